What follows belongs to an exercise in optimizing a design on an open flow for small area, a short achievable clock period and few clock cycles; a production flow would make more cautious choices. In this exercise RTL edits were held to simulation tests only and were not proved equivalent to the original. Order is by start time. A run may have started before the one above it ended, and the first run may already hold edits. Some runs may be left out. An edit can pass the tests and still lose a function that they never use. No activity file was given, so power comes from the tool's default toggle rates.

**config.mk**
```make
export PLATFORM = sky130hd
export DESIGN_NAME = cpu
export DESIGN_NICKNAME = cpu
export VERILOG_FILES = /design/flow/design.v
export SDC_FILE = /design/flow/constraint.sdc
export NUM_CORES = 4
export LEC_CHECK = 0
export CAP_MARGIN = 20
export CORE_MARGIN = 2
export CORE_UTILIZATION = 40
export SLEW_MARGIN = 20
```
**constraint.sdc**
```tcl
create_clock -name core_clock -period 22.0 [get_ports {clk}]
set_input_delay 4.4000 -clock core_clock [delete_from_list [all_inputs] [get_ports {clk}]]
set_output_delay 4.4000 -clock core_clock [all_outputs]
set_load 0.01 [all_outputs]
```
**design.v**
```verilog
module Registrador (
    input  wire        Clk,
    input  wire        Reset,
    input  wire        Load,
    input  wire [31:0] Entrada,
    output reg  [31:0] Saida
);
    always @(posedge Clk or posedge Reset) begin
        if (Reset)
            Saida <= 32'd0;
        else if (Load)
            Saida <= Entrada;
    end
endmodule
module Instr_Reg (
    input  wire        Clk,
    input  wire        Reset,
    input  wire        Load_ir,
    input  wire [31:0] Entrada,
    output reg  [5:0]  Instr31_26,
    output reg  [4:0]  Instr25_21,
    output reg  [4:0]  Instr20_16,
    output reg  [15:0] Instr15_0
);
    always @(posedge Clk or posedge Reset) begin
        if (Reset) begin
            Instr31_26 <= 6'd0;
            Instr25_21 <= 5'd0;
            Instr20_16 <= 5'd0;
            Instr15_0  <= 16'd0;
        end else if (Load_ir) begin
            Instr31_26 <= Entrada[31:26];
            Instr25_21 <= Entrada[25:21];
            Instr20_16 <= Entrada[20:16];
            Instr15_0  <= Entrada[15:0];
        end
    end
endmodule
module Banco_reg (
    input  wire        Clk,
    input  wire        Reset,
    input  wire        RegWrite,
    input  wire [4:0]  ReadReg1,
    input  wire [4:0]  ReadReg2,
    input  wire [4:0]  WriteReg,
    input  wire [31:0] WriteData,
    output wire [31:0] ReadData1,
    output wire [31:0] ReadData2
);
    reg [31:0] Cluster [0:31];
    integer i;
    assign ReadData1 = Cluster[ReadReg1];
    assign ReadData2 = Cluster[ReadReg2];
    always @(posedge Clk or posedge Reset) begin
        if (Reset) begin
            for (i = 0; i < 32; i = i + 1)
                Cluster[i] <= 32'd0;
        end else if (RegWrite) begin
            Cluster[WriteReg] <= WriteData;
        end
    end
endmodule
module RegDesloc (
    input  wire        Clk,
    input  wire        Reset,
    input  wire [2:0]  Shift,
    input  wire [4:0]  N,
    input  wire [31:0] Entrada,
    output wire [31:0] Saida
);
    reg [31:0] temp;
    reg [4:0]  n_shift;
    assign Saida = temp;
    always @(posedge Clk or posedge Reset) begin
        if (Reset) begin
            temp <= 32'd0;
        end else begin
            case (Shift)
                3'b001: temp <= Entrada;
                3'b010: temp <= temp << n_shift;
                3'b011: temp <= temp >> n_shift;
                3'b100: temp <= $signed(temp) >>> n_shift;
                3'b101: temp <= (temp >> n_shift) | (temp << (6'd32 - {1'b0, n_shift}));
                3'b110: temp <= (temp << n_shift) | (temp >> (6'd32 - {1'b0, n_shift}));
                default: temp <= temp;
            endcase
        end
    end
    always @(posedge Clk) begin
        if (Shift == 3'b001)
            n_shift <= N;
    end
endmodule
module ula32 (
    input  wire [31:0] A,
    input  wire [31:0] B,
    input  wire [2:0]  Seletor,
    output reg  [31:0] S,
    output wire        Overflow,
    output wire        Negativo,
    output wire        z,
    output wire        Igual,
    output wire        Maior,
    output wire        Menor
);
    reg  [31:0] novo_B;
    reg  [31:0] soma_temp;
    reg  [31:0] carry_temp;
    reg         c;
    integer     k;
    always @(*) begin
        case (Seletor)
            3'b001:  novo_B = B;
            3'b100:  novo_B = 32'd1;
            default: novo_B = ~B;
        endcase
        c = Seletor[1];
        for (k = 0; k < 32; k = k + 1) begin
            soma_temp[k]  = A[k] ^ novo_B[k] ^ c;
            carry_temp[k] = (c & (A[k] | novo_B[k])) | (A[k] & novo_B[k]);
            c = carry_temp[k];
        end
    end
    always @(*) begin
        case (Seletor)
            3'b000:  S = A;
            3'b001:  S = soma_temp;
            3'b010:  S = soma_temp;
            3'b011:  S = A & B;
            3'b110:  S = A ^ B;
            3'b101:  S = ~A;
            3'b100:  S = soma_temp;
            default: S = 32'd0;
        endcase
    end
    assign Negativo = S[31];
    assign z        = (S == 32'd0);
    assign Overflow = carry_temp[31] ^ carry_temp[30];
    assign Igual    = (soma_temp == 32'd0) ? ~Overflow : 1'b0;
    assign Maior    = ((~soma_temp[31] & ~Overflow) | (Overflow & ~A[31])) & ~Igual;
    assign Menor    = (soma_temp[31] & ~Overflow) | (Overflow & A[31]);
endmodule
module concat_IPC(
    input   wire    [27:0]   Data_Instr,  
    input   wire    [31:0]   Data_PC,  
    output  wire    [31:0]   Data_out
);
    assign Data_out = {Data_PC[31:28], Data_Instr};
endmodule
module concat_inst(
    input   wire    [4:0]   Instr_25_21,  
    input   wire    [4:0]   Instr_20_16,  
    input   wire    [15:0]  Instr_15_0,  
    output  wire    [25:0]  Data_out
);
    assign Data_out = {Instr_25_21, Instr_20_16, Instr_15_0};
endmodule
module shift_left16(
    input   wire    [15:0]  Data_in,  
    output  wire    [31:0]  Data_out
);
    assign Data_out     =   Data_in << 16;
endmodule
module shift_left2(
    input   wire    [31:0]  Data_in,  
    output  wire    [31:0]  Data_out
);
    assign Data_out     =   Data_in << 2;
endmodule
module shift_left26(
    input   wire    [25:0]  Data_in,  
    output  wire    [27:0]  Data_out
);
    assign Data_out     =   {Data_in, 2'b0};
endmodule
module sign_extend16_32(
    input wire  [15:0] Data_in,      
    output wire [31:0] Data_out
);
    assign Data_out = (Data_in[15]) ? {{16{1'b1}}, Data_in} : {{16{1'b0}}, Data_in};
endmodule
module sign_extend1_32(
    input wire         Data_in,      
    output wire [31:0] Data_out
);
    assign Data_out = {31'b0, Data_in};
endmodule
module load_size (
    input   wire       [1:0]  LSCtrl,
    input   wire       [31:0] Data_MDR, 
    output  reg       [31:0] Data_out
);
    always @ (*) begin
        case(LSCtrl)
            2'b01: Data_out     =   Data_MDR;                     
            2'b10: Data_out     =   {16'b0, Data_MDR[15:0]};     
            2'b11: Data_out     =   {24'b0, Data_MDR[7:0]};      
            default: Data_out   =   Data_MDR;
        endcase
    end
endmodule
module store_size(
    input   wire       [1:0]  SSCtrl,
    input   wire       [31:0] Data_MDR,
    input   wire       [31:0] Data_B,
    output  reg       [31:0] Data_out
);
    always @ (*) begin
        case(SSCtrl)
            2'b01:  Data_out    =   Data_B;                              
            2'b10:  Data_out    =   {Data_MDR[31:16], Data_B[15:0]};      
            2'b11:  Data_out    =   {Data_MDR[31:8], Data_B[7:0]};        
            default: Data_out   =   Data_B;
        endcase
    end
endmodule
module mux_Except(
    input   wire    [1:0]       ExcptCtrl,
    output  wire    [31:0]      Data_out    
);
    parameter OPCODE    = 32'd253;
    parameter Overflow  = 32'd254;
    parameter Div0      = 32'd255;
    wire [31:0] out1;
    assign out1     =   (ExcptCtrl[0]) ? Overflow : OPCODE;      
    assign Data_out =   (ExcptCtrl[1]) ? Div0 : out1;          
endmodule
module mux_HI (
    input   wire    HISrc,
    input   wire    [31:0]  Data_0,      
    input   wire    [31:0]  Data_1,      
    output  wire    [31:0]  Data_out
);
    assign  Data_out    =   (HISrc) ? Data_1  :   Data_0;
endmodule
module mux_IorD (
    input wire  [2:0] selector,          
    input wire  [31:0] Data_0,       
    input wire  [31:0] Data_1,       
    input wire  [31:0] Data_2,       
    input wire  [31:0] Data_3,       
    input wire  [31:0] Data_4,       
    input wire  [31:0] Data_5,       
    output wire [31:0] Data_out      
);
    wire [31:0] out1, out2, out3, out4;
    assign out1 = (selector[0]) ? Data_1 : Data_0;
    assign out2 = (selector[0]) ? Data_3 : Data_2;
    assign out3 = (selector[1]) ? out2 : out1;
    assign out4 = (selector[1]) ? Data_5 : Data_4;
    assign Data_out = (selector[2]) ? out4 : out3;
endmodule
module mux_LO (
    input   wire    LOSrc,
    input   wire    [31:0]  Data_0,      
    input   wire    [31:0]  Data_1,      
    output  wire    [31:0]  Data_out
);
assign  Data_out    =   (LOSrc) ? Data_1  :   Data_0;
endmodule
module mux_LdA (
    input   wire    LoadAMem,
    input   wire    [31:0]  Data_0,      
    input   wire    [31:0]  Data_1,      
    output  wire    [31:0]  Data_out
);
assign  Data_out    =   (LoadAMem) ? Data_1  :   Data_0;
endmodule
module mux_LdB (
    input   wire    LoadBMem,
    input   wire    [31:0]  Data_0,      
    input   wire    [31:0]  Data_1,      
    output  wire    [31:0]  Data_out
);
assign  Data_out    =   (LoadBMem) ? Data_1  :   Data_0;
endmodule
module mux_Sa (
    input wire  [1:0] selector,     
    input wire  [31:0] Data_0,       
    input wire  [15:0] Data_1,       
    input wire  [31:0] Data_2,        
    output wire [4:0] Data_out      
);
    wire [4:0] out;
    assign out = (selector[0]) ? Data_1[10:6] : Data_0[4:0];
    assign Data_out = (selector[1]) ? Data_2[4:0] : out;
endmodule
module mux_Src(
    input   wire    SHIFTSrc,
    input   wire    [31:0]  Data_0,      
    input   wire    [31:0]  Data_1,      
    output   wire    [31:0]  Data_out
);
    assign  Data_out    =   (SHIFTSrc) ? Data_1  :   Data_0;
endmodule
module mux_aluA(
    input wire [1:0] ALUSrcA,
    input wire [31:0] Data_0,  
    input wire [31:0] Data_1,  
    input wire [31:0] Data_2,  
    output wire [31:0] Data_out
);
    wire [31:0] out1;
    assign out1 = (ALUSrcA[0]) ? Data_1 : Data_0;
    assign Data_out = (ALUSrcA[1]) ? Data_2 : out1;
endmodule
module mux_aluB(
    input wire [1:0] ALUSrcB,
    input wire [31:0] Data_0,  
    input wire [31:0] Data_2,  
    input wire [31:0] Data_3,  
    output wire [31:0] Data_out
);
    parameter four = 32'd4;
    wire [31:0] out1;
    wire [31:0] out2;
    assign out1 = (ALUSrcB[0]) ? four : Data_0;
    assign out2 = (ALUSrcB[0]) ? Data_3 : Data_2;
    assign Data_out = (ALUSrcB[1]) ? out2 : out1;
endmodule
module mux_pc(
    input wire [1:0] PCSrc, 
    input wire [31:0] Data_0,  
    input wire [31:0] Data_1,  
    input wire [31:0] Data_2,  
    input wire [31:0] Data_3,  
    output wire [31:0] Data_out      
);
    wire [31:0] out1, out2;
    assign out1 = (PCSrc[0]) ? Data_1 : Data_0;
    assign out2 = (PCSrc[0]) ? Data_3 : Data_2;
    assign Data_out = (PCSrc[1]) ? out2 : out1;
endmodule
module mux_wd(
    input wire [3:0] DataSrc, 
    input wire [31:0] Data_0,  
    input wire [31:0] Data_1,  
    input wire [31:0] Data_2,  
    input wire [31:0] Data_3,  
    input wire [31:0] Data_5,  
    input wire [31:0] Data_6,  
    input wire [31:0] Data_7,  
    input wire [31:0] Data_8,  
    output wire [31:0] Data_out
);
    wire [31:0] out1, out2, out3, out4, out5, out6, out7;
    parameter spAddr = 32'd227;
    assign out1 = (DataSrc[0]) ? Data_1 : Data_0;
    assign out2 = (DataSrc[0]) ? Data_3 : Data_2;
    assign out3 = (DataSrc[0]) ? Data_5 : spAddr;
    assign out4 = (DataSrc[0]) ? Data_7 : Data_6;
    assign out5 = (DataSrc[1]) ? out2 : out1;
    assign out6 = (DataSrc[1]) ? out4 : out3;
    assign out7 = (DataSrc[2]) ? out6 : out5;
    assign Data_out = (DataSrc[3]) ? Data_8 : out7;
endmodule
module mux_wr(
    input wire [1:0] Selector,
    input wire [4:0] Data_0,  
    input wire [15:0] Data_3,  
    output wire [4:0] Data_out
);
    wire [31:0] out1, out2;
    parameter sp = 5'd29;
    parameter ra = 5'd31;
    assign out1 = (Selector[0]) ? sp : Data_0;
    assign out2 = (Selector[0]) ? Data_3[15:11] : ra;
    assign Data_out = (Selector[1]) ? out2 : out1;
endmodule
module control_unit(
    input wire clk,
    input wire reset,
    input wire overflow,
    input wire EQ,
    input wire GT,
    input wire zero,
    input wire NG,
    input wire DivZero,
    input wire [5:0] OPCODE,
    input wire [5:0] funct,
    output reg [2:0] ALUOp,
    output reg [2:0] SHIFTOp,
    output reg [1:0] SSCtrl,
    output reg [1:0] LSCtrl,
    output reg       MultCtrl,
    output reg       DivCtrl,
    output reg [2:0] IorD, 
    output reg [1:0] EXCPCtrl,
    output reg [1:0] RegDst,
    output reg [3:0] DataSrc,
    output reg       LoadAMem,
    output reg       LoadBMem,
    output reg [1:0] SHIFTAmt,
    output reg       SHIFTSrc,
    output reg [1:0] ALUSrcA,
    output reg [1:0] ALUSrcB, 
    output reg       LOSrc,
    output reg       HISrc,
    output reg [1:0] PCSrc,
    output reg PCWrite,
    output reg MemWrite,
    output reg IRWrite,
    output reg RegWrite,
    output reg ALUOutWrite,
    output reg EPCWrite,
    output reg HILOWrite,
    output reg RegAWrite,
    output reg RegBWrite,
    output reg MDRWrite
);
parameter FETCH1            = 7'd0;
parameter FETCH2            = 7'd1;
parameter FETCH3            = 7'd2;
parameter DECODE1           = 7'd3;
parameter DECODE2           = 7'd4;
parameter EXECUTE           = 7'd5;
parameter ALUOUTRT          = 7'd9;
parameter ALUOUTRD          = 7'd10;
parameter SHIFTENDRD        = 7'd11;
parameter SHIFTENDRT        = 7'd12;
parameter EXCEPTOPCODE1     = 7'd20;
parameter EXCEPTOVERFLOW1   = 7'd21;
parameter EXCEPTOVERFLOW2   = 7'd22;
parameter EXCEPTOPCODE2     = 7'd23;
parameter ENDEXCEPT1        = 7'd24;
parameter ENDEXCEPT2        = 7'd25;
parameter ENDEXCEPT3        = 7'd26;
parameter SLLM2     = 7'd30;
parameter SLLM3     = 7'd31;
parameter SLLM4     = 7'd32;
parameter SLLM5     = 7'd33;
parameter SLLM6     = 7'd34;
parameter ADDM2     = 7'd35;
parameter ADDM3     = 7'd36;
parameter ADDM4     = 7'd37;
parameter ADDM5     = 7'd38;
parameter JAL2      = 7'd39;
parameter JAL3      = 7'd40;
parameter SB2       = 7'd41;
parameter LW2       = 7'd42;
parameter LW3       = 7'd43;
parameter LW4       = 7'd44;
parameter LH2       = 7'd45;
parameter LH3       = 7'd46;
parameter LH4       = 7'd47;
parameter LB2       = 7'd48; 
parameter LB3       = 7'd49; 
parameter LB4       = 7'd50;  
parameter SLLV2     = 7'd51; 
parameter SRAV2     = 7'd52; 
parameter SLL2      = 7'd53;  
parameter SRL2      = 7'd54;
parameter SRA2      = 7'd55;
parameter BEQ2      = 7'd56;
parameter BNE2      = 7'd57;
parameter BLE2      = 7'd58;
parameter BGT2      = 7'd59;
parameter SB3       = 7'd60;
parameter SB4       = 7'd61;
parameter SB5       = 7'd62;
parameter SW2       = 7'd63;
parameter SW3       = 7'd64;
parameter SW4       = 7'd65;
parameter SW5       = 7'd66;
parameter SH2       = 7'd67;
parameter SH3       = 7'd68;
parameter SH4       = 7'd69;
parameter SH5       = 7'd70;
parameter LB5       = 7'd71;
parameter LB6       = 7'd72;
parameter END       = 7'd100;  
parameter OPCODEZero = 6'd0;
parameter ADD         = 6'h20;
parameter AND         = 6'h24;
parameter DIV         = 6'h1a;
parameter MULT        = 6'h18;
parameter JR          = 6'h8;
parameter MFHI        = 6'h10;
parameter MFLO        = 6'h12;
parameter SLL         = 6'h0;
parameter SLLV        = 6'h4;
parameter SLT         = 6'h2a;
parameter SRA         = 6'h3;
parameter SRAV        = 6'h7;
parameter SRL         = 6'h2;
parameter SUB         = 6'h22;
parameter BREAK       = 6'hD;
parameter RTE         = 6'h13;
parameter ADDM        = 6'h5;
parameter ADDI      = 6'h8;
parameter ADDIU     = 6'h9;
parameter BEQ       = 6'h4;
parameter BNE       = 6'h5;
parameter BLE       = 6'h6;
parameter BGT       = 6'h7;
parameter SLLM      = 6'h1;
parameter LB        = 6'h20;
parameter LH        = 6'h21;
parameter LUI       = 6'hF;
parameter LW        = 6'h23;
parameter SB        = 6'h28;
parameter SH        = 6'h29;
parameter SLTI      = 6'hA;
parameter SW        = 6'h2a;
parameter J     = 6'h2;
parameter JAL   = 6'h3;
reg[6:0] CURRSTATE;
always @(posedge clk) begin
    if(reset == 1'b1) begin
      PCWrite      <= 0;
      MemWrite     <= 0;
      IRWrite      <= 0;
      RegWrite     <= 1;   
      ALUOutWrite  <= 0;
      EPCWrite     <= 0;
      HILOWrite    <= 0;
      RegAWrite    <= 0; 
      RegBWrite    <= 0; 
      MDRWrite     <= 0;
      ALUOp        <= 3'b000;
      SHIFTOp      <= 3'b000;
      SSCtrl       <= 2'b00;
      LSCtrl       <= 2'b00;
      MultCtrl     <= 0;
      DivCtrl      <= 0;
      IorD         <= 3'd0;
      EXCPCtrl     <= 2'd0;
      RegDst       <= 2'd1;    
      DataSrc      <= 4'd4;  
      LoadAMem     <= 0;
      LoadBMem     <= 0;
      SHIFTAmt     <= 2'd0;
      SHIFTSrc     <= 0;
      ALUSrcA      <= 2'd0;
      ALUSrcB      <= 2'd0;
      LOSrc        <= 0;
      HISrc        <= 0;
      PCSrc        <= 2'd0;
      CURRSTATE <= FETCH1;        
    end
    else begin
        case(CURRSTATE)
            FETCH1: begin
                RegWrite    <= 0;
                RegDst      <= 2'd0;  
                DataSrc     <= 4'd0;  
                IorD        <= 3'd0;  
                MemWrite    <= 0;  
                ALUSrcA     <= 2'd0;  
                ALUOp       <= 3'b001;  
                ALUSrcB     <= 2'd1;  
                CURRSTATE <= FETCH2;             
            end
            FETCH2: begin
                PCSrc       <= 2'd0;  
                PCWrite     <= 1;
                CURRSTATE <= FETCH3;  
            end
            FETCH3: begin
                PCWrite     <= 0;
                LSCtrl      <= 0;
                SSCtrl      <= 0;
                IRWrite     <= 1;
                CURRSTATE <= DECODE1;
            end
            DECODE1: begin  
                IRWrite     <= 0;
                ALUSrcA     <= 2'd0;  
                ALUSrcB     <= 2'd3;  
                ALUOp       <= 3'b001;  
                ALUOutWrite <= 1;
                CURRSTATE <= DECODE2; 
            end
            DECODE2: begin  
                LoadAMem    <= 0;
                LoadBMem    <= 0;
                RegAWrite   <= 1;  
                RegBWrite   <= 1;  
                ALUOutWrite <= 0;
                CURRSTATE <= EXECUTE;
            end
            EXECUTE: begin
                RegAWrite <= 0;
                RegBWrite <= 0; 
                case(OPCODE)
                    OPCODEZero: begin 
                        case(funct)
                                ADD: begin  
                                    ALUSrcA <= 2'd2;  
                                    ALUSrcB <= 2'd0;  
                                    ALUOp <= 3'b001;  
                                    ALUOutWrite <= 1;
                                    CURRSTATE <= ALUOUTRD;
                                end
                                AND: begin  
                                    ALUSrcA <= 2'd2;  
                                    ALUSrcB <= 2'd0;  
                                    ALUOp <= 3'b011;  
                                    ALUOutWrite <= 1;
                                    CURRSTATE <= ALUOUTRD;
                                end
                                DIV: begin
                                end
                                MULT: begin
                                end
                                JR: begin   
                                    ALUSrcA <= 2'd2;  
                                    ALUOp <= 3'b000;  
                                    PCSrc <= 2'd0;
                                    PCWrite <= 1;
                                    CURRSTATE <= END;
                                end
                                MFHI: begin  
                                    DataSrc <= 4'd2;  
                                    RegDst <=  2'd3;  
                                    RegWrite <= 1;
                                    CURRSTATE <= END;
                                end 
                                MFLO: begin  
                                    DataSrc <= 4'd3;  
                                    RegDst <=  2'd3;  
                                    RegWrite <= 1;
                                    CURRSTATE <= END; 
                                end
                                SLL: begin  
                                    SHIFTSrc <= 0;  
                                    SHIFTAmt <= 2'd1;  
                                    SHIFTOp <= 3'b001;  
                                    CURRSTATE <= SLL2;
                                end
                                SLLV: begin  
                                    SHIFTSrc <= 1;  
                                    SHIFTAmt <= 2'd0;  
                                    SHIFTOp <= 3'b001;  
                                    CURRSTATE <= SLLV2;
                                end  
                                SLT: begin  
                                    ALUSrcA <= 2'd2;  
                                    ALUSrcB <= 2'd0;  
                                    ALUOp <= 3'b111;  
                                    DataSrc <= 4'd6;  
                                    RegDst <= 2'd3;  
                                    RegWrite <= 1;
                                    CURRSTATE <= END;
                                end                                                                                                      
                                SRA: begin  
                                    SHIFTSrc <= 0 ;  
                                    SHIFTAmt <= 2'd1;  
                                    SHIFTOp <= 3'b001;  
                                    CURRSTATE <= SRA2;
                                end  
                                SRAV: begin    
                                    SHIFTSrc <= 1;  
                                    SHIFTAmt <= 2'd0;  
                                    SHIFTOp <= 3'b001;  
                                    CURRSTATE <= SRAV2;
                                end  
                                SRL: begin  
                                    SHIFTSrc <= 0;  
                                    SHIFTAmt <= 2'd1;  
                                    SHIFTOp <= 3'b001;  
                                    CURRSTATE <= SRL2;
                                end
                                SUB: begin
                                    ALUSrcA <= 2'd2;  
                                    ALUSrcB <= 2'd0;  
                                    ALUOp <= 3'b010;  
                                    ALUOutWrite <= 1;
                                    CURRSTATE <= ALUOUTRD;
                                end
                                BREAK: begin  
                                    ALUSrcA <= 2'd1;  
                                    ALUSrcB <= 2'd1;  
                                    ALUOp <= 3'b010;  
                                    PCSrc <= 2'd0;
                                    PCWrite <= 1;
                                    CURRSTATE <= END;
                                end
                                RTE: begin  
                                    PCSrc <= 2'd3;  
                                    PCWrite <= 1;
                                    CURRSTATE <= END;
                                end
                                ADDM: begin  
                                    IorD <= 3'd5;  
                                    MDRWrite <= 1;
                                    CURRSTATE <= ADDM2;     
                                end 
                        endcase
                    end
                    J: begin 
                        PCSrc <= 2'd2;  
                        PCWrite <= 1;
                        CURRSTATE <= END;
                    end 
                    JAL: begin
                        ALUSrcA <= 2'd0;  
                        ALUOp <= 3'b000;  
                        ALUOutWrite <= 1; 
                        CURRSTATE <= JAL2;                        
                    end                   
                    ADDI: begin  
                        ALUSrcA <= 2'd2;  
                        ALUSrcB <= 2'd2;  
                        ALUOp <= 3'b001;  
                        ALUOutWrite <= 1;
                        CURRSTATE <= ALUOUTRT;
                    end
                    ADDIU: begin  
                        ALUSrcA <= 2'd2;  
                        ALUSrcB <= 2'd2;  
                        ALUOp <= 3'b001;  
                        ALUOutWrite <= 1;
                        CURRSTATE <= ALUOUTRT;
                    end
                    BEQ: begin
                        ALUSrcA <= 2'd2;  
                        ALUSrcB <= 2'd0;  
                        ALUOp <= 3'b111;  
                        CURRSTATE <= BEQ2;
                    end
                    BNE: begin
                        ALUSrcA <= 2'd2;  
                        ALUSrcB <= 2'd0;  
                        ALUOp <= 3'b111;  
                        CURRSTATE <= BNE2;
                    end
                    BLE: begin
                        ALUSrcA <= 2'd2;  
                        ALUSrcB <= 2'd0;  
                        ALUOp <= 3'b111;  
                        CURRSTATE <= BLE2;
                    end
                    BGT: begin
                        ALUSrcA <= 2'd2;  
                        ALUSrcB <= 2'd0;  
                        ALUOp <= 3'b111;  
                        CURRSTATE <= BGT2;
                    end
                    SLLM: begin   
                        ALUSrcA <= 2'd2;  
                        ALUSrcB <= 2'd2;  
                        ALUOp <= 3'b001;  
                        ALUOutWrite <= 1;
                        IorD <= 3'd3;
                        CURRSTATE <= SLLM2; 
                    end
                    LB: begin
                        ALUSrcA    <= 2'd2;   
                        ALUSrcB    <= 2'd2;   
                        ALUOp      <= 3'b001;    
                        IorD       <=  3'd2;   
                        MemWrite   <= 0;
                        CURRSTATE  <= LB2;
                    end
                    LH: begin
                        LoadAMem   <= 0;      
                        ALUSrcA    <= 2'd2;   
                        ALUSrcB    <= 2'd2;   
                        ALUOp      <= 3'b001;    
                        IorD       <= 3'd2;   
                        MemWrite   <= 0;
                        CURRSTATE  <= LH2;
                    end
                    LUI: begin
                        DataSrc <= 4'd5;    
                        RegDst <= 2'd0;      
                        RegWrite <= 1;
                        CURRSTATE <= END;
                    end
                    LW: begin
                        LoadAMem   <= 0;      
                        ALUSrcA    <= 2'd2;   
                        ALUSrcB    <= 2'd2;   
                        ALUOp      <= 3'b001;    
                        IorD       <= 3'd2;   
                        MemWrite   <= 0;
                        CURRSTATE  <= LW2;
                    end
                    SB: begin
                        LoadAMem    <= 0;
                        ALUSrcA     <= 2'd2;  
                        ALUSrcB     <= 2'd2;  
                        ALUOp       <= 3'b001;  
                        ALUOutWrite <= 1;
                        CURRSTATE   <= SB2;
                    end
                    SH: begin
                        LoadAMem    <= 0;
                        ALUSrcA     <= 2'd2;  
                        ALUSrcB     <= 2'd2;  
                        ALUOp       <= 3'b001;  
                        ALUOutWrite <= 1;
                        CURRSTATE   <= SH2;
                    end
                    SLTI: begin  
                        ALUSrcA  <= 2'd2;    
                        ALUSrcB  <= 2'd2;    
                        ALUOp    <= 3'b111;   
                        DataSrc  <= 4'd6;  
                        RegDst   <= 2'd0;    
                        RegWrite <= 1;  
                        CURRSTATE <= END;
                    end
                    SW: begin  
                        ALUSrcA     <= 2'd2;  
                        ALUSrcB     <= 2'd2;  
                        ALUOp       <= 3'b001;  
                        ALUOutWrite <= 1;
                        CURRSTATE   <= SW2;
                    end
                    default: begin  
                        CURRSTATE <= EXCEPTOPCODE1;
                    end
                endcase
            end
            ALUOUTRD: begin
                RegWrite <= 1;
                ALUOutWrite <= 0;
                RegDst <= 2'd3;  
                DataSrc <= 4'd0;  
                CURRSTATE <= END; 
            end
            ALUOUTRT: begin
                RegWrite <= 1;
                ALUOutWrite <= 0;
                RegDst <= 2'd0;  
                DataSrc <= 4'd0;  
                CURRSTATE <= END; 
            end
            ADDM2: begin  
                MDRWrite <= 0;
                LoadBMem <= 1;
                RegBWrite <= 1;
                CURRSTATE <= ADDM3;
            end
            ADDM3: begin  
                LoadBMem <= 0;
                RegBWrite <= 0;
                IorD <= 3'd5;  
                MDRWrite <= 1;
                CURRSTATE <= ADDM4;
            end
            ADDM4: begin  
                MDRWrite <= 0;
                LoadAMem <= 1;
                RegAWrite <= 1;
                CURRSTATE <= ADDM5;
            end
            ADDM5: begin  
                LoadAMem <= 0;
                ALUSrcA <= 2'd2;  
                ALUSrcB <= 2'd0;  
                ALUOp <= 3'b001;  
                ALUOutWrite <= 1;
                CURRSTATE <= ALUOUTRD;
            end
            JAL2: begin
                ALUOutWrite <= 0;
                DataSrc <= 4'd0;  
                RegDst <= 2'd2;  
                RegWrite <= 1;
                CURRSTATE <= JAL3;
            end
            JAL3: begin
                RegWrite <= 0;
                PCSrc <= 2'd2; 
                PCWrite <= 1;
                CURRSTATE <= END;
            end
            BEQ2: begin
                if (EQ == 1) begin
                    PCSrc <= 2'd1;
                    PCWrite <= 1;                
                end    
                CURRSTATE <= END;
            end
            BNE2: begin
                if (EQ == 0) begin
                    PCSrc <= 2'd1;
                    PCWrite <= 1;                                    
                end
                CURRSTATE <= END;
            end
            BLE2: begin
                if(GT == 0) begin
                    PCSrc <= 2'd1;
                    PCWrite <= 1;                    
                end
                CURRSTATE <= END;
            end
            BGT2: begin
                if(GT == 1) begin
                    PCSrc <= 2'd1;
                    PCWrite <= 1;
                end
                CURRSTATE <= END;
            end
            SLLM2: begin  
                MDRWrite <= 1;
                CURRSTATE <= SLLM3;
            end
            SLLM3: begin
                MDRWrite <= 0;
                CURRSTATE <= SLLM4;           
            end
            SLLM4: begin  
                SHIFTAmt <= 2'd2;  
                SHIFTSrc <= 0;  
                SHIFTOp <= 3'b001;  
                CURRSTATE <= SLLM5;
            end
            SLLM5: begin  
                SHIFTOp <= 3'b010; 
                CURRSTATE <= SHIFTENDRT;
            end
            LB2: begin
                MemWrite <= 0;     
                CURRSTATE <= LB3;  
            end
            LB3: begin
                MemWrite <= 0;
                CURRSTATE <= LB4;
            end
            LB4: begin
                MemWrite <= 0;
                CURRSTATE <= LB5;
            end
            LB5: begin
                MDRWrite <= 1;
                CURRSTATE <= LB6;
            end
            LB6: begin
                LSCtrl       <= 2'b11;     
                DataSrc      <= 4'd1;   
                RegDst       <= 2'd0;     
                RegWrite     <= 1;
                CURRSTATE <= END;
            end
            LH2: begin
                MDRWrite <= 1;
                CURRSTATE  <= LH3;
            end
            LH3: begin
                CURRSTATE  <= LH4;
            end
            LH4: begin
                LSCtrl <= 2'd2;  
                RegWrite <= 1;
                RegDst  <= 2'd0;
                DataSrc <= 4'd1;
                CURRSTATE  <= END;
            end
            LW2: begin
                MDRWrite <= 1;   
                CURRSTATE <= LW3;  
            end
            LW3: begin
                CURRSTATE <= LW4;
            end
            LW4: begin
                MDRWrite <= 0;    
                MDRWrite <= 0;
                LSCtrl <= 2'd1;  
                RegWrite <= 1;
                DataSrc <= 4'd1;
                RegDst <= 2'd0;
                CURRSTATE <= END;
            end
            SLLV2: begin
                SHIFTOp <= 3'b010;
                CURRSTATE <= SHIFTENDRD;
            end
            SRAV2: begin
                SHIFTOp <= 3'b100;
                CURRSTATE <= SHIFTENDRD;
            end 
            SLL2: begin
                SHIFTOp <= 3'b010;
                CURRSTATE <= SHIFTENDRD;
            end
            SRL2: begin
                SHIFTOp <= 3'b011;
                CURRSTATE <= SHIFTENDRD;                
            end
            SRA2: begin
                SHIFTOp <= 3'b100;
                CURRSTATE <= SHIFTENDRD;
            end
            SB2: begin
                MemWrite <= 0;
                IorD <= 2'd2;     
                MDRWrite <= 1;
                CURRSTATE <= SB3;
            end
            SB3: begin
                CURRSTATE <= SB4;
            end
            SB4: begin
                CURRSTATE <= SB5;
            end
            SB5: begin
                MemWrite <= 1;
                SSCtrl <= 2'b11;  
                CURRSTATE <= END;
            end
            SW2: begin  
                MemWrite <= 1;
                IorD <= 2'd3;     
                MDRWrite <= 1;
                CURRSTATE <= SW3;
            end
            SW3: begin 
                MemWrite <= 1;
                SSCtrl <= 2'b01;  
                CURRSTATE <= END;
            end
            SH2: begin
                MemWrite <= 0;
                IorD <= 2'd2;     
                MDRWrite <= 1;
                CURRSTATE <= SH3;
            end
            SH3: begin
                CURRSTATE <= SH4;
            end
            SH4: begin
                CURRSTATE <= SH5;
            end
            SH5: begin
                MemWrite <= 1;
                SSCtrl <= 2'b10;  
                CURRSTATE <= END;
            end
            SHIFTENDRT: begin
                DataSrc <= 4'd7;
                RegDst <= 2'd0;  
                RegWrite <= 1;
                CURRSTATE <= END;
            end
            SHIFTENDRD: begin
                DataSrc <= 4'd7;
                RegDst <= 2'd3;  
                RegWrite <= 1;
                CURRSTATE <= END;
            end
            EXCEPTOPCODE1 : begin  
                ALUSrcA     <= 2'd0;  
                ALUSrcB     <= 2'd1;  
                ALUOp       <= 3'b10;  
                EPCWrite    <= 1;
                CURRSTATE <= EXCEPTOPCODE2;
            end
            EXCEPTOPCODE2 : begin
                IorD      <= 3'd1;
                MemWrite  <= 0;
                CURRSTATE <= ENDEXCEPT1;
            end
            EXCEPTOVERFLOW1 : begin
                ALUSrcA   <= 2'd0;
                ALUSrcB   <= 2'd1;
                ALUOp     <= 3'b10;   
                EPCWrite  <= 1;
                CURRSTATE <= EXCEPTOVERFLOW2;
            end
            EXCEPTOVERFLOW2 : begin
                IorD      <= 3'd1;
                MemWrite  <= 0;
                CURRSTATE <= ENDEXCEPT1;
            end
            ENDEXCEPT1 : begin
                CURRSTATE <= ENDEXCEPT2;
            end
            ENDEXCEPT2 : begin
                CURRSTATE <= ENDEXCEPT3;
            end
            ENDEXCEPT3 : begin
                PCWrite     <= 1;
                MDRWrite    <= 1;
                EXCPCtrl    <= 0;
                LSCtrl      <= 2'b11;
                PCSrc       <= 2'd1;
                CURRSTATE <= END;
            end
            END: begin  
                PCWrite      <= 0;
                MemWrite     <= 0;
                IRWrite      <= 0;
                RegWrite     <= 0;   
                ALUOutWrite  <= 0;
                EPCWrite     <= 0;
                HILOWrite    <= 0;
                RegAWrite    <= 0; 
                RegBWrite    <= 0; 
                MDRWrite     <= 0;
                ALUOp        <= 3'b000;
                SHIFTOp      <= 3'b000;
                SSCtrl       <= 2'b00;
                LSCtrl       <= 2'b00;
                MultCtrl     <= 0;
                DivCtrl      <= 0;
                IorD         <= 3'b000;
                EXCPCtrl     <= 2'b00;
                RegDst       <= 2'b00;    
                DataSrc      <= 4'b0000;  
                LoadAMem     <= 0;
                LoadBMem     <= 0;
                SHIFTAmt     <= 2'b00;
                SHIFTSrc     <= 0;
                ALUSrcA      <= 2'b00;
                ALUSrcB      <= 2'b00;
                LOSrc        <= 0;
                HISrc        <= 0;
                PCSrc        <= 2'b00;
                CURRSTATE <= FETCH1;        
            end
        endcase
    end
end
endmodule
module cpu (
    input wire clk,
    input wire reset,
    output wire [31:0] mem_addr,
    output wire [31:0] mem_wdata,
    output wire        mem_we,
    input  wire [31:0] mem_rdata
);
    wire overflow;
    wire EQ;
    wire GT;
    wire zero;
    wire NG; 
    wire LT;  
    wire [2:0] IorD; 
    wire [1:0] EXCPCtrl;
    wire [1:0] RegDst;
    wire [3:0] DataSrc;
    wire LoadAMem;
    wire LoadBMem;
    wire [1:0] SHIFTAmt;
    wire SHIFTSrc;
    wire [1:0] ALUSrcA;
    wire [1:0] ALUSrcB; 
    wire LOSrc;
    wire HISrc;
    wire [1:0] PCSrc;
    wire [2:0] SHIFTOp;
    wire [2:0] ALUOp;
    wire [1:0]  LSCtrl;
    wire [1:0]  SSCtrl; 
    wire PCWrite;
    wire MemWrite;
    wire IRWrite;
    wire RegWrite;
    wire ALUOutWrite;
    wire EPCWrite;
    wire HILOWrite;
    wire RegAWrite;
    wire RegBWrite;
    wire MDRWrite;
    wire  MultCtrl;
    wire  DivCtrl;
    wire  DivZero;
    wire [31:0] MUXIorDOut;
    wire [4:0] MUXRegDstOut;
    wire [31:0] MUXDataSrcOut;
    wire [31:0] MUXEXCPOut;
    wire [31:0] MUXLoadAOut;
    wire [31:0] MUXLoadBOut;
    wire [31:0] MUXALUSrcAOut;
    wire [31:0] MUXALUSrcBOut;
    wire [31:0] MUXLOOut;
    wire [31:0] MUXHIOut;
    wire [4:0] MUXSHIFTAmtOut;
    wire [31:0] MUXSHIFTSrcOut;
    wire [31:0] MUXPCSrcOut;
    wire [31:0] PCOut;
    wire [31:0] HIOut;
    wire [31:0] LOOut;
    wire [31:0] AOut;
    wire [31:0] BOut;
    wire [31:0] ALUOutOut;
    wire [31:0] MDROut;
    wire [31:0] EPCOut;
    wire [5:0] OPCODE;
    wire [4:0] RS;
    wire [4:0] RT;
    wire [15:0] IMMEDIATE;
    wire [31:0] ReadData1Out;  
    wire [31:0] ReadData2Out;  
    wire [31:0] MEMOut;
    wire [31:0] SSOut;  
    wire [31:0] LSOut;  
    wire [31:0] SL16Out;  
    wire [27:0] SL26_28Out;  
    wire [31:0] SL2Out;  
    wire [31:0] SE1_32Out;  
    wire [31:0] SE16_32Out;  
    wire [31:0] SHIFTRegOut;
    wire [31:0] ALUResult;
    wire [31:0]  MultHOut;
    wire [31:0]  MultLOut;
    wire [31:0]  DivHOut;
    wire [31:0]  DivLOut;
    wire [25:0] ConcatINSTOut;
    wire [31:0] ConcatIPCOut;
    Registrador PC_ (
        clk,
        reset,
        PCWrite,
        MUXPCSrcOut,
        PCOut
    );
    Registrador MDR_(
        clk,
        reset,
        MDRWrite,
        MEMOut,
        MDROut
    );
    Registrador HI_(
        clk,
        reset,
        HILOWrite,
        MUXHIOut,
        HIOut        
    );
    Registrador LO_(
        clk,
        reset,
        HILOWrite,
        MUXLOOut,
        LOOut        
    );
    Registrador A_(
        clk,
        reset,
        RegAWrite,   
        MUXLoadAOut,
        AOut
    );
    Registrador B_(
        clk,
        reset,
        RegBWrite,   
        MUXLoadBOut,
        BOut
    );
    Registrador ALUOut_(
        clk,
        reset,
        ALUOutWrite,
        ALUResult,
        ALUOutOut
    );
    Registrador EPC_(
        clk,
        reset,
        EPCWrite,
        ALUResult,
        EPCOut
    );
    RegDesloc SHIFTReg_(
        clk,
        reset,
        SHIFTOp,
        MUXSHIFTAmtOut,
        MUXSHIFTSrcOut,
        SHIFTRegOut
    );
    ula32 ALU_(
        MUXALUSrcAOut,
        MUXALUSrcBOut,
        ALUOp,
        ALUResult,
        overflow,
        NG,
        zero,
        EQ,
        GT,
        LT
    );
    assign mem_addr  = MUXIorDOut;
    assign mem_wdata = SSOut;
    assign mem_we    = MemWrite;
    assign MEMOut    = mem_rdata;
    Instr_Reg IR_(
        clk,
        reset,
        IRWrite,
        MEMOut,
        OPCODE,
        RS,
        RT,
        IMMEDIATE
    );
    Banco_reg REGS_(
        clk,
        reset,
        RegWrite,
        RS,
        RT,
        MUXRegDstOut,
        MUXDataSrcOut,
        ReadData1Out,
        ReadData2Out
    );
    load_size LSize_(
        LSCtrl,
        MDROut,
        LSOut
    );
    store_size SSize_(
        SSCtrl,
        MDROut,
        BOut,
        SSOut
    );
    assign MultHOut = 32'd0;
    assign MultLOut = 32'd0;
    assign DivHOut  = 32'd0;
    assign DivLOut  = 32'd0;
    assign DivZero  = 1'b0;
    concat_inst concat_inst_(
         RS,
         RT,
         IMMEDIATE,
         ConcatINSTOut
    );
    concat_IPC concat_IPC_(
        SL26_28Out,
        PCOut,
        ConcatIPCOut
    );
    shift_left26 shift_left26_(
        ConcatINSTOut,
        SL26_28Out
    );
    shift_left16 shift_left16_(
        IMMEDIATE,
        SL16Out
    );
    shift_left2 shift_left2_(
        SE16_32Out,
        SL2Out   
    );
     sign_extend1_32 sign_extend1_32_(
         LT,
         SE1_32Out
     );
     sign_extend16_32 sign_extend16_32_(
         IMMEDIATE,
         SE16_32Out
     );
    mux_IorD mux_IorD_( 
        IorD, 
        PCOut,
        MUXEXCPOut,
        ALUResult,
        ALUOutOut,
        AOut,
        BOut,
        MUXIorDOut
    );
    mux_Except mux_Except_(
        EXCPCtrl,
        MUXEXCPOut
    );
    mux_LO mux_LO_(
        LOSrc,
        MultLOut,
        DivLOut,
        MUXLOOut
    );
    mux_HI mux_HI_( 
        HISrc,
        MultHOut,
        DivHOut,
        MUXHIOut
    );
    mux_wr mux_WR_(
        RegDst,
        RT,
        IMMEDIATE,
        MUXRegDstOut 
    );
    mux_wd mux_WD_(
        DataSrc,
        ALUOutOut,
        LSOut,
        HIOut,
        LOOut,
        SL16Out,
        SE1_32Out,  
        SHIFTRegOut,
        PCOut,
        MUXDataSrcOut 
    );
    mux_LdA mux_LdA_( 
        LoadAMem,
        ReadData1Out,
        MDROut,
        MUXLoadAOut
    );
    mux_LdB mux_LdB_( 
        LoadBMem,
        ReadData2Out,
        MDROut,
        MUXLoadBOut
    );
    mux_Sa mux_Sa_(
        SHIFTAmt,
        BOut,
        IMMEDIATE,
        MDROut,
        MUXSHIFTAmtOut
    );
    mux_Src mux_Src_( 
        SHIFTSrc,
        BOut,
        AOut,
        MUXSHIFTSrcOut
    );
    mux_aluA mux_aluA_(
        ALUSrcA,
        PCOut,
        PCOut,
        AOut,
        MUXALUSrcAOut
    );
    mux_aluB mux_aluB_(
        ALUSrcB,
        BOut,
        SE16_32Out,
        SL2Out,
        MUXALUSrcBOut      
    );
    mux_pc mux_pc_( 
        PCSrc,
        ALUResult,
        ALUOutOut,
        ConcatIPCOut,
        EPCOut,
        MUXPCSrcOut
    );
    control_unit control_unit_(
        clk,
        reset,
        overflow,
        EQ,
        GT,
        zero,
        NG,
        DivZero,
        OPCODE,
        IMMEDIATE[5:0],  
        ALUOp,
        SHIFTOp,
        SSCtrl,
        LSCtrl,
        MultCtrl,
        DivCtrl,
        IorD,
        EXCPCtrl,
        RegDst,
        DataSrc,
        LoadAMem,
        LoadBMem,
        SHIFTAmt,
        SHIFTSrc,
        ALUSrcA,
        ALUSrcB,
        LOSrc,
        HISrc,
        PCSrc,
        PCWrite,
        MemWrite,
        IRWrite,
        RegWrite,
        ALUOutWrite,
        EPCWrite,
        HILOWrite,
        RegAWrite,   
        RegBWrite,   
        MDRWrite
    );
endmodule          
```
**run.sh**
```bash
#!/bin/bash
# synth_recipe.tcl (not shown) runs the flow's synth.tcl, then flattens the netlist and writes it again
# the make line also repeats each setting of config.mk as NAME=value (left out here)
make -C /OpenROAD-flow-scripts/flow DESIGN_CONFIG=/design/flow/config.mk WORK_HOME=/design/flow/orfs CLKGATE_MAP_FILE= SYNTH_SCRIPT=/design/flow/synth_recipe.tcl finish
```
==> impl_metrics.yaml, run 1 <==
placement:
  hpwl_um: 255000
  post-place-ws_ns: 3.24
  gp_congestion: 1.04
  numPortBuffers: 98
  place_area_um2: 81600
drt:
  first_iter_violations: 14857
  drc_errors: 0
  post_drt_wl_per_cell_um: 37.7
  viasPerCell: 7.10
  drtAntennaViolNets: 0
  first_pass_iters: 11
  vias: 80534
  routed_wl_um: 428000
synthesis:
  synthTopCellsByArea: "dfrtp_1 (41%), a22oi_1 (9.2%), a21oi_1 (6.8%)"
  synthFlopType: "dfrtp_1"
  syn_inst: 9007
  yosys.area.top_type: "dfrtp_1"
  yosysMostFrequentCell: "dfrtp_1"
  synth_common_cells: "dfrtp_1 (1280), nand2_1 (1096), a21oi_1 (1062), nor2_1 (1051), a22oi_1 (962)"
  ys_seq_area_frac: 0.423
  synth_async_sr_flop_share: 0.963
  synth_top_area_frac: 0.410
  yosys_warnings: 9
  synth_area_um2: 78100
  yosysUniqueCellTypes: 105
  synth_nets: 9107
  synth_edf_count: 5
  synth-seq-cells: 1329
  synth_area_per_cell_um2: 8.67
cts:
  cts_tree: "built"
  clock_latency_ns: 0.85
  cts_resized: 0
  clkSinkCount: 1329
  cts_made_buffers: 154
  post_cts_buffers: 0
  clockBufferDepth: 3
  cts_hold_buf: 0
  root_buffer: "clkbuf_16"
  cts.clk_slew.worst_paths_ns: 0.06
  htree_levels: 4
cells_and_area:
  drive_gt1_frac: 0.129
  fin_nets: 8751
  area_delta_synth_final_pct: 11.6
  stdcell_area_um2: 87200
timing:
  worst_slew_pin_slew_ns: 1.39
  hold_viol_final: 0
  fin_crit_sh: 0.900
  fin_ws_ns: 2.19
  fin_worst_skew_ns: 0.0676
  slew_headroom: 0.0756
  period_minus_slack_ns: 19.81
  slew_viol_final: 0
  grt_setup_unrepaired: "false"
  fin_tns_setup_ns: 0
  fmax_ghz: 0.0505
  setup_viol: 0
grt:
  grt_max_degree: 160
  grt_pass1_vias: 74677
  gr-usage-all-layers: 0.419
  antenna_found_initial: 32
  grt_overflow: 0
  grt_pass1_wl_um: 592000
floorplan:
  boundaryPins: 99
  dieWidth_um: 446
  die_h_um: 446
  row_count: 162
  dieArea_um2: 199000
  start_util: 0.402
  core_um2: 195000
worst_setup_path:
  worstSetupPathType: "flip-flop to output port"
  worstPathArrival_ns: 15.41
  endpoint_kind: "output port"
  cpMaxStageDelayCell: "dfxtp_4"
  cpPeakStageDelay_ns: 0.64
  startpoint_type: "flip-flop"
  cp_max_fo: 37
  critPathMostFrequentCell: "fa_1"
  regToRegSetupSlack_ns: 7.01
  crit_required_ns: 17.60
pwr:
  clkPwrFrac: 0.200
  seq_power_share: 0.313
  pwr-share-comb: 0.486
  p_leak_uw: 0.0367
  power.density_nw_per_um2: 159
  switching_share: 0.479
  ir_drop_mv: 0.0972
  power_switching_uw: 6630
  internal_power_uw: 7220
run:
  drv_cap: 0
min_path:
  hold_path.class: "flip-flop to flip-flop"
outcome:
  status: "no timing/DRC/antenna violations"
==> cell type report <==
| cell class | count | area (µm²) |
|---|---|---|
| fill | 18914 | 107000 |
| multi-input combinational | 6708 | 41900 |
| sequential | 1329 | 33100 |
| clock buffer | 221 | 4500 |
| timing repair buffer | 390 | 3300 |
| tap | 2542 | 3180 |
| clock inverter | 62 | 911 |
| inverter | 68 | 262 |
| antenna | 26 | 65.1 |
==> cells by family (layout without fill, tap and decap cells) <==
| logic type | Yosys count | count (layout) | synth area share |
|---|---|---|---|
| buf+inv | 970 | 741 | 0.0508 |
| mux | 596 | 596 | 0.0933 |
| simple gates | 2832 | 2832 | 0.158 |
| xor+xnor | 16 | 16 | 0.00189 |
| other cells | 0 | 26 | 0 |
| fa+ha+maj | 66 | 66 | 0.0137 |
| flops | 1329 | 1329 | 0.423 |
| compound gates | 3198 | 3198 | 0.259 |
==> layout by cell type, fill, tap and decap left out, drive strengths merged, types with 79 or more instances in the layout <==
cell           instances
dfrtp               1280
nand2               1096
a21oi               1062
nor2                1053
a22oi                962
o21ai                592
mux2                 294
buf                  292
mux2i                226
clkbuf               221
nor3                 112
clkdlybuf4s50         98
a211oi                86
nand4                 81
nor4                  80
nand3                 79
==> sequential cells by signal (all words and copies together), names as in the netlist, 3 cells and up <==
| signal | count |
|---|---|
| REGS_.Cluster | 1024 |
| ALUOut_.Saida | 32 |
| A_.Saida | 32 |
| B_.Saida | 32 |
| EPC_.Saida | 32 |
| MDR_.Saida | 32 |
| PC_.Saida | 32 |
| SHIFTReg_.temp | 32 |
| IR_.Instr15_0 | 16 |
| control_unit_.CURRSTATE | 7 |
| IR_.Instr31_26 | 6 |
| IR_.Instr20_16 | 5 |
| IR_.Instr25_21 | 5 |
| SHIFTReg_.n_shift | 5 |
| control_unit_.ALUOp | 3 |
| control_unit_.DataSrc | 3 |
| control_unit_.IorD | 3 |
| control_unit_.SHIFTOp | 3 |
==> routing by layer <==
layer,global-route usage,part of all wire,vias to the layer above
met2,0.565,0.39,7110
met1,0.529,0.36,39064
met5,0,0.0014,-
met4,0.291,0.089,42
met3,0.190,0.16,2123
li1,-,-,32195
==> path summary, 6_finish.rpt <==
check                                        from                endpoint  cells after the start
min in group asynchronous                   reset    REGS_.Cluster[0][27]                      3
max reg2reg                control_unit_.ALUOp[2]  control_unit_.PCSrc[0]                     48
min                        control_unit_.MemWrite  control_unit_.MemWrite                      2
max in group asynchronous                   reset    REGS_.Cluster[12][6]                      8
max                        control_unit_.ALUOp[2]            mem_addr[31]                     49
min reg2reg                control_unit_.MemWrite  control_unit_.MemWrite                      2
==> per-stage QoR <==
stage	total power (µW)	utilization	hold WS (ns)	cells
floorplan	7970	-	0.435	9007
global route	14300	0.448	0.517	11324
global placement	10600	0.419	0.469	11031
detailed placement	10700	0.419	0.475	11033
CTS	13500	0.447	0.489	11316
finish	13900	0.448	0.499	11346
==> power by group through the flow <==
| stage | registers [µW] | logic [µW] | clock network (µW) |
|---|---|---|---|
| floorplan | 3870 | 4100 | 0 |
| global placement | 4290 | 6290 | 0 |
| detailed placement | 4320 | 6370 | 0 |
| CTS | 4290 | 6400 | 2770 |
| global route | 4420 | 7040 | 2870 |
| finish | 4340 | 6740 | 2770 |
==> worst max-delay path: cells and delay by family, from the launching register on <==
family / cells / cell delay, ns
simple gates: 3 / 0.50
mux: 1 / 0.17
flops: 1 / 0.64
buf+inv: 7 / 0.98
fa+ha+maj: 32 / 10.93
compound gates: 6 / 1.39
Testbench counts, summed over its fixed seeds: cycles 147,840.
==> run 2, diff against run 1 <==
==> design.v (replaced) <==
module cpu (
    input  wire        clk,
    input  wire        reset,
    output wire [31:0] mem_addr,
    output wire [31:0] mem_wdata,
    output wire        mem_we,
    input  wire [31:0] mem_rdata
);
    reg  [31:0] ma;                  
    reg  [31:0] wd;                  
    reg         we;                  
    reg         isf0, isf1, isf2;    
    reg  [31:0] fpc;                 
    reg  [31:0] npc;                 
    reg  [31:0] ir;
    reg         irv;
    reg         l1v, l2v, l3v;
    reg  [4:0]  l1r, l2r, l3r;
    reg  [1:0]  l1t, l2t, l3t;       
    reg  [1:0]  rmw;                 
    reg  [31:0] rf [0:31];           
    reg  [31:0] rv;                  
    assign mem_addr  = ma;
    assign mem_wdata = wd;
    assign mem_we    = we;
    wire [5:0]  op  = ir[31:26];
    wire [4:0]  rs  = ir[25:21];
    wire [4:0]  rt  = ir[20:16];
    wire [4:0]  rd  = ir[15:11];
    wire [4:0]  sh  = ir[10:6];
    wire [5:0]  fn  = ir[5:0];
    wire [15:0] imm = ir[15:0];
    wire [31:0] sext = {{16{imm[15]}}, imm};
    wire rtype  = (op == 6'h00);
    wire r_add  = rtype & (fn == 6'h20);
    wire r_sub  = rtype & (fn == 6'h22);
    wire r_and  = rtype & (fn == 6'h24);
    wire r_slt  = rtype & (fn == 6'h2A);
    wire r_sll  = rtype & (fn == 6'h00);
    wire r_srl  = rtype & (fn == 6'h02);
    wire r_sra  = rtype & (fn == 6'h03);
    wire r_sllv = rtype & (fn == 6'h04);
    wire r_srav = rtype & (fn == 6'h07);
    wire r_jr   = rtype & (fn == 6'h08);
    wire r_brk  = rtype & (fn == 6'h0D);
    wire i_addi = (op == 6'h08) | (op == 6'h09);
    wire i_slti = (op == 6'h0A);
    wire i_lui  = (op == 6'h0F);
    wire i_ld   = (op == 6'h23) | (op == 6'h21) | (op == 6'h20);
    wire i_sw   = (op == 6'h2A);
    wire i_sp   = (op == 6'h29) | (op == 6'h28);     
    wire i_br   = (op[5:2] == 4'b0001);              
    wire i_j    = (op == 6'h02);
    wire i_jal  = (op == 6'h03);
    wire r_shift = r_sll | r_srl | r_sra | r_sllv | r_srav;
    wire w_rd    = r_add | r_sub | r_and | r_slt | r_shift;
    wire w_rt    = i_addi | i_slti | i_lui;
    wire writes  = w_rd | w_rt | i_jal;
    wire [4:0] dest = w_rd ? rd : (w_rt ? rt : 5'd31);
    wire uses_rs = ~(i_j | i_jal);
    wire uses_rt = rtype | i_br | i_sw | i_sp;
    wire d_wr    = writes | i_ld;
    wire [4:0] d_dest = i_ld ? rt : dest;
    wire [31:0] ra = rv[rs] ? rf[rs] : ((rs == 5'd29) ? 32'd227 : 32'd0);
    wire [31:0] rb = rv[rt] ? rf[rt] : ((rt == 5'd29) ? 32'd227 : 32'd0);
    wire hz1 = l1v & ((uses_rs & (rs == l1r)) | (uses_rt & (rt == l1r)) | (d_wr & (d_dest == l1r)));
    wire hz2 = l2v & ((uses_rs & (rs == l2r)) | (uses_rt & (rt == l2r)) | (d_wr & (d_dest == l2r)));
    wire hz3 = l3v & (writes | (uses_rs & (rs == l3r)) | (uses_rt & (rt == l3r)));
    wire e_ok = irv & ~hz1 & ~hz2 & ~hz3 & ~r_brk & (rmw == 2'd0);
    wire rmw_end = (rmw == 2'd3);
    wire use_imm = i_addi | i_slti | i_ld | i_sw | i_sp;
    wire do_sub  = r_sub | r_slt | i_slti | i_br;
    wire [31:0] bop = use_imm ? sext : rb;
    wire [31:0] sum = ra + (do_sub ? ~bop : bop) + {31'd0, do_sub};
    wire lt = (ra[31] ^ bop[31]) ? ra[31] : sum[31];
    wire eq = (ra == rb);
    wire [31:0] shv = (r_sllv | r_srav) ? ra : rb;
    wire [4:0]  sha = (r_sllv | r_srav) ? rb[4:0] : sh;
    wire        sh_left  = r_sll | r_sllv;
    wire        sh_arith = r_sra | r_srav;
    wire [31:0] shl = shv << sha;
    wire signed [31:0] sra = $signed(shv) >>> sha;
    wire [31:0] shr = sh_arith ? sra : (shv >> sha);
    wire [31:0] shres = sh_left ? shl : shr;
    reg [31:0] res;
    always @(*) begin
        if (r_and)               res = ra & rb;
        else if (r_slt | i_slti) res = {31'd0, lt};
        else if (i_lui)          res = {imm, 16'd0};
        else if (r_shift)        res = shres;
        else if (i_jal)          res = npc;
        else                     res = sum;
    end
    reg taken;
    always @(*) begin
        case (op[1:0])
            2'b00: taken = eq;           
            2'b01: taken = ~eq;          
            2'b10: taken = lt | eq;      
            default: taken = ~(lt | eq);  
        endcase
    end
    wire [31:0] btgt = npc + {sext[29:0], 2'b00};
    wire [31:0] jtgt = {npc[31:28], ir[25:0], 2'b00};
    wire [31:0] tgt  = r_jr ? ra : ((i_j | i_jal) ? jtgt : btgt);
    wire redirect = e_ok & ((i_br & taken) | i_j | i_jal | r_jr);
    wire consume  = (e_ok & ~i_sp) | rmw_end;
    wire memop    = (e_ok & (i_ld | i_sw | i_sp)) | rmw_end;
    wire ir_free  = ~irv | consume;
    wire drop     = isf2 & ~redirect & ~ir_free;
    wire kill     = redirect | drop;
    wire [31:0] fa  = redirect ? tgt : (drop ? npc : fpc);
    wire [31:0] fa4 = fa + 32'd4;
    reg [31:0] ldata;
    always @(*) begin
        case (l3t)
            2'd2:    ldata = mem_rdata;
            2'd1:    ldata = {16'd0, mem_rdata[15:0]};
            default: ldata = {24'd0, mem_rdata[7:0]};
        endcase
    end
    wire        wen   = l3v | (e_ok & writes);
    wire [4:0]  waddr = l3v ? l3r : dest;
    wire [31:0] wdat  = l3v ? ldata : res;
    always @(posedge clk) begin
        if (wen) rf[waddr] <= wdat;
    end
    always @(posedge clk or posedge reset) begin
        if (reset) rv <= 32'd0;
        else if (wen) rv[waddr] <= 1'b1;
    end
    always @(posedge clk or posedge reset) begin
        if (reset) begin
            ma   <= 32'd0;
            we   <= 1'b0;
            isf0 <= 1'b1;
            isf1 <= 1'b0;
            isf2 <= 1'b0;
            fpc  <= 32'd4;
            npc  <= 32'd4;
            irv  <= 1'b0;
            l1v  <= 1'b0;
            l2v  <= 1'b0;
            l3v  <= 1'b0;
            rmw  <= 2'd0;
        end else begin
            ma   <= memop ? sum : fa;
            we   <= (e_ok & i_sw) | rmw_end;
            fpc  <= memop ? fa : fa4;
            npc  <= redirect ? fa4 : (consume ? npc + 32'd4 : npc);
            isf0 <= ~memop;
            isf1 <= isf0 & ~kill;
            isf2 <= isf1 & ~kill;
            if (isf2 & ~redirect & ir_free) irv <= 1'b1;
            else if (consume)               irv <= 1'b0;
            l1v  <= e_ok & i_ld;
            l2v  <= l1v;
            l3v  <= l2v;
            if (e_ok & i_sp)  rmw <= 2'd1;
            else if (rmw != 2'd0) rmw <= rmw + 2'd1;
        end
    end
    always @(posedge clk) begin
        if (isf2 & ~redirect & ir_free) ir <= mem_rdata;
        l1r <= rt;
        l1t <= op[1] ? 2'd2 : (op[0] ? 2'd1 : 2'd0);
        l2r <= l1r;  l2t <= l1t;
        l3r <= l2r;  l3t <= l2t;
        if (e_ok & (i_sw | i_sp))  wd <= rb;
        else if (rmw_end)          wd <= op[0] ? {mem_rdata[31:16], wd[15:0]}    
                                               : {mem_rdata[31:8],  wd[7:0]};    
    end
endmodule
==> run 2 against run 1 <==
Non-clock buffer count decreased by 94. First-iteration DRC count decreased by 52%. Synthesized cell count shrank 47%. Clock skew is 0.012 ns lower. Register-to-register slack improved by 4.9 ns. Worst hold slack lost 0.17 ns. Critical path depth is 19 lower. Global-route usage decreased by 14 points.
==> impl_metrics.yaml, run 2 <==
timing:
  fin_crit_sh: 0.457
  slew_viol_final: 0
  slew_headroom: 0.229
  fmax_ghz: 0.0995
  hold_viol_final: 0
  worst_slew_pin_slew_ns: 1.16
  fin_tns_setup_ns: 0
  grt_setup_unrepaired: "false"
  fin_worst_skew_ns: 0.0561
  period_minus_slack_ns: 10.05
  setup_viol: 0
floorplan:
  boundaryPins: 99
  core_um2: 174000
  die_h_um: 422
  row_count: 153
  start_util: 0.402
  dieWidth_um: 422
  dieArea_um2: 178000
cts:
  cts_hold_buf: 0
  cts_made_buffers: 137
  htree_levels: 4
  post_cts_buffers: 0
  root_buffer: "clkbuf_16"
  cts_tree: "built"
  clkSinkCount: 1257
  cts.clk_slew.worst_paths_ns: 0.06
  clock_latency_ns: 0.81
  cts_resized: 0
  clockBufferDepth: 3
grt:
  grt_pass1_vias: 46144
  gr-usage-all-layers: 0.275
  antenna_found_initial: 6
  grt_pass1_wl_um: 350000
  grt_overflow: 0
  grt_max_degree: 101
placement:
  numPortBuffers: 98
  gp_congestion: 1.02
  dp_cells: 7060
  hpwl_um: 155000
  place_area_um2: 74200
cells_and_area:
  regMostFlops: "rf"
  fin_nets: 5013
  fillers: 15251
  layout_common_cells: "edfxtp_1 (1088), mux4_2 (644), nand2_1 (355), mux2i_1 (257), nor2_1 (245)"
  stdcell_area_um2: 78800
  drive_gt1_frac: 0.256
  layout_commonest_cell: "edfxtp_1"
  largest_reg_flops: 1024
  area_delta_synth_final_pct: 12.9
  finalCoreUtilization: 0.454
  final_cells: 7306
worst_setup_path:
  cpPeakStageDelay_ns: 0.90
  r2r_cells: 30
  worstPathArrival_ns: 10.75
  regToRegSetupSlack_ns: 11.95
  cpMaxStageDelayCell: "dfxtp_4"
  endpoint_kind: "flip-flop"
  startpoint_type: "flip-flop"
  worstSetupPathType: "flip-flop to flip-flop"
  cp_max_fo: 100
  r2r_end: "npc[16]"
  critPathMostFrequentCell: "mux2i_1"
  crit_required_ns: 22.70
drt:
  viasPerCell: 6.50
  post_drt_wl_per_cell_um: 33.9
  vias: 47515
  routed_wl_um: 248000
  drc_errors: 0
  first_pass_iters: 8
  first_iter_violations: 7124
  drtAntennaViolNets: 0
synthesis:
  synthFlopType: "edfxtp_1"
  yosysUniqueCellTypes: 101
  synth_top_area_frac: 0.468
  synth_edf_count: 1088
  yosysMostFrequentCell: "edfxtp_1"
  synthTopCellsByArea: "edfxtp_1 (47%), mux4_2 (21%), dfrtp_1 (4.8%)"
  synth-seq-cells: 1257
  synth_area_per_cell_um2: 14.6
  synth_nets: 4925
  synth_common_cells: "edfxtp_1 (1088), mux4_2 (644), nand2_1 (358), nor2_1 (279), mux2i_1 (260)"
  ys_seq_area_frac: 0.527
  syn_inst: 4788
  synth_area_um2: 69800
  yosys.area.top_type: "edfxtp_1"
  synth_async_sr_flop_share: 0.110
  yosys_warnings: 1
min_path:
  hold_path.class: "flip-flop to flip-flop"
  hold_depth: 0
  hp-start: "l1t[0]"
  hold_end: "l2t[0]"
run:
  drv_cap: 0
outcome:
  status: "no timing/DRC/antenna violations"
[run 2: cell count changes after synthesis, sizes merged, moves of 65 or more]
cell / previous run / this run
xor2: 7 / 72
edfxtp: 5 / 1088
nor2: 1053 / 279
nand2: 1096 / 358
mux2: 294 / 96
o21ai: 592 / 206
a21oi: 1062 / 246
xnor2: 9 / 114
mux4: 76 / 644
a22oi: 962 / 17
dfrtp: 1280 / 135
clkbuf: 714 / 163
ha: 33 / 101
a221o: 67 / 2
[run 2: cell families after synthesis]
logic type,synth area share
AO/OA/AOI/OAI,0.0783
XOR/XNOR,0.0233
adder cells (fa/ha/maj),0.0187
buffers and inverters,0.0263
flip-flops,0.527
multiplexers,0.261
AND/OR/NAND/NOR,0.0661
[run 2: routing by layer]
metal,track usage,share of wire,vias up
met3,0.0526,0.094,503
li1,-,-,19461
met1,0.377,0.39,24835
met2,0.426,0.46,2716
met4,0.121,0.049,0
met5,0,0,-
[run 2: layout make-up]
type	instances	area (µm²)	area share
Antenna cell	2	5.00	0.0000635
Multi-Input combinational cell	3143	31900	0.404
Tap cell	2325	2910	0.0369
Inverter	41	161	0.00205
Timing Repair Buffer	296	2510	0.0319
Sequential cell	1257	36800	0.467
Clock buffer	166	3620	0.0460
Clock inverter	76	935	0.0119
[run 2: worst max-delay path by stage]
| stage | from | end | slack [ns] | depth (start not counted) |
|---|---|---|---|---|
| 4_1_cts | flip-flop | npc[16] | 11.98 | 30 |
| 3_3_place_gp | flip-flop | npc[16] | 12.03 | 30 |
| 5_1_grt | flip-flop | npc[24] | 11.04 | 30 |
| 3_5_place_dp | flip-flop | npc[26] | 12.03 | 30 |
| 2_1_floorplan | reset | fpc[0] | 13.91 | 1 |
| 6_report | flip-flop | npc[16] | 11.95 | 30 |
[run 2: per-stage QoR]
step / setup WS (ns) / hold WS (ns)
after CTS: 11.98 / 0.331
after detailed placement: 12.03 / 0.312
after floorplan: 13.91 / 0.310
final: 11.95 / 0.327
after global routing: 11.04 / 0.332
after global placement: 12.03 / 0.313
[run 2: critical path: cells and delay by family (launching register included)]
family,cells,cell delay (ns)
AOI/OAI and AO/OA,8,2.15
xor gates and xnor gates,1,0.09
adders and majority gates,2,0.67
buffers and inverters,5,1.76
DFF,1,0.90
muxes,6,2.35
and+or+nand+nor,8,1.85
Testbench counts for the RTL of run 2, summed over its fixed seeds: cycles 31,730.
Power of run 2 is not shown: the default activity estimate is doubtful for this run.
==> run 3, diff against run 2 <==
--- a/design.v
+++ b/design.v
@@ -10,14 +10,17 @@
     reg  [31:0] wd;                  
     reg         we;                  
     reg         isf0, isf1, isf2;    
-    reg  [31:0] fpc;                 
-    reg  [31:0] npc;                 
+    reg  [31:0] fsave;               
+    reg  [31:0] pc;                  
     reg  [31:0] ir;
     reg         irv;
+    reg         boot;                
     reg         l1v, l2v, l3v;
     reg  [4:0]  l1r, l2r, l3r;
     reg  [1:0]  l1t, l2t, l3t;       
     reg  [1:0]  rmw;                 
+    reg         rmwh;                
+    reg  [31:0] da;                  
     reg  [31:0] rf [0:31];           
     reg  [31:0] rv;                  
     assign mem_addr  = ma;
@@ -66,8 +69,11 @@
     wire hz1 = l1v & ((uses_rs & (rs == l1r)) | (uses_rt & (rt == l1r)) | (d_wr & (d_dest == l1r)));
     wire hz2 = l2v & ((uses_rs & (rs == l2r)) | (uses_rt & (rt == l2r)) | (d_wr & (d_dest == l2r)));
     wire hz3 = l3v & (writes | (uses_rs & (rs == l3r)) | (uses_rt & (rt == l3r)));
-    wire e_ok = irv & ~hz1 & ~hz2 & ~hz3 & ~r_brk & (rmw == 2'd0);
     wire rmw_end = (rmw == 2'd3);
+    wire e_mem   = i_ld | i_sw | i_sp;
+    wire e_ctl   = i_br | i_j | i_jal | r_jr;
+    wire hzm     = ((rmw != 2'd0) & e_mem) | (rmw_end & e_ctl);
+    wire e_ok = irv & ~hz1 & ~hz2 & ~hz3 & ~hzm & ~r_brk;
     wire use_imm = i_addi | i_slti | i_ld | i_sw | i_sp;
     wire do_sub  = r_sub | r_slt | i_slti | i_br;
     wire [31:0] bop = use_imm ? sext : rb;
@@ -82,13 +88,16 @@
     wire signed [31:0] sra = $signed(shv) >>> sha;
     wire [31:0] shr = sh_arith ? sra : (shv >> sha);
     wire [31:0] shres = sh_left ? shl : shr;
+    wire [31:0] pc4 = pc + 32'd4;
+    wire [31:0] pc8 = pc + 32'd8;
+    wire [3:0]  pc8h = pc8[31:28];
     reg [31:0] res;
     always @(*) begin
         if (r_and)               res = ra & rb;
         else if (r_slt | i_slti) res = {31'd0, lt};
         else if (i_lui)          res = {imm, 16'd0};
         else if (r_shift)        res = shres;
-        else if (i_jal)          res = npc;
+        else if (i_jal)          res = pc4;
         else                     res = sum;
     end
     reg taken;
@@ -100,17 +109,21 @@
             default: taken = ~(lt | eq);  
         endcase
     end
-    wire [31:0] btgt = npc + {sext[29:0], 2'b00};
-    wire [31:0] jtgt = {npc[31:28], ir[25:0], 2'b00};
-    wire [31:0] tgt  = r_jr ? ra : ((i_j | i_jal) ? jtgt : btgt);
-    wire redirect = e_ok & ((i_br & taken) | i_j | i_jal | r_jr);
-    wire consume  = (e_ok & ~i_sp) | rmw_end;
-    wire memop    = (e_ok & (i_ld | i_sw | i_sp)) | rmw_end;
+    wire [31:0] btgt = pc4 + {sext[29:0], 2'b00};
+    wire [31:0] jtgt = {pc4[31:28], ir[25:0], 2'b00};
+    wire [31:0] tgt  = r_jr ? ra : btgt;
+    wire redirect = e_ok & ((i_br & taken) | r_jr);
+    wire consume  = e_ok;
+    wire memop    = e_ok & e_mem;
     wire ir_free  = ~irv | consume;
+    wire ir_load  = isf2 & ~redirect & ir_free;
     wire drop     = isf2 & ~redirect & ~ir_free;
-    wire kill     = redirect | drop;
-    wire [31:0] fa  = redirect ? tgt : (drop ? npc : fpc);
-    wire [31:0] fa4 = fa + 32'd4;
+    wire pj       = ir_load & (mem_rdata[31:27] == 5'b00001);
+    wire [3:0]  pjh = irv ? pc8h : pc4[31:28];           
+    wire [31:0] pjt = {pjh, mem_rdata[25:0], 2'b00};
+    wire kill     = redirect | drop | pj;
+    wire [31:0] fpc = isf0 ? ma + 32'd4 : fsave;
+    wire [31:0] fa  = redirect ? tgt : (pj ? pjt : (drop ? pc4 : fpc));
     reg [31:0] ldata;
     always @(*) begin
         case (l3t)
@@ -125,8 +138,8 @@
     always @(posedge clk) begin
         if (wen) rf[waddr] <= wdat;
     end
-    always @(posedge clk or posedge reset) begin
-        if (reset) rv <= 32'd0;
+    always @(posedge clk) begin
+        if (boot)     rv <= 32'd0;
         else if (wen) rv[waddr] <= 1'b1;
     end
     always @(posedge clk or posedge reset) begin
@@ -136,23 +149,21 @@
             isf0 <= 1'b1;
             isf1 <= 1'b0;
             isf2 <= 1'b0;
-            fpc  <= 32'd4;
-            npc  <= 32'd4;
             irv  <= 1'b0;
+            boot <= 1'b1;
             l1v  <= 1'b0;
             l2v  <= 1'b0;
             l3v  <= 1'b0;
             rmw  <= 2'd0;
         end else begin
-            ma   <= memop ? sum : fa;
+            ma   <= rmw_end ? da : (memop ? sum : fa);
             we   <= (e_ok & i_sw) | rmw_end;
-            fpc  <= memop ? fa : fa4;
-            npc  <= redirect ? fa4 : (consume ? npc + 32'd4 : npc);
-            isf0 <= ~memop;
+            isf0 <= ~(memop | rmw_end);
             isf1 <= isf0 & ~kill;
             isf2 <= isf1 & ~kill;
-            if (isf2 & ~redirect & ir_free) irv <= 1'b1;
-            else if (consume)               irv <= 1'b0;
+            if (ir_load)      irv <= 1'b1;
+            else if (consume) irv <= 1'b0;
+            boot <= 1'b0;
             l1v  <= e_ok & i_ld;
             l2v  <= l1v;
             l3v  <= l2v;
@@ -161,13 +172,23 @@
         end
     end
     always @(posedge clk) begin
-        if (isf2 & ~redirect & ir_free) ir <= mem_rdata;
+        fsave <= fa;
+        if (boot)          pc <= 32'd0;
+        else if (redirect) pc <= tgt;
+        else if (consume)  pc <= (i_j | i_jal) ? jtgt : pc4;
+        if (ir_load) begin
+            ir  <= mem_rdata;
+        end
         l1r <= rt;
         l1t <= op[1] ? 2'd2 : (op[0] ? 2'd1 : 2'd0);
         l2r <= l1r;  l2t <= l1t;
         l3r <= l2r;  l3t <= l2t;
+        if (e_ok & i_sp) begin
+            da   <= sum;
+            rmwh <= op[0];
+        end
         if (e_ok & (i_sw | i_sp))  wd <= rb;
-        else if (rmw_end)          wd <= op[0] ? {mem_rdata[31:16], wd[15:0]}    
-                                               : {mem_rdata[31:8],  wd[7:0]};    
+        else if (rmw_end)          wd <= rmwh ? {mem_rdata[31:16], wd[15:0]}    
+                                              : {mem_rdata[31:8],  wd[7:0]};    
     end
 endmodule
==> flow/run.sh (new file) <==
#!/bin/bash
# Own layout flow: the standard synthesis unchanged, then the standard
# layout with a larger setup-slack margin for ORFS's repair_timing, so that the
# layout is optimised for a clock well below the 22 ns it is signed off at.
# Each step's full output goes to a log file in the work folder.
set -euo pipefail
bash standard.sh synth > synth.log 2>&1
bash standard.sh SETUP_SLACK_MARGIN=16 finish > layout.log 2>&1
==> standard.sh (new file) <==
#!/bin/bash
# synth_recipe.tcl (not shown) runs the flow's synth.tcl, then flattens the netlist and writes it again
# the make line also repeats each setting of config.mk as NAME=value (left out here)
make -C /OpenROAD-flow-scripts/flow DESIGN_CONFIG=/design/flow/config.mk WORK_HOME=/design/flow/orfs CLKGATE_MAP_FILE= SYNTH_SCRIPT=/design/flow/synth_recipe.tcl "${@:-finish}"
removed: run.sh
==> run 3 against run 2 <==
Synthesized cell count increased by 20%. Design area increased by 12%. Utilization increased by 3.4 points. Critical endpoint is now rf[23][30]. Highest routed layer is now met5.
==> impl_metrics.yaml, run 3 <==
outcome:
  status: "no timing/DRC/antenna violations"
synthesis:
  synth_area_um2: 72500
  yosys_warnings: 1
  synth_top_area_frac: 0.465
  synth_edf_count: 1121
  yosysUniqueCellTypes: 98
  synthTopCellsByArea: "edfxtp_1 (46%), mux4_2 (12%), mux2i_1 (6.2%)"
  synth_async_sr_flop_share: 0.0333
  yosys.area.top_type: "edfxtp_1"
  syn_inst: 5764
  synthFlopType: "edfxtp_1"
  synth_nets: 5901
  yosysMostFrequentCell: "edfxtp_1"
  ys_seq_area_frac: 0.515
  synth_common_cells: "edfxtp_1 (1121), mux2i_1 (446), nand2_1 (426), mux4_2 (396), nor2_1 (384)"
  synth_area_per_cell_um2: 12.6
  synth-seq-cells: 1291
worst_setup_path:
  regToRegSetupSlack_ns: 15.66
  startpoint_type: "flip-flop"
  worstPathArrival_ns: 6.93
  cp_max_fo: 24
  endpoint_kind: "flip-flop"
  worstSetupPathType: "flip-flop to flip-flop"
  crit_required_ns: 22.59
  cpMaxStageDelayCell: "or4_4"
  cpPeakStageDelay_ns: 0.54
  critPathMostFrequentCell: "a21o_1"
floorplan:
  die_h_um: 430
  start_util: 0.402
  dieWidth_um: 430
  boundaryPins: 99
  dieArea_um2: 185000
  core_um2: 180000
  row_count: 156
cells_and_area:
  largest_reg_flops: 1024
  area_delta_synth_final_pct: 21.3
  layout_commonest_cell: "edfxtp_1"
  regMostFlops: "rf"
  drive_gt1_frac: 0.262
  fin_nets: 6285
  layout_common_cells: "edfxtp_1 (1121), mux2i_1 (435), nand2_1 (408), mux4_2 (396), buf_4 (367)"
drt:
  vias: 60213
  first_iter_violations: 9706
  post_drt_wl_per_cell_um: 39.1
  viasPerCell: 6.97
  routed_wl_um: 338000
  drtAntennaViolNets: 0
  drc_errors: 0
  first_pass_iters: 9
grt:
  grt_pass1_vias: 56040
  grt_max_degree: 66
  grt_pass1_wl_um: 450000
  grt_overflow: 0
  gr-usage-all-layers: 0.348
  antenna_found_initial: 16
timing:
  worst_slew_pin_slew_ns: 1.33
  fin_tns_setup_ns: 0
  slew_viol_final: 0
  hold_viol_final: 0
  setup_viol: 0
  period_minus_slack_ns: 6.34
  fin_crit_sh: 0.288
  fin_worst_skew_ns: 0.0541
  slew_headroom: 0.112
  grt_setup_unrepaired: "true"
  fmax_ghz: 0.158
placement:
  numPortBuffers: 98
  hpwl_um: 200000
  gp_congestion: 1.07
cts:
  cts_tree: "built"
  htree_levels: 4
  cts_made_buffers: 143
  root_buffer: "clkbuf_16"
  clock_latency_ns: 0.84
  clockBufferDepth: 3
  clkSinkCount: 1291
  cts.clk_slew.worst_paths_ns: 0.06
min_path:
  hold_path.class: "flip-flop to flip-flop"
run:
  drv_cap: 0
run 3: cell count changes after synthesis, sizes merged, moves of 37 or more:
| cell | before | now |
|---|---|---|
| clkbuf | 163 | 238 |
| nand4 | 31 | 68 |
| nand2 | 358 | 427 |
| dfxtp | 31 | 127 |
| nor2 | 279 | 384 |
| a22oi | 17 | 221 |
| mux4 | 644 | 396 |
| dfrtp | 135 | 41 |
| mux2i | 260 | 461 |
| nand3 | 70 | 144 |
| inv | 41 | 112 |
| o22ai | 20 | 61 |
run 3: worst paths after layout:
path | startpoint | to | cells after the start
min reg2reg | l2t[0] | l3t[0] | 0
max reg2reg | flip-flop | rf[23][30] | 26
max | flip-flop | rf[23][30] | 26
min in group asynchronous | reset | ma[8] | 3
min | l2t[0] | l3t[0] | 0
max in group asynchronous | reset | ma[22] | 3
run 3: layout make-up:
type / count / area [µm²]
sequential: 1291 / 37300
tap: 2370 / 2970
timing repair buffer: 642 / 7330
clock buffer: 177 / 3740
fill: 15731 / 92500
inverter: 114 / 465
multi-input combinational: 3956 / 35100
clock inverter: 85 / 920
antenna: 5 / 12.5
run 3: routing by layer:
layer  wire length, µm  track usage  share of wire  up-vias
met5               380            0         0.0011        -
li1                  -            -              -    23673
met4             26000        0.209          0.077       20
met1            118000        0.437           0.35    30285
met2            147000        0.529           0.43     5010
met3             46200        0.106           0.14     1225
run 3: cells by family (layout without fill, tap and decap cells):
kind of cell	Yosys count	count (layout)	share of synthesized area
AND/OR/NAND/NOR	1410	1418	0.0921
AO/OA/AOI/OAI	1330	1340	0.125
flip-flops	1291	1291	0.515
multiplexers	917	917	0.197
buffers and inverters	535	1018	0.0316
XOR/XNOR	176	176	0.0213
adder cells (fa/ha/maj)	104	104	0.0181
other	1	6	0.0000518
run 3: through the flow:
| stage | cells | cell area, µm² | utilization | worst slack [ns] | hold WS [ns] |
|---|---|---|---|---|---|
| 2_1_floorplan | 5764 | 72600 | - | 16.00 | 0.310 |
| 3_3_place_gp | 8021 | 76800 | 0.426 | 12.44 | 0.312 |
| 3_5_place_dp | 8022 | 76800 | 0.426 | 12.48 | 0.317 |
| 4_1_cts | 8521 | 85700 | 0.475 | 15.79 | 0.326 |
| 5_1_grt | 8635 | 87900 | 0.487 | 15.64 | 0.338 |
| 6_report | 8640 | 87900 | 0.487 | 15.66 | 0.327 |
run 3: timing repair:
action,CTS,global route
gates resized for setup,440,219
gates cloned,47,27
hold buffers,0,0
setup buffers,190,85
endpoints found under the hold margin,0,0
setup endpoints to repair,1391,1253
pin swaps,58,67
run 3: worst max-delay path, delay by kind of cell (launching register included):
kind	cells	cell delay [ns]
mux	2	0.28
flops	1	0.36
buf+inv	7	1.51
simple gates	5	1.31
fa+ha+maj	1	0.34
compound gates	10	2.08
xor+xnor	1	0.15
Testbench counts for the RTL of run 3, summed over its fixed seeds: cycles 29,288.
Power of run 3 is not shown: the default activity estimate is doubtful for this run.
==> run 4, diff against run 3 <==
--- a/design.v
+++ b/design.v
@@ -18,6 +18,7 @@
     reg         l1v, l2v, l3v;
     reg  [4:0]  l1r, l2r, l3r;
     reg  [1:0]  l1t, l2t, l3t;       
+    reg  [1:0]  sk;                  
     reg  [1:0]  rmw;                 
     reg         rmwh;                
     reg  [31:0] da;                  
@@ -84,10 +85,16 @@
     wire [4:0]  sha = (r_sllv | r_srav) ? rb[4:0] : sh;
     wire        sh_left  = r_sll | r_sllv;
     wire        sh_arith = r_sra | r_srav;
-    wire [31:0] shl = shv << sha;
-    wire signed [31:0] sra = $signed(shv) >>> sha;
-    wire [31:0] shr = sh_arith ? sra : (shv >> sha);
-    wire [31:0] shres = sh_left ? shl : shr;
+    function [31:0] rev(input [31:0] x);
+        integer k;
+        begin
+            for (k = 0; k < 32; k = k + 1) rev[k] = x[31-k];
+        end
+    endfunction
+    wire [31:0] shx  = sh_left ? rev(shv) : shv;
+    wire        shf  = sh_arith & shv[31];
+    wire [63:0] shy  = {{32{shf}}, shx} >> sha;
+    wire [31:0] shres = sh_left ? rev(shy[31:0]) : shy[31:0];
     wire [31:0] pc4 = pc + 32'd4;
     wire [31:0] pc8 = pc + 32'd8;
     wire [3:0]  pc8h = pc8[31:28];
@@ -112,12 +119,17 @@
     wire [31:0] btgt = pc4 + {sext[29:0], 2'b00};
     wire [31:0] jtgt = {pc4[31:28], ir[25:0], 2'b00};
     wire [31:0] tgt  = r_jr ? ra : btgt;
-    wire redirect = e_ok & ((i_br & taken) | r_jr);
+    wire [1:0] nfl  = {1'b0, isf2} + {1'b0, isf1} + {1'b0, isf0};    
+    wire short_br   = (imm[15:2] == 14'd0) & (imm[1:0] != 2'd0) & (imm[1:0] < nfl);
+    wire btaken     = e_ok & i_br & taken;
+    wire skip       = btaken & short_br;
+    wire redirect   = (btaken & ~short_br) | (e_ok & r_jr);
+    wire skipping   = skip | (sk != 2'd0);           
     wire consume  = e_ok;
     wire memop    = e_ok & e_mem;
     wire ir_free  = ~irv | consume;
-    wire ir_load  = isf2 & ~redirect & ir_free;
-    wire drop     = isf2 & ~redirect & ~ir_free;
+    wire ir_load  = isf2 & ~redirect & ~skipping & ir_free;
+    wire drop     = isf2 & ~redirect & ~skipping & ~ir_free;
     wire pj       = ir_load & (mem_rdata[31:27] == 5'b00001);
     wire [3:0]  pjh = irv ? pc8h : pc4[31:28];           
     wire [31:0] pjt = {pjh, mem_rdata[25:0], 2'b00};
@@ -155,7 +167,10 @@
             l2v  <= 1'b0;
             l3v  <= 1'b0;
             rmw  <= 2'd0;
+            sk   <= 2'd0;
         end else begin
+            if (skip)            sk <= imm[1:0] - {1'b0, isf2};
+            else if (isf2 & (sk != 2'd0)) sk <= sk - 2'd1;
             ma   <= rmw_end ? da : (memop ? sum : fa);
             we   <= (e_ok & i_sw) | rmw_end;
             isf0 <= ~(memop | rmw_end);
@@ -174,7 +189,7 @@
     always @(posedge clk) begin
         fsave <= fa;
         if (boot)          pc <= 32'd0;
-        else if (redirect) pc <= tgt;
+        else if (redirect | skip) pc <= tgt;
         else if (consume)  pc <= (i_j | i_jal) ? jtgt : pc4;
         if (ir_load) begin
             ir  <= mem_rdata;
==> run 4 against run 3 <==
Now fails the layout checks on max-capacitance violations, max-slew violations. Worst hold slack improved by 0.0016 ns. Global-route usage fell by 1.0 points. Maximum frequency fell by 3.8%. Critical path depth fell by 9. Non-clock buffer count rose by 33. Via count fell by 8.9%. Clock skew rose by 0.034 ns. Critical path type unchanged. Critical endpoint is now ma[22]. Largest cell class unchanged.
==> impl_metrics.yaml, run 4 <==
outcome:
  status: "finished with violations"
  failed_checks: "max-capacitance violations, max-slew violations"
cells_and_area:
  area_delta_synth_final_pct: 25.5
  layout_common_cells: "edfxtp_1 (1121), mux4_2 (583), nand2_1 (370), buf_4 (333), nor2_1 (290)"
  finalCoreUtilization: 0.504
  drive_gt1_frac: 0.348
  largest_reg_flops: 1024
  stdcell_area_um2: 88600
  fin_nets: 5674
  seq_area_um2: 37400
  layout_commonest_cell: "edfxtp_1"
  fillers: 14725
  multiInputGateArea_um2: 34900
  regMostFlops: "rf"
worst_setup_path:
  startpoint_type: "flip-flop"
  worstPathCellList: "nand3_1 -> xor2_1 -> inv_1 -> ha_1 -> inv_1 -> o21bai_1 -> a21oi_1 -> o21ai_0 -> a211o_1 -> a31o_2 -> a21oi_1 -> o21ai_0 -> a21oi_1 -> xnor2_1 -> o21ai_0 -> nor2_1 -> o31a_1"
  r2r_start: "pc[2]"
  worstPathArrival_ns: 7.31
  cpPeakStageDelay_ns: 1.55
  crit_required_ns: 22.71
  cpMaxStageDelayCell: "o21ai_0"
  worstSetupPathType: "flip-flop to flip-flop"
  cp_max_fo: 11
  crit_start: "pc[2]"
  endpoint_kind: "flip-flop"
drt:
  post_drt_wl_per_cell_um: 38.9
  routed_wl_um: 311000
  first_iter_violations: 9225
  drtAntennaViolNets: 0
  first_pass_iters: 6
  viasPerCell: 6.86
  drc_errors: 0
  vias: 54862
placement:
  place_area_um2: 75200
  numPortBuffers: 98
  hpwl_um: 183000
  gp_congestion: 1.05
run:
  drv_cap: 1
synthesis:
  yosys_warnings: 1
  synth_mux_area_frac: 0.238
  synth_nets: 5201
  synth_top_area_frac: 0.476
  yosysUniqueCellTypes: 108
  synth_area_per_cell_um2: 14.0
  synth_compound_area_frac: 0.0860
  synth_area_um2: 70700
  yosysMostFrequentCell: "edfxtp_1"
  yosys.area.top_type: "edfxtp_1"
  synth-seq-cells: 1293
  synth_top_family_by_area: "multiplexers"
  synthAdderAreaFrac: 0.0194
  ys_seq_area_frac: 0.528
  synthTopCellsByArea: "edfxtp_1 (48%), mux4_2 (19%), dfxtp_1 (3.6%)"
  synthFlopType: "edfxtp_1"
  synth_common_cells: "edfxtp_1 (1121), mux4_2 (583), nand2_1 (392), nor2_1 (349), a21oi_1 (243)"
  synth_edf_count: 1121
  synth_async_sr_flop_share: 0.0348
  syn_inst: 5060
  synthSimpleGateAreaFrac: 0.0744
  synthXorXnorAreaFrac: 0.0237
min_path:
  hold_path.class: "flip-flop to flip-flop"
  hp-start: "l2t[0]"
cts:
  cts_tree: "built"
  clockBufferDepth: 3
  htree_levels: 4
  clkSinkCount: 1293
  root_buffer: "clkbuf_16"
  cts.clk_slew.worst_paths_ns: 0.06
  clock_latency_ns: 0.86
  cts_hold_buf: 0
  cts_made_buffers: 142
grt:
  antenna_found_initial: 19
  gr-usage-all-layers: 0.338
  grt_max_degree: 65
  grt_pass1_wl_um: 423000
  grt_overflow: 0
  grt_pass1_vias: 52166
timing:
  period_minus_slack_ns: 6.60
  grt_setup_unrepaired: "true"
  slew_viol_final: 3
  worst_slew_pin_slew_ns: 2.04
  fin_crit_sh: 0.300
  slew_headroom: -0.375
  setup_viol: 0
  fin_tns_setup_ns: 0
  hold_viol_final: 0
  fmax_ghz: 0.152
  fin_worst_skew_ns: 0.0882
floorplan:
  boundaryPins: 99
  dieWidth_um: 424
  start_util: 0.402
  dieArea_um2: 180000
  row_count: 154
  core_um2: 176000
  die_h_um: 424
pwr:
  power.density_nw_per_um2: 178
  p_leak_uw: 0.0312
  ir_drop_mv: 0.130
-- run 4: cell types whose count changed in the layout (fill, tap and decap cells not counted), moves of 39 or more --
cell	delta
mux2i_1	-221
a22oi_1	-195
mux4_2	+187
o21ai_0	-86
nand3_1	-69
a21oi_1	-50
o21ai_1	+47
nand4_1	-46
nor2_1	-40
a21o_1	-39
-- run 4: timing repair --
item,in CTS,in global routing
hold endpoints to repair,0,0
resized for setup,741,203
setup endpoints to repair,1520,1593
setup buffers,203,67
pin swaps,185,127
gates cloned,95,14
-- run 4: worst max-delay path, delay by kind of cell, from the launching register on --
family	cells	cell delay (ns)
AO/OA/AOI/OAI	10	3.81
XOR/XNOR	2	0.77
adder cells (fa/ha/maj)	1	0.34
buffers and inverters	2	0.39
flip-flops	1	0.68
AND/OR/NAND/NOR	2	0.50
-- run 4: final cells by class --
class | instances | area share
flip-flops and latches | 1293 | 0.422
multi-input cells | 3322 | 0.393
repair buffers | 675 | 0.0943
clock buffers | 169 | 0.0418
well taps | 2340 | 0.0330
clock inverters | 85 | 0.0109
inverters | 99 | 0.00440
diodes | 10 | 0.000282
-- run 4: kinds of logic (layout without fill, tap and decap cells) --
group / after synthesis / count (layout)
AOI/OAI and AO/OA: 936 / 955
xor gates and xnor gates: 191 / 191
adders and majority gates: 108 / 108
buffers and inverters: 473 / 1028
DFF: 1293 / 1293
muxes: 903 / 903
other: 1 / 11
and+or+nand+nor: 1155 / 1164
-- run 4: report_power, final --
group / switching, µW / internal, µW
Sequential: 215 / 3830
Combinational: 5280 / 4010
Clock: 1080 / 1350
-- run 4: final timing paths --
check	end	slack (ns)	depth (start not counted)
min in group asynchronous	l3v	4.14	3
min	l3t[0]	0.33	0
max in group asynchronous	ma[18]	17.21	3
max reg2reg	ma[22]	15.40	17
max	ma[22]	15.40	17
min reg2reg	l3t[0]	0.33	0
-- run 4: routing by layer --
layer / track usage / share of wire / vias up
li1: - / - / 21328
met1: 0.443 / 0.36 / 28241
met2: 0.492 / 0.43 / 4348
met3: 0.102 / 0.13 / 933
met4: 0.205 / 0.074 / 12
met5: 0 / 0.00031 / -
-- run 4: metrics by stage --
step	setup WS, ns	hold WS (ns)	std cells	power, µW
finish	15.40	0.329	7993	15800
global route	15.41	0.334	7984	16100
CTS	15.58	0.328	7898	15000
detailed placement	12.22	0.314	7346	10500
global placement	12.03	0.311	7340	10500
floorplan	15.67	0.310	5060	8120
Testbench counts for the RTL of run 4, summed over its fixed seeds: cycles 28,911.
==> run 5, diff against run 4 <==
--- a/design.v
+++ b/design.v
@@ -74,7 +74,7 @@
     wire e_mem   = i_ld | i_sw | i_sp;
     wire e_ctl   = i_br | i_j | i_jal | r_jr;
     wire hzm     = ((rmw != 2'd0) & e_mem) | (rmw_end & e_ctl);
-    wire e_ok = irv & ~hz1 & ~hz2 & ~hz3 & ~hzm & ~r_brk;
+    wire e_ok = irv & ~hz1 & ~hz2 & ~hz3 & ~hzm;
     wire use_imm = i_addi | i_slti | i_ld | i_sw | i_sp;
     wire do_sub  = r_sub | r_slt | i_slti | i_br;
     wire [31:0] bop = use_imm ? sext : rb;
@@ -118,12 +118,12 @@
     end
     wire [31:0] btgt = pc4 + {sext[29:0], 2'b00};
     wire [31:0] jtgt = {pc4[31:28], ir[25:0], 2'b00};
-    wire [31:0] tgt  = r_jr ? ra : btgt;
+    wire [31:0] tgt  = r_jr ? ra : (r_brk ? pc : btgt);    
     wire [1:0] nfl  = {1'b0, isf2} + {1'b0, isf1} + {1'b0, isf0};    
     wire short_br   = (imm[15:2] == 14'd0) & (imm[1:0] != 2'd0) & (imm[1:0] < nfl);
     wire btaken     = e_ok & i_br & taken;
     wire skip       = btaken & short_br;
-    wire redirect   = (btaken & ~short_br) | (e_ok & r_jr);
+    wire redirect   = (btaken & ~short_br) | (e_ok & (r_jr | r_brk));
     wire skipping   = skip | (sk != 2'd0);           
     wire consume  = e_ok;
     wire memop    = e_ok & e_mem;
--- a/config.mk
+++ b/config.mk
@@ -5,7 +5,7 @@
 export SDC_FILE = /design/flow/constraint.sdc
 export NUM_CORES = 4
 export LEC_CHECK = 0
-export CAP_MARGIN = 20
+export CAP_MARGIN = 30
 export CORE_MARGIN = 2
 export CORE_UTILIZATION = 40
-export SLEW_MARGIN = 20
+export SLEW_MARGIN = 30
==> run 5 against run 4 <==
Now clean on timing, DRC and antenna. Worst setup slack better by 0.22 ns. Synthesized cell count up 6.5%. Combinational power down 9.6%. First-iteration DRC count down 3.3%. Sequential power down 4%. Critical path depth up 5. Die area about the same. Via count up 3.4%. Sequential cell count unchanged. Maximum frequency up 3.4%. Worst hold slack worse by 0.0067 ns. Critical path type unchanged. Critical endpoint is now ma[15]. Largest power group unchanged.
==> impl_metrics.yaml, run 5 <==
outcome:
  status: "no timing/DRC/antenna violations"
worst_setup_path:
  critPathMostFrequentCell: "buf_4"
  cpPeakStageDelay_ns: 0.57
  path_buf_inv: 6
  critPathTopFamily: "simple AND/OR/NAND/NOR gates"
  crit_required_ns: 22.72
  endpoint_kind: "flip-flop"
  worstPathCellList: "buf_16 -> buf_4 -> and3b_4 -> buf_4 -> a22oi_1 -> o211ai_1 -> nor2_1 -> buf_4 -> buf_4 -> nor2_1 -> ha_1 -> nor4_1 -> nand4_1 -> o31ai_1 -> nand2_1 -> a21boi_1 -> nor2_1 -> nand4_1 -> buf_12 -> mux2_4 -> mux2_4 -> a221o_1"
  startpoint_type: "flip-flop"
  cpMaxStageDelayCell: "nor2_1"
  cp_max_fo: 13
  worstSetupPathType: "flip-flop to flip-flop"
  worstPathArrival_ns: 7.09
cells_and_area:
  layout_commonest_cell: "edfxtp_1"
  regMostFlops: "rf"
  layout_common_cells: "edfxtp_1 (1121), mux4_2 (445), buf_4 (393), nand2_1 (383), nor2_1 (335)"
  fin_nets: 5993
  drive_gt1_frac: 0.297
  diodes: 0
  largest_reg_flops: 1024
  finalCoreUtilization: 0.498
  fillers: 15018
  area_delta_synth_final_pct: 24.1
floorplan:
  row_count: 154
  dieArea_um2: 180000
  die_h_um: 424
  start_util: 0.402
  boundaryPins: 99
  dieWidth_um: 424
  core_um2: 176000
pwr:
  power_switching_uw: 6370
  pwr-share-comb: 0.570
  totalPowerFinal_uw: 14700
  p_leak_uw: 0.0314
  seq_power_share: 0.264
  ir_drop_mv: 0.0901
  power.density_nw_per_um2: 168
  clkPwrFrac: 0.166
  internal_power_uw: 8370
  switching_share: 0.432
timing:
  hold_ws_ns: 0.322
  slew_viol_final: 0
  hold_viol_final: 0
  slew_headroom: 0.175
  fin_worst_skew_ns: 0.0696
  fmax_ghz: 0.157
  grt_setup_unrepaired: "true"
  fin_crit_sh: 0.290
  setup_viol: 0
  period_minus_slack_ns: 6.38
  worst_slew_pin_slew_ns: 1.23
  fin_tns_setup_ns: 0
synthesis:
  synth_top_area_frac: 0.476
  synth_edf_count: 1121
  synth_area_per_cell_um2: 13.1
  yosys_warnings: 1
  synth_common_cells: "edfxtp_1 (1121), mux4_2 (445), nor2_1 (414), nand2_1 (394), mux2i_1 (351)"
  yosysUniqueCellTypes: 90
  synth_area_um2: 70700
  synthFlopType: "edfxtp_1"
  yosysMostFrequentCell: "edfxtp_1"
  ys_seq_area_frac: 0.528
  syn_inst: 5390
  synth_async_sr_flop_share: 0.0348
  synthTopCellsByArea: "edfxtp_1 (48%), mux4_2 (14%), mux2i_1 (5.0%)"
  yosys.area.top_type: "edfxtp_1"
  synth-seq-cells: 1293
  synth_nets: 5531
cts:
  cts_made_buffers: 145
  root_buffer: "clkbuf_16"
  cts_hold_buf: 0
  clkSinkCount: 1293
  htree_levels: 4
  cts.clk_slew.worst_paths_ns: 0.06
  clockBufferDepth: 3
  cts_tree: "built"
  clock_latency_ns: 0.85
drt:
  drtAntennaViolNets: 0
  viasPerCell: 6.82
  vias: 56712
  drc_errors: 0
  post_drt_wl_per_cell_um: 38.9
  first_pass_iters: 6
  routed_wl_um: 323000
  first_iter_violations: 8919
run:
  drv_cap: 0
grt:
  grt_pass1_vias: 53668
  grt_max_degree: 63
  antenna_found_initial: 17
  grt_overflow: 0
  gr-usage-all-layers: 0.347
  grt_pass1_wl_um: 434000
placement:
  numPortBuffers: 98
  hpwl_um: 193000
  gp_congestion: 1.03
min_path:
  hold_path.class: "flip-flop to flip-flop"
  hp-start: "l1t[0]"
==> run 5: stage by stage <==
stage,cells,cell area (µm²),setup slack (ns)
2_1_floorplan,5390,70900,15.72
3_3_place_gp,7651,75100,12.08
3_5_place_dp,7655,75300,12.10
4_1_cts,8181,85400,15.76
5_1_grt,8312,87700,15.67
6_report,8312,87700,15.62
==> run 5: what timing repair did <==
action / in CTS / in global routing
cloned: 53 / 17
buffers inserted: 206 / 114
pin swaps: 118 / 134
gates resized for setup: 603 / 206
setup endpoints to repair: 1447 / 1336
==> run 5: path summary, 6_finish.rpt <==
| kind | end | slack, ns | cells past startpoint |
|---|---|---|---|
| worst min register to register | l2t[0] | 0.32 | 0 |
| worst max register to register | ma[15] | 15.62 | 22 |
| max in group asynchronous | ma[22] | 17.35 | 3 |
| worst max-delay path | ma[15] | 15.62 | 22 |
| min in group asynchronous | ma[0] | 4.07 | 3 |
| worst min-delay path | l2t[0] | 0.32 | 0 |
==> run 5: power by group through the flow <==
stage / clock, µW / sequential [µW] / combinational (µW)
final: 2450 / 3900 / 8400
after global placement: 0 / 4020 / 6120
after detailed placement: 0 / 4020 / 6200
after floorplan: 0 / 3880 / 3850
after CTS: 2460 / 3890 / 7700
after global routing: 2560 / 3910 / 8630
==> run 5: worst reg2reg max path, stage by stage (launching register included) <==
cell      delay (ns)
dfxtp_4         0.40
buf_16          0.23
buf_4           0.18
and3b_4         0.29
buf_4           0.39
a22oi_1         0.16
o211ai_1        0.26
nor2_1          0.10
buf_4           0.19
buf_4           0.18
nor2_1          0.57
ha_1            0.36
nor4_1          0.43
nand4_1         0.39
o31ai_1         0.35
nand2_1         0.15
a21boi_1        0.35
nor2_1          0.08
nand4_1         0.22
buf_12          0.16
mux2_4          0.29
mux2_4          0.26
a221o_1         0.29
==> run 5: metal layers <==
layer / track usage / part of all wire
met5: 0 / 0.00043
met4: 0.217 / 0.080
met3: 0.0874 / 0.12
met2: 0.528 / 0.44
met1: 0.444 / 0.36
==> run 5: layout make-up <==
class,count,area (µm²),area share
flip-flops and latches,1293,37400,0.426
multi-input cells,3627,34000,0.388
repair buffers,700,8260,0.0943
clock buffers,182,3850,0.0440
well taps,2340,2930,0.0334
clock inverters,85,897,0.0102
inverters,85,319,0.00364
==> run 5: logic make-up after synthesis <==
group                    after synthesis  synth area share
AO/OA/AOI/OAI                       1158             0.113
XOR/XNOR                             186            0.0231
adder cells (fa/ha/maj)              107            0.0193
buffers and inverters                481            0.0294
flip-flops                          1293             0.528
multiplexers                         854             0.201
other                                  1         0.0000531
AND/OR/NAND/NOR                     1310            0.0859
Testbench counts for the RTL of run 5, summed over its fixed seeds: cycles 28,911.
==> run 6, diff against run 5 <==
--- a/design.v
+++ b/design.v
@@ -65,8 +65,11 @@
     wire uses_rt = rtype | i_br | i_sw | i_sp;
     wire d_wr    = writes | i_ld;
     wire [4:0] d_dest = i_ld ? rt : dest;
-    wire [31:0] ra = rv[rs] ? rf[rs] : ((rs == 5'd29) ? 32'd227 : 32'd0);
-    wire [31:0] rb = rv[rt] ? rf[rt] : ((rt == 5'd29) ? 32'd227 : 32'd0);
+    wire [4:0]  ars = mem_rdata[25:21];
+    wire [4:0]  art = mem_rdata[20:16];
+    wire [31:0] pra = rv[ars] ? rf[ars] : ((ars == 5'd29) ? 32'd227 : 32'd0);
+    wire [31:0] prb = rv[art] ? rf[art] : ((art == 5'd29) ? 32'd227 : 32'd0);
+    reg  [31:0] ra, rb;
     wire hz1 = l1v & ((uses_rs & (rs == l1r)) | (uses_rt & (rt == l1r)) | (d_wr & (d_dest == l1r)));
     wire hz2 = l2v & ((uses_rs & (rs == l2r)) | (uses_rt & (rt == l2r)) | (d_wr & (d_dest == l2r)));
     wire hz3 = l3v & (writes | (uses_rs & (rs == l3r)) | (uses_rt & (rt == l3r)));
@@ -193,6 +196,11 @@
         else if (consume)  pc <= (i_j | i_jal) ? jtgt : pc4;
         if (ir_load) begin
             ir  <= mem_rdata;
+            ra  <= (wen & (waddr == ars)) ? wdat : pra;
+            rb  <= (wen & (waddr == art)) ? wdat : prb;
+        end else begin
+            if (wen & (waddr == rs)) ra <= wdat;
+            if (wen & (waddr == rt)) rb <= wdat;
         end
         l1r <= rt;
         l1t <= op[1] ? 2'd2 : (op[0] ? 2'd1 : 2'd0);
==> run 6 against run 5 <==
Still clean on timing, DRC and antenna. Via count is 2.0% lower. Wire length fell by 3.7%. Synthesized cell count decreased by 2.5%. Clock skew is 0.031 ns lower. Design area increased by 1.6%. Global-route usage is 2.9 points lower. Critical path type is now input pin to flip-flop. Highest routed layer unchanged.
==> impl_metrics.yaml, run 6 <==
timing:
  fin_crit_sh: 0.281
  slew_headroom: 0.195
  worst_slew_pin_slew_ns: 1.21
  fin_ws_ns: 15.82
  fin_tns_setup_ns: 0
  fmax_ghz: 0.162
  grt_setup_unrepaired: "true"
  slew_viol_final: 0
  hold_viol_final: 0
  period_minus_slack_ns: 6.18
  fin_worst_skew_ns: 0.0391
  setup_viol: 0
cts:
  clockBufferDepth: 3
  clkSinkCount: 1347
  root_buffer: "clkbuf_16"
  htree_levels: 4
  cts.clk_slew.worst_paths_ns: 0.06
  clock_latency_ns: 0.83
  cts_hold_buf: 0
  cts_made_buffers: 146
  cts_tree: "built"
placement:
  numPortBuffers: 98
  gp_congestion: 1.01
  post-place-ws_ns: 12.72
  place_area_um2: 79700
  hpwl_um: 176000
  dp_cells: 7621
synthesis:
  yosys_warnings: 1
  yosysMostFrequentCell: "edfxtp_1"
  ys_seq_area_frac: 0.519
  syn_inst: 5256
  synthFlopType: "edfxtp_1"
  synth_edf_count: 1185
  yosys.area.top_type: "edfxtp_1"
  synth_nets: 5398
  yosysUniqueCellTypes: 108
  synth_top_area_frac: 0.473
  synth_area_um2: 75200
  synth_common_cells: "edfxtp_1 (1185), mux4_2 (664), nor2_1 (331), mux2i_1 (310), clkbuf_1 (268)"
  synthTopCellsByArea: "edfxtp_1 (47%), mux4_2 (20%), mux2i_1 (4.1%)"
  synth_area_per_cell_um2: 14.3
  synth-seq-cells: 1347
  synth_async_sr_flop_share: 0.0334
drt:
  first_iter_violations: 8563
  first_pass_iters: 10
  viasPerCell: 6.89
  drc_errors: 0
  drtAntennaViolNets: 0
  post_drt_wl_per_cell_um: 38.6
  routed_wl_um: 311000
  vias: 55563
floorplan:
  boundaryPins: 99
  dieArea_um2: 191000
  dieWidth_um: 438
  row_count: 159
  start_util: 0.402
  core_um2: 187000
  die_h_um: 438
grt:
  grt_overflow: 0
  use_met3: 0.0819
  grt.busiest_layer: "met2"
  grt_pass1_vias: 53147
  grt_pass1_wl_um: 425000
  use_met1: 0.409
  gr-usage-all-layers: 0.317
  grt_max_degree: 69
  met2_usage: 0.477
  antenna_found_initial: 18
cells_and_area:
  layout_common_cells: "edfxtp_1 (1185), mux4_2 (664), mux2i_1 (279), nor2_1 (261), nand2_1 (233)"
  regMostFlops: "rf"
  drive_gt1_frac: 0.296
  finalCoreUtilization: 0.476
  final_cells: 8070
  stdcell_area_um2: 89000
  fin_nets: 5597
  area_delta_synth_final_pct: 18.4
  largest_reg_flops: 1024
  layout_commonest_cell: "edfxtp_1"
worst_setup_path:
  crit_end: "rb[19]"
  r2r_cells: 15
  r2r_start: "ir[30]"
  startpoint_type: "input pin"
  r2r_end: "ra[14]"
  endpoint_kind: "flip-flop"
  worstSetupPathType: "input pin to flip-flop"
  worstPathArrival_ns: 6.74
  crit_required_ns: 22.56
  cp_max_fo: 8
  crit_start: "mem_rdata[16]"
  regToRegSetupSlack_ns: 15.93
pwr:
  power.density_nw_per_um2: 166
  p_leak_uw: 0.0301
  ir_drop_mv: 0.127
run:
  drv_cap: 0
outcome:
  status: "no timing/DRC/antenna violations"
min_path:
  hold_path.class: "flip-flop to flip-flop"
run 6: final cells by class:
class	count	area, µm²
Antenna cell	7	17.5
Clock buffer	190	3910
Clock inverter	71	885
Fill cell	15874	98200
Inverter	102	419
Multi-Input combinational cell	3394	35600
Sequential cell	1347	39100
Tap cell	2495	3120
Timing Repair Buffer	455	5970
Timing Repair inverter	9	67.6
run 6: metal layers:
metal	vias to the layer above	share of wire	routed length [µm]
li1	21788	-	-
met5	-	0.00022	67
met1	28435	0.36	112000
met2	4267	0.44	138000
met4	10	0.076	23500
met3	1063	0.12	37600
run 6: timing repair:
| action | CTS | global route |
|---|---|---|
| setup endpoints to repair | 1097 | 630 |
| gates cloned | 65 | 15 |
| pin swaps | 26 | 38 |
| resized for setup | 343 | 136 |
| setup buffers | 72 | 28 |
| endpoints found under the hold margin | 0 | 0 |
run 6: logic make-up (layout without fill, tap and decap cells):
| group | Yosys count | in the layout | synth area share |
|---|---|---|---|
| muxes | 1109 | 1109 | 0.260 |
| xor gates and xnor gates | 194 | 194 | 0.0226 |
| buffers and inverters | 518 | 827 | 0.0278 |
| adders and majority gates | 109 | 109 | 0.0184 |
| AOI/OAI and AO/OA | 951 | 953 | 0.0855 |
| and+or+nand+nor | 1027 | 1028 | 0.0658 |
| other | 1 | 8 | 0.0000499 |
| DFF | 1347 | 1347 | 0.519 |
run 6: worst min path at each step:
stage                       from     end  cells past startpoint
final                     l1t[1]  l2t[1]                      0
after CTS                 l1t[1]  l2t[1]                      0
after global routing      l2t[1]  l3t[1]                      0
after global placement    l2t[1]  l3t[1]                      0
after detailed placement  l1t[1]  l2t[1]                      0
after floorplan           l1t[0]  l2t[0]                      0
run 6: through the flow:
stage	power, µW	hold slack (ns)
2_1_floorplan	8600	0.310
5_1_grt	15200	0.331
4_1_cts	14200	0.327
6_report	14800	0.326
3_3_place_gp	11200	0.311
3_5_place_dp	11400	0.314
run 6: worst max-delay path, cell delays in order:
cell	delay [ns]
buf_16	0.12
buf_8	0.13
mux4_2	0.50
mux4_2	0.53
mux2i_4	0.22
buf_8	0.15
buf_12	0.14
buf_16	0.21
nor2_1	0.07
mux2_4	0.26
run 6: power breakdown:
group	switching [µW]	leakage, µW	internal, µW
clock network	1080	0.00232	1430
registers	368	0.0122	4760
logic	4930	0.0156	2200
total	6380	0.0301	8390
Testbench counts for the RTL of run 6, summed over its fixed seeds: cycles 28,911.
==> run 7, diff against run 6 <==
--- a/design.v
+++ b/design.v
@@ -65,11 +65,8 @@
     wire uses_rt = rtype | i_br | i_sw | i_sp;
     wire d_wr    = writes | i_ld;
     wire [4:0] d_dest = i_ld ? rt : dest;
-    wire [4:0]  ars = mem_rdata[25:21];
-    wire [4:0]  art = mem_rdata[20:16];
-    wire [31:0] pra = rv[ars] ? rf[ars] : ((ars == 5'd29) ? 32'd227 : 32'd0);
-    wire [31:0] prb = rv[art] ? rf[art] : ((art == 5'd29) ? 32'd227 : 32'd0);
-    reg  [31:0] ra, rb;
+    wire [31:0] ra = rv[rs] ? rf[rs] : ((rs == 5'd29) ? 32'd227 : 32'd0);
+    wire [31:0] rb = rv[rt] ? rf[rt] : ((rt == 5'd29) ? 32'd227 : 32'd0);
     wire hz1 = l1v & ((uses_rs & (rs == l1r)) | (uses_rt & (rt == l1r)) | (d_wr & (d_dest == l1r)));
     wire hz2 = l2v & ((uses_rs & (rs == l2r)) | (uses_rt & (rt == l2r)) | (d_wr & (d_dest == l2r)));
     wire hz3 = l3v & (writes | (uses_rs & (rs == l3r)) | (uses_rt & (rt == l3r)));
@@ -196,11 +193,6 @@
         else if (consume)  pc <= (i_j | i_jal) ? jtgt : pc4;
         if (ir_load) begin
             ir  <= mem_rdata;
-            ra  <= (wen & (waddr == ars)) ? wdat : pra;
-            rb  <= (wen & (waddr == art)) ? wdat : prb;
-        end else begin
-            if (wen & (waddr == rs)) ra <= wdat;
-            if (wen & (waddr == rt)) rb <= wdat;
         end
         l1r <= rt;
         l1t <= op[1] ? 2'd2 : (op[0] ? 2'd1 : 2'd0);
--- a/config.mk
+++ b/config.mk
@@ -8,4 +8,5 @@
 export CAP_MARGIN = 30
 export CORE_MARGIN = 2
 export CORE_UTILIZATION = 40
+export CTS_BUF_LIST = sky130_fd_sc_hd__clkbuf_8
 export SLEW_MARGIN = 30
==> run 7 against run 6 <==
Highest routed layer unchanged. Critical path type is now flip-flop to flip-flop. Die area shrank 6.0%. Register-to-register slack got worse by 0.53 ns. Maximum frequency fell by 6.3%. Largest power group unchanged.
==> impl_metrics.yaml, run 7 <==
outcome:
  status: "no timing/DRC/antenna violations"
pwr:
  internal_power_uw: 8380
  switching_share: 0.439
  ir_drop_mv: 0.105
  pwr-share-comb: 0.600
  seq_power_share: 0.261
  power.density_nw_per_um2: 170
  power_switching_uw: 6560
  p_leak_uw: 0.0319
  clkPwrFrac: 0.139
min_path:
  hold_end: "l3t[1]"
  hold_path.class: "flip-flop to flip-flop"
  hp-start: "l2t[1]"
  hold_depth: 0
floorplan:
  core_um2: 176000
  dieWidth_um: 424
  die_h_um: 424
  dieArea_um2: 180000
  boundaryPins: 99
  row_count: 154
  start_util: 0.402
cts:
  cts_tree: "built"
  clockBufferDepth: 3
  clkSinkCount: 1293
  htree_levels: 4
  cts.clk_slew.worst_paths_ns: 0.07
  cts_made_buffers: 212
  cts_hold_buf: 0
  clock_latency_ns: 1.07
  root_buffer: "clkbuf_8"
drt:
  first_pass_iters: 7
  drc_errors: 0
  viasPerCell: 6.78
  routed_wl_um: 327000
  vias: 57543
  first_iter_violations: 8763
  drtAntennaViolNets: 0
  post_drt_wl_per_cell_um: 38.5
grt:
  grt_max_degree: 63
  antenna_found_initial: 17
  use_met1: 0.446
  use_met3: 0.0926
  grt_pass1_wl_um: 438000
  grt_overflow: 0
  grt.busiest_layer: "met2"
  grt_pass1_vias: 54407
  met2_usage: 0.527
  gr-usage-all-layers: 0.350
synthesis:
  syn_inst: 5390
  synth_area_per_cell_um2: 13.1
  synth_top_family_by_area: "multiplexers"
  yosysMostFrequentCell: "edfxtp_1"
  synth_compound_area_frac: 0.113
  synth_top_area_frac: 0.476
  yosys.area.top_type: "edfxtp_1"
  synthSimpleGateAreaFrac: 0.0859
  synthFlopType: "edfxtp_1"
  synth_nets: 5531
  synth_common_cells: "edfxtp_1 (1121), mux4_2 (445), nor2_1 (414), nand2_1 (394), mux2i_1 (351)"
  synth_edf_count: 1121
  synth_async_sr_flop_share: 0.0348
  synth_mux_area_frac: 0.201
  synth_area_um2: 70700
  yosys_warnings: 1
  ys_seq_area_frac: 0.528
  synthXorXnorAreaFrac: 0.0231
  synthTopCellsByArea: "edfxtp_1 (48%), mux4_2 (14%), mux2i_1 (5.0%)"
  synthAdderAreaFrac: 0.0193
  synth-seq-cells: 1293
  yosysUniqueCellTypes: 90
cells_and_area:
  drive_gt1_frac: 0.318
  fin_nets: 6102
  finalCoreUtilization: 0.500
  largest_reg_flops: 1024
  area_delta_synth_final_pct: 24.5
  layout_common_cells: "edfxtp_1 (1121), mux4_2 (445), buf_4 (390), nand2_1 (379), nor2_1 (332)"
  layout_commonest_cell: "edfxtp_1"
  regMostFlops: "rf"
timing:
  fmax_ghz: 0.152
  slew_headroom: 0.223
  hold_viol_final: 0
  fin_crit_sh: 0.300
  setup_viol: 0
  fin_worst_skew_ns: 0.124
  period_minus_slack_ns: 6.60
  worst_slew_pin_slew_ns: 1.17
  grt_setup_unrepaired: "true"
  fin_tns_setup_ns: 0
  slew_viol_final: 0
  hold_ws_ns: 0.327
worst_setup_path:
  worstPathArrival_ns: 7.46
  r2r_end: "ma[6]"
  startpoint_type: "flip-flop"
  worstSetupPathType: "flip-flop to flip-flop"
  crit_required_ns: 22.86
  endpoint_kind: "flip-flop"
  r2r_cells: 20
  regToRegSetupSlack_ns: 15.41
  cp_max_fo: 37
placement:
  hpwl_um: 193000
  gp_congestion: 1.03
  numPortBuffers: 98
run:
  drv_cap: 0
==> run 7: cell types whose count changed after synthesis, moves of 61 or more <==
cell / change
a22oi_1: +110
nor2_1: +83
buf_2: +61
edfxtp_1: -64
nand2_1: +161
mux2_2: -69
mux4_2: -219
==> run 7: area by class of cell <==
class | count | area, µm²
Antenna cell | 9 | 22.5
Clock inverter | 168 | 1010
Inverter | 85 | 319
Fill cell | 15030 | 87900
Clock buffer | 221 | 3040
Timing Repair Buffer | 740 | 9010
Tap cell | 2340 | 2930
Sequential cell | 1293 | 37400
Multi-Input combinational cell | 3629 | 34300
==> run 7: kinds of logic (layout without fill, tap and decap cells) <==
group           count (synthesis)  in the layout
simple gates                 1310           1315
flops                        1293           1293
compound gates               1158           1166
mux                           854            854
buf+inv                       481           1214
xor+xnor                      186            186
fa+ha+maj                     107            107
other cells                     1             10
==> run 7: worst max-delay path by stage <==
stage                   from           end  slack [ns]  depth (start not counted)
5_1_grt            flip-flop        ma[15]       15.57                         27
4_1_cts               ma[22]  mem_addr[22]       15.78                          1
2_1_floorplan  mem_rdata[30]        ma[15]       15.72                          7
3_3_place_gp       flip-flop     flip-flop       12.08                         23
6_report           flip-flop         ma[6]       15.41                         20
3_5_place_dp       flip-flop     flip-flop       12.10                         23
==> run 7: per-layer routing <==
metal | vias to the layer above | part of all wire
met5 | - | 0.00021
met4 | 10 | 0.077
met3 | 1066 | 0.13
met2 | 4550 | 0.44
met1 | 29163 | 0.36
li1 | 22754 | -
==> run 7: stage by stage <==
stage	std cells	total power [µW]	setup slack, ns	area [µm²]
floorplan	5390	7730	15.72	70900
global placement	7651	10100	12.08	75100
detailed placement	7655	10200	12.10	75300
CTS	8363	13900	15.78	85600
global route	8480	15300	15.57	88000
finish	8485	14900	15.41	88000
==> run 7: power by group through the flow <==
stage | combinational (µW) | sequential [µW] | clock (µW)
after floorplan | 3850 | 3880 | 0
after global placement | 6120 | 4020 | 0
after detailed placement | 6200 | 4020 | 0
after CTS | 7940 | 3890 | 2100
after global routing | 9190 | 3900 | 2200
final | 8970 | 3890 | 2080
==> run 7: worst max-delay path, stage by stage, from the launching register on <==
cell	delay [ns]
dfxtp_4	0.41
buf_16	0.20
nand2_1	0.20
buf_4	0.38
a211oi_1	0.09
a2111oi_0	0.80
nor3_1	0.26
nor2_2	0.48
ha_1	0.34
nor4_1	0.45
nand4_1	0.40
o31ai_1	0.37
nand2_1	0.15
a21boi_0	0.43
nor2_1	0.09
nand4_1	0.20
buf_12	0.15
buf_8	0.15
mux2i_1	0.28
mux2i_4	0.11
a221o_1	0.31
==> run 7: timing repair <==
item | in CTS | in global routing
gates resized for setup | 839 | 208
hold endpoints to repair | 0 | 0
pin swaps | 147 | 142
buffers inserted | 259 | 78
cloned | 60 | 34
setup endpoints to repair | 1447 | 1353
Testbench counts for the RTL of run 7, summed over its fixed seeds: cycles 28,911.
==> run 8, diff against run 7 <==
--- a/design.v
+++ b/design.v
@@ -27,64 +27,118 @@
     assign mem_addr  = ma;
     assign mem_wdata = wd;
     assign mem_we    = we;
+    function [32:0] dec(input [31:0] w);
+        reg [5:0] o, f;
+        reg rtype, r_add, r_sub, r_and, r_slt, r_sll, r_srl, r_sra, r_sllv, r_srav, r_jr, r_brk;
+        reg i_addi, i_slti, i_lui, i_ld, i_sw, i_sp, i_br, i_j, i_jal;
+        reg r_shift, w_rd, w_rt, writes, i_mem;
+        reg [4:0] dest;
+        begin
+            o = w[31:26];
+            f = w[5:0];
+            rtype  = (o == 6'h00);
+            r_add  = rtype & (f == 6'h20);
+            r_sub  = rtype & (f == 6'h22);
+            r_and  = rtype & (f == 6'h24);
+            r_slt  = rtype & (f == 6'h2A);
+            r_sll  = rtype & (f == 6'h00);
+            r_srl  = rtype & (f == 6'h02);
+            r_sra  = rtype & (f == 6'h03);
+            r_sllv = rtype & (f == 6'h04);
+            r_srav = rtype & (f == 6'h07);
+            r_jr   = rtype & (f == 6'h08);
+            r_brk  = rtype & (f == 6'h0D);
+            i_addi = (o == 6'h08) | (o == 6'h09);
+            i_slti = (o == 6'h0A);
+            i_lui  = (o == 6'h0F);
+            i_ld   = (o == 6'h23) | (o == 6'h21) | (o == 6'h20);
+            i_sw   = (o == 6'h2A);
+            i_sp   = (o == 6'h29) | (o == 6'h28);     
+            i_br   = (o[5:2] == 4'b0001);             
+            i_j    = (o == 6'h02);
+            i_jal  = (o == 6'h03);
+            r_shift = r_sll | r_srl | r_sra | r_sllv | r_srav;
+            w_rd   = r_add | r_sub | r_and | r_slt | r_shift;
+            w_rt   = i_addi | i_slti | i_lui;
+            writes = w_rd | w_rt | i_jal;
+            dest   = w_rd ? w[15:11] : (w_rt ? w[20:16] : 5'd31);
+            i_mem  = i_ld | i_sw | i_sp;
+            dec[0]     = r_and;
+            dec[1]     = r_slt | i_slti;
+            dec[2]     = r_sllv | r_srav;               
+            dec[3]     = r_sll | r_sllv;                
+            dec[4]     = r_sra | r_srav;                
+            dec[5]     = r_jr;
+            dec[6]     = r_brk;
+            dec[7]     = i_lui;
+            dec[8]     = i_ld;
+            dec[9]     = i_sw;
+            dec[10]    = i_sp;
+            dec[11]    = i_br;
+            dec[12]    = i_j | i_jal;
+            dec[13]    = i_jal;
+            dec[14]    = r_shift;
+            dec[15]    = writes;
+            dec[20:16] = dest;
+            dec[21]    = ~(i_j | i_jal);                
+            dec[22]    = rtype | i_br | i_sw | i_sp;    
+            dec[23]    = writes | i_ld;                 
+            dec[28:24] = i_ld ? w[20:16] : dest;        
+            dec[29]    = i_addi | i_slti | i_mem;       
+            dec[30]    = r_sub | r_slt | i_slti | i_br;  
+            dec[31]    = i_mem;
+            dec[32]    = i_br | i_j | i_jal | r_jr;
+        end
+    endfunction
+    reg  [32:0] ctl;
     wire [5:0]  op  = ir[31:26];
     wire [4:0]  rs  = ir[25:21];
     wire [4:0]  rt  = ir[20:16];
-    wire [4:0]  rd  = ir[15:11];
     wire [4:0]  sh  = ir[10:6];
-    wire [5:0]  fn  = ir[5:0];
     wire [15:0] imm = ir[15:0];
     wire [31:0] sext = {{16{imm[15]}}, imm};
-    wire rtype  = (op == 6'h00);
-    wire r_add  = rtype & (fn == 6'h20);
-    wire r_sub  = rtype & (fn == 6'h22);
-    wire r_and  = rtype & (fn == 6'h24);
-    wire r_slt  = rtype & (fn == 6'h2A);
-    wire r_sll  = rtype & (fn == 6'h00);
-    wire r_srl  = rtype & (fn == 6'h02);
-    wire r_sra  = rtype & (fn == 6'h03);
-    wire r_sllv = rtype & (fn == 6'h04);
-    wire r_srav = rtype & (fn == 6'h07);
-    wire r_jr   = rtype & (fn == 6'h08);
-    wire r_brk  = rtype & (fn == 6'h0D);
-    wire i_addi = (op == 6'h08) | (op == 6'h09);
-    wire i_slti = (op == 6'h0A);
-    wire i_lui  = (op == 6'h0F);
-    wire i_ld   = (op == 6'h23) | (op == 6'h21) | (op == 6'h20);
-    wire i_sw   = (op == 6'h2A);
-    wire i_sp   = (op == 6'h29) | (op == 6'h28);     
-    wire i_br   = (op[5:2] == 4'b0001);              
-    wire i_j    = (op == 6'h02);
-    wire i_jal  = (op == 6'h03);
-    wire r_shift = r_sll | r_srl | r_sra | r_sllv | r_srav;
-    wire w_rd    = r_add | r_sub | r_and | r_slt | r_shift;
-    wire w_rt    = i_addi | i_slti | i_lui;
-    wire writes  = w_rd | w_rt | i_jal;
-    wire [4:0] dest = w_rd ? rd : (w_rt ? rt : 5'd31);
-    wire uses_rs = ~(i_j | i_jal);
-    wire uses_rt = rtype | i_br | i_sw | i_sp;
-    wire d_wr    = writes | i_ld;
-    wire [4:0] d_dest = i_ld ? rt : dest;
-    wire [31:0] ra = rv[rs] ? rf[rs] : ((rs == 5'd29) ? 32'd227 : 32'd0);
-    wire [31:0] rb = rv[rt] ? rf[rt] : ((rt == 5'd29) ? 32'd227 : 32'd0);
+    wire r_and   = ctl[0];
+    wire slt_any = ctl[1];
+    wire sh_var  = ctl[2];
+    wire sh_left = ctl[3];
+    wire sh_arith= ctl[4];
+    wire r_jr    = ctl[5];
+    wire r_brk   = ctl[6];
+    wire i_lui   = ctl[7];
+    wire i_ld    = ctl[8];
+    wire i_sw    = ctl[9];
+    wire i_sp    = ctl[10];
+    wire i_br    = ctl[11];
+    wire i_jj    = ctl[12];
+    wire i_jal   = ctl[13];
+    wire r_shift = ctl[14];
+    wire writes  = ctl[15];
+    wire [4:0] dest = ctl[20:16];
+    wire uses_rs = ctl[21];
+    wire uses_rt = ctl[22];
+    wire d_wr    = ctl[23];
+    wire [4:0] d_dest = ctl[28:24];
+    wire use_imm = ctl[29];
+    wire do_sub  = ctl[30];
+    wire e_mem   = ctl[31];
+    wire e_ctl   = ctl[32];
+    wire [4:0]  ars = mem_rdata[25:21];
+    wire [4:0]  art = mem_rdata[20:16];
+    wire [31:0] pra = rv[ars] ? rf[ars] : ((ars == 5'd29) ? 32'd227 : 32'd0);
+    wire [31:0] prb = rv[art] ? rf[art] : ((art == 5'd29) ? 32'd227 : 32'd0);
+    reg  [31:0] ra, rb;
     wire hz1 = l1v & ((uses_rs & (rs == l1r)) | (uses_rt & (rt == l1r)) | (d_wr & (d_dest == l1r)));
     wire hz2 = l2v & ((uses_rs & (rs == l2r)) | (uses_rt & (rt == l2r)) | (d_wr & (d_dest == l2r)));
     wire hz3 = l3v & (writes | (uses_rs & (rs == l3r)) | (uses_rt & (rt == l3r)));
     wire rmw_end = (rmw == 2'd3);
-    wire e_mem   = i_ld | i_sw | i_sp;
-    wire e_ctl   = i_br | i_j | i_jal | r_jr;
     wire hzm     = ((rmw != 2'd0) & e_mem) | (rmw_end & e_ctl);
     wire e_ok = irv & ~hz1 & ~hz2 & ~hz3 & ~hzm;
-    wire use_imm = i_addi | i_slti | i_ld | i_sw | i_sp;
-    wire do_sub  = r_sub | r_slt | i_slti | i_br;
     wire [31:0] bop = use_imm ? sext : rb;
     wire [31:0] sum = ra + (do_sub ? ~bop : bop) + {31'd0, do_sub};
     wire lt = (ra[31] ^ bop[31]) ? ra[31] : sum[31];
     wire eq = (ra == rb);
-    wire [31:0] shv = (r_sllv | r_srav) ? ra : rb;
-    wire [4:0]  sha = (r_sllv | r_srav) ? rb[4:0] : sh;
-    wire        sh_left  = r_sll | r_sllv;
-    wire        sh_arith = r_sra | r_srav;
+    wire [31:0] shv = sh_var ? ra : rb;
+    wire [4:0]  sha = sh_var ? rb[4:0] : sh;
     function [31:0] rev(input [31:0] x);
         integer k;
         begin
@@ -101,7 +155,7 @@
     reg [31:0] res;
     always @(*) begin
         if (r_and)               res = ra & rb;
-        else if (r_slt | i_slti) res = {31'd0, lt};
+        else if (slt_any)        res = {31'd0, lt};
         else if (i_lui)          res = {imm, 16'd0};
         else if (r_shift)        res = shres;
         else if (i_jal)          res = pc4;
@@ -190,9 +244,15 @@
         fsave <= fa;
         if (boot)          pc <= 32'd0;
         else if (redirect | skip) pc <= tgt;
-        else if (consume)  pc <= (i_j | i_jal) ? jtgt : pc4;
+        else if (consume)  pc <= i_jj ? jtgt : pc4;
         if (ir_load) begin
             ir  <= mem_rdata;
+            ctl <= dec(mem_rdata);
+            ra  <= (wen & (waddr == ars)) ? wdat : pra;
+            rb  <= (wen & (waddr == art)) ? wdat : prb;
+        end else begin
+            if (wen & (waddr == rs)) ra <= wdat;
+            if (wen & (waddr == rt)) rb <= wdat;
         end
         l1r <= rt;
         l1t <= op[1] ? 2'd2 : (op[0] ? 2'd1 : 2'd0);
==> run 8 against run 7 <==
Still clean on timing, DRC and antenna. Non-clock buffer count down 390. Combinational power down 55%. Worst hold slack about the same. Via count down 10%. Critical endpoint is now rf[8][6].
==> impl_metrics.yaml, run 8 <==
grt:
  antenna_found_initial: 28
  gr-usage-all-layers: 0.302
  grt_max_degree: 97
  grt_pass1_wl_um: 392000
  grt_pass1_vias: 49751
  grt_overflow: 0
synthesis:
  synth_common_cells: "edfxtp_1 (1214), mux4_2 (696), nor2_1 (301), nand2_1 (287), clkbuf_1 (243)"
  synth_area_um2: 73300
  synth_area_per_cell_um2: 14.9
  synthFlopType: "edfxtp_1"
  yosysUniqueCellTypes: 98
  synth-seq-cells: 1376
  yosys_warnings: 1
  yosysMostFrequentCell: "edfxtp_1"
  synthTopCellsByArea: "edfxtp_1 (50%), mux4_2 (21%), dfxtp_1 (3.2%)"
  synth_nets: 5062
  synth_async_sr_flop_share: 0.0327
  syn_inst: 4920
  ys_seq_area_frac: 0.545
  synth_top_area_frac: 0.498
  yosys.area.top_type: "edfxtp_1"
  synth_edf_count: 1214
cts:
  cts_tree: "built"
  cts_made_buffers: 230
  clock_latency_ns: 1.01
  cts.clk_slew.worst_paths_ns: 0.06
  htree_levels: 4
  clkSinkCount: 1376
  clockBufferDepth: 3
  cts_hold_buf: 0
  root_buffer: "clkbuf_8"
timing:
  slew_viol_final: 0
  hold_ws_ns: 0.327
  fin_tns_setup_ns: 0
  fin_worst_skew_ns: 0.0774
  setup_viol: 0
  fmax_ghz: 0.163
  slew_headroom: 0.264
  fin_crit_sh: 0.279
  period_minus_slack_ns: 6.14
  grt_setup_unrepaired: "true"
  fin_ws_ns: 15.86
  worst_slew_pin_slew_ns: 1.09
  hold_viol_final: 0
floorplan:
  dieArea_um2: 187000
  core_um2: 182000
  start_util: 0.401
  row_count: 157
  boundaryPins: 99
  dieWidth_um: 432
  die_h_um: 432
cells_and_area:
  largest_reg_flops: 1024
  area_delta_synth_final_pct: 15.1
  seq_area_um2: 39900
  drive_gt1_frac: 0.293
  fillers: 15796
  layout_commonest_cell: "edfxtp_1"
  layout_common_cells: "edfxtp_1 (1214), mux4_2 (696), nand2_1 (284), nor2_1 (264), clkbuf_8 (239)"
  multiInputGateArea_um2: 32400
  reg_top3: "rf x1024, ctl x33"
  fin_nets: 5293
  final_cells: 7751
  regMostFlops: "rf"
drt:
  first_iter_violations: 7424
  drc_errors: 0
  post_drt_wl_per_cell_um: 37.0
  viasPerCell: 6.65
  first_pass_iters: 8
  drtAntennaViolNets: 0
  vias: 51518
  routed_wl_um: 287000
placement:
  dp_cells: 7204
  hpwl_um: 169000
  post-place-ws_ns: 12.54
  numPortBuffers: 98
  gp_congestion: 1.02
pwr:
  power.density_nw_per_um2: 120
  p_leak_uw: 0.0286
  ir_drop_mv: 0.101
worst_setup_path:
  worstPathArrival_ns: 6.70
  worstSetupPathType: "input pin to flip-flop"
  crit_required_ns: 22.56
  startpoint_type: "input pin"
  cp_max_fo: 32
  endpoint_kind: "flip-flop"
min_path:
  hold_path.class: "flip-flop to flip-flop"
outcome:
  status: "no timing/DRC/antenna violations"
run:
  drv_cap: 0
## run 8: what timing repair did
item	4_1_cts	5_1_grt
pin swaps	5	7
gates resized for setup	380	57
setup buffers	28	32
setup endpoints to repair	367	413
gates cloned	28	12
## run 8: where the power goes
| part | leakage [µW] | internal [µW] | switching, µW | total (µW) |
|---|---|---|---|---|
| Combinational | 0.0134 | 1320 | 2700 | 4020 |
| Clock | 0.00261 | 1190 | 1120 | 2310 |
| Sequential | 0.0126 | 3460 | 320 | 3780 |
| Total | 0.0286 | 5960 | 4140 | 10100 |
## run 8: kinds of logic after synthesis
kind of cell,synth area share
xor gates and xnor gates,0.0246
other,0.0000512
DFF,0.545
AOI/OAI and AO/OA,0.0782
adders and majority gates,0.0188
and+or+nand+nor,0.0608
muxes,0.248
buffers and inverters,0.0245
## run 8: through the flow
| stage | instance area, µm² | util | power, µW |
|---|---|---|---|
| 6_report | 84300 | 0.462 | 10100 |
| 4_1_cts | 83600 | 0.458 | 9920 |
| 3_3_place_gp | 77600 | 0.425 | 7520 |
| 5_1_grt | 84300 | 0.462 | 10400 |
| 3_5_place_dp | 77900 | 0.427 | 7560 |
| 2_1_floorplan | 74500 | - | 5980 |
## run 8: area by class of cell
type | count | share of cell area
Sequential cell | 1376 | 0.474
Multi-Input combinational cell | 3086 | 0.384
Clock buffer | 239 | 0.0390
Timing Repair inverter | 11 | 0.000979
Clock inverter | 191 | 0.0157
Tap cell | 2385 | 0.0354
Timing Repair Buffer | 350 | 0.0451
Inverter | 96 | 0.00553
Antenna cell | 17 | 0.000504
## run 8: metal layers
metal,vias to the layer above,share of wire,GRT usage
li1,20509,-,-
met1,26550,0.36,0.382
met2,3558,0.46,0.470
met3,885,0.11,0.0738
met4,16,0.070,0.184
met5,-,0.00042,0
## run 8: worst max-delay path: stages
cell,delay [ns]
clkdlybuf4s50_1,0.61
a222oi_1,0.64
o21a_1,0.50
inv_1,0.52
## run 8: path summary, 6_finish.rpt
check	start	to	slack, ns	cells past startpoint
max in group asynchronous	reset	ma[16]	17.45	3
max reg2reg	rb[0]	rf[3][26]	16.06	14
min reg2reg	l2t[0]	l3t[0]	0.33	0
max	mem_rdata[6]	rf[8][6]	15.86	4
min	l2t[0]	l3t[0]	0.33	0
min in group asynchronous	reset	l2v	3.95	3
Testbench counts for the RTL of run 8, summed over its fixed seeds: cycles 28,911.
==> run 9, diff against run 8 <==
--- a/flow/run.sh
+++ b/flow/run.sh
@@ -5,4 +5,4 @@
 # Each step's full output goes to a log file in the work folder.
 set -euo pipefail
 bash standard.sh synth > synth.log 2>&1
-bash standard.sh SETUP_SLACK_MARGIN=16 finish > layout.log 2>&1
+bash standard.sh SETUP_SLACK_MARGIN=15 finish > layout.log 2>&1
==> run 9 against run 8 <==
Still clean. Combinational power down 8.2%. Sequential cell count unchanged. Power down 3.9%.
==> impl_metrics.yaml, run 9 <==
timing:
  worst_slew_pin_slew_ns: 1.05
  fin_crit_sh: 0.316
  fin_ws_ns: 15.05
  slew_headroom: 0.293
  fmax_ghz: 0.144
  period_minus_slack_ns: 6.95
  fin_worst_skew_ns: 0.0805
  fin_tns_setup_ns: 0
  hold_viol_final: 0
  setup_viol: 0
  slew_viol_final: 0
  grt_setup_unrepaired: "false"
cells_and_area:
  layout_common_cells: "edfxtp_1 (1214), mux4_2 (696), nand2_1 (286), nor2_1 (263), clkbuf_8 (241)"
  fin_nets: 5163
  drive_gt1_frac: 0.252
  final_cells: 7607
  largest_reg_flops: 1024
  layout_commonest_cell: "edfxtp_1"
  area_delta_synth_final_pct: 12.0
  reg_top3: "rf x1024, ctl x33"
  stdcell_area_um2: 82100
  regMostFlops: "rf"
grt:
  gr-usage-all-layers: 0.277
  met2_usage: 0.441
  grt_max_degree: 89
  grt_overflow: 0
  grt.busiest_layer: "met2"
  use_met3: 0.0580
  use_met1: 0.362
  grt_pass1_wl_um: 366000
  grt_pass1_vias: 48577
  antenna_found_initial: 9
drt:
  drtAntennaViolNets: 0
  first_pass_iters: 8
  first_iter_violations: 6154
  drc_errors: 0
  post_drt_wl_per_cell_um: 34.1
  viasPerCell: 6.46
  vias: 49165
  routed_wl_um: 260000
synthesis:
  syn_inst: 4920
  synthTopCellsByArea: "edfxtp_1 (50%), mux4_2 (21%), dfxtp_1 (3.2%)"
  synth_nets: 5062
  synth_top_area_frac: 0.498
  ys_seq_area_frac: 0.545
  synth_area_um2: 73300
  synth-seq-cells: 1376
  yosysMostFrequentCell: "edfxtp_1"
  synth_edf_count: 1214
  synth_area_per_cell_um2: 14.9
  yosys.area.top_type: "edfxtp_1"
  synthFlopType: "edfxtp_1"
  synth_common_cells: "edfxtp_1 (1214), mux4_2 (696), nor2_1 (301), nand2_1 (287), clkbuf_1 (243)"
  synth_async_sr_flop_share: 0.0327
  yosys_warnings: 1
  yosysUniqueCellTypes: 98
pwr:
  ir_drop_mv: 0.0774
  power.density_nw_per_um2: 118
  p_leak_uw: 0.0275
cts:
  clock_latency_ns: 1.01
  root_buffer: "clkbuf_8"
  htree_levels: 4
  cts_hold_buf: 0
  clockBufferDepth: 3
  cts_made_buffers: 225
  clkSinkCount: 1376
  cts_tree: "built"
  cts.clk_slew.worst_paths_ns: 0.07
floorplan:
  dieWidth_um: 432
  boundaryPins: 99
  start_util: 0.401
  dieArea_um2: 187000
  row_count: 157
  die_h_um: 432
  core_um2: 182000
worst_setup_path:
  r2r_end: "ra[10]"
  r2r_start: "ctl[29]"
  r2r_cells: 20
  worstSetupPathType: "input pin to flip-flop"
  endpoint_kind: "flip-flop"
  regToRegSetupSlack_ns: 15.34
  cp_max_fo: 42
  crit_required_ns: 22.73
  startpoint_type: "input pin"
  worstPathArrival_ns: 7.68
placement:
  dp_cells: 7175
  hpwl_um: 160000
  post-place-ws_ns: 13.16
  place_area_um2: 77400
  gp_congestion: 1.03
  numPortBuffers: 98
run:
  drv_cap: 0
min_path:
  hold_end: "l2t[1]"
  hp-start: "l1t[1]"
  hold_depth: 0
  hold_path.class: "flip-flop to flip-flop"
outcome:
  status: "no timing/DRC/antenna violations"
==> run 9: cell counts after synthesis <==
Identical to the previous run, type by type.
==> run 9: kinds of logic after synthesis <==
logic type,synth area share
XOR/XNOR,0.0246
AO/OA/AOI/OAI,0.0782
other,0.0000512
adder cells (fa/ha/maj),0.0188
multiplexers,0.248
AND/OR/NAND/NOR,0.0608
buffers and inverters,0.0245
flip-flops,0.545
==> run 9: area by class of cell <==
type	count	area (µm²)
Timing Repair Buffer	240	2220
Clock inverter	176	1150
Multi-Input combinational cell	3082	32100
Inverter	96	379
Clock buffer	241	3320
Antenna cell	11	27.5
Sequential cell	1376	39900
Fill cell	15927	100000
Tap cell	2385	2980
==> run 9: report_power, final <==
| group | switching (µW) | internal (µW) |
|---|---|---|
| clock | 1070 | 1170 |
| combinational | 2430 | 1260 |
| sequential | 321 | 3460 |
==> run 9: through the flow <==
stage | hold slack, ns | util | total power, µW
after detailed placement | 0.312 | 0.424 | 7390
after floorplan | 0.310 | - | 5930
after CTS | 0.307 | 0.449 | 9640
after global placement | 0.311 | 0.424 | 7360
final | 0.300 | 0.450 | 9710
after global routing | 0.326 | 0.450 | 10100
==> run 9: how the worst max path moves through the flow <==
stage	startpoint	to	depth (start not counted)
global placement	mem_rdata[16]	rb[0]	10
global route	mem_rdata[18]	rb[0]	9
detailed placement	mem_rdata[16]	rb[0]	10
CTS	mem_rdata[16]	rb[0]	10
finish	mem_rdata[18]	rb[0]	9
floorplan	mem_rdata[22]	ra[5]	10
==> run 9: timing repair <==
action	4_1_cts	5_1_grt
gates cloned	1	0
endpoints found under the setup margin	38	77
buffers inserted	0	1
gates resized for setup	15	17
==> run 9: metal layers <==
metal  vias up  routed length (µm)
li1      20228                   -
met1     25476               99400
met2      2880              122000
met3       581               24400
met4         0               13700
met5         -                   0
==> run 9: critical path, stage by stage <==
cell,delay [ns]
clkdlybuf4s50_1,0.87
clkinv_8,0.48
mux4_2,0.69
mux2i_4,0.16
buf_6,0.44
nor2_1,0.11
nor2_1,0.14
nor2_1,0.06
a21o_1,0.17
==> run 10, diff against run 9 <==
--- a/flow/run.sh
+++ b/flow/run.sh
@@ -5,4 +5,4 @@
 # Each step's full output goes to a log file in the work folder.
 set -euo pipefail
 bash standard.sh synth > synth.log 2>&1
-bash standard.sh SETUP_SLACK_MARGIN=15 finish > layout.log 2>&1
+bash standard.sh SETUP_SLACK_MARGIN=16 finish > layout.log 2>&1
--- a/config.mk
+++ b/config.mk
@@ -8,5 +8,4 @@
 export CAP_MARGIN = 30
 export CORE_MARGIN = 2
 export CORE_UTILIZATION = 40
-export CTS_BUF_LIST = sky130_fd_sc_hd__clkbuf_8
 export SLEW_MARGIN = 30
==> run 10 against run 9 <==
Utilization increased by 2.1 points. First-iteration DRC count grew 24%. Final cell count increased by 0.26%. Power up 7.6%. Clock power grew 17%. Worst setup slack improved by 0.86 ns. Die area is the same. Sequential cell count is the same. Critical path type unchanged. Highest routed layer is now met5.
==> impl_metrics.yaml, run 10 <==
placement:
  gp_congestion: 1.02
  hpwl_um: 169000
  post-place-ws_ns: 12.54
  numPortBuffers: 98
worst_setup_path:
  r2r_cells: 13
  worstSetupPathType: "input pin to flip-flop"
  regToRegSetupSlack_ns: 16.01
  path_buf_inv: 5
  critPathMostFrequentCell: "buf_12"
  cpMaxStageDelayCell: "mux4_2"
  crit_required_ns: 22.53
  r2r_end: "rf[16][21]"
  cp_max_fo: 6
  worstPathCellList: "buf_16 -> buf_12 -> mux4_2 -> mux4_2 -> mux2i_4 -> buf_12 -> buf_16 -> buf_12 -> nor3_2 -> a21o_1"
  startpoint_type: "input pin"
  r2r_start: "rb[6]"
  endpoint_kind: "flip-flop"
  worstPathArrival_ns: 6.62
  cpPeakStageDelay_ns: 0.54
  critPathTopFamily: "multiplexers"
drt:
  viasPerCell: 6.79
  drtAntennaViolNets: 0
  first_iter_violations: 7623
  post_drt_wl_per_cell_um: 38.5
  routed_wl_um: 294000
  first_pass_iters: 6
  vias: 51771
  drc_errors: 0
cts:
  root_buffer: "clkbuf_16"
  clockBufferDepth: 3
  cts_hold_buf: 0
  cts.clk_slew.worst_paths_ns: 0.06
  clkSinkCount: 1376
  clock_latency_ns: 0.82
  cts_tree: "built"
  htree_levels: 4
  cts_made_buffers: 152
floorplan:
  die_h_um: 432
  dieWidth_um: 432
  dieArea_um2: 187000
  core_um2: 182000
  start_util: 0.401
  row_count: 157
  boundaryPins: 99
grt:
  grt_pass1_vias: 49952
  grt_pass1_wl_um: 400000
  gr-usage-all-layers: 0.309
  antenna_found_initial: 29
  grt_overflow: 0
  grt_max_degree: 67
synthesis:
  synth-seq-cells: 1376
  yosys.area.top_type: "edfxtp_1"
  synth_common_cells: "edfxtp_1 (1214), mux4_2 (696), nor2_1 (301), nand2_1 (287), clkbuf_1 (243)"
  ys_seq_area_frac: 0.545
  synth_edf_count: 1214
  synthTopCellsByArea: "edfxtp_1 (50%), mux4_2 (21%), dfxtp_1 (3.2%)"
  synth_async_sr_flop_share: 0.0327
  yosysMostFrequentCell: "edfxtp_1"
  synth_top_area_frac: 0.498
  synth_nets: 5062
  syn_inst: 4920
  synth_area_per_cell_um2: 14.9
  yosysUniqueCellTypes: 98
  yosys_warnings: 1
  synth_area_um2: 73300
  synthFlopType: "edfxtp_1"
pwr:
  clkPwrFrac: 0.250
  pwr-share-comb: 0.389
  switching_share: 0.398
  ir_drop_mv: 0.0960
  power_switching_uw: 4160
  power.density_nw_per_um2: 122
  p_leak_uw: 0.0290
  internal_power_uw: 6290
  seq_power_share: 0.362
timing:
  fin_tns_setup_ns: 0
  hold_ws_ns: 0.322
  slew_headroom: 0.239
  grt_setup_unrepaired: "true"
  fin_worst_skew_ns: 0.0623
  worst_slew_pin_slew_ns: 1.14
  fin_ws_ns: 15.91
  fmax_ghz: 0.164
  slew_viol_final: 0
  hold_viol_final: 0
  setup_viol: 0
  period_minus_slack_ns: 6.09
  fin_crit_sh: 0.277
outcome:
  status: "no timing/DRC/antenna violations"
min_path:
  hold_end: "l3t[1]"
  hp-start: "l2t[1]"
  hold_depth: 0
  hold_path.class: "flip-flop to flip-flop"
cells_and_area:
  largest_reg_flops: 1024
  drive_gt1_frac: 0.283
  layout_commonest_cell: "edfxtp_1"
  area_delta_synth_final_pct: 17.3
  regMostFlops: "rf"
  layout_common_cells: "edfxtp_1 (1214), mux4_2 (696), nand2_1 (284), nor2_1 (260), a21oi_1 (214)"
  fin_nets: 5248
  reg_top3: "rf x1024, ctl x33"
run:
  drv_cap: 0
[run 10: cell types whose count changed in the layout (fill, tap and decap cells not counted), sizes merged, moves of 18 or more]
cell	previous run	this run
buf	148	266
dlygate4sd2	0	64
clkdlybuf4s50	90	15
clkinvlp	3	24
clkbuf	242	196
inv	168	94
clkinv	88	70
[run 10: worst max-delay path by stage]
stage / from / to / depth (start not counted)
after floorplan: mem_rdata[21] / ra[0] / 11
after global placement: mem_rdata[16] / rb[6] / 10
after detailed placement: mem_rdata[16] / rb[6] / 10
after CTS: mem_rdata[21] / ra[0] / 10
after global routing: mem_rdata[16] / rb[7] / 11
final: mem_rdata[16] / rb[22] / 10
[run 10: area by class of cell]
| cell class | instances | area (µm²) |
|---|---|---|
| clock inverter | 94 | 1060 |
| multi-input combinational | 3086 | 32500 |
| inverter | 96 | 450 |
| tap | 2385 | 2980 |
| sequential | 1376 | 39900 |
| clock buffer | 183 | 4040 |
| timing repair inverter | 13 | 97.6 |
| timing repair buffer | 381 | 4870 |
| fill | 15471 | 96500 |
| antenna | 13 | 32.5 |
[run 10: kinds of logic (layout without fill, tap and decap cells)]
kind of cell	count (synthesis)	in the layout	share of synthesized area
xor+xnor	206	206	0.0246
compound gates	873	874	0.0782
simple gates	957	960	0.0608
fa+ha+maj	108	108	0.0188
buf+inv	462	767	0.0245
flops	1376	1376	0.545
mux	937	937	0.248
other cells	1	14	0.0000512
[run 10: routing by layer]
| layer | GRT usage | routed length, µm | vias up |
|---|---|---|---|
| li1 | - | - | 20411 |
| met1 | 0.387 | 104000 | 26744 |
| met2 | 0.477 | 134000 | 3693 |
| met3 | 0.0818 | 33600 | 905 |
| met4 | 0.197 | 21800 | 18 |
| met5 | 0 | 127 | - |
[run 10: stage by stage]
step	power [µW]	instance area, µm²	utilization	cells
CTS	10300	85200	0.467	7577
floorplan	5980	74500	-	4920
detailed placement	7560	77900	0.427	7204
global placement	7520	77600	0.425	7197
finish	10400	86000	0.471	7627
global route	10800	85900	0.471	7614
[run 10: power by group through the flow]
stage / registers [µW] / clock network (µW) / logic, µW
after floorplan: 3670 / 0 / 2310
after detailed placement: 3820 / 0 / 3740
after global routing: 3780 / 2740 / 4230
after CTS: 3760 / 2630 / 3880
final: 3780 / 2610 / 4060
after global placement: 3810 / 0 / 3710
[run 10: timing repair]
action / in CTS / in global routing
gates resized for setup: 248 / 62
gates cloned: 48 / 16
buffers inserted: 48 / 20
endpoints found under the setup margin: 593 / 330
pin swaps: 7 / 17
==> run 11, diff against run 10 <==
--- a/config.mk
+++ b/config.mk
@@ -7,5 +7,7 @@
 export LEC_CHECK = 0
 export CAP_MARGIN = 30
 export CORE_MARGIN = 2
-export CORE_UTILIZATION = 40
+export CORE_UTILIZATION = 50
+export CTS_BUF_LIST = sky130_fd_sc_hd__clkbuf_8
+export PLACE_DENSITY = 0.7
 export SLEW_MARGIN = 30
==> run 11 against run 10 <==
Via count up 0.41%. Synthesized cell count unchanged. Still clean on timing, DRC and antenna. Final cell count decreased by 5.1%. Clock power down 15%. Worst setup slack better by 0.0063 ns.
==> impl_metrics.yaml, run 11 <==
timing:
  slew_viol_final: 0
  fin_crit_sh: 0.277
  setup_viol: 0
  period_minus_slack_ns: 6.08
  hold_viol_final: 0
  fin_worst_skew_ns: 0.0821
  fmax_ghz: 0.164
  grt_setup_unrepaired: "true"
  fin_ws_ns: 15.92
  hold_ws_ns: 0.333
  worst_slew_pin_slew_ns: 1.09
  slew_headroom: 0.276
  fin_tns_setup_ns: 0
pwr:
  power_switching_uw: 4030
  switching_share: 0.406
  seq_power_share: 0.376
  p_leak_uw: 0.0284
  internal_power_uw: 5910
  pwr-share-comb: 0.401
  power.density_nw_per_um2: 119
  clkPwrFrac: 0.224
  ir_drop_mv: 0.0856
drt:
  viasPerCell: 7.18
  first_iter_violations: 8544
  first_pass_iters: 7
  drc_errors: 0
  drtAntennaViolNets: 0
  routed_wl_um: 272000
  vias: 51982
  post_drt_wl_per_cell_um: 37.6
cts:
  clock_latency_ns: 1.02
  root_buffer: "clkbuf_8"
  htree_levels: 4
  clkSinkCount: 1376
  cts.clk_slew.worst_paths_ns: 0.07
  clockBufferDepth: 3
  cts_tree: "built"
  cts_made_buffers: 217
  cts_hold_buf: 0
synthesis:
  ys_seq_area_frac: 0.545
  synth-seq-cells: 1376
  synthFlopType: "edfxtp_1"
  yosysUniqueCellTypes: 98
  synth_area_um2: 73300
  synth_top_area_frac: 0.498
  yosys.area.top_type: "edfxtp_1"
  synth_common_cells: "edfxtp_1 (1214), mux4_2 (696), nor2_1 (301), nand2_1 (287), clkbuf_1 (243)"
  synth_async_sr_flop_share: 0.0327
  syn_inst: 4920
  synth_edf_count: 1214
  yosys_warnings: 1
  synthTopCellsByArea: "edfxtp_1 (50%), mux4_2 (21%), dfxtp_1 (3.2%)"
  synth_area_per_cell_um2: 14.9
  yosysMostFrequentCell: "edfxtp_1"
  synth_nets: 5062
cells_and_area:
  finalCoreUtilization: 0.572
  reg_top3: "rf x1024, ctl x33"
  fillers: 11144
  area_delta_synth_final_pct: 13.8
  largest_reg_flops: 1024
  layout_commonest_cell: "edfxtp_1"
  regMostFlops: "rf"
  layout_common_cells: "edfxtp_1 (1214), mux4_2 (696), nand2_1 (284), nor2_1 (265), clkbuf_8 (228)"
  stdcell_area_um2: 83300
  drive_gt1_frac: 0.292
  fin_nets: 5269
grt:
  grt_pass1_vias: 49946
  grt_overflow: 0
  grt.busiest_layer: "met2"
  gr-usage-all-layers: 0.354
  use_met3: 0.102
  met2_usage: 0.525
  grt_max_degree: 81
  grt_pass1_wl_um: 373000
  use_met1: 0.469
  antenna_found_initial: 15
worst_setup_path:
  endpoint_kind: "flip-flop"
  cp_max_fo: 16
  worstSetupPathType: "input pin to flip-flop"
  worstPathArrival_ns: 6.70
  crit_required_ns: 22.61
  startpoint_type: "input pin"
placement:
  post-place-ws_ns: 12.78
  place_area_um2: 77000
  hpwl_um: 158000
  gp_congestion: 1.03
  numPortBuffers: 98
floorplan:
  die_h_um: 387
  row_count: 140
  boundaryPins: 99
  start_util: 0.503
  dieArea_um2: 150000
  core_um2: 146000
  dieWidth_um: 387
outcome:
  status: "no timing/DRC/antenna violations"
run:
  drv_cap: 0
min_path:
  hold_path.class: "flip-flop to flip-flop"
run 11: kinds of logic after synthesis:
| kind of cell | synth area share |
|---|---|
| AOI/OAI and AO/OA | 0.0782 |
| xor gates and xnor gates | 0.0246 |
| adders and majority gates | 0.0188 |
| buffers and inverters | 0.0245 |
| DFF | 0.545 |
| muxes | 0.248 |
| other | 0.0000512 |
| and+or+nand+nor | 0.0608 |
run 11: area by class of cell:
type	count	area (µm²)	area share
Tap cell	1917	2400	0.0288
Sequential cell	1376	39900	0.479
Timing Repair inverter	10	77.6	0.000931
Clock buffer	228	3140	0.0377
Multi-Input combinational cell	3085	32400	0.388
Antenna cell	11	27.5	0.000330
Inverter	96	453	0.00544
Timing Repair Buffer	341	3710	0.0446
Clock inverter	177	1240	0.0149
run 11: metal layers:
layer	part of all wire	wire (µm)
met1	0.35	95300
met2	0.44	121000
met3	0.14	38500
met4	0.065	17700
met5	0.00026	70
run 11: worst max-delay path, cell delays in order:
cell and delay (ns):
clkdlybuf4s50_1 0.64, a222oi_1 0.75, o21a_2 0.49, clkinvlp_4 0.39
run 11: final timing paths:
| path | from | to | slack, ns | cells past startpoint |
|---|---|---|---|---|
| worst max register to register | rb[2] | rf[11][21] | 15.98 | 13 |
| worst max-delay path | mem_rdata[6] | rf[2][6] | 15.92 | 4 |
| max in group asynchronous | reset | ma[8] | 17.66 | 2 |
| worst min-delay path | l1t[0] | l2t[0] | 0.33 | 0 |
| worst min register to register | l1t[0] | l2t[0] | 0.33 | 0 |
| min in group asynchronous | reset | irv | 3.82 | 2 |
run 11: metrics by stage:
stage          cells  power (µW)
4_1_cts         7197        9730
6_report        7241        9940
3_5_place_dp    6717        7450
2_1_floorplan   4920        5980
3_3_place_gp    6716        7410
5_1_grt         7232       10300
run 11: power by group through the flow:
stage               clock network, µW  registers (µW)  logic, µW
floorplan                           0            3670       2310
global placement                    0            3780       3630
detailed placement                  0            3780       3670
CTS                              2240            3710       3770
global route                     2350            3740       4170
finish                           2220            3730       3980
run 11: what timing repair did:
| item | in CTS | in global routing |
|---|---|---|
| pin swaps | 6 | 8 |
| setup buffers | 46 | 18 |
| endpoints found under the setup margin | 665 | 350 |
| gates resized for setup | 379 | 47 |
| gates cloned | 29 | 14 |
==> run 12, diff against run 11 <==
--- a/flow/run.sh
+++ b/flow/run.sh
@@ -5,4 +5,4 @@
 # Each step's full output goes to a log file in the work folder.
 set -euo pipefail
 bash standard.sh synth > synth.log 2>&1
-bash standard.sh SETUP_SLACK_MARGIN=16 finish > layout.log 2>&1
+bash standard.sh SETUP_SLACK_MARGIN=16.5 finish > layout.log 2>&1
--- a/config.mk
+++ b/config.mk
@@ -7,7 +7,5 @@
 export LEC_CHECK = 0
 export CAP_MARGIN = 30
 export CORE_MARGIN = 2
-export CORE_UTILIZATION = 50
-export CTS_BUF_LIST = sky130_fd_sc_hd__clkbuf_8
-export PLACE_DENSITY = 0.7
+export CORE_UTILIZATION = 40
 export SLEW_MARGIN = 30
==> run 12 against run 11 <==
Clock skew is 0.022 ns lower. Critical path type unchanged. Count of clock-buffer cells in the layout is 36 lower. Sequential share of layout area is 2.8 points lower. Still clean.
==> impl_metrics.yaml, run 12 <==
cts:
  clock_latency_ns: 0.85
  cts_tree: "built"
  root_buffer: "clkbuf_16"
  clockBufferDepth: 3
  cts.clk_slew.worst_paths_ns: 0.06
  htree_levels: 4
  clkSinkCount: 1376
  cts_made_buffers: 151
  cts_hold_buf: 0
min_path:
  hold_path.class: "flip-flop to flip-flop"
run:
  drv_cap: 0
timing:
  worst_slew_pin_slew_ns: 1.14
  fin_worst_skew_ns: 0.0601
  fmax_ghz: 0.165
  fin_crit_sh: 0.275
  slew_viol_final: 0
  fin_ws_ns: 15.94
  period_minus_slack_ns: 6.06
  grt_setup_unrepaired: "true"
  slew_headroom: 0.239
  setup_viol: 0
  fin_tns_setup_ns: 0
  hold_viol_final: 0
cells_and_area:
  drive_gt1_frac: 0.334
  fin_nets: 5387
  layout_common_cells: "edfxtp_1 (1214), mux4_2 (696), nand2_1 (281), nor2_1 (253), buf_4 (240)"
  regMostFlops: "rf"
  finalCoreUtilization: 0.485
  layout_commonest_cell: "edfxtp_1"
  largest_reg_flops: 1024
  area_delta_synth_final_pct: 21.0
  reg_top3: "rf x1024, ctl x33"
  stdcell_area_um2: 88600
  fillers: 15193
grt:
  gr-usage-all-layers: 0.318
  grt_overflow: 0
  grt_max_degree: 64
  antenna_found_initial: 18
  grt_pass1_wl_um: 409000
  grt_pass1_vias: 50847
synthesis:
  synth_area_per_cell_um2: 14.9
  yosysUniqueCellTypes: 98
  synth_nets: 5062
  yosysMostFrequentCell: "edfxtp_1"
  syn_inst: 4920
  synthTopCellsByArea: "edfxtp_1 (50%), mux4_2 (21%), dfxtp_1 (3.2%)"
  synth_top_area_frac: 0.498
  synth_area_um2: 73300
  ys_seq_area_frac: 0.545
  synth-seq-cells: 1376
  yosys_warnings: 1
  synth_common_cells: "edfxtp_1 (1214), mux4_2 (696), nor2_1 (301), nand2_1 (287), clkbuf_1 (243)"
  synth_async_sr_flop_share: 0.0327
  synth_edf_count: 1214
  synthFlopType: "edfxtp_1"
  yosys.area.top_type: "edfxtp_1"
drt:
  vias: 52820
  drtAntennaViolNets: 0
  drc_errors: 0
  post_drt_wl_per_cell_um: 38.9
  first_pass_iters: 9
  first_iter_violations: 8316
  routed_wl_um: 302000
  viasPerCell: 6.80
floorplan:
  start_util: 0.401
  dieWidth_um: 432
  row_count: 157
  die_h_um: 432
  boundaryPins: 99
  core_um2: 182000
  dieArea_um2: 187000
outcome:
  status: "no timing/DRC/antenna violations"
worst_setup_path:
  crit_required_ns: 22.56
  startpoint_type: "input pin"
  critPathMostFrequentCell: "buf_16"
  cpMaxStageDelayCell: "mux4_2"
  worstSetupPathType: "input pin to flip-flop"
  cp_max_fo: 10
  cpPeakStageDelay_ns: 0.52
  worstPathArrival_ns: 6.61
  endpoint_kind: "flip-flop"
  worstPathCellList: "buf_16 -> buf_16 -> mux4_2 -> mux4_2 -> mux2i_4 -> buf_12 -> buf_12 -> buf_16 -> or3_1 -> o21ai_1"
pwr:
  p_leak_uw: 0.0301
  ir_drop_mv: 0.0798
  power.density_nw_per_um2: 121
placement:
  gp_congestion: 1.06
  place_area_um2: 78000
  numPortBuffers: 98
  hpwl_um: 172000
  post-place-ws_ns: 12.77
==> run 12: kinds of logic (layout without fill, tap and decap cells) <==
logic type,after synthesis,after routing,synth area share
mux,937,937,0.248
buf+inv,462,899,0.0245
xor+xnor,206,206,0.0246
simple gates,957,963,0.0608
compound gates,873,877,0.0782
flops,1376,1376,0.545
fa+ha+maj,108,108,0.0188
other cells,1,13,0.0000512
==> run 12: stage by stage <==
step	hold WS (ns)	instances	power (µW)
5_1_grt	0.339	7754	11000
6_report	0.327	7764	10700
4_1_cts	0.328	7696	10400
2_1_floorplan	0.310	4920	6010
3_3_place_gp	0.312	7197	7500
3_5_place_dp	0.314	7203	7530
==> run 12: worst max-delay path: cells and delay by family <==
family	cells	cell delay, ns
compound gates	1	0.06
buf+inv	5	0.77
simple gates	1	0.13
mux	3	1.23
==> run 12: layer usage <==
metal  global-route usage  up-vias  part of all wire
met1                0.418    27346              0.36
met5                    0        -           0.00033
met4                0.213        8             0.080
met2                0.475     3887              0.44
met3               0.0676      881              0.11
li1                     -    20698                 -
==> run 12: layout make-up <==
class                           instances  area, µm²  share of cell area
Clock buffer                          192       3990              0.0450
Clock inverter                         83       1010              0.0114
Inverter                               96        465             0.00525
Timing Repair Buffer                  510       6520              0.0736
Antenna cell                           12       30.0            0.000339
Multi-Input combinational cell       3092      33500               0.378
Sequential cell                      1376      39900               0.451
Tap cell                             2385       2980              0.0337
Timing Repair inverter                 18        151             0.00171
==> run 12: worst paths after layout <==
check,cells after the start,slack (ns),endpoint,from
min,0,0.33,l3t[0],l2t[0]
max in group asynchronous,2,17.49,ma[6],reset
min in group asynchronous,2,4.00,sk[0],reset
max reg2reg,15,16.40,rb[4],rb[0]
min reg2reg,0,0.33,l3t[0],l2t[0]
max,10,15.94,ra[31],mem_rdata[21]
==> run 12: where the power goes <==
| part | internal (µW) | leakage [µW] | switching, µW |
|---|---|---|---|
| logic | 1530 | 0.0151 | 2820 |
| clock network | 1470 | 0.00239 | 1120 |
| registers | 3450 | 0.0126 | 303 |
==> run 12: repair_timing <==
item / in CTS / in global routing
setup buffers: 137 / 42
gates resized for setup: 695 / 115
endpoints found under the setup margin: 891 / 731
pin swaps: 92 / 57
cloned: 81 / 13
==> run 13, diff against run 12 <==
--- a/design.v
+++ b/design.v
@@ -22,6 +22,9 @@
     reg  [1:0]  rmw;                 
     reg         rmwh;                
     reg  [31:0] da;                  
+    reg  [4:0]  rmw_rs;              
+    reg  [11:0] rmw_imm;             
+    reg         rmw_ok;              
     reg  [31:0] rf [0:31];           
     reg  [31:0] rv;                  
     assign mem_addr  = ma;
@@ -131,7 +134,10 @@
     wire hz2 = l2v & ((uses_rs & (rs == l2r)) | (uses_rt & (rt == l2r)) | (d_wr & (d_dest == l2r)));
     wire hz3 = l3v & (writes | (uses_rs & (rs == l3r)) | (uses_rt & (rt == l3r)));
     wire rmw_end = (rmw == 2'd3);
-    wire hzm     = ((rmw != 2'd0) & e_mem) | (rmw_end & e_ctl);
+    wire [11:0] rmw_d = imm[11:0] - rmw_imm;
+    wire rmw_ovl = (rmw_d >= 12'hFFD) | (rmw_d <= 12'h001);
+    wire ld_ok   = i_ld & rmw_ok & (rs == rmw_rs) & ~rmw_ovl & ~rmw_end;
+    wire hzm     = (((rmw != 2'd0) & e_mem) & ~ld_ok) | (rmw_end & e_ctl);
     wire e_ok = irv & ~hz1 & ~hz2 & ~hz3 & ~hzm;
     wire [31:0] bop = use_imm ? sext : rb;
     wire [31:0] sum = ra + (do_sub ? ~bop : bop) + {31'd0, do_sub};
@@ -259,8 +265,13 @@
         l2r <= l1r;  l2t <= l1t;
         l3r <= l2r;  l3t <= l2t;
         if (e_ok & i_sp) begin
-            da   <= sum;
-            rmwh <= op[0];
+            da      <= sum;
+            rmwh    <= op[0];
+            rmw_rs  <= rs;
+            rmw_imm <= imm[11:0];
+            rmw_ok  <= 1'b1;
+        end else if (wen & (waddr == rmw_rs)) begin
+            rmw_ok  <= 1'b0;
         end
         if (e_ok & (i_sw | i_sp))  wd <= rb;
         else if (rmw_end)          wd <= rmwh ? {mem_rdata[31:16], wd[15:0]}    
--- a/flow/run.sh
+++ b/flow/run.sh
@@ -5,4 +5,4 @@
 # Each step's full output goes to a log file in the work folder.
 set -euo pipefail
 bash standard.sh synth > synth.log 2>&1
-bash standard.sh SETUP_SLACK_MARGIN=16.5 finish > layout.log 2>&1
+bash standard.sh SETUP_SLACK_MARGIN=16 finish > layout.log 2>&1
--- a/config.mk
+++ b/config.mk
@@ -7,5 +7,7 @@
 export LEC_CHECK = 0
 export CAP_MARGIN = 30
 export CORE_MARGIN = 2
-export CORE_UTILIZATION = 40
+export CORE_UTILIZATION = 50
+export CTS_BUF_LIST = sky130_fd_sc_hd__clkbuf_8
+export PLACE_DENSITY = 0.7
 export SLEW_MARGIN = 30
==> run 13 against run 12 <==
Count of clock-buffer cells in the layout is 40 higher. Synthesized cell count is 1.5% higher. Final cell count is 5.6% lower. First-iteration DRC count is 0.26% higher. Sequential cell count is 18 higher. Critical endpoint is now mem_wdata[1]. Largest cell class unchanged.
==> impl_metrics.yaml, run 13 <==
cells_and_area:
  regMostFlops: "rf"
  finalCoreUtilization: 0.574
  area_delta_synth_final_pct: 13.9
  reg_top3: "rf x1024, ctl x33"
  final_cells: 7332
  layout_common_cells: "edfxtp_1 (1231), mux4_2 (691), nor2_1 (309), nand2_1 (247), clkbuf_8 (234)"
  drive_gt1_frac: 0.299
  fin_nets: 5367
  largest_reg_flops: 1024
  layout_commonest_cell: "edfxtp_1"
drt:
  vias: 51314
  first_pass_iters: 11
  post_drt_wl_per_cell_um: 35.1
  drc_errors: 0
  routed_wl_um: 258000
  viasPerCell: 7.00
  drtAntennaViolNets: 0
  first_iter_violations: 8338
synthesis:
  synth_top_area_frac: 0.496
  synth_area_per_cell_um2: 14.9
  yosys_warnings: 1
  synth_area_um2: 74500
  synth_nets: 5149
  synthTopCellsByArea: "edfxtp_1 (50%), mux4_2 (21%), mux2i_1 (3.2%)"
  yosysUniqueCellTypes: 95
  syn_inst: 4995
  synth_edf_count: 1231
  synthFlopType: "edfxtp_1"
  synth_common_cells: "edfxtp_1 (1231), mux4_2 (691), nor2_1 (345), nand2_1 (257), clkbuf_1 (242)"
  yosys.area.top_type: "edfxtp_1"
  synth_async_sr_flop_share: 0.0323
  yosysMostFrequentCell: "edfxtp_1"
  ys_seq_area_frac: 0.543
  synth-seq-cells: 1394
worst_setup_path:
  cp.depth: 1
  crit_required_ns: 17.60
  worstPathCellList: "buf_2"
  startpoint_type: "flip-flop"
  path_buf_inv: 1
  regToRegSetupSlack_ns: 16.07
  cp_max_fo: 1
  cpMaxStageDelayCell: "edfxtp_1"
  endpoint_kind: "output port"
  worstPathArrival_ns: 1.74
  r2r_cells: 16
  worstSetupPathType: "flip-flop to output port"
  cpPeakStageDelay_ns: 0.54
  critPathTopFamily: "flip-flops"
cts:
  cts_tree: "built"
  cts_hold_buf: 0
  cts.clk_slew.worst_paths_ns: 0.07
  clkSinkCount: 1394
  htree_levels: 4
  cts_made_buffers: 224
  clockBufferDepth: 3
  clock_latency_ns: 1.00
  root_buffer: "clkbuf_8"
grt:
  grt_overflow: 0
  grt_pass1_wl_um: 361000
  antenna_found_initial: 12
  gr-usage-all-layers: 0.334
  grt_max_degree: 64
  grt_pass1_vias: 49676
run:
  drv_cap: 0
placement:
  numPortBuffers: 98
  gp_congestion: 1.02
  hpwl_um: 148000
  post-place-ws_ns: 13.19
  dp_cells: 6810
min_path:
  hold_depth: 0
  hold_path.class: "flip-flop to flip-flop"
timing:
  fmax_ghz: 0.163
  fin_tns_setup_ns: 0
  grt_setup_unrepaired: "true"
  setup_viol: 0
  slew_viol_final: 0
  worst_slew_pin_slew_ns: 1.14
  period_minus_slack_ns: 6.14
  fin_worst_skew_ns: 0.0648
  fin_crit_sh: 0.279
  hold_ws_ns: 0.329
  fin_ws_ns: 15.86
  hold_viol_final: 0
  slew_headroom: 0.229
floorplan:
  core_um2: 148000
  dieWidth_um: 390
  row_count: 141
  start_util: 0.504
  die_h_um: 390
  boundaryPins: 99
  dieArea_um2: 152000
pwr:
  power.density_nw_per_um2: 116
  ir_drop_mv: 0.0778
  p_leak_uw: 0.0292
outcome:
  status: "no timing/DRC/antenna violations"
[run 13: cell type report]
type	instances	area [µm²]
tap	1930	2410
inverter	109	474
timing repair buffer	332	3740
sequential	1394	40500
timing repair inverter	8	60.1
fill	11289	63000
multi-input combinational	3144	33200
antenna	2	5.00
clock buffer	232	3190
clock inverter	181	1250
[run 13: kinds of logic (layout without fill, tap and decap cells)]
kind of cell / Yosys count / after routing / synth area share
xor gates and xnor gates: 228 / 228 / 0.0268
and+or+nand+nor: 1008 / 1010 / 0.0639
adders and majority gates: 120 / 120 / 0.0206
muxes: 1018 / 1018 / 0.255
buffers and inverters: 459 / 862 / 0.0242
DFF: 1394 / 1394 / 0.543
AOI/OAI and AO/OA: 767 / 767 / 0.0667
other: 1 / 3 / 0.0000504
[run 13: per-layer routing]
layer	global-route usage	up-vias	wire [µm]	part of all wire
met2	0.511	4000	116000	0.45
met1	0.440	25932	91000	0.35
met5	0	-	80	0.00031
li1	-	20569	-	-
met3	0.0860	801	34300	0.13
met4	0.180	12	15900	0.062
[run 13: what timing repair did]
action | 4_1_cts | 5_1_grt
pin swaps | 4 | 5
setup buffers | 41 | 27
cloned | 23 | 14
hold endpoints to repair | 0 | 0
resized for setup | 446 | 78
setup endpoints to repair | 1160 | 1076
[run 13: metrics by stage]
stage | total power [µW] | area, µm²
3_5_place_dp | 7340 | 78300
4_1_cts | 9630 | 84000
2_1_floorplan | 6030 | 75900
3_3_place_gp | 7280 | 78200
6_report | 9830 | 84800
5_1_grt | 10200 | 84800
[run 13: worst paths after layout]
check,start,end
max in group asynchronous,reset,ma[15]
max reg2reg,rb[12],ra[0]
min,l2t[0],l3t[0]
max,wd[1],mem_wdata[1]
min reg2reg,l2t[0],l3t[0]
min in group asynchronous,reset,ma[23]
[run 13: where the power goes]
group / internal [µW] / switching (µW)
clock network: 1150 / 1110
registers: 3490 / 309
logic: 1340 / 2430
total: 5980 / 3850
Testbench counts for the RTL of run 13, summed over its fixed seeds: cycles 28,638.
==> run 14, diff against run 13 <==
--- a/config.mk
+++ b/config.mk
@@ -7,7 +7,7 @@
 export LEC_CHECK = 0
 export CAP_MARGIN = 30
 export CORE_MARGIN = 2
-export CORE_UTILIZATION = 50
+export CORE_UTILIZATION = 60
 export CTS_BUF_LIST = sky130_fd_sc_hd__clkbuf_8
-export PLACE_DENSITY = 0.7
+export PLACE_DENSITY = 0.8
 export SLEW_MARGIN = 30
==> run 14 against run 13 <==
Still clean. Via count rose by 4.1%. Final cell count fell by 3.9%. Die area is 17% lower. Combinational power is essentially flat. Sequential power about the same. Sequential cell count unchanged. Design area down 0.64%. Utilization rose by 11 points. Area after synthesis is the same.
==> impl_metrics.yaml, run 14 <==
outcome:
  status: "no timing/DRC/antenna violations"
cts:
  root_buffer: "clkbuf_8"
  clkSinkCount: 1394
  htree_levels: 4
  clockBufferDepth: 3
  clock_latency_ns: 1.02
  cts_tree: "built"
  cts.clk_slew.worst_paths_ns: 0.06
  cts_made_buffers: 219
  cts_hold_buf: 0
drt:
  first_iter_violations: 9542
  dr_wl_met3_um: 41300
  drt-met1-wl_um: 85300
  drtAntennaViolNets: 0
  drc_errors: 0
  vias: 53421
  wl_met2_um: 121000
  viasPerCell: 7.58
  routed_wl_um: 269000
  first_pass_iters: 10
  post_drt_wl_per_cell_um: 38.2
  top_layer: "met5"
timing:
  slew_headroom: 0.261
  slew_viol_final: 0
  setup_viol: 0
  period_minus_slack_ns: 6.11
  fmax_ghz: 0.164
  hold_viol_final: 0
  worst_slew_pin_slew_ns: 1.11
  fin_worst_skew_ns: 0.0683
  fin_tns_setup_ns: 0
  grt_setup_unrepaired: "true"
  fin_crit_sh: 0.278
pwr:
  power_switching_uw: 3880
  internal_power_uw: 5960
  clkPwrFrac: 0.229
  seq_power_share: 0.387
  ir_drop_mv: 0.100
  switching_share: 0.394
  power.density_nw_per_um2: 117
  p_leak_uw: 0.0292
  pwr-share-comb: 0.384
cells_and_area:
  reg_top3: "rf x1024, ctl x33"
  regMostFlops: "rf"
  layout_common_cells: "edfxtp_1 (1231), mux4_2 (691), nor2_1 (307), nand2_1 (248), a21oi_1 (233)"
  layout_commonest_cell: "edfxtp_1"
  seq_area_um2: 40500
  largest_reg_flops: 1024
  fillers: 7937
  stdcell_area_um2: 84300
  fin_nets: 5358
  drive_gt1_frac: 0.297
  multiInputGateArea_um2: 33200
  area_delta_synth_final_pct: 13.1
worst_setup_path:
  startpoint_type: "flip-flop"
  critPathTopFamily: "flip-flops"
  endpoint_kind: "output port"
  worstSetupPathType: "flip-flop to output port"
  regToRegSetupSlack_ns: 16.04
  crit_required_ns: 17.60
  cpMaxStageDelayCell: "edfxtp_1"
  worstPathArrival_ns: 1.71
  path_buf_inv: 1
  cp_max_fo: 1
  worstPathCellList: "buf_2"
  cpPeakStageDelay_ns: 0.52
floorplan:
  dieArea_um2: 127000
  row_count: 129
  boundaryPins: 99
  core_um2: 123000
  die_h_um: 356
  start_util: 0.603
  dieWidth_um: 356
synthesis:
  synthFlopType: "edfxtp_1"
  yosys_warnings: 1
  synth_top_area_frac: 0.496
  yosysUniqueCellTypes: 95
  syn_inst: 4995
  yosys.area.top_type: "edfxtp_1"
  ys_seq_area_frac: 0.543
  synth-seq-cells: 1394
  yosysMostFrequentCell: "edfxtp_1"
  synth_area_um2: 74500
  synth_nets: 5149
  synth_edf_count: 1231
  synth_area_per_cell_um2: 14.9
  synthTopCellsByArea: "edfxtp_1 (50%), mux4_2 (21%), mux2i_1 (3.2%)"
  synth_common_cells: "edfxtp_1 (1231), mux4_2 (691), nor2_1 (345), nand2_1 (257), clkbuf_1 (242)"
  synth_async_sr_flop_share: 0.0323
placement:
  numPortBuffers: 98
  gp_congestion: 1.05
  place_area_um2: 77900
  hpwl_um: 151000
grt:
  grt_pass1_vias: 51937
  gr-usage-all-layers: 0.420
  grt_max_degree: 65
  grt_overflow: 0
  antenna_found_initial: 10
  grt_pass1_wl_um: 375000
run:
  drv_cap: 0
min_path:
  hold_path.class: "flip-flop to flip-flop"
==> run 14: area by class of cell <==
cell class / instances / area share
Antenna cell: 12 / 0.000356
Clock buffer: 223 / 0.0364
Clock inverter: 189 / 0.0155
Inverter: 109 / 0.00532
Multi-Input combinational cell: 3144 / 0.394
Sequential cell: 1394 / 0.480
Tap cell: 1637 / 0.0243
Timing Repair Buffer: 331 / 0.0430
Timing Repair inverter: 5 / 0.000475
==> run 14: cells by family after synthesis <==
group,count (synthesis),share of synthesized area
compound gates,767,0.0667
flops,1394,0.543
xor+xnor,228,0.0268
simple gates,1008,0.0639
fa+ha+maj,120,0.0206
mux,1018,0.255
buf+inv,459,0.0242
other cells,1,0.0000504
==> run 14: what timing repair did <==
item,in CTS,in global routing
cloned,29,5
gates resized for setup,423,71
buffers inserted,45,26
setup endpoints to repair,1584,1430
pin swaps,4,7
==> run 14: power by group through the flow <==
stage	sequential [µW]	clock [µW]	combinational [µW]
2_1_floorplan	3700	0	2330
3_3_place_gp	3840	0	3390
3_5_place_dp	3850	0	3470
4_1_cts	3770	2240	3560
5_1_grt	3800	2350	3970
6_report	3800	2260	3780
==> run 14: through the flow <==
stage	instances	total power [µW]	hold WS, ns	util	worst slack, ns
floorplan	4995	6030	0.310	-	15.20
global placement	6509	7230	0.314	0.630	12.43
detailed placement	6512	7310	0.314	0.631	12.33
CTS	6998	9570	0.329	0.677	15.88
global route	7034	10100	0.332	0.682	15.86
finish	7044	9840	0.328	0.682	15.89
==> run 14: worst paths after layout <==
| check | from | end | cells past startpoint |
|---|---|---|---|
| max | wd[1] | mem_wdata[1] | 1 |
| min | l2t[1] | l3t[1] | 0 |
| max reg2reg | ir[0] | rb[1] | 18 |
| min reg2reg | l2t[1] | l3t[1] | 0 |
| max in group asynchronous | reset | ma[9] | 2 |
| min in group asynchronous | reset | ma[21] | 2 |
==> run 14: worst register-to-register path: cells and delay by family (launching register included) <==
kind                       cells  cell delay [ns]
AOI/OAI and AO/OA              6             2.10
and+or+nand+nor                5             1.07
buffers and inverters          4             0.97
adders and majority gates      2             0.66
muxes                          1             0.51
DFF                            1             0.38
==> run 14: routing by layer <==
layer / up-vias / GRT usage
met2: 5347 / 0.628
li1: 20564 / -
met1: 26217 / 0.525
met5: - / 0
met3: 1287 / 0.137
met4: 6 / 0.287

[afterwards: timing with drivers on the ports]
The flow's constraints put no driver on any port. The routed layouts listed below were extracted and timed again, unchanged, in two steps. Step 1 (the two cells are an assumption about what drives the block):
set clk [get_ports {clk}]
set_driving_cell -lib_cell sky130_fd_sc_hd__clkbuf_16 $clk
set_driving_cell -lib_cell sky130_fd_sc_hd__buf_2 [delete_from_list [all_inputs] $clk]
Step 2 times the ports against the registers' clock, not the clock port: input delays grow and output delays shrink by t, the midpoint of the rising clock arrivals with the driver on. a / b / c = ideal ports / drivers / drivers and shift; a / b = the first two.
| run | t, ns | setup slack, ns | hold slack, ns | worst setup path after step 2 | clock arrival spread, ns |
|---|---|---|---|---|---|
| run 1 | 0.909 | 2.192 / 2.103 / 3.012 | 0.499 / 0.499 / 0.499 | register to output | 0.073 / 0.073 |
| run 2 | 0.869 | 11.950 / 11.950 / 11.950 | 0.327 / 0.327 / 0.327 | register to register | 0.057 / 0.056 |
| run 3 | 0.906 | 15.656 / 15.656 / 15.074 | 0.327 / 0.327 / 0.327 | input to register | 0.054 / 0.054 |
| run 4 | 0.898 | 15.405 / 15.405 / 14.722 | 0.329 / 0.329 / 0.329 | input to register | 0.088 / 0.088 |
| run 5 | 0.911 | 15.623 / 15.623 / 14.996 | 0.322 / 0.322 / 0.322 | input to register | 0.070 / 0.070 |
| run 6 | 0.901 | 15.820 / 15.577 / 14.675 | 0.326 / 0.326 / 0.326 | input to register | 0.039 / 0.039 |
| run 7 | 1.083 | 15.405 / 15.405 / 14.725 | 0.327 / 0.327 / 0.327 | input to register | 0.124 / 0.124 |
| run 8 | 1.066 | 15.857 / 15.778 / 14.841 | 0.327 / 0.327 / 0.327 | input to register | 0.077 / 0.077 |
| run 9 | 1.041 | 15.051 / 15.101 / 14.060 | 0.300 / 0.300 / 0.300 | input to register | 0.081 / 0.080 |
| run 10 | 0.882 | 15.910 / 15.752 / 14.870 | 0.322 / 0.322 / 0.322 | input to register | 0.062 / 0.062 |
| run 11 | 1.052 | 15.917 / 15.816 / 14.764 | 0.333 / 0.333 / 0.333 | input to register | 0.082 / 0.082 |
| run 12 | 0.911 | 15.944 / 15.675 / 14.764 | 0.327 / 0.327 / 0.327 | input to register | 0.060 / 0.060 |
| run 13 | 1.044 | 15.861 / 15.788 / 14.806 | 0.329 / 0.329 / 0.329 | input to register | 0.065 / 0.065 |
| run 14 | 1.050 | 15.890 / 15.700 / 14.650 | 0.328 / 0.328 / 0.328 | input to register | 0.068 / 0.069 |
The setup slack of run 14, which loses most, moves by -0.190 ns with the drivers and by -1.240 ns with both steps.
